What follows belongs to an exercise in optimizing a design on an open flow for small area, a short achievable clock period and few clock cycles per item; a production flow would make more cautious choices.
Where RTL was checked, it was by simulation tests only, not by an equivalence proof against the original.
Order is by start time. A run may have started before the one above it ended, and the first run may already hold edits.
Some runs may be left out. An edit can pass the tests and still lose a function that they never use.
The RTL of run 1 was laid out without a check of its function.
Power figures rest on the tool's default switching activity, not on a simulated workload.

===== flow/design.v =====
module mmm_control #(
   parameter integer N = 32
) (
   input wire clk,
   input wire rn,
   input wire start,
   output wire active,  
   output wire ready
);
localparam integer CNT_SIZE = $clog2(N);
reg [CNT_SIZE-1:0] cnt;
wire done;
reg i_active;
reg i_ready;
always @(posedge clk, negedge rn) begin
   if (!rn) cnt <= 0;
   else if (start) cnt <= 0;
   else if (active) cnt <= cnt + 1;
end
assign done = (cnt == (N-1));
always @(posedge clk, negedge rn) begin
   if (!rn) i_active <= 1'b0;
   else if (start) i_active <= 1'b1;
   else if (done) i_active <= 1'b0;
end
assign active = i_active;
always @(posedge clk, negedge rn) begin
   if (!rn) i_ready <= 1'b0;
   else i_ready <= done;
end
assign ready = i_ready;
endmodule
module mmm_iteration #(
   parameter integer N = 32
) (
   input wire [N-1:0] a,
   input wire [N-1:0] b,
   input wire [N-1:0] n,
   input wire [N:0] s_ps,
   output wire [N:0] s_ns,
   output wire [N-1:0] y
);
wire [N+1:0] p;
wire q;
wire [N+1:0] t;
wire [N:0] d;
assign p = (s_ps + a[0]*b) % 2;
assign q = p[0];
assign t = (s_ps + q*n + a[0]*b) / 2;
assign d = ((s_ps >= n) ? (s_ps - n) : s_ps);
assign s_ns = t[N:0];
assign y = d[N-1:0];
endmodule
module mmm #(
   parameter integer N = 256
) (
   input wire clk,
   input wire rn,
   input wire start,
   input wire [N-1:0] a,
   input wire [N-1:0] b,
   input wire [N-1:0] n,
   output wire ready,
   output wire [N-1:0] y
);
wire active;
reg [N-1:0] a_reg;
reg [N-1:0] b_reg;
reg [N:0] s_reg;
wire [N:0] mmm_s_ns;
mmm_control #(
   .N(N)
) u_ctrl (
   .clk(clk),
   .rn(rn),
   .start(start),
   .active(active),
   .ready(ready)
);
mmm_iteration #(
   .N(N)
) u_it (
   .a(a_reg),
   .b(b_reg),
   .n(n),
   .s_ps(s_reg),
   .s_ns(mmm_s_ns),
   .y(y)
);
always @(posedge clk, negedge rn) begin
   if (!rn) a_reg <= 0;
   else if (start) a_reg <= a;
   else if (active) a_reg <= a_reg >> 1;
end
always @(posedge clk, negedge rn) begin
   if (!rn) b_reg <= 0;
   else if (start) b_reg <= b;
end
always @(posedge clk, negedge rn) begin
   if (!rn) s_reg <= 0;
   else if (start) s_reg <= 0;
   else if (active) s_reg <= mmm_s_ns;
end
endmodule

===== flow/run.sh =====
#!/bin/bash
# synth_recipe.tcl (not shown) runs the flow's synth.tcl, then flattens the netlist and writes it again
# the make line also repeats each setting of config.mk as NAME=value (left out here)
make -C /OpenROAD-flow-scripts/flow DESIGN_CONFIG=/design/flow/config.mk WORK_HOME=/design/flow/orfs CLKGATE_MAP_FILE= SYNTH_SCRIPT=/design/flow/synth_recipe.tcl finish

===== flow/config.mk =====
export PLATFORM = sky130hd
export DESIGN_NAME = mmm
export DESIGN_NICKNAME = mmm
export VERILOG_FILES = /design/flow/design.v
export SDC_FILE = /design/flow/constraint.sdc
export NUM_CORES = 4
export LEC_CHECK = 0
export CAP_MARGIN = 20
export CORE_MARGIN = 2
export CORE_UTILIZATION = 35
export SETUP_SLACK_MARGIN = 0.3
export SLEW_MARGIN = 20

===== flow/constraint.sdc =====
create_clock -name core_clock -period 12.0 [get_ports {clk}]
set_input_delay 2.4000 -clock core_clock [delete_from_list [all_inputs] [get_ports {clk}]]
set_output_delay 2.4000 -clock core_clock [all_outputs]
set_load 0.01 [all_outputs]

==> key figures, run 1 <==
Finish
  – Layout cells sized above 1: 6.44%
  – Synth-to-layout area growth: 20.7%
  – FF/Latch Area: 19500 sq um
  – Multi-input logic area: 56000 sq um
  – # fillers: 24300
  – Fin area: 99400 sq um
  – Max reg flops: 257
  – Final nets: 13300
  – Final design utilization: 42.4%

Route
  – Post-route antenna net violation count: 0
  – DRC viols: 0
  – Via Count: 87200
  – Drt first-iter violations: 8231
  – Avg Vias per Cell: 5.82
  – Drt first pass iters: 8
  – Drt total wl: 478 mm
  – Routed len/inst: 31.9 um

Global route
  – First-pass GRT wire length: 658 mm
  – Met3 Track Usage GR: 6.95%
  – GRT overflow: 0
  – Initial antenna violation count: 60
  – Met1 Use GR: 48.7%
  – Top Usage Layer GRT: met2
  – Largest net degree at the start of global routing: 217
  – GR Util met2: 61.4%
  – Vias in the first global route: 85700
  – Total GRT Usage: 38.7%

Synthesis
  – Post-synth EDFFs: 0
  – Largest family of logic cells by synthesized area: compound AO/OA/AOI/OAI gates
  – Syn. warnings: 2
  – Async S/R FF share, synth: 100%
  – Synth Flop Type: dfrtp_1
  – Register area share after synthesis: 23.7%
  – Mean Syn Cell Area: 7.50 sq um
  – Post-synthesis mux area share: 8.08%
  – Synth area leader: dfrtp_1
  – Post-synth top cells: nand2_1, inv_1, a21oi_1, o21ai_0, nor2_1
  – Yosys cell types: 104
  – Mapped Area: 82400 sq um
  – Mapped Cells: 11000
  – Count leader, synth: nand2_1
  – Synth Area in Compound Gates: 22.6%
  – Adder-cell share of the synthesized area: 14.1%
  – Post-Synth Simple-Gate Area: 17.7%
  – Synth Area in XOR/XNOR: 5.37%
  – Post-synth top area share: 23.7%
  – Seq cells post-synth: 779
  – Synth area leaders: dfrtp_1, ha_1, nand2_1, a21oi_1, fa_1

Clock network
  – CTS tree: done
  – H-tree levels: 3
  – Reg clk slew, reported paths: 0.06 ns
  – Number of CTS-inserted buffers: 102
  – Clk buf depth: 3
  – CTS sink count: 779
  – Setup bufs post-CTS: 0
  – Root Buffer: clkbuf_16
  – Clock Latency Late Sink: 0.81 ns

Pwr
  – Sequential Power Share: 15.4%
  – Leakage: 46.6 nW
  – Clock Power Share: 13.0%
  – Max VDD drop: 151 uV
  – P_sw: 13.8 mW
  – P_int: 11.0 mW
  – Sw frac: 55.8%
  – Pwr/cell area: 249 nW/um^2
  – Comb pwr share: 71.6%

STA
  – Clock skew: 0.0606 ns
  – Setup TNS: 0 ns
  – Final worst setup slack: 0.428 ns
  – F_max: 86.4 MHz
  – Max Slew Vio Count: 0
  – Period utilisation layout: 96.4%
  – RSZ-0062 raised after global routing: true
  – Slew headroom: 17.0%
  – Min Hold Slack: 0.508 ns
  – # setup viols final: 0
  – Final Hold Viols: 0
  – Final min period: 11.57 ns
  – Worst-margin pin slew: 1.23 ns

Placement
  – DP Worst Slack: 0.398 ns
  – I/O Buffers: 1027
  – DP Area: 96000 sq um
  – Dpl hpwl: 409 mm
  – GP Congestion: 1.10

Setup path
  – CP required: 9.60 ns
  – Reg2reg start: a_reg[0]
  – CP arrival: 9.17 ns
  – Reg2Reg Depth: 23
  – Reg2reg setup slack: 2.46 ns
  – Max incr delay on CP: 0.59 ns
  – Crit path capture type: primary output
  – CP Cell Sequence: clkdlybuf4s50_1 -> inv_1 -> ha_1 -> nor2b_1 -> o31a_1 -> o31ai_1 -> buf_4 -> a21boi_1 -> o311a_1 -> o211ai_2 -> nand3b_1 -> a21oi_2 -> o221ai_1 -> a21oi_1 -> o31ai_1 -> buf_4 -> a31oi_1 -> o311ai_0 -> xnor2_1 -> o21ai_0 -> clkdlybuf4s50_1
  – CP max-delay cell: clkdlybuf4s50_1
  – CP startpoint kind: input pin
  – Crit Path Class: input pin to primary output
  – Crit-path max FO: 5
  – R2R Path End: s_reg[226]

Hold path
  – Class of the most critical hold timing path: register to register
  – Hold path depth: 1
  – Worst hold start: b_reg[179]
  – Hold Path Sink: b_reg[179]

Die
  – Die Ht: 489 um
  – Die width: 489 um
  – FP Rows: 178
  – IO Count: 1028
  – Initial Utilization: 35.1%
  – Core area: 235000 sq um
  – Die ar.: 239000 sq um

Flow run
  – Max-cap check violation count: 0

Status
  – Outcome: timing/DRC/antenna clean
## area by class of cell
cell class | count | area share, %
diodes | 37 | 0.0931
clock buffers | 137 | 2.86
clock inverters | 42 | 0.525
inverters | 1210 | 4.57
multi-input cells | 8392 | 56.3
flip-flops and latches | 779 | 19.6
well taps | 3150 | 3.96
repair buffers | 1237 | 12.1
## power by group through the flow
stage / Clock, mW / Combinational (mW) / Sequential [mW]
after floorplan: 0 / 10.1 / 3.40
after global placement: 0 / 17.3 / 3.82
after detailed placement: 0 / 17.3 / 3.83
after CTS: 3.28 / 17.4 / 3.78
after global routing: 3.37 / 18.8 / 3.82
final: 3.23 / 17.7 / 3.81
## layout by cell type (no fill, tap or decap), drive strengths merged, types with 345 or more instances in the layout
master,count
dfrtp,779
a21oi,1145
nand2,1553
o21ai,964
inv,1217
nor2,898
xnor2,345
mux2i,374
ha,514
clkdlybuf4s50,1019
## critical path: cells and delay by family
family                     cells  cell delay [ns]
buffers and inverters          5             1.59
and+or+nand+nor                2             0.51
xor gates and xnor gates       1             0.47
AOI/OAI and AO/OA             12             3.79
adders and majority gates      1             0.38
## routing by layer
layer	wire [um]	share of wire [%]	vias up
li1	-	-	39200
met3	34900	7.3	916
met2	213000	45	4064
met5	321	0.067	-
met4	34800	7.3	38
met1	195000	41	42900
## per-stage QoR
step / power, mW / instances
floorplan: 13.5 / 11000
global placement: 21.1 / 14800
detailed placement: 21.1 / 14800
CTS: 24.4 / 14900
global route: 26.0 / 15000
finish: 24.8 / 15000
## how the worst max path moves through the flow
stage	from	endpoint	slack [ns]	depth (start not counted)
after floorplan	n[2]	y[234]	3.62	17
after global placement	n[2]	y[166]	0.34	21
after detailed placement	n[2]	y[166]	0.40	21
after CTS	n[2]	y[166]	0.37	21
after global routing	n[2]	y[166]	0.30	21
final	n[2]	y[166]	0.43	21
## kinds of logic (layout without fill, tap and decap cells)
family                     Yosys count  count (layout)
AOI/OAI and AO/OA                 3146            3146
xor gates and xnor gates           505             505
muxes                              633             633
other                                0              37
DFF                                779             779
adders and majority gates          771             771
and+or+nand+nor                   3337            3337
buffers and inverters             1813            2626
## timing repair
item                       in CTS  in global routing
hold buffers                    0                  0
setup endpoints to repair       0                  8
resized for setup               0                  4
==> run 2: changes to the inputs <==
==> flow/design.v (replaced) <==
module mmm_control #(
   parameter integer N = 32,
   parameter integer K = 1,
   parameter integer F = 4
) (
   input wire clk,
   input wire rn,
   input wire start,
   output wire iter,
   output wire fin,
   output wire sel,
   output wire [1:0] fcnt,
   output wire ready
);
localparam integer STEPS = N / K;
localparam integer CNT_SIZE = $clog2(STEPS);
reg [CNT_SIZE-1:0] cnt;
reg i_iter;
reg i_fin;
reg i_sel;
reg i_ready;
wire done_iter = i_iter & (cnt == (STEPS-1));
wire done_fin = i_fin & (cnt[1:0] == (F-1));
always @(posedge clk, negedge rn) begin
   if (!rn) cnt <= 0;
   else if (start | done_iter) cnt <= 0;
   else cnt <= cnt + 1;
end
assign fcnt = cnt[1:0];
always @(posedge clk, negedge rn) begin
   if (!rn) begin
      i_iter <= 1'b0;
      i_fin <= 1'b0;
      i_sel <= 1'b0;
      i_ready <= 1'b0;
   end else begin
      i_iter <= start | (i_iter & ~done_iter);
      i_fin <= ~start & (done_iter | (i_fin & ~done_fin));
      i_sel <= ~start & done_fin;
      i_ready <= ~start & i_sel;
   end
end
assign iter = i_iter;
assign fin = i_fin;
assign sel = i_sel;
assign ready = i_ready;
endmodule
module mmm_iteration #(
   parameter integer N = 32,
   parameter integer K = 4
) (
   input wire [K-1:0] a,
   input wire [N-1:0] b,
   input wire [N-1:0] n,
   input wire [N:0] s_ps,
   input wire [N:0] c_ps,
   input wire ci_ps,
   output wire [N:0] s_ns,
   output wire [N:0] c_ns,
   output wire ci_ns
);
localparam integer TW = N + 5;
wire [3:0] lo = s_ps[3:0] + c_ps[3:0] + ci_ps + (a[0] ? b[3:0] : 4'd0) + (a[1] ? {b[2:0], 1'b0} : 4'd0)
              + (a[2] ? {b[1:0], 2'b00} : 4'd0) + (a[3] ? {b[0], 3'b000} : 4'd0);
wire q0 = lo[0];
wire [3:0] lo1 = lo + (q0 ? n[3:0] : 4'd0);
wire q1 = lo1[1];
wire [3:0] lo2 = lo1 + (q1 ? {n[2:0], 1'b0} : 4'd0);
wire q2 = lo2[2];
wire [3:0] lo3 = lo2 + (q2 ? {n[1:0], 2'b00} : 4'd0);
wire q3 = lo3[3];
wire [TW-1:0] r0 = {{(TW-N-1){1'b0}}, s_ps};
wire [TW-1:0] r1 = {{(TW-N-1){1'b0}}, c_ps};
wire [TW-1:0] p0 = {{(TW-N){1'b0}}, b & {N{a[0]}}};
wire [TW-1:0] p1 = {{(TW-N-1){1'b0}}, b & {N{a[1]}}, ci_ps};
wire [TW-1:0] p2 = {{(TW-N-2){1'b0}}, b & {N{a[2]}}, 2'b0};
wire [TW-1:0] p3 = {{(TW-N-3){1'b0}}, b & {N{a[3]}}, 3'b0};
wire [TW-1:0] m0 = {{(TW-N){1'b0}}, n & {N{q0}}};
wire [TW-1:0] m1 = {{(TW-N-1){1'b0}}, n & {N{q1}}, 1'b0};
wire [TW-1:0] m2 = {{(TW-N-2){1'b0}}, n & {N{q2}}, 2'b0};
wire [TW-1:0] m3 = {{(TW-N-3){1'b0}}, n & {N{q3}}, 3'b0};
   wire [TW-1:0] s1 = r0 ^ r1 ^ p0; 
   wire [TW-1:0] c1 = {((r0 & r1) | (r0 & p0) | (r1 & p0)), 1'b0};
   wire [TW-1:0] s2 = p1 ^ p2 ^ p3; 
   wire [TW-1:0] c2 = {((p1 & p2) | (p1 & p3) | (p2 & p3)), 1'b0};
   wire [TW-1:0] s3 = s1 ^ c1 ^ s2; 
   wire [TW-1:0] c3 = {((s1 & c1) | (s1 & s2) | (c1 & s2)), 1'b0};
   wire [TW-1:0] s4 = s3 ^ c3 ^ c2; 
   wire [TW-1:0] c4 = {((s3 & c3) | (s3 & c2) | (c3 & c2)), 1'b0};
   wire [TW-1:0] s5 = m0 ^ m1 ^ m2; 
   wire [TW-1:0] c5 = {((m0 & m1) | (m0 & m2) | (m1 & m2)), 1'b0};
   wire [TW-1:0] s6 = s4 ^ c4 ^ m3; 
   wire [TW-1:0] c6 = {((s4 & c4) | (s4 & m3) | (c4 & m3)), 1'b0};
   wire [TW-1:0] s7 = s6 ^ c6 ^ s5; 
   wire [TW-1:0] c7 = {((s6 & c6) | (s6 & s5) | (c6 & s5)), 1'b0};
   wire [TW-1:0] s8 = s7 ^ c7 ^ c5; 
   wire [TW-1:0] c8 = {((s7 & c7) | (s7 & c5) | (c7 & c5)), 1'b0};
assign s_ns = s8[N+4:4];
assign c_ns = c8[N+4:4];
assign ci_ns = |{s8[3:0], c8[3:0]};
endmodule
module mmm #(
   parameter integer N = 256,
   parameter integer K = 4,
   parameter integer F = 4
) (
   input wire clk,
   input wire rn,
   input wire start,
   input wire [N-1:0] a,
   input wire [N-1:0] b,
   input wire [N-1:0] n,
   output wire ready,
   output wire [N-1:0] y
);
localparam integer W = (N + 1 + F - 1) / F;   
localparam integer SW = W * F;                
wire iter;
wire fin;
wire sel;
wire [1:0] fcnt;
reg [N-1:0] a_reg;
reg [N-1:0] b_reg;
reg [N-1:0] n_reg;
reg [SW-1:0] s_reg;
reg [SW-1:0] c_reg;
reg [W-1:0] nc_reg;
reg ct_reg;
reg cy_reg;
reg cd_reg;
wire ci_ns;
wire [N:0] s_ns;
wire [N:0] c_ns;
mmm_control #(
   .N(N),
   .K(K),
   .F(F)
) u_ctrl (
   .clk(clk),
   .rn(rn),
   .start(start),
   .iter(iter),
   .fin(fin),
   .sel(sel),
   .fcnt(fcnt),
   .ready(ready)
);
mmm_iteration #(
   .N(N),
   .K(K)
) u_it (
   .a(a_reg[K-1:0]),
   .b(b_reg),
   .n(n_reg),
   .s_ps(s_reg[N:0]),
   .c_ps(c_reg[N:0]),
   .ci_ps(ct_reg),
   .s_ns(s_ns),
   .c_ns(c_ns),
   .ci_ns(ci_ns)
);
always @(posedge clk) n_reg <= n;
always @(posedge clk) begin
   if (start) a_reg <= a;
   else a_reg <= a_reg >> K;
end
always @(posedge clk) begin
   if (start) b_reg <= b;
end
wire [SW-1:0] n_ext = {{(SW-N){1'b0}}, n_reg};
wire [W-1:0] n_chunk = n_ext[fcnt*W +: W];
wire [W:0] t_c = s_reg[W-1:0] + c_reg[W-1:0] + ct_reg;
wire [W-1:0] d_x = s_reg[W-1:0] ^ c_reg[W-1:0] ^ ~n_chunk;
wire [W-1:0] d_y = (s_reg[W-1:0] & c_reg[W-1:0]) | (s_reg[W-1:0] & ~n_chunk) | (c_reg[W-1:0] & ~n_chunk);
wire [W:0] d_c = {1'b0, d_x} + {1'b0, d_y[W-2:0], cy_reg} + cd_reg;
always @(posedge clk) begin
   if (start) begin
      ct_reg <= 1'b0;
      cy_reg <= 1'b0;
      cd_reg <= 1'b1;
   end else if (fin) begin
      ct_reg <= t_c[W];
      cy_reg <= d_y[W-1];
      cd_reg <= d_c[W];
   end else if (!sel) begin
      ct_reg <= ci_ns;
      cy_reg <= ci_ns;
      cd_reg <= 1'b1;
   end
end
always @(posedge clk) begin
   if (start) begin
      s_reg <= 0;
      c_reg <= 0;
   end else if (fin) begin
      s_reg <= {t_c[W-1:0], s_reg[SW-1:W]};
      c_reg <= {d_c[W-1:0], c_reg[SW-1:W]};
   end else if (sel) begin
      if (cd_reg | cy_reg) s_reg <= c_reg;
   end else begin
      s_reg <= {{(SW-N-1){1'b0}}, s_ns};
      c_reg <= {{(SW-N-1){1'b0}}, c_ns};
   end
end
assign y = s_reg[N-1:0];
endmodule
==> run 2 against run 1 <==
Effect of this change: utilization shrank 1.8 points; hold slack lost 0.096 ns; first-iteration DRC count shrank 25%; synthesized cell count grew 11%; sequential share of layout area increased by 1.0 points; critical path type is now register to register; design area grew 40%; critical endpoint is now s_reg[154]; die area up 46%.
==> key figures, run 2 <==
Die
  – Die Ht: 590 um (was 489 um)
  – IO Count: 1028 (unchanged)
  – Die ar.: 348000 sq um (was 239000 sq um)
  – Core area: 342000 sq um (was 235000 sq um)
  – Die width: 590 um (was 489 um)
  – FP Rows: 215 (was 178)
  – Initial Utilization: 35.1% (about the same)

Synthesis
  – Post-synth EDFFs: 256 (was 0)
  – Register area share after synthesis: 23.8% (was 23.7%)
  – Mapped Area: 120000 sq um (was 82400 sq um)
  – Synth Area in XOR/XNOR: 0.998% (was 5.37%)
  – Post-Synth Simple-Gate Area: 15.2% (was 17.7%)
  – Post-synth top area share: 35.2% (was 23.7%)
  – Synth area leaders: fa_1, dfxtp_1, and2_1, edfxtp_1, inv_1 (was dfrtp_1, ha_1, nand2_1, a21oi_1, fa_1)
  – Count leader, synth: fa_1 (was nand2_1)
  – Mean Syn Cell Area: 9.89 sq um (was 7.50 sq um)
  – Synth area leader: fa_1 (was dfrtp_1)
  – Synth Area in Compound Gates: 6.48% (was 22.6%)
  – Yosys cell types: 75 (was 104)
  – Synth Flop Type: dfxtp_1 (was dfrtp_1)
  – Post-synthesis mux area share: 7.01% (was 8.08%)
  – Syn. warnings: 2 (unchanged)
  – Seq cells post-synth: 1301 (was 779)
  – Largest family of logic cells by synthesized area: adder cells (was compound AO/OA/AOI/OAI gates)
  – Async S/R FF share, synth: 0.769% (was 100%)
  – Mapped Cells: 12200 (was 11000)
  – Adder-cell share of the synthesized area: 36.9% (was 14.1%)
  – Post-synth top cells: fa_1, inv_1, and2_1, nand2_1, dfxtp_1 (was nand2_1, inv_1, a21oi_1, o21ai_0, nor2_1)

Clock network
  – Number of CTS-inserted buffers: 173 (was 102)
  – CTS sink count: 1301 (was 779)
  – Reg clk slew, reported paths: 0.07 ns (was 0.06 ns)
  – CTS tree: done (unchanged)
  – Post-CTS Hold Fix Bufs: 0 (unchanged)
  – Setup bufs post-CTS: 0 (unchanged)
  – Clk buf depth: 4 (was 3)
  – Clock Latency Late Sink: 0.92 ns (was 0.81 ns)
  – Post-CTS sizing: 0 (unchanged)
  – Root Buffer: clkbuf_16 (unchanged)
  – H-tree levels: 4 (was 3)

Global route
  – GRT overflow: 0 (unchanged)
  – Initial antenna violation count: 47 (was 60)
  – Largest net degree at the start of global routing: 180 (was 217)
  – Vias in the first global route: 93100 (was 85700)
  – First-pass GRT wire length: 640 mm (was 658 mm)
  – Total GRT Usage: 25.1% (was 38.7%)

Placement
  – GP Congestion: 0.906 (was 1.10)
  – Dpl hpwl: 336 mm (was 409 mm)
  – I/O Buffers: 1027 (unchanged)

Route
  – Drt first-iter violations: 6150 (was 8231)
  – Drt first pass iters: 5 (was 8)
  – Post-route antenna net violation count: 0 (unchanged)
  – Avg Vias per Cell: 5.06 (was 5.82)
  – Drt total wl: 439 mm (was 478 mm)
  – Via Count: 87600 (was 87200)
  – DRC viols: 0 (unchanged)
  – Routed len/inst: 25.3 um (was 31.9 um)

Setup path
  – CP required: 12.81 ns (was 9.60 ns)
  – CP startpoint kind: register (was input pin)
  – Reg2reg setup slack: 3.21 ns (was 2.46 ns)
  – Reg2reg start: b_reg[0] (was a_reg[0])
  – CP Launch Point: b_reg[0] (was n[2])
  – Crit Path Class: register to register (was input pin to primary output)
  – Crit path capture type: register (was primary output)
  – Crit-path max FO: 111 (was 5)
  – CP arrival: 9.61 ns (was 9.17 ns)

STA
  – # setup viols final: 0 (unchanged)
  – Max Slew Vio Count: 0 (unchanged)
  – Period utilisation layout: 73.3% (was 96.4%)
  – Final min period: 8.79 ns (was 11.57 ns)
  – Worst-margin pin slew: 1.26 ns (was 1.23 ns)
  – Setup TNS: 0 ns (unchanged)
  – F_max: 114 MHz (was 86.4 MHz)
  – Clock skew: 0.0877 ns (was 0.0606 ns)
  – RSZ-0062 raised after global routing: false (was true)
  – Slew headroom: 15.6% (was 17.0%)
  – Final Hold Viols: 0 (unchanged)

Flow run
  – Max-cap check violation count: 0 (unchanged)

Finish
  – Commonest non-fill, non-tap cell in the layout: fa_1 (was nand2_1)
  – Final nets: 15600 (was 13300)
  – Layout cells sized above 1: 5.71% (was 6.44%)
  – Synth-to-layout area growth: 15.5% (was 20.7%)
  – Most frequent cells in the layout: fa_1, inv_1, and2_1 (was nand2_1, inv_1, a21oi_1)

Hold path
  – Worst hold start: a_reg[98] (was b_reg[179])
  – Class of the most critical hold timing path: register to register (unchanged)

Status
  – Outcome: timing/DRC/antenna clean (unchanged)
-- run 2: cell types whose count changed in the layout (fill, tap and decap cells not counted), sizes merged, moves of 268 or more --
cell   before   now
a21oi    1145   614
fa        257  2117
nor2      898   528
and2       33  1521
nand4     333    38
xnor2     345    77
dfxtp       0  1035
dfrtp     779    10
nand2    1553  1053
inv      1217  1975
o21ai     964   297
ha        514   156
-- run 2: area by class of cell --
cell class / instances / area [sq um]
timing repair buffer: 1121 / 11200
antenna: 19 / 47.5
clock inverter: 86 / 931
clock buffer: 232 / 4930
tap: 4557 / 5700
multi-input combinational: 8034 / 80100
sequential: 1301 / 28700
inverter: 1964 / 7370
fill: 33700 / 203000
-- run 2: final timing paths --
| check | cells after the start | end |
|---|---|---|
| setup / recovery | 25 | s_reg[154] |
| hold / removal | 1 | a_reg[94] |
| setup reg to reg | 25 | s_reg[154] |
| hold reg to reg | 1 | a_reg[94] |
| max in group asynchronous | 1 | u_ctrl.i_sel |
| min in group asynchronous | 1 | u_ctrl.i_fin |
-- run 2: kinds of logic (layout without fill, tap and decap cells) --
family,Yosys count,in the layout
muxes,734,734
other,0,19
adders and majority gates,2273,2273
AOI/OAI and AO/OA,1325,1325
xor gates and xnor gates,137,137
and+or+nand+nor,3565,3565
buffers and inverters,2826,3403
DFF,1301,1301
-- run 2: stage by stage --
| step | cell area, sq um | std cells | setup WS, ns | utilization [%] | hold WS [ns] |
|---|---|---|---|---|---|
| finish | 139000 | 17300 | 3.21 | 40.6 | 0.412 |
| global route | 139000 | 17300 | 2.87 | 40.6 | 0.433 |
| CTS | 139000 | 17300 | 3.33 | 40.6 | 0.383 |
| detailed placement | 133000 | 17000 | 3.35 | 38.9 | 0.440 |
| global placement | 133000 | 17000 | 3.39 | 38.9 | 0.437 |
| floorplan | 120000 | 12200 | 4.50 | - | 0.434 |
-- run 2: worst max-delay path, cell delays in order, from the launching register on --
cell and delay (ns):
edfxtp_1 0.43, and2_1 0.22, fa_1 0.50, inv_1 0.06, fa_1 0.50, inv_1 0.05, ha_1 0.31, fa_4 1.04
and2_1 0.21, inv_1 0.07, fa_4 1.06, nand2b_1 0.23, xnor2_1 0.16, xnor2_1 0.15, xnor2_1 0.14, xnor2_2 0.39
buf_12 0.44, nand2_1 0.25, fa_1 0.56, fa_1 0.53, inv_1 0.07, fa_1 0.47, mux2i_1 0.06, o21ai_0 0.18
nand2_1 0.07, a21oi_1 0.17
-- run 2: routing by layer --
| metal | GRT usage [%] | wire length (um) | vias to the layer above |
|---|---|---|---|
| li1 | - | - | 38100 |
| met5 | 0 | 149 | - |
| met4 | 9.56 | 19200 | 24 |
| met1 | 32.0 | 177000 | 45400 |
| met3 | 4.61 | 32100 | 738 |
| met2 | 42.1 | 210000 | 3309 |
Testbench counts for the RTL of run 2, summed over its fixed seeds: cycles 17,944, items 256.
Power of run 2 is left out: the tool's default activity adds up to more than one toggle a clock period on the data nets, which glitch-free logic cannot reach.
==> run 3: changes to the inputs <==
==> flow/design.v (replaced) <==
module mmm_control #(
   parameter integer N = 32,
   parameter integer K = 1,
   parameter integer F = 4
) (
   input wire clk,
   input wire rn,
   input wire start,
   output wire iter,
   output wire fin,
   output wire sel,
   output wire [1:0] fcnt,
   output wire ready
);
localparam integer STEPS = N / K;
localparam integer CNT_SIZE = $clog2(STEPS);
reg [CNT_SIZE-1:0] cnt;
reg i_iter;
reg i_fin;
reg i_sel;
reg i_ready;
wire done_iter = i_iter & (cnt == (STEPS-1));
wire done_fin = i_fin & (cnt[1:0] == (F-1));
always @(posedge clk, negedge rn) begin
   if (!rn) cnt <= 0;
   else if (start | done_iter) cnt <= 0;
   else cnt <= cnt + 1;
end
assign fcnt = cnt[1:0];
always @(posedge clk, negedge rn) begin
   if (!rn) begin
      i_iter <= 1'b0;
      i_fin <= 1'b0;
      i_sel <= 1'b0;
      i_ready <= 1'b0;
   end else begin
      i_iter <= start | (i_iter & ~done_iter);
      i_fin <= ~start & (done_iter | (i_fin & ~done_fin));
      i_sel <= ~start & done_fin;
      i_ready <= ~start & i_sel;
   end
end
assign iter = i_iter;
assign fin = i_fin;
assign sel = i_sel;
assign ready = i_ready;
endmodule
module mmm_iteration #(
   parameter integer N = 32
) (
   input wire [3:0] a,
   input wire [3:0] ab,
   input wire [N-1:0] b,
   input wire [N-1:0] n,
   input wire [N+1:0] s_ps,
   input wire [N+1:0] c_ps,
   input wire ci_ps,
   output wire [N+1:0] s_ns,
   output wire [N+1:0] c_ns,
   output wire ci_ns
);
localparam integer TW = N + 6;
wire [3:0] v = s_ps[3:0] + c_ps[3:0] + ci_ps + ab;
wire ni1 = ~n[1];
wire [1:0] m0 = {v[1] ^ (v[0] & ni1), v[0]};
wire e0_s1 = m0[0];                  
wire e0_s2 = m0[1] & ~m0[0];         
wire e0_ng = m0[1] & m0[0];          
wire [3:0] en0 = e0_s1 ? (e0_ng ? (4'd0 - n[3:0]) : n[3:0]) : (e0_s2 ? {n[2:0], 1'b0} : 4'd0);
wire [3:0] v1 = v + en0;
wire [1:0] m1 = {v1[3] ^ (v1[2] & ni1), v1[2]};
wire e1_s1 = m1[0];
wire e1_s2 = m1[1] & ~m1[0];
wire e1_ng = m1[1] & m1[0];
wire [N:0] m0v = ({(N+1){e0_s1}} & {1'b0, n}) | ({(N+1){e0_s2}} & {n, 1'b0});
wire [N:0] m1v = ({(N+1){e1_s1}} & {1'b0, n}) | ({(N+1){e1_s2}} & {n, 1'b0});
wire [TW-1:0] r0 = {{(TW-N-2){1'b0}}, s_ps};
wire [TW-1:0] r1 = {{(TW-N-2){1'b0}}, c_ps};
wire [TW-1:0] p0 = {{(TW-N){1'b0}}, b & {N{a[0]}}};
wire [TW-1:0] p1 = {{(TW-N-1){1'b0}}, b & {N{a[1]}}, ci_ps};
wire [TW-1:0] p2 = {{(TW-N-2){1'b0}}, b & {N{a[2]}}, 1'b0, e0_ng};
wire [TW-1:0] p3 = {{(TW-N-3){1'b0}}, b & {N{a[3]}}, e1_ng, 2'b00};
wire [TW-1:0] q0 = {{(TW-N-2){1'b0}}, ~e0_ng, m0v ^ {(N+1){e0_ng}}};
wire [TW-1:0] q1 = {{(TW-N-4){1'b0}}, ~e1_ng, m1v ^ {(N+1){e1_ng}}, 2'b00};
wire [TW-1:0] s1, c1, s2, c2, s3, c3, s4, c4, s5, c5, s6, c6;
mmm_csa #(.W(TW)) u_l1a (.x(r0), .y(r1), .z(p0), .s(s1), .c(c1));
mmm_csa #(.W(TW)) u_l1b (.x(p1), .y(p2), .z(p3), .s(s2), .c(c2));
mmm_csa #(.W(TW)) u_l2 (.x(s1), .y(c1), .z(s2), .s(s3), .c(c3));
mmm_csa #(.W(TW)) u_l3 (.x(s3), .y(c3), .z(q0), .s(s4), .c(c4));
mmm_csa #(.W(TW)) u_l4 (.x(s4), .y(c4), .z(c2), .s(s5), .c(c5));
mmm_csa #(.W(TW)) u_l5 (.x(s5), .y(c5), .z(q1), .s(s6), .c(c6));
assign s_ns = s6[N+5:4];
assign c_ns = c6[N+5:4];
assign ci_ns = |{s6[3:0], c6[3:0]};
endmodule
module mmm_csa #(
   parameter integer W = 8
) (
   input wire [W-1:0] x,
   input wire [W-1:0] y,
   input wire [W-1:0] z,
   output wire [W-1:0] s,
   output wire [W-1:0] c
);
assign s = x ^ y ^ z;
assign c = {((x[W-2:0] & y[W-2:0]) | (x[W-2:0] & z[W-2:0]) | (y[W-2:0] & z[W-2:0])), 1'b0};
endmodule
module mmm #(
   parameter integer N = 256
) (
   input wire clk,
   input wire rn,
   input wire start,
   input wire [N-1:0] a,
   input wire [N-1:0] b,
   input wire [N-1:0] n,
   output wire ready,
   output wire [N-1:0] y
);
localparam integer K = 4;                     
localparam integer F = 4;                     
localparam integer W = 65;                    
localparam integer SW = W * F;                
localparam integer PW = N + 2;                
localparam [SW-1:0] NEG_CB = 260'hf5555555555555555555555555555555555555555555555555555555555555556;
wire iter;
wire fin;
wire sel;
wire [1:0] fcnt;
reg [N-1:0] a_reg;
reg [SW-1:0] b_reg;
reg [N-1:0] n_reg;
reg [K-1:0] ab_reg;
reg [SW-1:0] s_reg;
reg [SW-1:0] c_reg;
reg yt_reg;    
reg ct_reg;    
reg y1_reg;    
reg c1_reg;    
reg y2_reg;    
reg c2_reg;    
wire [PW-1:0] s_ns;
wire [PW-1:0] c_ns;
wire ci_ns;
mmm_control #(
   .N(N),
   .K(K),
   .F(F)
) u_ctrl (
   .clk(clk),
   .rn(rn),
   .start(start),
   .iter(iter),
   .fin(fin),
   .sel(sel),
   .fcnt(fcnt),
   .ready(ready)
);
mmm_iteration #(
   .N(N)
) u_it (
   .a(a_reg[K-1:0]),
   .ab(ab_reg),
   .b(b_reg[N-1:0]),
   .n(n_reg),
   .s_ps(s_reg[PW-1:0]),
   .c_ps(c_reg[PW-1:0]),
   .ci_ps(yt_reg),
   .s_ns(s_ns),
   .c_ns(c_ns),
   .ci_ns(ci_ns)
);
always @(posedge clk) n_reg <= n;
wire [K-1:0] a_nx = start ? a[K-1:0] : a_reg[2*K-1:K];
wire [K-1:0] b_nx = start ? b[K-1:0] : b_reg[K-1:0];
wire [2*K-1:0] ab_full = a_nx * b_nx;
always @(posedge clk) begin
   if (start) a_reg <= a;
   else a_reg <= a_reg >> K;
end
always @(posedge clk) ab_reg <= ab_full[K-1:0];
wire [SW-1:0] n_ext = {{(SW-N){1'b0}}, n_reg};
wire [W-1:0] nc = n_ext[fcnt*W +: W];
wire [W-1:0] kc = NEG_CB[fcnt*W +: W];
wire [W-1:0] sc = s_reg[W-1:0];
wire [W-1:0] cc = c_reg[W-1:0];
wire [W-1:0] x0 = sc ^ cc ^ kc;
wire [W-1:0] y0 = (sc & cc) | (sc & kc) | (cc & kc);
wire [W-1:0] y0s = {y0[W-2:0], yt_reg};
wire [W:0] t_c = {1'b0, x0} + {1'b0, y0s} + ct_reg;
wire [W-1:0] x1 = x0 ^ y0s ^ ~nc;
wire [W-1:0] y1 = (x0 & y0s) | (x0 & ~nc) | (y0s & ~nc);
wire [W:0] d1_c = {1'b0, x1} + {1'b0, y1[W-2:0], y1_reg} + c1_reg;
wire [W-1:0] x2 = x0 ^ y0s ^ nc;
wire [W-1:0] y2 = (x0 & y0s) | (x0 & nc) | (y0s & nc);
wire [W:0] d2_c = {1'b0, x2} + {1'b0, y2[W-2:0], y2_reg} + c2_reg;
always @(posedge clk) begin
   if (iter) begin
      yt_reg <= ci_ns;
      ct_reg <= 1'b0;
      y1_reg <= 1'b0;
      c1_reg <= 1'b1;
      y2_reg <= 1'b0;
      c2_reg <= 1'b0;
   end else if (fin) begin
      yt_reg <= y0[W-1];
      ct_reg <= t_c[W];
      y1_reg <= y1[W-1];
      c1_reg <= d1_c[W];
      y2_reg <= y2[W-1];
      c2_reg <= d2_c[W];
   end else begin
      yt_reg <= 1'b0;
      ct_reg <= 1'b0;
      y1_reg <= 1'b0;
      c1_reg <= 1'b1;
      y2_reg <= 1'b0;
      c2_reg <= 1'b0;
   end
end
always @(posedge clk) begin
   if (start) b_reg <= {{(SW-N){1'b0}}, b};
   else if (fin) b_reg <= {d2_c[W-1:0], b_reg[SW-1:W]};
end
wire [SW-1:0] s_sel = s_reg[SW-1] ? b_reg : (c_reg[SW-1] ? s_reg : c_reg);
wire [SW-1:0] s_alt = fin ? {t_c[W-1:0], s_reg[SW-1:W]} : sel ? s_sel : {SW{1'b0}};
wire [SW-1:0] c_alt = fin ? {d1_c[W-1:0], c_reg[SW-1:W]} : {SW{1'b0}};
always @(posedge clk) begin
   s_reg <= iter ? {{(SW-PW){1'b0}}, s_ns} : s_alt;
   c_reg <= iter ? {{(SW-PW){1'b0}}, c_ns} : c_alt;
end
assign y = s_reg[N-1:0];
endmodule
--- a/flow/config.mk
+++ b/flow/config.mk
@@ -10,3 +10,4 @@
 export CORE_UTILIZATION = 35
 export SETUP_SLACK_MARGIN = 0.3
 export SLEW_MARGIN = 20
+export SYNTH_HIERARCHICAL = 1
==> run 3 against run 2 <==
Effect of this change: critical path depth is 7 lower; count of clock-buffer cells in the layout decreased by 7; flip-flop and latch count grew 11; global-route usage grew 0.82 points; first-iteration DRC count rose by 42%; hold slack improved by 0.0088 ns; clock skew fell by 0.025 ns; wire length increased by 5.0%.
==> key figures, run 3 <==
Status
  – Outcome: timing/DRC/antenna clean (unchanged)

Route
  – DRC viols: 0 (unchanged)
  – Via Count: 92300 (was 87600)
  – Avg Vias per Cell: 5.53 (was 5.06)
  – Post-route antenna net violation count: 0 (unchanged)
  – Drt total wl: 460 mm (was 439 mm)
  – Drt first-iter violations: 8734 (was 6150)
  – Drt first pass iters: 6 (was 5)
  – Routed len/inst: 27.6 um (was 25.3 um)

Synthesis
  – Post-synth top area share: 29.4% (was 35.2%)
  – Mapped Area: 120000 sq um (about the same)
  – Post-synth top cells: fa_1, o21ai_0, and2_1, nand2_1, dfxtp_1 (was fa_1, inv_1, and2_1, nand2_1, dfxtp_1)
  – Yosys cell types: 95 (was 75)
  – Seq cells post-synth: 1312 (was 1301)
  – Mean Syn Cell Area: 10.3 sq um (was 9.89 sq um)
  – Register area share after synthesis: 26.1% (was 23.8%)
  – Synth Flop Type: dfxtp_1 (unchanged)
  – Synth area leaders: fa_1, dfxtp_1, edfxtp_1, mux2_2, and2_1 (was fa_1, dfxtp_1, and2_1, edfxtp_1, inv_1)
  – Count leader, synth: fa_1 (unchanged)
  – Synth area leader: fa_1 (unchanged)
  – Post-synth EDFFs: 514 (was 256)
  – Syn. warnings: 8 (was 2)
  – Mapped Cells: 11600 (was 12200)
  – Async S/R FF share, synth: 0.762% (was 0.769%)

STA
  – Final min period: 7.91 ns (was 8.79 ns)
  – Slew headroom: 13.5% (was 15.6%)
  – F_max: 126 MHz (was 114 MHz)
  – RSZ-0062 raised after global routing: false (unchanged)
  – Final Hold Viols: 0 (unchanged)
  – Clock skew: 0.0631 ns (was 0.0877 ns)
  – Final worst setup slack: 4.09 ns (was 3.21 ns)
  – Worst-margin pin slew: 1.30 ns (was 1.26 ns)
  – Setup TNS: 0 ns (unchanged)
  – # setup viols final: 0 (unchanged)
  – Max Slew Vio Count: 0 (unchanged)
  – Period utilisation layout: 65.9% (was 73.3%)

Flow run
  – Max-cap check violation count: 0 (unchanged)

Finish
  – Layout cells sized above 1: 9.39% (was 5.71%)
  – Multi-input logic area: 81600 sq um (was 80100 sq um)
  – # fillers: 33500 (was 33700)
  – Commonest non-fill, non-tap cell in the layout: fa_1 (unchanged)
  – Fin area: 139000 sq um (about the same)
  – Post-route insts no fill: 16700 (was 17300)
  – Synth-to-layout area growth: 15.3% (was 15.5%)
  – Final nets: 14700 (was 15600)
  – FF/Latch Area: 31500 sq um (was 28700 sq um)
  – Most frequent cells in the layout: fa_1, o21ai_0, and2_1 (was fa_1, inv_1, and2_1)

Clock network
  – Post-CTS sizing: 0 (unchanged)
  – CTS sink count: 1312 (was 1301)
  – Reg clk slew, reported paths: 0.06 ns (was 0.07 ns)
  – CTS tree: done (unchanged)
  – Clk buf depth: 4 (unchanged)
  – Setup bufs post-CTS: 0 (unchanged)
  – Root Buffer: clkbuf_16 (unchanged)
  – Clock Latency Late Sink: 0.90 ns (was 0.92 ns)
  – Number of CTS-inserted buffers: 171 (was 173)
  – H-tree levels: 4 (unchanged)
  – Post-CTS Hold Fix Bufs: 0 (unchanged)

Placement
  – I/O Buffers: 1027 (unchanged)
  – Dpl hpwl: 342 mm (was 336 mm)
  – GP Congestion: 0.936 (was 0.906)
  – DP Worst Slack: 4.17 ns (was 3.35 ns)
  – Placed Cells: 16400 (was 17000)
  – DP Area: 133000 sq um (about the same)

Setup path
  – CP startpoint kind: register (unchanged)
  – CP arrival: 8.65 ns (was 9.61 ns)
  – Crit-path max FO: 17 (was 111)
  – Crit path capture type: register (unchanged)
  – CP required: 12.74 ns (was 12.81 ns)
  – Crit Path Class: register to register (unchanged)

Die
  – Core area: 343000 sq um (was 342000 sq um)
  – Die ar.: 349000 sq um (was 348000 sq um)
  – Die Ht: 591 um (was 590 um)
  – FP Rows: 215 (unchanged)
  – Initial Utilization: 35.1% (about the same)
  – IO Count: 1028 (unchanged)
  – Die width: 591 um (was 590 um)

Global route
  – Initial antenna violation count: 43 (was 47)
  – Largest net degree at the start of global routing: 196 (was 180)
  – GRT overflow: 0 (unchanged)
  – Vias in the first global route: 94900 (was 93100)
  – Total GRT Usage: 25.9% (was 25.1%)
  – First-pass GRT wire length: 665 mm (was 640 mm)

Hold path
  – Class of the most critical hold timing path: register to register (unchanged)
==> run 3: changes by cell type in the layout (fill, tap and decap cells not counted), sizes merged, moves of 263 or more <==
| cell | previous run | this run |
|---|---|---|
| nor2b | 283 | 20 |
| mux2i | 415 | 70 |
| o21ai | 297 | 1085 |
| xnor2 | 77 | 363 |
| mux2 | 258 | 617 |
| and2 | 1521 | 1040 |
| nor2 | 528 | 191 |
| inv | 1975 | 735 |
| nand3 | 30 | 534 |
| fa | 2117 | 1770 |
==> run 3: final timing paths <==
path	start	to	slack (ns)	cells after the start
hold reg to reg	a_reg[37]	a_reg[33]	0.42	1
min in group asynchronous	rn	u_ctrl.i_ready	1.96	1
setup / recovery	u_ctrl.cnt[0]	c_reg[246]	4.09	18
hold / removal	a_reg[37]	a_reg[33]	0.42	1
max in group asynchronous	rn	u_ctrl.i_fin	9.46	1
setup reg to reg	u_ctrl.cnt[0]	c_reg[246]	4.09	18
==> run 3: per-stage QoR <==
stage          utilization, %  hold WS (ns)
6_report                 40.5         0.421
5_1_grt                  40.5         0.430
4_1_cts                  40.5         0.439
3_5_place_dp             38.7         0.442
3_3_place_gp             38.7         0.438
2_1_floorplan               -         0.434
==> run 3: worst max-delay path: stages, from the launching register on <==
cell and delay [ns]:
dfrtp_4 0.59, inv_4 0.29, buf_4 0.48, fa_1 0.55
inv_1 0.14, fa_1 0.47, ha_1 0.47, nand4_1 0.27
nor4_1 0.79, inv_1 0.12, a211oi_1 0.66, o21ai_0 0.50
a21oi_1 0.59, a221oi_1 0.26, nor3b_1 0.52, a21oi_1 0.27
o21ai_0 0.33, xnor2_1 0.20, o21ai_0 0.11
==> run 3: cell families (layout without fill, tap and decap cells) <==
family,after synthesis,in the layout,share of synthesized area [%]
muxes,748,748,7.49
other,7,69,0.0218
and+or+nand+nor,3085,3085,13.3
DFF,1312,1312,26.1
buffers and inverters,1742,2167,6.31
adders and majority gates,1974,1974,31.5
xor gates and xnor gates,454,454,3.42
AOI/OAI and AO/OA,2326,2326,11.8
==> run 3: final cells by class <==
cell class,count,share of cell area (%)
clock buffers,225,3.59
well taps,4557,4.11
multi-input cells,8630,58.8
flip-flops and latches,1312,22.7
inverters,720,1.96
repair buffers,1136,8.15
diodes,26,0.0469
clock inverters,86,0.712
==> run 3: metal layers <==
metal / share of wire, % / global-route usage, %
met3: 8.9 / 5.25
met2: 47 / 42.6
met1: 39 / 33.2
met4: 4.5 / 10.6
met5: 0.027 / 0
Testbench counts for the RTL of run 3, summed over its fixed seeds: cycles 17,944, items 256.
Power of run 3 is left out for the same reason.
==> run 4: changes to the inputs <==
--- a/flow/design.v
+++ b/flow/design.v
@@ -82,28 +82,21 @@
 wire [TW-1:0] p3 = {{(TW-N-3){1'b0}}, b & {N{a[3]}}, e1_ng, 2'b00};
 wire [TW-1:0] q0 = {{(TW-N-2){1'b0}}, ~e0_ng, m0v ^ {(N+1){e0_ng}}};
 wire [TW-1:0] q1 = {{(TW-N-4){1'b0}}, ~e1_ng, m1v ^ {(N+1){e1_ng}}, 2'b00};
-wire [TW-1:0] s1, c1, s2, c2, s3, c3, s4, c4, s5, c5, s6, c6;
-mmm_csa #(.W(TW)) u_l1a (.x(r0), .y(r1), .z(p0), .s(s1), .c(c1));
-mmm_csa #(.W(TW)) u_l1b (.x(p1), .y(p2), .z(p3), .s(s2), .c(c2));
-mmm_csa #(.W(TW)) u_l2 (.x(s1), .y(c1), .z(s2), .s(s3), .c(c3));
-mmm_csa #(.W(TW)) u_l3 (.x(s3), .y(c3), .z(q0), .s(s4), .c(c4));
-mmm_csa #(.W(TW)) u_l4 (.x(s4), .y(c4), .z(c2), .s(s5), .c(c5));
-mmm_csa #(.W(TW)) u_l5 (.x(s5), .y(c5), .z(q1), .s(s6), .c(c6));
+   wire [TW-1:0] s1 = r0 ^ r1 ^ p0; 
+   wire [TW-1:0] c1 = {((r0 & r1) | (r0 & p0) | (r1 & p0)), 1'b0};
+   wire [TW-1:0] s2 = p1 ^ p2 ^ p3; 
+   wire [TW-1:0] c2 = {((p1 & p2) | (p1 & p3) | (p2 & p3)), 1'b0};
+   wire [TW-1:0] s3 = s1 ^ c1 ^ s2; 
+   wire [TW-1:0] c3 = {((s1 & c1) | (s1 & s2) | (c1 & s2)), 1'b0};
+   wire [TW-1:0] s4 = s3 ^ c3 ^ q0; 
+   wire [TW-1:0] c4 = {((s3 & c3) | (s3 & q0) | (c3 & q0)), 1'b0};
+   wire [TW-1:0] s5 = s4 ^ c4 ^ c2; 
+   wire [TW-1:0] c5 = {((s4 & c4) | (s4 & c2) | (c4 & c2)), 1'b0};
+   wire [TW-1:0] s6 = s5 ^ c5 ^ q1; 
+   wire [TW-1:0] c6 = {((s5 & c5) | (s5 & q1) | (c5 & q1)), 1'b0};
 assign s_ns = s6[N+5:4];
 assign c_ns = c6[N+5:4];
 assign ci_ns = |{s6[3:0], c6[3:0]};
-endmodule
-module mmm_csa #(
-   parameter integer W = 8
-) (
-   input wire [W-1:0] x,
-   input wire [W-1:0] y,
-   input wire [W-1:0] z,
-   output wire [W-1:0] s,
-   output wire [W-1:0] c
-);
-assign s = x ^ y ^ z;
-assign c = {((x[W-2:0] & y[W-2:0]) | (x[W-2:0] & z[W-2:0]) | (y[W-2:0] & z[W-2:0])), 1'b0};
 endmodule
 module mmm #(
    parameter integer N = 256
--- a/flow/config.mk
+++ b/flow/config.mk
@@ -10,4 +10,3 @@
 export CORE_UTILIZATION = 35
 export SETUP_SLACK_MARGIN = 0.3
 export SLEW_MARGIN = 20
-export SYNTH_HIERARCHICAL = 1
==> run 4 against run 3 <==
Effect of this change: hold slack better by 0.021 ns; critical endpoint is now yt_reg; flip-flop and latch count stayed put; maximum frequency is 15% lower; non-clock buffer count is 10 lower; utilization hardly changed; synthesized cell count is 3.5% higher; clock skew is 0.024 ns higher; count of clock-buffer cells in the layout is 14 higher.
==> key figures, run 4 <==
Setup path
  – Crit path capture type: register (unchanged)
  – Crit-path max FO: 41 (was 17)
  – CP required: 12.76 ns (was 12.74 ns)
  – Crit Path Class: register to register (unchanged)
  – CP startpoint kind: register (unchanged)
  – CP arrival: 10.04 ns (was 8.65 ns)

Synthesis
  – Mapped Area: 122000 sq um (was 120000 sq um)
  – Mean Syn Cell Area: 10.1 sq um (was 10.3 sq um)
  – Synth area leader: fa_1 (unchanged)
  – Mapped Cells: 12100 (was 11600)
  – Post-synth EDFFs: 514 (unchanged)
  – Yosys cell types: 88 (was 95)
  – Post-synth top area share: 28.7% (was 29.4%)
  – Synth Flop Type: dfxtp_1 (unchanged)
  – Post-synth top cells: inv_1, fa_1, and2_1, dfxtp_1, nand2_1 (was fa_1, o21ai_0, and2_1, nand2_1, dfxtp_1)
  – Async S/R FF share, synth: 0.762% (unchanged)
  – Count leader, synth: inv_1 (was fa_1)
  – Register area share after synthesis: 25.9% (was 26.1%)
  – Synth area leaders: fa_1, dfxtp_1, edfxtp_1, inv_1, mux2_2 (was fa_1, dfxtp_1, edfxtp_1, mux2_2, and2_1)
  – Seq cells post-synth: 1312 (unchanged)
  – Syn. warnings: 2 (was 8)

STA
  – Final min period: 9.28 ns (was 7.91 ns)
  – Final Hold Viols: 0 (unchanged)
  – Clock skew: 0.0866 ns (was 0.0631 ns)
  – F_max: 108 MHz (was 126 MHz)
  – Period utilisation layout: 77.4% (was 65.9%)
  – Worst-margin pin slew: 1.15 ns (was 1.30 ns)
  – Setup TNS: 0 ns (unchanged)
  – RSZ-0062 raised after global routing: false (unchanged)
  – Min Hold Slack: 0.442 ns (was 0.421 ns)
  – # setup viols final: 0 (unchanged)
  – Slew headroom: 23.1% (was 13.5%)
  – Max Slew Vio Count: 0 (unchanged)

Route
  – Drt first pass iters: 6 (unchanged)
  – Drt total wl: 467 mm (was 460 mm)
  – Drt first-iter violations: 8089 (was 8734)
  – Avg Vias per Cell: 5.29 (was 5.53)
  – Routed len/inst: 27.1 um (was 27.6 um)
  – Post-route antenna net violation count: 0 (unchanged)
  – Via Count: 91200 (was 92300)
  – DRC viols: 0 (unchanged)

Finish
  – Most frequent cells in the layout: inv_1, fa_1, clkdlybuf4s50_1 (was fa_1, o21ai_0, and2_1)
  – Final nets: 15200 (was 14700)
  – Commonest non-fill, non-tap cell in the layout: inv_1 (was fa_1)
  – Synth-to-layout area growth: 15.3% (about the same)
  – Layout cells sized above 1: 8.61% (was 9.39%)

Clock network
  – Root Buffer: clkbuf_16 (unchanged)
  – H-tree levels: 4 (unchanged)
  – Reg clk slew, reported paths: 0.06 ns (about the same)
  – Post-CTS Hold Fix Bufs: 0 (unchanged)
  – Clock Latency Late Sink: 0.93 ns (was 0.90 ns)
  – Post-CTS sizing: 0 (unchanged)
  – Clk buf depth: 4 (unchanged)
  – CTS sink count: 1312 (unchanged)
  – Setup bufs post-CTS: 0 (unchanged)
  – CTS tree: done (unchanged)
  – Number of CTS-inserted buffers: 175 (was 171)

Die
  – Die ar.: 352000 sq um (was 349000 sq um)
  – Initial Utilization: 35.2% (was 35.1%)
  – Die Ht: 594 um (was 591 um)
  – IO Count: 1028 (unchanged)
  – Die width: 594 um (was 591 um)
  – FP Rows: 216 (was 215)
  – Core area: 346000 sq um (was 343000 sq um)

Global route
  – First-pass GRT wire length: 677 mm (was 665 mm)
  – Largest net degree at the start of global routing: 127 (was 196)
  – Total GRT Usage: 26.1% (was 25.9%)
  – Vias in the first global route: 95300 (was 94900)
  – GRT overflow: 0 (unchanged)
  – Initial antenna violation count: 85 (was 43)

Hold path
  – Class of the most critical hold timing path: register to register (unchanged)

Placement
  – I/O Buffers: 1027 (unchanged)
  – Dpl hpwl: 344 mm (was 342 mm)
  – GP Congestion: 0.926 (was 0.936)

Status
  – Outcome: timing/DRC/antenna clean (unchanged)

Flow run
  – Max-cap check violation count: 0 (unchanged)
==> run 4: area by class of cell <==
cell class | count | area, sq um
Antenna cell | 40 | 100
Clock buffer | 239 | 5020
Clock inverter | 83 | 881
Fill cell | 33900 | 206000
Inverter | 2214 | 8320
Multi-Input combinational cell | 7629 | 77500
Sequential cell | 1312 | 31500
Tap cell | 4578 | 5730
Timing Repair Buffer | 1126 | 11200
==> run 4: final timing paths <==
kind                                start              to  slack (ns)  depth (start not counted)
min in group asynchronous              rn  u_ctrl.i_ready        1.94                          1
worst min register to register  a_reg[79]       a_reg[75]        0.44                          1
max in group asynchronous              rn   u_ctrl.cnt[0]        9.39                          1
worst min-delay path            a_reg[79]       a_reg[75]        0.44                          1
worst max-delay path             s_reg[0]          yt_reg        2.72                         26
worst max register to register   s_reg[0]          yt_reg        2.72                         26
==> run 4: metal layers <==
| layer | vias to the layer above | wire [um] | GRT usage [%] |
|---|---|---|---|
| li1 | 39300 | - | - |
| met1 | 46700 | 186000 | 34.0 |
| met5 | - | 285 | 0 |
| met2 | 4294 | 218000 | 42.4 |
| met3 | 761 | 41100 | 5.25 |
| met4 | 44 | 20600 | 10.8 |
==> run 4: through the flow <==
stage	instances	util, %	worst slack (ns)	instance area [sq um]
after floorplan	12100	-	2.44	122000
after global placement	16900	38.8	2.93	134000
after detailed placement	16900	38.8	2.74	134000
after CTS	17200	40.5	2.72	140000
after global routing	17200	40.5	2.25	140000
final	17200	40.6	2.72	140000
==> run 4: worst max-delay path, cell delays in order (launching register included) <==
cell and delay [ns]:
edfxtp_1 0.48, fa_1 0.56, ha_4 0.19, fa_2 1.23, nor2b_4 0.29, buf_4 0.40, nand2_1 0.12, o21ai_0 0.10
ha_1 0.25, a31oi_1 0.49, inv_1 0.09, a21oi_1 0.21, xnor2_1 0.12, xnor2_2 0.44, xnor2_4 0.16, buf_4 0.64
nand2_1 0.39, fa_1 0.55, fa_1 0.55, inv_1 0.05, fa_1 0.38, fa_1 0.53, fa_1 0.41, nor4_1 0.25
nand2_1 0.08, nand2_1 0.06, o21ai_0 0.08
==> run 4: cell families (layout without fill, tap and decap cells) <==
group | after synthesis | count (layout) | synth area share [%]
buffers and inverters | 3118 | 3662 | 10.5
AOI/OAI and AO/OA | 2128 | 2128 | 11.4
and+or+nand+nor | 2124 | 2124 | 9.06
adders and majority gates | 1963 | 1963 | 31.0
DFF | 1312 | 1312 | 25.9
muxes | 716 | 716 | 7.13
xor gates and xnor gates | 698 | 698 | 5.05
other | 0 | 40 | 0
Testbench counts for the RTL of run 4, summed over its fixed seeds: cycles 17,944, items 256.
Power of run 4 is left out for the same reason.
==> run 5: changes to the inputs <==
==> flow/design.v (replaced) <==
module mmm_control #(
   parameter integer STEPS = 65,
   parameter integer F = 4
) (
   input wire clk,
   input wire rn,
   input wire start,
   output wire iter,
   output wire fin,
   output wire sel,
   output wire [1:0] fcnt,
   output wire ready
);
localparam integer CNT_SIZE = $clog2(STEPS);
reg [CNT_SIZE-1:0] cnt;
reg i_iter;
reg i_fin;
reg i_sel;
reg i_ready;
wire done_iter = i_iter & (cnt == (STEPS-1));
wire done_fin = i_fin & (cnt[1:0] == (F-1));
always @(posedge clk, negedge rn) begin
   if (!rn) cnt <= 0;
   else if (start | done_iter) cnt <= 0;
   else cnt <= cnt + 1;
end
assign fcnt = cnt[1:0];
always @(posedge clk, negedge rn) begin
   if (!rn) begin
      i_iter <= 1'b0;
      i_fin <= 1'b0;
      i_sel <= 1'b0;
      i_ready <= 1'b0;
   end else begin
      i_iter <= start | (i_iter & ~done_iter);
      i_fin <= ~start & (done_iter | (i_fin & ~done_fin));
      i_sel <= ~start & done_fin;
      i_ready <= ~start & i_sel;
   end
end
assign iter = i_iter;
assign fin = i_fin;
assign sel = i_sel;
assign ready = i_ready;
endmodule
module mmm_iteration #(
   parameter integer N = 32
) (
   input wire [3:0] a,
   input wire first,
   input wire [N-1:0] b,
   input wire [N-1:0] n,
   input wire [N+4:0] s_ps,
   input wire [N+4:0] c_ps,
   input wire ci_ps,
   output wire [N+4:0] s_ns,
   output wire [N+4:0] c_ns,
   output wire ci_ns
);
localparam integer TW = N + 10;
wire e0_s1, e0_s2, e0_ng, e1_s1, e1_s2, e1_ng;
mmm_qsel u_q (
   .s(s_ps[3:0]),
   .c(c_ps[3:0]),
   .ci(ci_ps),
   .n(n[3:1]),
   .d({e1_ng, e1_s2, e1_s1, e0_ng, e0_s2, e0_s1})
);
wire [N:0] m0v = ({(N+1){e0_s1}} & {1'b0, n}) | ({(N+1){e0_s2}} & {n, 1'b0});
wire [N:0] m1v = ({(N+1){e1_s1}} & {1'b0, n}) | ({(N+1){e1_s2}} & {n, 1'b0});
wire [TW-1:0] r0 = {{(TW-N-5){1'b0}}, s_ps};
wire [TW-1:0] r1 = {{(TW-N-5){1'b0}}, c_ps};
wire [TW-1:0] p0 = {{(TW-N-4){1'b0}}, b & {N{a[0]}}, 4'd0};
wire [TW-1:0] p1 = {{(TW-N-5){1'b0}}, b & {N{a[1]}}, 4'd0, ci_ps};
wire [TW-1:0] p2 = {{(TW-N-6){1'b0}}, b & {N{a[2]}}, 5'd0, e0_ng};
wire [TW-1:0] p3 = {{(TW-N-7){1'b0}}, b & {N{a[3]}}, 4'd0, e1_ng, 2'd0};
wire [TW-1:0] q0 = {{(TW-N-2){1'b0}}, ~e0_ng & ~first, m0v ^ {(N+1){e0_ng}}};
wire [TW-1:0] q1 = {{(TW-N-4){1'b0}}, ~e1_ng & ~first, m1v ^ {(N+1){e1_ng}}, 2'd0};
wire [TW-1:0] s1, c1, s2, c2, s3, c3, s4, c4, s5, c5, s6, c6;
mmm_csa #(.W(TW)) u_l1a (.x(r0), .y(r1), .z(p0), .s(s1), .c(c1));
mmm_csa #(.W(TW)) u_l1b (.x(p1), .y(p2), .z(p3), .s(s2), .c(c2));
mmm_csa #(.W(TW)) u_l2 (.x(s1), .y(c1), .z(s2), .s(s3), .c(c3));
mmm_csa #(.W(TW)) u_l3 (.x(s3), .y(c3), .z(c2), .s(s4), .c(c4));
mmm_csa #(.W(TW)) u_l4 (.x(s4), .y(c4), .z(q0), .s(s5), .c(c5));
mmm_csa #(.W(TW)) u_l5 (.x(s5), .y(c5), .z(q1), .s(s6), .c(c6));
assign s_ns = s6[N+8:4];
assign c_ns = c6[N+8:4];
assign ci_ns = |{s6[3:0], c6[3:0]};
endmodule
module mmm_qsel (
   input wire [3:0] s,
   input wire [3:0] c,
   input wire ci,
   input wire [3:1] n,
   output reg [5:0] d
);
wire [3:0] v = s + c + ci;
always @(*) begin
   case ({n, v})
      7'd0: d = 6'b000000;
      7'd1: d = 6'b000101;
      7'd2: d = 6'b101010;
      7'd3: d = 6'b101001;
      7'd4: d = 6'b101000;
      7'd5: d = 6'b101101;
      7'd6: d = 6'b010010;
      7'd7: d = 6'b010001;
      7'd8: d = 6'b010000;
      7'd9: d = 6'b010101;
      7'd10: d = 6'b001010;
      7'd11: d = 6'b001001;
      7'd12: d = 6'b001000;
      7'd13: d = 6'b001101;
      7'd14: d = 6'b000010;
      7'd15: d = 6'b000001;
      7'd16: d = 6'b000000;
      7'd17: d = 6'b001001;
      7'd18: d = 6'b010010;
      7'd19: d = 6'b000101;
      7'd20: d = 6'b001000;
      7'd21: d = 6'b010001;
      7'd22: d = 6'b101010;
      7'd23: d = 6'b001101;
      7'd24: d = 6'b010000;
      7'd25: d = 6'b101001;
      7'd26: d = 6'b000010;
      7'd27: d = 6'b010101;
      7'd28: d = 6'b101000;
      7'd29: d = 6'b000001;
      7'd30: d = 6'b001010;
      7'd31: d = 6'b101101;
      7'd32: d = 6'b000000;
      7'd33: d = 6'b001101;
      7'd34: d = 6'b001010;
      7'd35: d = 6'b010001;
      7'd36: d = 6'b101000;
      7'd37: d = 6'b000101;
      7'd38: d = 6'b000010;
      7'd39: d = 6'b001001;
      7'd40: d = 6'b010000;
      7'd41: d = 6'b101101;
      7'd42: d = 6'b101010;
      7'd43: d = 6'b000001;
      7'd44: d = 6'b001000;
      7'd45: d = 6'b010101;
      7'd46: d = 6'b010010;
      7'd47: d = 6'b101001;
      7'd48: d = 6'b000000;
      7'd49: d = 6'b010001;
      7'd50: d = 6'b000010;
      7'd51: d = 6'b101101;
      7'd52: d = 6'b001000;
      7'd53: d = 6'b101001;
      7'd54: d = 6'b001010;
      7'd55: d = 6'b000101;
      7'd56: d = 6'b010000;
      7'd57: d = 6'b000001;
      7'd58: d = 6'b010010;
      7'd59: d = 6'b001101;
      7'd60: d = 6'b101000;
      7'd61: d = 6'b001001;
      7'd62: d = 6'b101010;
      7'd63: d = 6'b010101;
      7'd64: d = 6'b000000;
      7'd65: d = 6'b010101;
      7'd66: d = 6'b101010;
      7'd67: d = 6'b001001;
      7'd68: d = 6'b101000;
      7'd69: d = 6'b001101;
      7'd70: d = 6'b010010;
      7'd71: d = 6'b000001;
      7'd72: d = 6'b010000;
      7'd73: d = 6'b000101;
      7'd74: d = 6'b001010;
      7'd75: d = 6'b101001;
      7'd76: d = 6'b001000;
      7'd77: d = 6'b101101;
      7'd78: d = 6'b000010;
      7'd79: d = 6'b010001;
      7'd80: d = 6'b000000;
      7'd81: d = 6'b101001;
      7'd82: d = 6'b010010;
      7'd83: d = 6'b010101;
      7'd84: d = 6'b001000;
      7'd85: d = 6'b000001;
      7'd86: d = 6'b101010;
      7'd87: d = 6'b101101;
      7'd88: d = 6'b010000;
      7'd89: d = 6'b001001;
      7'd90: d = 6'b000010;
      7'd91: d = 6'b000101;
      7'd92: d = 6'b101000;
      7'd93: d = 6'b010001;
      7'd94: d = 6'b001010;
      7'd95: d = 6'b001101;
      7'd96: d = 6'b000000;
      7'd97: d = 6'b101101;
      7'd98: d = 6'b001010;
      7'd99: d = 6'b000001;
      7'd100: d = 6'b101000;
      7'd101: d = 6'b010101;
      7'd102: d = 6'b000010;
      7'd103: d = 6'b101001;
      7'd104: d = 6'b010000;
      7'd105: d = 6'b001101;
      7'd106: d = 6'b101010;
      7'd107: d = 6'b010001;
      7'd108: d = 6'b001000;
      7'd109: d = 6'b000101;
      7'd110: d = 6'b010010;
      7'd111: d = 6'b001001;
      7'd112: d = 6'b000000;
      7'd113: d = 6'b000001;
      7'd114: d = 6'b000010;
      7'd115: d = 6'b001101;
      7'd116: d = 6'b001000;
      7'd117: d = 6'b001001;
      7'd118: d = 6'b001010;
      7'd119: d = 6'b010101;
      7'd120: d = 6'b010000;
      7'd121: d = 6'b010001;
      7'd122: d = 6'b010010;
      7'd123: d = 6'b101101;
      7'd124: d = 6'b101000;
      7'd125: d = 6'b101001;
      7'd126: d = 6'b101010;
      7'd127: d = 6'b000101;      default: d = 6'd0;
   endcase
end
endmodule
module mmm_csa #(
   parameter integer W = 8
) (
   input wire [W-1:0] x,
   input wire [W-1:0] y,
   input wire [W-1:0] z,
   output wire [W-1:0] s,
   output wire [W-1:0] c
);
assign s = x ^ y ^ z;
assign c = {((x[W-2:0] & y[W-2:0]) | (x[W-2:0] & z[W-2:0]) | (y[W-2:0] & z[W-2:0])), 1'b0};
endmodule
module mmm #(
   parameter integer N = 256
) (
   input wire clk,
   input wire rn,
   input wire start,
   input wire [N-1:0] a,
   input wire [N-1:0] b,
   input wire [N-1:0] n,
   output wire ready,
   output wire [N-1:0] y
);
localparam integer K = 4;                     
localparam integer F = 4;                     
localparam integer W = 66;                    
localparam integer SW = W * F;                
localparam integer PW = N + 5;                
localparam [SW-1:0] NEG_CB = 264'hff5555555555555555555555555555555555555555555555555555555555555556;
wire iter;
wire fin;
wire sel;
wire [1:0] fcnt;
reg [N-1:0] a_reg;
reg [SW-1:0] b_reg;
reg [N-1:0] n_reg;
reg [SW-1:0] s_reg;
reg [SW-1:0] c_reg;
reg first;     
reg yt_reg;    
reg ct_reg;    
reg y1_reg;    
reg c1_reg;    
reg y2_reg;    
reg c2_reg;    
wire [PW-1:0] s_ns;
wire [PW-1:0] c_ns;
wire ci_ns;
mmm_control #(
   .STEPS(N/K+1),
   .F(F)
) u_ctrl (
   .clk(clk),
   .rn(rn),
   .start(start),
   .iter(iter),
   .fin(fin),
   .sel(sel),
   .fcnt(fcnt),
   .ready(ready)
);
mmm_iteration #(
   .N(N)
) u_it (
   .a(a_reg[K-1:0]),
   .first(first),
   .b(b_reg[N-1:0]),
   .n(n_reg),
   .s_ps(s_reg[PW-1:0]),
   .c_ps(c_reg[PW-1:0]),
   .ci_ps(yt_reg),
   .s_ns(s_ns),
   .c_ns(c_ns),
   .ci_ns(ci_ns)
);
always @(posedge clk) n_reg <= n;
always @(posedge clk) first <= start;
wire [SW-1:0] n_ext = {{(SW-N){1'b0}}, n_reg};
wire [W-1:0] nc = n_ext[fcnt*W +: W];
wire [W-1:0] kc = NEG_CB[fcnt*W +: W];
wire [W-1:0] sc = s_reg[W-1:0];
wire [W-1:0] cc = c_reg[W-1:0];
wire [W-1:0] x0 = sc ^ cc ^ kc;
wire [W-1:0] y0 = (sc & cc) | (sc & kc) | (cc & kc);
wire [W-1:0] y0s = {y0[W-2:0], yt_reg};
wire [W:0] t_c = {1'b0, x0} + {1'b0, y0s} + ct_reg;
wire [W-1:0] x1 = x0 ^ y0s ^ ~nc;
wire [W-1:0] y1 = (x0 & y0s) | (x0 & ~nc) | (y0s & ~nc);
wire [W:0] d1_c = {1'b0, x1} + {1'b0, y1[W-2:0], y1_reg} + c1_reg;
wire [W-1:0] x2 = x0 ^ y0s ^ nc;
wire [W-1:0] y2 = (x0 & y0s) | (x0 & nc) | (y0s & nc);
wire [W:0] d2_c = {1'b0, x2} + {1'b0, y2[W-2:0], y2_reg} + c2_reg;
always @(posedge clk) begin
   if (iter) begin
      yt_reg <= ci_ns;
      ct_reg <= 1'b0;
      y1_reg <= 1'b0;
      c1_reg <= 1'b1;
      y2_reg <= 1'b0;
      c2_reg <= 1'b0;
   end else if (fin) begin
      yt_reg <= y0[W-1];
      ct_reg <= t_c[W];
      y1_reg <= y1[W-1];
      c1_reg <= d1_c[W];
      y2_reg <= y2[W-1];
      c2_reg <= d2_c[W];
   end else begin
      yt_reg <= 1'b0;
      ct_reg <= 1'b0;
      y1_reg <= 1'b0;
      c1_reg <= 1'b1;
      y2_reg <= 1'b0;
      c2_reg <= 1'b0;
   end
end
wire [N-1:0] result = s_reg[SW-1] ? b_reg[N-1:0] : (c_reg[SW-1] ? s_reg[N-1:0] : c_reg[N-1:0]);
always @(posedge clk) begin
   if (start) a_reg <= a;
   else if (sel) a_reg <= result;
   else a_reg <= a_reg >> K;
end
always @(posedge clk) begin
   if (start) b_reg <= {{(SW-N){1'b0}}, b};
   else if (fin) b_reg <= {d2_c[W-1:0], b_reg[SW-1:W]};
end
wire [SW-1:0] s_alt = fin ? {t_c[W-1:0], s_reg[SW-1:W]} : {SW{1'b0}};
wire [SW-1:0] c_alt = fin ? {d1_c[W-1:0], c_reg[SW-1:W]} : {SW{1'b0}};
always @(posedge clk) begin
   s_reg <= iter ? {{(SW-PW){1'b0}}, s_ns} : s_alt;
   c_reg <= iter ? {{(SW-PW){1'b0}}, c_ns} : c_alt;
end
assign y = a_reg;
endmodule
--- a/flow/config.mk
+++ b/flow/config.mk
@@ -10,3 +10,4 @@
 export CORE_UTILIZATION = 35
 export SETUP_SLACK_MARGIN = 0.3
 export SLEW_MARGIN = 20
+export SYNTH_HIERARCHICAL = 1
==> run 5 against run 4 <==
Effect of this change: still clean on timing, DRC and antenna; sequential share of layout area down 1.1 points; die area shrank 4.3%; hold slack improved by 0.049 ns; critical path type unchanged; largest cell class unchanged.
==> key figures, run 5 <==
Status
  – Outcome: timing/DRC/antenna clean (unchanged)

STA
  – Setup TNS: 0 ns (unchanged)
  – Slew headroom: 14.5% (was 23.1%)
  – Final min period: 7.30 ns (was 9.28 ns)
  – Final Hold Viols: 0 (unchanged)
  – # setup viols final: 0 (unchanged)
  – Clock skew: 0.0623 ns (was 0.0866 ns)
  – Period utilisation layout: 60.9% (was 77.4%)
  – Min Hold Slack: 0.491 ns (was 0.442 ns)
  – Max Slew Vio Count: 0 (unchanged)
  – RSZ-0062 raised after global routing: false (unchanged)
  – Worst-margin pin slew: 1.28 ns (was 1.15 ns)
  – F_max: 137 MHz (was 108 MHz)

Clock network
  – Clock Latency Late Sink: 0.94 ns (was 0.93 ns)
  – Reg clk slew, reported paths: 0.07 ns (was 0.06 ns)
  – CTS tree: done (unchanged)
  – H-tree levels: 4 (unchanged)
  – CTS sink count: 1322 (was 1312)
  – Post-CTS Hold Fix Bufs: 0 (unchanged)
  – Post-CTS sizing: 0 (unchanged)
  – Clk buf depth: 4 (unchanged)
  – Number of CTS-inserted buffers: 180 (was 175)
  – Setup bufs post-CTS: 0 (unchanged)
  – Root Buffer: clkbuf_16 (unchanged)

Setup path
  – CP startpoint kind: register (unchanged)
  – CP required: 12.78 ns (was 12.76 ns)
  – Max incr delay on CP: 1.05 ns (was 1.23 ns)
  – Crit path capture type: register (unchanged)
  – Crit-path max FO: 38 (was 41)
  – Crit Path Class: register to register (unchanged)
  – CP Cell Sequence: buf_4 -> nor2_1 -> fa_1 -> fa_1 -> inv_1 -> fa_1 -> fa_1 -> and2b_1 -> nor3_1 -> o21a_1 -> o31a_1 -> o211ai_2 -> nand3_1 -> o31a_1 -> o41a_1 -> o311ai_2 -> xnor2_1 -> o21ai_1
  – CP max-delay cell: dfrtp_4 (was fa_2)
  – CP arrival: 8.08 ns (was 10.04 ns)
  – Crit-path most repeated cell: fa_1 (unchanged)

Global route
  – Total GRT Usage: 28.1% (was 26.1%)
  – Largest net degree at the start of global routing: 232 (was 127)
  – Vias in the first global route: 92600 (was 95300)
  – Top Usage Layer GRT: met2 (unchanged)
  – First-pass GRT wire length: 688 mm (was 677 mm)
  – Met1 Use GR: 38.1% (was 34.0%)
  – GR Util met2: 43.7% (was 42.4%)
  – Initial antenna violation count: 155 (was 85)
  – Met3 Track Usage GR: 5.90% (was 5.25%)
  – GRT overflow: 0 (unchanged)

Die
  – Die Ht: 581 um (was 594 um)
  – Die ar.: 337000 sq um (was 352000 sq um)
  – IO Count: 1028 (unchanged)
  – Core area: 331000 sq um (was 346000 sq um)
  – FP Rows: 211 (was 216)
  – Die width: 581 um (was 594 um)
  – Initial Utilization: 35.2% (about the same)

Synthesis
  – Mapped Cells: 11400 (was 12100)
  – Mapped Area: 116000 sq um (was 122000 sq um)
  – Mean Syn Cell Area: 10.2 sq um (was 10.1 sq um)
  – Syn. warnings: 9 (was 2)

Finish
  – Most frequent cells in the layout: fa_1, nand2_1, o21ai_0 (was inv_1, fa_1, clkdlybuf4s50_1)
  – Layout cells sized above 1: 5.85% (was 8.61%)
  – Commonest non-fill, non-tap cell in the layout: fa_1 (was inv_1)
  – # fillers: 32500 (was 33900)
  – Synth-to-layout area growth: 17.3% (was 15.3%)
  – Final nets: 14800 (was 15200)
  – Final design utilization: 41.3% (was 40.6%)

Placement
  – GP Congestion: 0.946 (was 0.926)
  – Dpl hpwl: 367 mm (was 344 mm)
  – I/O Buffers: 1027 (unchanged)

Route
  – Drt first-iter violations: 8463 (was 8089)
  – Post-route antenna net violation count: 0 (unchanged)
  – DRC viols: 0 (unchanged)
  – Via Count: 90700 (was 91200)
  – Routed len/inst: 29.1 um (was 27.1 um)
  – Drt first pass iters: 7 (was 6)
  – Drt total wl: 483 mm (was 467 mm)
  – Avg Vias per Cell: 5.45 (was 5.29)

Flow run
  – Max-cap check violation count: 0 (unchanged)

Hold path
  – Class of the most critical hold timing path: register to register (unchanged)
==> run 5: worst max-delay path: cells and delay by family, from the launching register on <==
family	cells	cell delay, ns
buf+inv	2	0.89
flops	1	1.05
simple gates	4	0.75
fa+ha+maj	4	1.97
xor+xnor	1	0.15
compound gates	7	2.29
==> run 5: area by class of cell <==
class	count	area, sq um	share of cell area (%)
Timing Repair Buffer	1122	11200	8.23
Clock inverter	87	1140	0.837
Multi-Input combinational cell	8908	82200	60.3
Sequential cell	1322	29100	21.3
Antenna cell	69	173	0.127
Tap cell	4366	5460	4.00
Clock buffer	247	5150	3.78
Inverter	517	1960	1.43
==> run 5: per-layer routing <==
metal	vias up	routed length, um	share of wire (%)
met5	-	674	0.14
met4	108	19800	4.1
met3	746	39700	8.2
met2	4139	219000	45
met1	46200	204000	42
li1	39400	-	-
==> run 5: worst paths after layout <==
| path | slack [ns] | from | end | cells past startpoint |
|---|---|---|---|---|
| max in group asynchronous | 9.34 | rn | u_ctrl.cnt[0] | 1 |
| worst max register to register | 4.70 | u_ctrl.cnt[0] | c_reg[252] | 18 |
| worst max-delay path | 4.70 | u_ctrl.cnt[0] | c_reg[252] | 18 |
| worst min register to register | 0.49 | c_reg[136] | c_reg[70] | 2 |
| min in group asynchronous | 1.97 | rn | u_ctrl.i_ready | 1 |
| worst min-delay path | 0.49 | c_reg[136] | c_reg[70] | 2 |
==> run 5: through the flow <==
stage	area (sq um)	cells	worst slack (ns)
finish	136000	16600	4.70
CTS	136000	16600	4.57
detailed placement	130000	16200	4.56
floorplan	117000	11500	3.13
global route	136000	16600	4.11
global placement	130000	16200	4.63
Testbench counts for the RTL of run 5, summed over its fixed seeds: cycles 18,200, items 256.
Power of run 5 is left out for the same reason.
==> run 6: changes to the inputs <==
==> flow/flow/run.sh (new file) <==
#!/bin/bash
# The standard layout (its SDC, config and settings), with the timing
# repair steps aiming at 8 ns of setup slack instead of config.mk's margin.
set -euo pipefail
bash standard.sh SETUP_SLACK_MARGIN=8 finish > standard.log 2>&1
==> flow/standard.sh (new file) <==
#!/bin/bash
# synth_recipe.tcl (not shown) runs the flow's synth.tcl, then flattens the netlist and writes it again
# the make line also repeats each setting of config.mk as NAME=value (left out here)
make -C /OpenROAD-flow-scripts/flow DESIGN_CONFIG=/design/flow/config.mk WORK_HOME=/design/flow/orfs CLKGATE_MAP_FILE= SYNTH_SCRIPT=/design/flow/synth_recipe.tcl "${@:-finish}"
removed: flow/run.sh
==> run 6 against run 5 <==
Effect of this change: die area stayed put; global-route usage is 2.4 points higher; count of clock-buffer cells in the layout is 11 higher; non-clock buffer count is 445 higher; largest cell class unchanged.
==> key figures, run 6 <==
Status
  – Outcome: timing/DRC/antenna clean (unchanged)

Route
  – Drt total wl: 525 mm (was 483 mm)
  – Drt first pass iters: 6 (was 7)
  – Via Count: 95700 (was 90700)
  – Drt first-iter violations: 9726 (was 8463)
  – Met2 WL: 233 mm (was 219 mm)
  – Post-route antenna net violation count: 0 (unchanged)
  – DRC viols: 0 (unchanged)
  – Detailed-routed wire length on met3: 52.7 mm (was 39.7 mm)
  – Routed len/inst: 30.7 um (was 29.1 um)
  – Met1 wire length: 209 mm (was 204 mm)
  – DR top layer: met5 (unchanged)
  – Avg Vias per Cell: 5.60 (was 5.45)

Setup path
  – CP startpoint kind: register (unchanged)
  – Reg2reg start: c_reg[0] (was u_ctrl.cnt[0])
  – CP arrival: 6.43 ns (was 8.08 ns)
  – CP Launch Point: c_reg[0] (was u_ctrl.cnt[0])
  – Reg2Reg Depth: 19 (was 18)
  – Crit path capture type: register (unchanged)
  – Crit Path Class: register to register (unchanged)
  – R2R Path End: yt_reg (was c_reg[252])
  – Crit-path max FO: 6 (was 38)
  – Reg2reg setup slack: 6.35 ns (was 4.70 ns)
  – CP required: 12.77 ns (was 12.78 ns)

Hold path
  – Class of the most critical hold timing path: register to register (unchanged)
  – Worst hold start: s_reg[71] (was c_reg[136])
  – Hold path depth: 2 (unchanged)
  – Hold Path Sink: s_reg[5] (was c_reg[70])

Clock network
  – Clk buf depth: 4 (unchanged)
  – Root Buffer: clkbuf_16 (unchanged)
  – CTS tree: done (unchanged)
  – Clock Latency Late Sink: 0.94 ns (about the same)
  – Number of CTS-inserted buffers: 182 (was 180)
  – Post-CTS Hold Fix Bufs: 0 (unchanged)
  – Reg clk slew, reported paths: 0.06 ns (was 0.07 ns)
  – CTS sink count: 1322 (unchanged)
  – H-tree levels: 4 (unchanged)

Finish
  – Commonest non-fill, non-tap cell in the layout: nand2_1 (was fa_1)
  – Layout cells sized above 1: 18.6% (was 5.85%)
  – Fin area: 151000 sq um (was 136000 sq um)
  – Synth-to-layout area growth: 29.5% (was 17.3%)
  – Final nets: 15300 (was 14800)
  – Most frequent cells in the layout: nand2_1, fa_1, and2_1 (was fa_1, nand2_1, o21ai_0)

Die
  – FP Rows: 211 (unchanged)
  – Die width: 581 um (unchanged)
  – IO Count: 1028 (unchanged)
  – Die ar.: 337000 sq um (unchanged)
  – Die Ht: 581 um (unchanged)
  – Initial Utilization: 35.2% (unchanged)
  – Core area: 331000 sq um (unchanged)

STA
  – Final min period: 5.65 ns (was 7.30 ns)
  – Slew headroom: 17.4% (was 14.5%)
  – Final worst setup slack: 6.35 ns (was 4.70 ns)
  – RSZ-0062 raised after global routing: true (was false)
  – Worst-margin pin slew: 1.20 ns (was 1.28 ns)
  – Clock skew: 0.0508 ns (was 0.0623 ns)
  – Setup TNS: 0 ns (unchanged)
  – Max Slew Vio Count: 0 (unchanged)
  – # setup viols final: 0 (unchanged)
  – Period utilisation layout: 47.1% (was 60.9%)
  – Final Hold Viols: 0 (unchanged)
  – F_max: 177 MHz (was 137 MHz)

Placement
  – Dpl hpwl: 363 mm (was 367 mm)
  – DP Area: 130000 sq um (about the same)
  – GP Congestion: 0.924 (was 0.946)
  – I/O Buffers: 1027 (unchanged)
  – DP Worst Slack: 5.50 ns (was 4.56 ns)

Global route
  – Vias in the first global route: 97800 (was 92600)
  – GRT overflow: 0 (unchanged)
  – First-pass GRT wire length: 740 mm (was 688 mm)
  – Total GRT Usage: 30.5% (was 28.1%)
  – Largest net degree at the start of global routing: 185 (was 232)
  – Initial antenna violation count: 153 (was 155)

Synthesis
  – Mapped Cells: 11400 (unchanged)
  – Mapped Area: 116000 sq um (unchanged)
  – Mean Syn Cell Area: 10.2 sq um (unchanged)
  – Syn. warnings: 9 (unchanged)

Flow run
  – Max-cap check violation count: 0 (unchanged)
==> run 6: per-layer routing <==
metal,vias up,GRT usage (%)
li1,40500,-
met1,48900,40.0
met2,5127,46.2
met3,1107,7.85
met4,86,15.6
met5,-,0
==> run 6: critical path, cell delays in order, from the launching register on <==
cell and delay [ns]:
dfxtp_4 0.35, inv_2 0.04, fa_2 0.41, fa_2 0.59, inv_4 0.08, ha_4 0.16
and2_4 0.14, a21oi_2 0.11, nor2_1 0.06, o32a_1 0.39, a32o_4 0.30, fa_1 0.48
fa_2 0.56, fa_2 0.44, fa_2 0.54, fa_1 0.42, nor4_2 0.19, nand2_1 0.09
nand2_1 0.06, o21ai_0 0.09
==> run 6: cell type report <==
| class | instances | area [sq um] |
|---|---|---|
| Fill cell | 31000 | 180000 |
| Multi-Input combinational cell | 8912 | 89200 |
| Sequential cell | 1322 | 29400 |
| Timing Repair Buffer | 1567 | 18100 |
| Tap cell | 4366 | 5460 |
| Clock buffer | 258 | 5320 |
| Inverter | 517 | 1970 |
| Clock inverter | 80 | 1100 |
| Antenna cell | 79 | 198 |
==> run 6: timing repair <==
| action | CTS | global route |
|---|---|---|
| gates cloned | 85 | 0 |
| buffers inserted | 295 | 66 |
| gates resized for setup | 2305 | 238 |
| setup endpoints to repair | 901 | 673 |
| pin swaps | 743 | 282 |
==> run 6: stage by stage <==
step,cells,hold WS (ns),utilization (%)
2_1_floorplan,11500,0.420,-
3_3_place_gp,16200,0.493,39.5
3_5_place_dp,16200,0.494,39.5
4_1_cts,17000,0.484,45.0
5_1_grt,17100,0.510,45.6
6_report,17100,0.491,45.6
==> run 6: worst max-delay path by stage <==
stage / endpoint / slack [ns]
floorplan: b_reg[0] / 4.77
global placement: yt_reg / 5.57
detailed placement: yt_reg / 5.50
CTS: yt_reg / 6.36
global route: yt_reg / 6.20
finish: yt_reg / 6.35
Power of run 6 is left out for the same reason.
==> run 7: changes to the inputs <==
==> flow/design.v (replaced) <==
module mmm_control #(
   parameter integer STEPS = 65,
   parameter integer F = 4
) (
   input wire clk,
   input wire rn,
   input wire start,
   output wire iter,
   output wire fin,
   output wire sel,
   output wire [1:0] fcnt,
   output wire ready
);
localparam integer CNT_SIZE = $clog2(STEPS);
reg [CNT_SIZE-1:0] cnt;
reg i_iter;
reg i_fin;
reg i_sel;
reg i_ready;
wire done_iter = i_iter & (cnt == (STEPS-1));
wire done_fin = i_fin & (cnt[1:0] == (F-1));
always @(posedge clk, negedge rn) begin
   if (!rn) cnt <= 0;
   else if (start | done_iter) cnt <= 0;
   else cnt <= cnt + 1;
end
assign fcnt = cnt[1:0];
always @(posedge clk, negedge rn) begin
   if (!rn) begin
      i_iter <= 1'b0;
      i_fin <= 1'b0;
      i_sel <= 1'b0;
      i_ready <= 1'b0;
   end else begin
      i_iter <= start | (i_iter & ~done_iter);
      i_fin <= ~start & (done_iter | (i_fin & ~done_fin));
      i_sel <= ~start & done_fin;
      i_ready <= ~start & i_sel;
   end
end
assign iter = i_iter;
assign fin = i_fin;
assign sel = i_sel;
assign ready = i_ready;
endmodule
module mmm_iteration #(
   parameter integer N = 32
) (
   input wire [3:0] a,
   input wire first,
   input wire [N-1:0] b,
   input wire [N-1:0] n,
   input wire [N+4:0] s_ps,
   input wire [N+4:0] c_ps,
   input wire ca_ps,
   input wire cb_ps,
   output wire [N+4:0] s_ns,
   output wire [N+4:0] c_ns,
   output wire ca_ns,
   output wire cb_ns
);
localparam integer TW = N + 10;
wire e0_s1, e0_s2, e0_ng, e1_s1, e1_s2, e1_ng;
mmm_qsel u_q (
   .s(s_ps[3:0]),
   .c(c_ps[3:0]),
   .ci({cb_ps, ca_ps}),
   .n(n[3:1]),
   .d({e1_ng, e1_s2, e1_s1, e0_ng, e0_s2, e0_s1})
);
wire [N:0] m0v = ({(N+1){e0_s1}} & {1'b0, n}) | ({(N+1){e0_s2}} & {n, 1'b0});
wire [N:0] m1v = ({(N+1){e1_s1}} & {1'b0, n}) | ({(N+1){e1_s2}} & {n, 1'b0});
wire [TW-1:0] r0 = {{(TW-N-5){1'b0}}, s_ps};
wire [TW-1:0] r1 = {{(TW-N-5){1'b0}}, c_ps};
wire [TW-1:0] p0 = {{(TW-N-4){1'b0}}, b & {N{a[0]}}, 4'd0};
wire [TW-1:0] p1 = {{(TW-N-5){1'b0}}, b & {N{a[1]}}, 4'd0, ca_ps};
wire [TW-1:0] p2 = {{(TW-N-6){1'b0}}, b & {N{a[2]}}, 5'd0, cb_ps};
wire [TW-1:0] p3 = {{(TW-N-7){1'b0}}, b & {N{a[3]}}, 7'd0};
wire [TW-1:0] q0 = {{(TW-N-2){1'b0}}, ~e0_ng & ~first, m0v ^ {(N+1){e0_ng}}};
wire [TW-1:0] q1 = {{(TW-N-4){1'b0}}, ~e1_ng & ~first, m1v ^ {(N+1){e1_ng}}, 2'd0};
wire [TW-1:0] s1, c1, s2, c2, s3, c3, s4, c4, s5, c5, s6, c6;
mmm_csa #(.W(TW)) u_l1a (.x(r0), .y(r1), .z(p0), .s(s1), .c(c1));
mmm_csa #(.W(TW)) u_l1b (.x(p1), .y(p2), .z(p3), .s(s2), .c(c2));
mmm_csa #(.W(TW)) u_l2 (.x(s1), .y(c1), .z(s2), .s(s3), .c(c3));
mmm_csa #(.W(TW)) u_l3 (.x(s3), .y(c3), .z(c2), .s(s4), .c(c4));
mmm_csa #(.W(TW)) u_l4 (.x(s4), .y(c4), .z(q0), .s(s5), .c(c5));
mmm_csa #(.W(TW)) u_l5 (.x(s5), .y(c5), .z(q1), .s(s6), .c(c6));
wire [3:0] lg = s6[3:0] & c6[3:0];
wire [3:0] lp = s6[3:0] | c6[3:0];
assign ca_ns = lg[3] | (lp[3] & lg[2]) | (lp[3] & lp[2] & lg[1]) | (lp[3] & lp[2] & lp[1] & lg[0]);
assign cb_ns = e0_ng | e1_ng;
assign s_ns = s6[N+8:4];
assign c_ns = c6[N+8:4];
endmodule
module mmm_qsel (
   input wire [3:0] s,
   input wire [3:0] c,
   input wire [1:0] ci,
   input wire [3:1] n,
   output reg [5:0] d
);
wire [3:0] g = s & c;
wire [3:0] p = s ^ c;
wire [3:0] k = {g[2] | (p[2] & g[1]) | (p[2] & p[1] & g[0]), g[1] | (p[1] & g[0]), g[0], 1'b0};
wire [3:0] w = p ^ k;
always @(*) begin
   case ({n, w, ci})
      9'd0: d = 6'b000000;
      9'd1: d = 6'b000101;
      9'd2: d = 6'b000101;
      9'd3: d = 6'b101010;
      9'd4: d = 6'b000101;
      9'd5: d = 6'b101010;
      9'd6: d = 6'b101010;
      9'd7: d = 6'b101001;
      9'd8: d = 6'b101010;
      9'd9: d = 6'b101001;
      9'd10: d = 6'b101001;
      9'd11: d = 6'b101000;
      9'd12: d = 6'b101001;
      9'd13: d = 6'b101000;
      9'd14: d = 6'b101000;
      9'd15: d = 6'b101101;
      9'd16: d = 6'b101000;
      9'd17: d = 6'b101101;
      9'd18: d = 6'b101101;
      9'd19: d = 6'b010010;
      9'd20: d = 6'b101101;
      9'd21: d = 6'b010010;
      9'd22: d = 6'b010010;
      9'd23: d = 6'b010001;
      9'd24: d = 6'b010010;
      9'd25: d = 6'b010001;
      9'd26: d = 6'b010001;
      9'd27: d = 6'b010000;
      9'd28: d = 6'b010001;
      9'd29: d = 6'b010000;
      9'd30: d = 6'b010000;
      9'd31: d = 6'b010101;
      9'd32: d = 6'b010000;
      9'd33: d = 6'b010101;
      9'd34: d = 6'b010101;
      9'd35: d = 6'b001010;
      9'd36: d = 6'b010101;
      9'd37: d = 6'b001010;
      9'd38: d = 6'b001010;
      9'd39: d = 6'b001001;
      9'd40: d = 6'b001010;
      9'd41: d = 6'b001001;
      9'd42: d = 6'b001001;
      9'd43: d = 6'b001000;
      9'd44: d = 6'b001001;
      9'd45: d = 6'b001000;
      9'd46: d = 6'b001000;
      9'd47: d = 6'b001101;
      9'd48: d = 6'b001000;
      9'd49: d = 6'b001101;
      9'd50: d = 6'b001101;
      9'd51: d = 6'b000010;
      9'd52: d = 6'b001101;
      9'd53: d = 6'b000010;
      9'd54: d = 6'b000010;
      9'd55: d = 6'b000001;
      9'd56: d = 6'b000010;
      9'd57: d = 6'b000001;
      9'd58: d = 6'b000001;
      9'd59: d = 6'b000000;
      9'd60: d = 6'b000001;
      9'd61: d = 6'b000000;
      9'd62: d = 6'b000000;
      9'd63: d = 6'b000101;
      9'd64: d = 6'b000000;
      9'd65: d = 6'b001001;
      9'd66: d = 6'b001001;
      9'd67: d = 6'b010010;
      9'd68: d = 6'b001001;
      9'd69: d = 6'b010010;
      9'd70: d = 6'b010010;
      9'd71: d = 6'b000101;
      9'd72: d = 6'b010010;
      9'd73: d = 6'b000101;
      9'd74: d = 6'b000101;
      9'd75: d = 6'b001000;
      9'd76: d = 6'b000101;
      9'd77: d = 6'b001000;
      9'd78: d = 6'b001000;
      9'd79: d = 6'b010001;
      9'd80: d = 6'b001000;
      9'd81: d = 6'b010001;
      9'd82: d = 6'b010001;
      9'd83: d = 6'b101010;
      9'd84: d = 6'b010001;
      9'd85: d = 6'b101010;
      9'd86: d = 6'b101010;
      9'd87: d = 6'b001101;
      9'd88: d = 6'b101010;
      9'd89: d = 6'b001101;
      9'd90: d = 6'b001101;
      9'd91: d = 6'b010000;
      9'd92: d = 6'b001101;
      9'd93: d = 6'b010000;
      9'd94: d = 6'b010000;
      9'd95: d = 6'b101001;
      9'd96: d = 6'b010000;
      9'd97: d = 6'b101001;
      9'd98: d = 6'b101001;
      9'd99: d = 6'b000010;
      9'd100: d = 6'b101001;
      9'd101: d = 6'b000010;
      9'd102: d = 6'b000010;
      9'd103: d = 6'b010101;
      9'd104: d = 6'b000010;
      9'd105: d = 6'b010101;
      9'd106: d = 6'b010101;
      9'd107: d = 6'b101000;
      9'd108: d = 6'b010101;
      9'd109: d = 6'b101000;
      9'd110: d = 6'b101000;
      9'd111: d = 6'b000001;
      9'd112: d = 6'b101000;
      9'd113: d = 6'b000001;
      9'd114: d = 6'b000001;
      9'd115: d = 6'b001010;
      9'd116: d = 6'b000001;
      9'd117: d = 6'b001010;
      9'd118: d = 6'b001010;
      9'd119: d = 6'b101101;
      9'd120: d = 6'b001010;
      9'd121: d = 6'b101101;
      9'd122: d = 6'b101101;
      9'd123: d = 6'b000000;
      9'd124: d = 6'b101101;
      9'd125: d = 6'b000000;
      9'd126: d = 6'b000000;
      9'd127: d = 6'b001001;
      9'd128: d = 6'b000000;
      9'd129: d = 6'b001101;
      9'd130: d = 6'b001101;
      9'd131: d = 6'b001010;
      9'd132: d = 6'b001101;
      9'd133: d = 6'b001010;
      9'd134: d = 6'b001010;
      9'd135: d = 6'b010001;
      9'd136: d = 6'b001010;
      9'd137: d = 6'b010001;
      9'd138: d = 6'b010001;
      9'd139: d = 6'b101000;
      9'd140: d = 6'b010001;
      9'd141: d = 6'b101000;
      9'd142: d = 6'b101000;
      9'd143: d = 6'b000101;
      9'd144: d = 6'b101000;
      9'd145: d = 6'b000101;
      9'd146: d = 6'b000101;
      9'd147: d = 6'b000010;
      9'd148: d = 6'b000101;
      9'd149: d = 6'b000010;
      9'd150: d = 6'b000010;
      9'd151: d = 6'b001001;
      9'd152: d = 6'b000010;
      9'd153: d = 6'b001001;
      9'd154: d = 6'b001001;
      9'd155: d = 6'b010000;
      9'd156: d = 6'b001001;
      9'd157: d = 6'b010000;
      9'd158: d = 6'b010000;
      9'd159: d = 6'b101101;
      9'd160: d = 6'b010000;
      9'd161: d = 6'b101101;
      9'd162: d = 6'b101101;
      9'd163: d = 6'b101010;
      9'd164: d = 6'b101101;
      9'd165: d = 6'b101010;
      9'd166: d = 6'b101010;
      9'd167: d = 6'b000001;
      9'd168: d = 6'b101010;
      9'd169: d = 6'b000001;
      9'd170: d = 6'b000001;
      9'd171: d = 6'b001000;
      9'd172: d = 6'b000001;
      9'd173: d = 6'b001000;
      9'd174: d = 6'b001000;
      9'd175: d = 6'b010101;
      9'd176: d = 6'b001000;
      9'd177: d = 6'b010101;
      9'd178: d = 6'b010101;
      9'd179: d = 6'b010010;
      9'd180: d = 6'b010101;
      9'd181: d = 6'b010010;
      9'd182: d = 6'b010010;
      9'd183: d = 6'b101001;
      9'd184: d = 6'b010010;
      9'd185: d = 6'b101001;
      9'd186: d = 6'b101001;
      9'd187: d = 6'b000000;
      9'd188: d = 6'b101001;
      9'd189: d = 6'b000000;
      9'd190: d = 6'b000000;
      9'd191: d = 6'b001101;
      9'd192: d = 6'b000000;
      9'd193: d = 6'b010001;
      9'd194: d = 6'b010001;
      9'd195: d = 6'b000010;
      9'd196: d = 6'b010001;
      9'd197: d = 6'b000010;
      9'd198: d = 6'b000010;
      9'd199: d = 6'b101101;
      9'd200: d = 6'b000010;
      9'd201: d = 6'b101101;
      9'd202: d = 6'b101101;
      9'd203: d = 6'b001000;
      9'd204: d = 6'b101101;
      9'd205: d = 6'b001000;
      9'd206: d = 6'b001000;
      9'd207: d = 6'b101001;
      9'd208: d = 6'b001000;
      9'd209: d = 6'b101001;
      9'd210: d = 6'b101001;
      9'd211: d = 6'b001010;
      9'd212: d = 6'b101001;
      9'd213: d = 6'b001010;
      9'd214: d = 6'b001010;
      9'd215: d = 6'b000101;
      9'd216: d = 6'b001010;
      9'd217: d = 6'b000101;
      9'd218: d = 6'b000101;
      9'd219: d = 6'b010000;
      9'd220: d = 6'b000101;
      9'd221: d = 6'b010000;
      9'd222: d = 6'b010000;
      9'd223: d = 6'b000001;
      9'd224: d = 6'b010000;
      9'd225: d = 6'b000001;
      9'd226: d = 6'b000001;
      9'd227: d = 6'b010010;
      9'd228: d = 6'b000001;
      9'd229: d = 6'b010010;
      9'd230: d = 6'b010010;
      9'd231: d = 6'b001101;
      9'd232: d = 6'b010010;
      9'd233: d = 6'b001101;
      9'd234: d = 6'b001101;
      9'd235: d = 6'b101000;
      9'd236: d = 6'b001101;
      9'd237: d = 6'b101000;
      9'd238: d = 6'b101000;
      9'd239: d = 6'b001001;
      9'd240: d = 6'b101000;
      9'd241: d = 6'b001001;
      9'd242: d = 6'b001001;
      9'd243: d = 6'b101010;
      9'd244: d = 6'b001001;
      9'd245: d = 6'b101010;
      9'd246: d = 6'b101010;
      9'd247: d = 6'b010101;
      9'd248: d = 6'b101010;
      9'd249: d = 6'b010101;
      9'd250: d = 6'b010101;
      9'd251: d = 6'b000000;
      9'd252: d = 6'b010101;
      9'd253: d = 6'b000000;
      9'd254: d = 6'b000000;
      9'd255: d = 6'b010001;
      9'd256: d = 6'b000000;
      9'd257: d = 6'b010101;
      9'd258: d = 6'b010101;
      9'd259: d = 6'b101010;
      9'd260: d = 6'b010101;
      9'd261: d = 6'b101010;
      9'd262: d = 6'b101010;
      9'd263: d = 6'b001001;
      9'd264: d = 6'b101010;
      9'd265: d = 6'b001001;
      9'd266: d = 6'b001001;
      9'd267: d = 6'b101000;
      9'd268: d = 6'b001001;
      9'd269: d = 6'b101000;
      9'd270: d = 6'b101000;
      9'd271: d = 6'b001101;
      9'd272: d = 6'b101000;
      9'd273: d = 6'b001101;
      9'd274: d = 6'b001101;
      9'd275: d = 6'b010010;
      9'd276: d = 6'b001101;
      9'd277: d = 6'b010010;
      9'd278: d = 6'b010010;
      9'd279: d = 6'b000001;
      9'd280: d = 6'b010010;
      9'd281: d = 6'b000001;
      9'd282: d = 6'b000001;
      9'd283: d = 6'b010000;
      9'd284: d = 6'b000001;
      9'd285: d = 6'b010000;
      9'd286: d = 6'b010000;
      9'd287: d = 6'b000101;
      9'd288: d = 6'b010000;
      9'd289: d = 6'b000101;
      9'd290: d = 6'b000101;
      9'd291: d = 6'b001010;
      9'd292: d = 6'b000101;
      9'd293: d = 6'b001010;
      9'd294: d = 6'b001010;
      9'd295: d = 6'b101001;
      9'd296: d = 6'b001010;
      9'd297: d = 6'b101001;
      9'd298: d = 6'b101001;
      9'd299: d = 6'b001000;
      9'd300: d = 6'b101001;
      9'd301: d = 6'b001000;
      9'd302: d = 6'b001000;
      9'd303: d = 6'b101101;
      9'd304: d = 6'b001000;
      9'd305: d = 6'b101101;
      9'd306: d = 6'b101101;
      9'd307: d = 6'b000010;
      9'd308: d = 6'b101101;
      9'd309: d = 6'b000010;
      9'd310: d = 6'b000010;
      9'd311: d = 6'b010001;
      9'd312: d = 6'b000010;
      9'd313: d = 6'b010001;
      9'd314: d = 6'b010001;
      9'd315: d = 6'b000000;
      9'd316: d = 6'b010001;
      9'd317: d = 6'b000000;
      9'd318: d = 6'b000000;
      9'd319: d = 6'b010101;
      9'd320: d = 6'b000000;
      9'd321: d = 6'b101001;
      9'd322: d = 6'b101001;
      9'd323: d = 6'b010010;
      9'd324: d = 6'b101001;
      9'd325: d = 6'b010010;
      9'd326: d = 6'b010010;
      9'd327: d = 6'b010101;
      9'd328: d = 6'b010010;
      9'd329: d = 6'b010101;
      9'd330: d = 6'b010101;
      9'd331: d = 6'b001000;
      9'd332: d = 6'b010101;
      9'd333: d = 6'b001000;
      9'd334: d = 6'b001000;
      9'd335: d = 6'b000001;
      9'd336: d = 6'b001000;
      9'd337: d = 6'b000001;
      9'd338: d = 6'b000001;
      9'd339: d = 6'b101010;
      9'd340: d = 6'b000001;
      9'd341: d = 6'b101010;
      9'd342: d = 6'b101010;
      9'd343: d = 6'b101101;
      9'd344: d = 6'b101010;
      9'd345: d = 6'b101101;
      9'd346: d = 6'b101101;
      9'd347: d = 6'b010000;
      9'd348: d = 6'b101101;
      9'd349: d = 6'b010000;
      9'd350: d = 6'b010000;
      9'd351: d = 6'b001001;
      9'd352: d = 6'b010000;
      9'd353: d = 6'b001001;
      9'd354: d = 6'b001001;
      9'd355: d = 6'b000010;
      9'd356: d = 6'b001001;
      9'd357: d = 6'b000010;
      9'd358: d = 6'b000010;
      9'd359: d = 6'b000101;
      9'd360: d = 6'b000010;
      9'd361: d = 6'b000101;
      9'd362: d = 6'b000101;
      9'd363: d = 6'b101000;
      9'd364: d = 6'b000101;
      9'd365: d = 6'b101000;
      9'd366: d = 6'b101000;
      9'd367: d = 6'b010001;
      9'd368: d = 6'b101000;
      9'd369: d = 6'b010001;
      9'd370: d = 6'b010001;
      9'd371: d = 6'b001010;
      9'd372: d = 6'b010001;
      9'd373: d = 6'b001010;
      9'd374: d = 6'b001010;
      9'd375: d = 6'b001101;
      9'd376: d = 6'b001010;
      9'd377: d = 6'b001101;
      9'd378: d = 6'b001101;
      9'd379: d = 6'b000000;
      9'd380: d = 6'b001101;
      9'd381: d = 6'b000000;
      9'd382: d = 6'b000000;
      9'd383: d = 6'b101001;
      9'd384: d = 6'b000000;
      9'd385: d = 6'b101101;
      9'd386: d = 6'b101101;
      9'd387: d = 6'b001010;
      9'd388: d = 6'b101101;
      9'd389: d = 6'b001010;
      9'd390: d = 6'b001010;
      9'd391: d = 6'b000001;
      9'd392: d = 6'b001010;
      9'd393: d = 6'b000001;
      9'd394: d = 6'b000001;
      9'd395: d = 6'b101000;
      9'd396: d = 6'b000001;
      9'd397: d = 6'b101000;
      9'd398: d = 6'b101000;
      9'd399: d = 6'b010101;
      9'd400: d = 6'b101000;
      9'd401: d = 6'b010101;
      9'd402: d = 6'b010101;
      9'd403: d = 6'b000010;
      9'd404: d = 6'b010101;
      9'd405: d = 6'b000010;
      9'd406: d = 6'b000010;
      9'd407: d = 6'b101001;
      9'd408: d = 6'b000010;
      9'd409: d = 6'b101001;
      9'd410: d = 6'b101001;
      9'd411: d = 6'b010000;
      9'd412: d = 6'b101001;
      9'd413: d = 6'b010000;
      9'd414: d = 6'b010000;
      9'd415: d = 6'b001101;
      9'd416: d = 6'b010000;
      9'd417: d = 6'b001101;
      9'd418: d = 6'b001101;
      9'd419: d = 6'b101010;
      9'd420: d = 6'b001101;
      9'd421: d = 6'b101010;
      9'd422: d = 6'b101010;
      9'd423: d = 6'b010001;
      9'd424: d = 6'b101010;
      9'd425: d = 6'b010001;
      9'd426: d = 6'b010001;
      9'd427: d = 6'b001000;
      9'd428: d = 6'b010001;
      9'd429: d = 6'b001000;
      9'd430: d = 6'b001000;
      9'd431: d = 6'b000101;
      9'd432: d = 6'b001000;
      9'd433: d = 6'b000101;
      9'd434: d = 6'b000101;
      9'd435: d = 6'b010010;
      9'd436: d = 6'b000101;
      9'd437: d = 6'b010010;
      9'd438: d = 6'b010010;
      9'd439: d = 6'b001001;
      9'd440: d = 6'b010010;
      9'd441: d = 6'b001001;
      9'd442: d = 6'b001001;
      9'd443: d = 6'b000000;
      9'd444: d = 6'b001001;
      9'd445: d = 6'b000000;
      9'd446: d = 6'b000000;
      9'd447: d = 6'b101101;
      9'd448: d = 6'b000000;
      9'd449: d = 6'b000001;
      9'd450: d = 6'b000001;
      9'd451: d = 6'b000010;
      9'd452: d = 6'b000001;
      9'd453: d = 6'b000010;
      9'd454: d = 6'b000010;
      9'd455: d = 6'b001101;
      9'd456: d = 6'b000010;
      9'd457: d = 6'b001101;
      9'd458: d = 6'b001101;
      9'd459: d = 6'b001000;
      9'd460: d = 6'b001101;
      9'd461: d = 6'b001000;
      9'd462: d = 6'b001000;
      9'd463: d = 6'b001001;
      9'd464: d = 6'b001000;
      9'd465: d = 6'b001001;
      9'd466: d = 6'b001001;
      9'd467: d = 6'b001010;
      9'd468: d = 6'b001001;
      9'd469: d = 6'b001010;
      9'd470: d = 6'b001010;
      9'd471: d = 6'b010101;
      9'd472: d = 6'b001010;
      9'd473: d = 6'b010101;
      9'd474: d = 6'b010101;
      9'd475: d = 6'b010000;
      9'd476: d = 6'b010101;
      9'd477: d = 6'b010000;
      9'd478: d = 6'b010000;
      9'd479: d = 6'b010001;
      9'd480: d = 6'b010000;
      9'd481: d = 6'b010001;
      9'd482: d = 6'b010001;
      9'd483: d = 6'b010010;
      9'd484: d = 6'b010001;
      9'd485: d = 6'b010010;
      9'd486: d = 6'b010010;
      9'd487: d = 6'b101101;
      9'd488: d = 6'b010010;
      9'd489: d = 6'b101101;
      9'd490: d = 6'b101101;
      9'd491: d = 6'b101000;
      9'd492: d = 6'b101101;
      9'd493: d = 6'b101000;
      9'd494: d = 6'b101000;
      9'd495: d = 6'b101001;
      9'd496: d = 6'b101000;
      9'd497: d = 6'b101001;
      9'd498: d = 6'b101001;
      9'd499: d = 6'b101010;
      9'd500: d = 6'b101001;
      9'd501: d = 6'b101010;
      9'd502: d = 6'b101010;
      9'd503: d = 6'b000101;
      9'd504: d = 6'b101010;
      9'd505: d = 6'b000101;
      9'd506: d = 6'b000101;
      9'd507: d = 6'b000000;
      9'd508: d = 6'b000101;
      9'd509: d = 6'b000000;
      9'd510: d = 6'b000000;
      9'd511: d = 6'b000001;      default: d = 6'd0;
   endcase
end
endmodule
module mmm_csa #(
   parameter integer W = 8
) (
   input wire [W-1:0] x,
   input wire [W-1:0] y,
   input wire [W-1:0] z,
   output wire [W-1:0] s,
   output wire [W-1:0] c
);
assign s = x ^ y ^ z;
assign c = {((x[W-2:0] & y[W-2:0]) | (x[W-2:0] & z[W-2:0]) | (y[W-2:0] & z[W-2:0])), 1'b0};
endmodule
module mmm #(
   parameter integer N = 256
) (
   input wire clk,
   input wire rn,
   input wire start,
   input wire [N-1:0] a,
   input wire [N-1:0] b,
   input wire [N-1:0] n,
   output wire ready,
   output wire [N-1:0] y
);
localparam integer K = 4;                     
localparam integer F = 4;                     
localparam integer W = 66;                    
localparam integer SW = W * F;                
localparam integer PW = N + 5;                
localparam [SW-1:0] NEG_CB = 264'hff5555555555555555555555555555555555555555555555555555555555555556;
wire iter;
wire fin;
wire sel;
wire [1:0] fcnt;
reg [N-1:0] a_reg;
reg [SW-1:0] b_reg;
reg [SW-1:0] n_reg;
reg [SW-1:0] s_reg;
reg [SW-1:0] c_reg;
reg first;     
reg yt_reg;    
reg ct_reg;    
reg y1_reg;    
reg c1_reg;    
reg y2_reg;    
reg c2_reg;    
wire [PW-1:0] s_ns;
wire [PW-1:0] c_ns;
wire ca_ns;
wire cb_ns;
mmm_control #(
   .STEPS(N/K+1),
   .F(F)
) u_ctrl (
   .clk(clk),
   .rn(rn),
   .start(start),
   .iter(iter),
   .fin(fin),
   .sel(sel),
   .fcnt(fcnt),
   .ready(ready)
);
mmm_iteration #(
   .N(N)
) u_it (
   .a(a_reg[K-1:0]),
   .first(first),
   .b(b_reg[N-1:0]),
   .n(n_reg[N-1:0]),
   .s_ps(s_reg[PW-1:0]),
   .c_ps(c_reg[PW-1:0]),
   .ca_ps(yt_reg),
   .cb_ps(ct_reg),
   .s_ns(s_ns),
   .c_ns(c_ns),
   .ca_ns(ca_ns),
   .cb_ns(cb_ns)
);
always @(posedge clk) begin
   if (fin) n_reg <= {n_reg[W-1:0], n_reg[SW-1:W]};
   else n_reg <= {{(SW-N){1'b0}}, n};
end
always @(posedge clk) first <= start;
wire [W-1:0] nc = n_reg[W-1:0];
wire [W-1:0] kc = NEG_CB[fcnt*W +: W];
wire [W-1:0] sc = s_reg[W-1:0];
wire [W-1:0] cc = c_reg[W-1:0];
wire [W-1:0] x0 = sc ^ cc ^ kc;
wire [W-1:0] y0 = (sc & cc) | (sc & kc) | (cc & kc);
wire [W-1:0] y0s = {y0[W-2:0], yt_reg};
wire [W+1:0] t_f = {1'b0, x0, 1'b1} + {1'b0, y0s, ct_reg};
wire [W-1:0] x1 = x0 ^ y0s ^ ~nc;
wire [W-1:0] y1 = (x0 & y0s) | (x0 & ~nc) | (y0s & ~nc);
wire [W+1:0] d1_f = {1'b0, x1, 1'b1} + {1'b0, y1[W-2:0], y1_reg, c1_reg};
wire [W-1:0] x2 = x0 ^ y0s ^ nc;
wire [W-1:0] y2 = (x0 & y0s) | (x0 & nc) | (y0s & nc);
wire [W+1:0] d2_f = {1'b0, x2, 1'b1} + {1'b0, y2[W-2:0], y2_reg, c2_reg};
wire [W:0] t_c = t_f[W+1:1];
wire [W:0] d1_c = d1_f[W+1:1];
wire [W:0] d2_c = d2_f[W+1:1];
always @(posedge clk) begin
   if (iter) begin
      yt_reg <= ca_ns;
      ct_reg <= cb_ns;
      y1_reg <= cb_ns;
      c1_reg <= 1'b1;
      y2_reg <= cb_ns;
      c2_reg <= 1'b0;
   end else if (fin) begin
      yt_reg <= y0[W-1];
      ct_reg <= t_c[W];
      y1_reg <= y1[W-1];
      c1_reg <= d1_c[W];
      y2_reg <= y2[W-1];
      c2_reg <= d2_c[W];
   end else begin
      yt_reg <= 1'b0;
      ct_reg <= 1'b0;
      y1_reg <= 1'b0;
      c1_reg <= 1'b1;
      y2_reg <= 1'b0;
      c2_reg <= 1'b0;
   end
end
wire [N-1:0] result = s_reg[SW-1] ? b_reg[N-1:0] : (c_reg[SW-1] ? s_reg[N-1:0] : c_reg[N-1:0]);
always @(posedge clk) begin
   if (start) a_reg <= a;
   else if (sel) a_reg <= result;
   else a_reg <= a_reg >> K;
end
always @(posedge clk) begin
   if (start) b_reg <= {{(SW-N){1'b0}}, b};
   else if (fin) b_reg <= {d2_c[W-1:0], b_reg[SW-1:W]};
end
wire [SW-1:0] s_alt = fin ? {t_c[W-1:0], s_reg[SW-1:W]} : {SW{1'b0}};
wire [SW-1:0] c_alt = fin ? {d1_c[W-1:0], c_reg[SW-1:W]} : {SW{1'b0}};
always @(posedge clk) begin
   s_reg <= iter ? {{(SW-PW){1'b0}}, s_ns} : s_alt;
   c_reg <= iter ? {{(SW-PW){1'b0}}, c_ns} : c_alt;
end
assign y = a_reg;
endmodule
==> flow/run.sh (new file) <==
#!/bin/bash
# synth_recipe.tcl (not shown) runs the flow's synth.tcl, then flattens the netlist and writes it again
# the make line also repeats each setting of config.mk as NAME=value (left out here)
make -C /OpenROAD-flow-scripts/flow DESIGN_CONFIG=/design/flow/config.mk WORK_HOME=/design/flow/orfs CLKGATE_MAP_FILE= SYNTH_SCRIPT=/design/flow/synth_recipe.tcl finish
removed: flow/flow/run.sh
removed: flow/standard.sh
==> run 7 against run 6 <==
Effect of this change: non-clock buffer count decreased by 430; via count down 1.6%; critical path type unchanged; global-route usage fell by 2.5 points; clock skew down 0.0053 ns; largest cell class unchanged; still clean; sequential share of layout area increased by 1.6 points.
==> key figures, run 7 <==
STA
  – Final worst setup slack: 5.81 ns (was 6.35 ns)
  – Clock skew: 0.0455 ns (was 0.0508 ns)
  – Period utilisation layout: 51.6% (was 47.1%)
  – Max Slew Vio Count: 0 (unchanged)
  – F_max: 161 MHz (was 177 MHz)
  – RSZ-0062 raised after global routing: false (was true)
  – # setup viols final: 0 (unchanged)
  – Slew headroom: 19.9% (was 17.4%)
  – Final min period: 6.19 ns (was 5.65 ns)
  – Setup TNS: 0 ns (unchanged)
  – Min Hold Slack: 0.457 ns (was 0.491 ns)
  – Worst-margin pin slew: 1.17 ns (was 1.20 ns)
  – Final Hold Viols: 0 (unchanged)

Placement
  – I/O Buffers: 1027 (unchanged)
  – GP Congestion: 0.939 (was 0.924)
  – Dpl hpwl: 377 mm (was 363 mm)
  – DP Worst Slack: 5.80 ns (was 5.50 ns)

Global route
  – Vias in the first global route: 95700 (was 97800)
  – First-pass GRT wire length: 706 mm (was 740 mm)
  – Initial antenna violation count: 143 (was 153)
  – Largest net degree at the start of global routing: 205 (was 185)
  – Total GRT Usage: 28.0% (was 30.5%)
  – GRT overflow: 0 (unchanged)

Hold path
  – Hold path depth: 1 (was 2)
  – Class of the most critical hold timing path: register to register (unchanged)

Die
  – Die Ht: 587 um (was 581 um)
  – FP Rows: 213 (was 211)
  – Die ar.: 344000 sq um (was 337000 sq um)
  – Core area: 337000 sq um (was 331000 sq um)
  – Die width: 587 um (was 581 um)
  – Initial Utilization: 35.2% (about the same)
  – IO Count: 1028 (unchanged)

Finish
  – Final design utilization: 41.2% (was 45.6%)
  – # fillers: 33400 (was 31000)
  – Commonest non-fill, non-tap cell in the layout: fa_1 (was nand2_1)
  – FF/Latch Area: 29300 sq um (was 29400 sq um)
  – Multi-input logic area: 84600 sq um (was 89200 sq um)
  – Most frequent cells in the layout: fa_1, nand2_1, o21ai_0 (was nand2_1, fa_1, and2_1)
  – Synth-to-layout area growth: 16.8% (was 29.5%)
  – Layout cells sized above 1: 7.31% (was 18.6%)
  – Final nets: 15200 (was 15300)

Route
  – Via Count: 94200 (was 95700)
  – DRC viols: 0 (unchanged)
  – Post-route antenna net violation count: 0 (unchanged)
  – Avg Vias per Cell: 5.50 (was 5.60)
  – Drt total wl: 494 mm (was 525 mm)
  – Drt first-iter violations: 9331 (was 9726)
  – Routed len/inst: 28.8 um (was 30.7 um)
  – Drt first pass iters: 6 (unchanged)

Setup path
  – Max incr delay on CP: 0.88 ns (was 0.59 ns)
  – CP required: 12.78 ns (was 12.77 ns)
  – CP max-delay cell: ha_1 (was fa_2)
  – CP top delay family: buffers and inverters (was adder cells)
  – CP Depth: 17 (was 19)
  – Crit Path Class: register to register (unchanged)
  – CP Cell Sequence: ha_1 -> xor2_4 -> buf_4 -> nand2_1 -> o211ai_1 -> o211a_1 -> a211oi_1 -> a21oi_4 -> buf_4 -> buf_4 -> buf_4 -> a22oi_1 -> xnor2_1 -> fa_1 -> nand2_1 -> o311ai_0 -> a211o_1 (was inv_2 -> fa_2 -> fa_2 -> inv_4 -> ha_4 -> and2_4 -> a21oi_2 -> nor2_1 -> o32a_1 -> a32o_4 -> fa_1 -> fa_2 -> fa_2 -> fa_2 -> fa_1 -> nor4_2 -> nand2_1 -> nand2_1 -> o21ai_0)
  – CP startpoint kind: register (unchanged)
  – Crit-path most repeated cell: buf_4 (was fa_2)
  – Crit path capture type: register (unchanged)
  – Reg2Reg Depth: 17 (was 19)
  – CP arrival: 6.98 ns (was 6.43 ns)
  – Crit-path max FO: 51 (was 6)
  – Critical path buffer and inverter count: 4 (was 2)

Synthesis
  – Mapped Cells: 11800 (was 11400)
  – Syn. warnings: 9 (unchanged)
  – Mapped Area: 119000 sq um (was 116000 sq um)
  – Mean Syn Cell Area: 10.1 sq um (was 10.2 sq um)

Clock network
  – Setup bufs post-CTS: 0 (was 295)
  – Post-CTS Hold Fix Bufs: 0 (unchanged)
  – Reg clk slew, reported paths: 0.06 ns (about the same)
  – Root Buffer: clkbuf_16 (unchanged)
  – Clk buf depth: 4 (unchanged)
  – CTS sink count: 1330 (was 1322)
  – H-tree levels: 4 (unchanged)
  – Clock Latency Late Sink: 0.91 ns (was 0.94 ns)
  – Post-CTS sizing: 0 (was 2305)
  – CTS tree: done (unchanged)
  – Number of CTS-inserted buffers: 176 (was 182)

Flow run
  – Max-cap check violation count: 0 (unchanged)

Status
  – Outcome: timing/DRC/antenna clean (unchanged)
==> run 7: changes by cell type in the layout (fill, tap and decap cells not counted), moves of 219 or more <==
cell	change
a22oi_2	-251
o21ai_1	-378
a22oi_1	+252
fa_2	-219
clkdlybuf4s50_1	+257
o21ai_0	+445
mux2_2	+261
==> run 7: area by class of cell <==
| cell class | count | share of cell area, % |
|---|---|---|
| Multi-Input combinational cell | 9268 | 60.9 |
| Sequential cell | 1330 | 21.1 |
| Timing Repair Buffer | 1137 | 8.14 |
| Tap cell | 4515 | 4.07 |
| Clock buffer | 263 | 3.89 |
| Inverter | 481 | 1.31 |
| Clock inverter | 61 | 0.452 |
| Antenna cell | 62 | 0.112 |
==> run 7: layer usage <==
metal / share of wire (%) / routed length, um / global-route usage (%) / vias to the layer above
met2: 45 / 222000 / 43.4 / 4305
met4: 3.8 / 19000 / 10.5 / 88
met5: 0.11 / 537 / 0 / -
met3: 8.6 / 42600 / 6.00 / 747
met1: 42 / 209000 / 38.2 / 48100
li1: - / - / - / 40900
==> run 7: final timing paths <==
| check | start | to | slack, ns |
|---|---|---|---|
| min in group asynchronous | rn | u_ctrl.i_ready | 1.99 |
| max | c_reg[0] | c_reg[238] | 5.81 |
| min reg2reg | n_reg[257] | n_reg[191] | 0.46 |
| min | n_reg[257] | n_reg[191] | 0.46 |
| max in group asynchronous | rn | u_ctrl.i_iter | 9.44 |
| max reg2reg | c_reg[0] | c_reg[238] | 5.81 |
==> run 7: per-stage QoR <==
step	area, sq um	std cells
after floorplan	119000	11900
after global placement	133000	16700
after detailed placement	133000	16700
after CTS	139000	17100
after global routing	139000	17100
final	139000	17100
Testbench counts for the RTL of run 7, summed over its fixed seeds: cycles 18,200, items 256.
Power of run 7 is left out for the same reason.
==> run 8: changes to the inputs <==
==> flow/design.v (replaced) <==
module mmm_control #(
   parameter integer STEPS = 65,
   parameter integer F = 4
) (
   input wire clk,
   input wire rn,
   input wire start,
   output wire iter,
   output wire fin,
   output wire sel,
   output wire [2:0] fcnt,
   output wire ready
);
localparam integer CNT_SIZE = $clog2(STEPS);
reg [CNT_SIZE-1:0] cnt;
reg i_iter;
reg i_fin;
reg i_sel;
reg i_ready;
wire done_iter = i_iter & (cnt == (STEPS-1));
wire done_fin = i_fin & (cnt[2:0] == F);
always @(posedge clk, negedge rn) begin
   if (!rn) cnt <= 0;
   else if (start | done_iter) cnt <= 0;
   else cnt <= cnt + 1;
end
assign fcnt = cnt[2:0];
always @(posedge clk, negedge rn) begin
   if (!rn) begin
      i_iter <= 1'b0;
      i_fin <= 1'b0;
      i_sel <= 1'b0;
      i_ready <= 1'b0;
   end else begin
      i_iter <= start | (i_iter & ~done_iter);
      i_fin <= ~start & (done_iter | (i_fin & ~done_fin));
      i_sel <= ~start & done_fin;
      i_ready <= ~start & i_sel;
   end
end
assign iter = i_iter;
assign fin = i_fin;
assign sel = i_sel;
assign ready = i_ready;
endmodule
module mmm_iteration #(
   parameter integer N = 32
) (
   input wire [3:0] a,
   input wire first,
   input wire [N-1:0] b,
   input wire [N-1:0] n,
   input wire [3:1] nq,
   input wire [N+4:0] s_ps,
   input wire [N+4:0] c_ps,
   input wire ca_ps,
   input wire cc_ps,
   output wire [N+4:0] s_ns,
   output wire [N+4:0] c_ns,
   output wire ca_ns,
   output wire cc_ns
);
localparam integer TW = N + 10;
localparam integer QC = 4;                    
localparam integer QW = (N + 1 + QC - 1) / QC;
wire [N:0] q0v;
wire [N:0] q1v;
wire e0_ng;
wire e1_ng;
genvar i;
generate
   for (i = 0; i < QC; i = i + 1) begin : g_q
      localparam integer LO = i * QW;
      localparam integer HI = (LO + QW > N + 1) ? N : LO + QW - 1;
      wire [5:0] d;
      mmm_qsel u_q (
         .s(s_ps[3:0]),
         .ci(ca_ps),
         .n(nq),
         .d(d)
      );
      wire [N+1:0] nx = {1'b0, n, 1'b0};
      genvar j;
      for (j = LO; j <= HI; j = j + 1) begin : g_b
         if (j == 0) begin : g_lsb
            assign q0v[j] = d[0];
            assign q1v[j] = d[3];
         end else begin : g_bit
            assign q0v[j] = ((d[0] & nx[j+1]) | (d[1] & nx[j])) ^ d[2];
            assign q1v[j] = ((d[3] & nx[j+1]) | (d[4] & nx[j])) ^ d[5];
         end
      end
      if (i == 0) begin : g_ng
         assign e0_ng = d[2];
         assign e1_ng = d[5];
      end
   end
endgenerate
wire [TW-1:0] r0 = {{(TW-N-5){1'b0}}, s_ps};
wire [TW-1:0] r1 = {{(TW-N-5){1'b0}}, c_ps};
wire [TW-1:0] p0 = {{(TW-N-4){1'b0}}, b & {N{a[0]}}, 4'd0};
wire [TW-1:0] p1 = {{(TW-N-5){1'b0}}, b & {N{a[1]}}, cc_ps, 3'd0, ca_ps};
wire [TW-1:0] p2 = {{(TW-N-6){1'b0}}, b & {N{a[2]}}, 6'd0};
wire [TW-1:0] p3 = {{(TW-N-7){1'b0}}, b & {N{a[3]}}, 7'd0};
wire [TW-1:0] q0 = {{(TW-N-2){1'b0}}, ~e0_ng & ~first, q0v};
wire [TW-1:0] q1 = {{(TW-N-4){1'b0}}, ~e1_ng & ~first, q1v, 2'd0};
wire [TW-1:0] s1, c1, s2, c2, s3, c3, s4, c4, s5, c5, s6, c6;
mmm_csa #(.W(TW)) u_l1a (.x(r0), .y(r1), .z(p0), .s(s1), .c(c1));
mmm_csa #(.W(TW)) u_l1b (.x(p1), .y(p2), .z(p3), .s(s2), .c(c2));
mmm_csa #(.W(TW)) u_l2 (.x(s1), .y(c1), .z(s2), .s(s3), .c(c3));
mmm_csa #(.W(TW)) u_l3 (.x(s3), .y(c3), .z(c2), .s(s4), .c(c4));
mmm_csa #(.W(TW)) u_l4 (.x(s4), .y(c4), .z(q0), .s(s5), .c(c5));
mmm_csa #(.W(TW)) u_l5 (.x(s5), .y(c5), .z(q1), .s(s6), .c(c6));
reg [4:0] z;
always @(*) begin
   case ({s6[7:4], c6[7:4]})
      8'd0: z = 5'd0;
      8'd1: z = 5'd1;
      8'd2: z = 5'd2;
      8'd3: z = 5'd3;
      8'd4: z = 5'd4;
      8'd5: z = 5'd5;
      8'd6: z = 5'd6;
      8'd7: z = 5'd7;
      8'd8: z = 5'd8;
      8'd9: z = 5'd9;
      8'd10: z = 5'd10;
      8'd11: z = 5'd11;
      8'd12: z = 5'd12;
      8'd13: z = 5'd13;
      8'd14: z = 5'd14;
      8'd15: z = 5'd15;
      8'd16: z = 5'd1;
      8'd17: z = 5'd2;
      8'd18: z = 5'd3;
      8'd19: z = 5'd4;
      8'd20: z = 5'd5;
      8'd21: z = 5'd6;
      8'd22: z = 5'd7;
      8'd23: z = 5'd8;
      8'd24: z = 5'd9;
      8'd25: z = 5'd10;
      8'd26: z = 5'd11;
      8'd27: z = 5'd12;
      8'd28: z = 5'd13;
      8'd29: z = 5'd14;
      8'd30: z = 5'd15;
      8'd31: z = 5'd16;
      8'd32: z = 5'd2;
      8'd33: z = 5'd3;
      8'd34: z = 5'd4;
      8'd35: z = 5'd5;
      8'd36: z = 5'd6;
      8'd37: z = 5'd7;
      8'd38: z = 5'd8;
      8'd39: z = 5'd9;
      8'd40: z = 5'd10;
      8'd41: z = 5'd11;
      8'd42: z = 5'd12;
      8'd43: z = 5'd13;
      8'd44: z = 5'd14;
      8'd45: z = 5'd15;
      8'd46: z = 5'd16;
      8'd47: z = 5'd17;
      8'd48: z = 5'd3;
      8'd49: z = 5'd4;
      8'd50: z = 5'd5;
      8'd51: z = 5'd6;
      8'd52: z = 5'd7;
      8'd53: z = 5'd8;
      8'd54: z = 5'd9;
      8'd55: z = 5'd10;
      8'd56: z = 5'd11;
      8'd57: z = 5'd12;
      8'd58: z = 5'd13;
      8'd59: z = 5'd14;
      8'd60: z = 5'd15;
      8'd61: z = 5'd16;
      8'd62: z = 5'd17;
      8'd63: z = 5'd18;
      8'd64: z = 5'd4;
      8'd65: z = 5'd5;
      8'd66: z = 5'd6;
      8'd67: z = 5'd7;
      8'd68: z = 5'd8;
      8'd69: z = 5'd9;
      8'd70: z = 5'd10;
      8'd71: z = 5'd11;
      8'd72: z = 5'd12;
      8'd73: z = 5'd13;
      8'd74: z = 5'd14;
      8'd75: z = 5'd15;
      8'd76: z = 5'd16;
      8'd77: z = 5'd17;
      8'd78: z = 5'd18;
      8'd79: z = 5'd19;
      8'd80: z = 5'd5;
      8'd81: z = 5'd6;
      8'd82: z = 5'd7;
      8'd83: z = 5'd8;
      8'd84: z = 5'd9;
      8'd85: z = 5'd10;
      8'd86: z = 5'd11;
      8'd87: z = 5'd12;
      8'd88: z = 5'd13;
      8'd89: z = 5'd14;
      8'd90: z = 5'd15;
      8'd91: z = 5'd16;
      8'd92: z = 5'd17;
      8'd93: z = 5'd18;
      8'd94: z = 5'd19;
      8'd95: z = 5'd20;
      8'd96: z = 5'd6;
      8'd97: z = 5'd7;
      8'd98: z = 5'd8;
      8'd99: z = 5'd9;
      8'd100: z = 5'd10;
      8'd101: z = 5'd11;
      8'd102: z = 5'd12;
      8'd103: z = 5'd13;
      8'd104: z = 5'd14;
      8'd105: z = 5'd15;
      8'd106: z = 5'd16;
      8'd107: z = 5'd17;
      8'd108: z = 5'd18;
      8'd109: z = 5'd19;
      8'd110: z = 5'd20;
      8'd111: z = 5'd21;
      8'd112: z = 5'd7;
      8'd113: z = 5'd8;
      8'd114: z = 5'd9;
      8'd115: z = 5'd10;
      8'd116: z = 5'd11;
      8'd117: z = 5'd12;
      8'd118: z = 5'd13;
      8'd119: z = 5'd14;
      8'd120: z = 5'd15;
      8'd121: z = 5'd16;
      8'd122: z = 5'd17;
      8'd123: z = 5'd18;
      8'd124: z = 5'd19;
      8'd125: z = 5'd20;
      8'd126: z = 5'd21;
      8'd127: z = 5'd22;
      8'd128: z = 5'd8;
      8'd129: z = 5'd9;
      8'd130: z = 5'd10;
      8'd131: z = 5'd11;
      8'd132: z = 5'd12;
      8'd133: z = 5'd13;
      8'd134: z = 5'd14;
      8'd135: z = 5'd15;
      8'd136: z = 5'd16;
      8'd137: z = 5'd17;
      8'd138: z = 5'd18;
      8'd139: z = 5'd19;
      8'd140: z = 5'd20;
      8'd141: z = 5'd21;
      8'd142: z = 5'd22;
      8'd143: z = 5'd23;
      8'd144: z = 5'd9;
      8'd145: z = 5'd10;
      8'd146: z = 5'd11;
      8'd147: z = 5'd12;
      8'd148: z = 5'd13;
      8'd149: z = 5'd14;
      8'd150: z = 5'd15;
      8'd151: z = 5'd16;
      8'd152: z = 5'd17;
      8'd153: z = 5'd18;
      8'd154: z = 5'd19;
      8'd155: z = 5'd20;
      8'd156: z = 5'd21;
      8'd157: z = 5'd22;
      8'd158: z = 5'd23;
      8'd159: z = 5'd24;
      8'd160: z = 5'd10;
      8'd161: z = 5'd11;
      8'd162: z = 5'd12;
      8'd163: z = 5'd13;
      8'd164: z = 5'd14;
      8'd165: z = 5'd15;
      8'd166: z = 5'd16;
      8'd167: z = 5'd17;
      8'd168: z = 5'd18;
      8'd169: z = 5'd19;
      8'd170: z = 5'd20;
      8'd171: z = 5'd21;
      8'd172: z = 5'd22;
      8'd173: z = 5'd23;
      8'd174: z = 5'd24;
      8'd175: z = 5'd25;
      8'd176: z = 5'd11;
      8'd177: z = 5'd12;
      8'd178: z = 5'd13;
      8'd179: z = 5'd14;
      8'd180: z = 5'd15;
      8'd181: z = 5'd16;
      8'd182: z = 5'd17;
      8'd183: z = 5'd18;
      8'd184: z = 5'd19;
      8'd185: z = 5'd20;
      8'd186: z = 5'd21;
      8'd187: z = 5'd22;
      8'd188: z = 5'd23;
      8'd189: z = 5'd24;
      8'd190: z = 5'd25;
      8'd191: z = 5'd26;
      8'd192: z = 5'd12;
      8'd193: z = 5'd13;
      8'd194: z = 5'd14;
      8'd195: z = 5'd15;
      8'd196: z = 5'd16;
      8'd197: z = 5'd17;
      8'd198: z = 5'd18;
      8'd199: z = 5'd19;
      8'd200: z = 5'd20;
      8'd201: z = 5'd21;
      8'd202: z = 5'd22;
      8'd203: z = 5'd23;
      8'd204: z = 5'd24;
      8'd205: z = 5'd25;
      8'd206: z = 5'd26;
      8'd207: z = 5'd27;
      8'd208: z = 5'd13;
      8'd209: z = 5'd14;
      8'd210: z = 5'd15;
      8'd211: z = 5'd16;
      8'd212: z = 5'd17;
      8'd213: z = 5'd18;
      8'd214: z = 5'd19;
      8'd215: z = 5'd20;
      8'd216: z = 5'd21;
      8'd217: z = 5'd22;
      8'd218: z = 5'd23;
      8'd219: z = 5'd24;
      8'd220: z = 5'd25;
      8'd221: z = 5'd26;
      8'd222: z = 5'd27;
      8'd223: z = 5'd28;
      8'd224: z = 5'd14;
      8'd225: z = 5'd15;
      8'd226: z = 5'd16;
      8'd227: z = 5'd17;
      8'd228: z = 5'd18;
      8'd229: z = 5'd19;
      8'd230: z = 5'd20;
      8'd231: z = 5'd21;
      8'd232: z = 5'd22;
      8'd233: z = 5'd23;
      8'd234: z = 5'd24;
      8'd235: z = 5'd25;
      8'd236: z = 5'd26;
      8'd237: z = 5'd27;
      8'd238: z = 5'd28;
      8'd239: z = 5'd29;
      8'd240: z = 5'd15;
      8'd241: z = 5'd16;
      8'd242: z = 5'd17;
      8'd243: z = 5'd18;
      8'd244: z = 5'd19;
      8'd245: z = 5'd20;
      8'd246: z = 5'd21;
      8'd247: z = 5'd22;
      8'd248: z = 5'd23;
      8'd249: z = 5'd24;
      8'd250: z = 5'd25;
      8'd251: z = 5'd26;
      8'd252: z = 5'd27;
      8'd253: z = 5'd28;
      8'd254: z = 5'd29;
      8'd255: z = 5'd30;
      default: z = 5'd0;
   endcase
end
assign ca_ns = |{s6[3:0], c6[3:0]};
assign cc_ns = z[4];
assign s_ns = {s6[N+8:8], z[3:0]};
assign c_ns = {c6[N+8:8], 4'd0};
endmodule
module mmm_qsel (
   input wire [3:0] s,
   input wire ci,
   input wire [3:1] n,
   output reg [5:0] d
);
always @(*) begin
   case ({n, s, ci})
      8'd0: d = 6'b000000;
      8'd1: d = 6'b000101;
      8'd2: d = 6'b000101;
      8'd3: d = 6'b101010;
      8'd4: d = 6'b101010;
      8'd5: d = 6'b101001;
      8'd6: d = 6'b101001;
      8'd7: d = 6'b101000;
      8'd8: d = 6'b101000;
      8'd9: d = 6'b101101;
      8'd10: d = 6'b101101;
      8'd11: d = 6'b010010;
      8'd12: d = 6'b010010;
      8'd13: d = 6'b010001;
      8'd14: d = 6'b010001;
      8'd15: d = 6'b010000;
      8'd16: d = 6'b010000;
      8'd17: d = 6'b010101;
      8'd18: d = 6'b010101;
      8'd19: d = 6'b001010;
      8'd20: d = 6'b001010;
      8'd21: d = 6'b001001;
      8'd22: d = 6'b001001;
      8'd23: d = 6'b001000;
      8'd24: d = 6'b001000;
      8'd25: d = 6'b001101;
      8'd26: d = 6'b001101;
      8'd27: d = 6'b000010;
      8'd28: d = 6'b000010;
      8'd29: d = 6'b000001;
      8'd30: d = 6'b000001;
      8'd31: d = 6'b000000;
      8'd32: d = 6'b000000;
      8'd33: d = 6'b001001;
      8'd34: d = 6'b001001;
      8'd35: d = 6'b010010;
      8'd36: d = 6'b010010;
      8'd37: d = 6'b000101;
      8'd38: d = 6'b000101;
      8'd39: d = 6'b001000;
      8'd40: d = 6'b001000;
      8'd41: d = 6'b010001;
      8'd42: d = 6'b010001;
      8'd43: d = 6'b101010;
      8'd44: d = 6'b101010;
      8'd45: d = 6'b001101;
      8'd46: d = 6'b001101;
      8'd47: d = 6'b010000;
      8'd48: d = 6'b010000;
      8'd49: d = 6'b101001;
      8'd50: d = 6'b101001;
      8'd51: d = 6'b000010;
      8'd52: d = 6'b000010;
      8'd53: d = 6'b010101;
      8'd54: d = 6'b010101;
      8'd55: d = 6'b101000;
      8'd56: d = 6'b101000;
      8'd57: d = 6'b000001;
      8'd58: d = 6'b000001;
      8'd59: d = 6'b001010;
      8'd60: d = 6'b001010;
      8'd61: d = 6'b101101;
      8'd62: d = 6'b101101;
      8'd63: d = 6'b000000;
      8'd64: d = 6'b000000;
      8'd65: d = 6'b001101;
      8'd66: d = 6'b001101;
      8'd67: d = 6'b001010;
      8'd68: d = 6'b001010;
      8'd69: d = 6'b010001;
      8'd70: d = 6'b010001;
      8'd71: d = 6'b101000;
      8'd72: d = 6'b101000;
      8'd73: d = 6'b000101;
      8'd74: d = 6'b000101;
      8'd75: d = 6'b000010;
      8'd76: d = 6'b000010;
      8'd77: d = 6'b001001;
      8'd78: d = 6'b001001;
      8'd79: d = 6'b010000;
      8'd80: d = 6'b010000;
      8'd81: d = 6'b101101;
      8'd82: d = 6'b101101;
      8'd83: d = 6'b101010;
      8'd84: d = 6'b101010;
      8'd85: d = 6'b000001;
      8'd86: d = 6'b000001;
      8'd87: d = 6'b001000;
      8'd88: d = 6'b001000;
      8'd89: d = 6'b010101;
      8'd90: d = 6'b010101;
      8'd91: d = 6'b010010;
      8'd92: d = 6'b010010;
      8'd93: d = 6'b101001;
      8'd94: d = 6'b101001;
      8'd95: d = 6'b000000;
      8'd96: d = 6'b000000;
      8'd97: d = 6'b010001;
      8'd98: d = 6'b010001;
      8'd99: d = 6'b000010;
      8'd100: d = 6'b000010;
      8'd101: d = 6'b101101;
      8'd102: d = 6'b101101;
      8'd103: d = 6'b001000;
      8'd104: d = 6'b001000;
      8'd105: d = 6'b101001;
      8'd106: d = 6'b101001;
      8'd107: d = 6'b001010;
      8'd108: d = 6'b001010;
      8'd109: d = 6'b000101;
      8'd110: d = 6'b000101;
      8'd111: d = 6'b010000;
      8'd112: d = 6'b010000;
      8'd113: d = 6'b000001;
      8'd114: d = 6'b000001;
      8'd115: d = 6'b010010;
      8'd116: d = 6'b010010;
      8'd117: d = 6'b001101;
      8'd118: d = 6'b001101;
      8'd119: d = 6'b101000;
      8'd120: d = 6'b101000;
      8'd121: d = 6'b001001;
      8'd122: d = 6'b001001;
      8'd123: d = 6'b101010;
      8'd124: d = 6'b101010;
      8'd125: d = 6'b010101;
      8'd126: d = 6'b010101;
      8'd127: d = 6'b000000;
      8'd128: d = 6'b000000;
      8'd129: d = 6'b010101;
      8'd130: d = 6'b010101;
      8'd131: d = 6'b101010;
      8'd132: d = 6'b101010;
      8'd133: d = 6'b001001;
      8'd134: d = 6'b001001;
      8'd135: d = 6'b101000;
      8'd136: d = 6'b101000;
      8'd137: d = 6'b001101;
      8'd138: d = 6'b001101;
      8'd139: d = 6'b010010;
      8'd140: d = 6'b010010;
      8'd141: d = 6'b000001;
      8'd142: d = 6'b000001;
      8'd143: d = 6'b010000;
      8'd144: d = 6'b010000;
      8'd145: d = 6'b000101;
      8'd146: d = 6'b000101;
      8'd147: d = 6'b001010;
      8'd148: d = 6'b001010;
      8'd149: d = 6'b101001;
      8'd150: d = 6'b101001;
      8'd151: d = 6'b001000;
      8'd152: d = 6'b001000;
      8'd153: d = 6'b101101;
      8'd154: d = 6'b101101;
      8'd155: d = 6'b000010;
      8'd156: d = 6'b000010;
      8'd157: d = 6'b010001;
      8'd158: d = 6'b010001;
      8'd159: d = 6'b000000;
      8'd160: d = 6'b000000;
      8'd161: d = 6'b101001;
      8'd162: d = 6'b101001;
      8'd163: d = 6'b010010;
      8'd164: d = 6'b010010;
      8'd165: d = 6'b010101;
      8'd166: d = 6'b010101;
      8'd167: d = 6'b001000;
      8'd168: d = 6'b001000;
      8'd169: d = 6'b000001;
      8'd170: d = 6'b000001;
      8'd171: d = 6'b101010;
      8'd172: d = 6'b101010;
      8'd173: d = 6'b101101;
      8'd174: d = 6'b101101;
      8'd175: d = 6'b010000;
      8'd176: d = 6'b010000;
      8'd177: d = 6'b001001;
      8'd178: d = 6'b001001;
      8'd179: d = 6'b000010;
      8'd180: d = 6'b000010;
      8'd181: d = 6'b000101;
      8'd182: d = 6'b000101;
      8'd183: d = 6'b101000;
      8'd184: d = 6'b101000;
      8'd185: d = 6'b010001;
      8'd186: d = 6'b010001;
      8'd187: d = 6'b001010;
      8'd188: d = 6'b001010;
      8'd189: d = 6'b001101;
      8'd190: d = 6'b001101;
      8'd191: d = 6'b000000;
      8'd192: d = 6'b000000;
      8'd193: d = 6'b101101;
      8'd194: d = 6'b101101;
      8'd195: d = 6'b001010;
      8'd196: d = 6'b001010;
      8'd197: d = 6'b000001;
      8'd198: d = 6'b000001;
      8'd199: d = 6'b101000;
      8'd200: d = 6'b101000;
      8'd201: d = 6'b010101;
      8'd202: d = 6'b010101;
      8'd203: d = 6'b000010;
      8'd204: d = 6'b000010;
      8'd205: d = 6'b101001;
      8'd206: d = 6'b101001;
      8'd207: d = 6'b010000;
      8'd208: d = 6'b010000;
      8'd209: d = 6'b001101;
      8'd210: d = 6'b001101;
      8'd211: d = 6'b101010;
      8'd212: d = 6'b101010;
      8'd213: d = 6'b010001;
      8'd214: d = 6'b010001;
      8'd215: d = 6'b001000;
      8'd216: d = 6'b001000;
      8'd217: d = 6'b000101;
      8'd218: d = 6'b000101;
      8'd219: d = 6'b010010;
      8'd220: d = 6'b010010;
      8'd221: d = 6'b001001;
      8'd222: d = 6'b001001;
      8'd223: d = 6'b000000;
      8'd224: d = 6'b000000;
      8'd225: d = 6'b000001;
      8'd226: d = 6'b000001;
      8'd227: d = 6'b000010;
      8'd228: d = 6'b000010;
      8'd229: d = 6'b001101;
      8'd230: d = 6'b001101;
      8'd231: d = 6'b001000;
      8'd232: d = 6'b001000;
      8'd233: d = 6'b001001;
      8'd234: d = 6'b001001;
      8'd235: d = 6'b001010;
      8'd236: d = 6'b001010;
      8'd237: d = 6'b010101;
      8'd238: d = 6'b010101;
      8'd239: d = 6'b010000;
      8'd240: d = 6'b010000;
      8'd241: d = 6'b010001;
      8'd242: d = 6'b010001;
      8'd243: d = 6'b010010;
      8'd244: d = 6'b010010;
      8'd245: d = 6'b101101;
      8'd246: d = 6'b101101;
      8'd247: d = 6'b101000;
      8'd248: d = 6'b101000;
      8'd249: d = 6'b101001;
      8'd250: d = 6'b101001;
      8'd251: d = 6'b101010;
      8'd252: d = 6'b101010;
      8'd253: d = 6'b000101;
      8'd254: d = 6'b000101;
      8'd255: d = 6'b000000;
      default: d = 6'd0;
   endcase
end
endmodule
module mmm_csa #(
   parameter integer W = 8
) (
   input wire [W-1:0] x,
   input wire [W-1:0] y,
   input wire [W-1:0] z,
   output wire [W-1:0] s,
   output wire [W-1:0] c
);
assign s = x ^ y ^ z;
assign c = {((x[W-2:0] & y[W-2:0]) | (x[W-2:0] & z[W-2:0]) | (y[W-2:0] & z[W-2:0])), 1'b0};
endmodule
module mmm #(
   parameter integer N = 256
) (
   input wire clk,
   input wire rn,
   input wire start,
   input wire [N-1:0] a,
   input wire [N-1:0] b,
   input wire [N-1:0] n,
   output wire ready,
   output wire [N-1:0] y
);
localparam integer K = 4;                     
localparam integer F = 4;                     
localparam integer W = 66;                    
localparam integer SW = W * F;                
localparam integer PW = N + 5;                
localparam [SW-1:0] NEG_CB = 264'hff5555555555555555555555555555555555555555555555555555555555555556;
wire iter;
wire fin;
wire sel;
wire [2:0] fcnt;
reg [N-1:0] a_reg;
reg [SW-1:0] b_reg;
reg [3:1] nq_reg;
reg [W-1:0] nc_reg;
reg [SW-1:0] s_reg;
reg [SW-1:0] c_reg;
reg first;     
reg yt_reg;    
reg ct_reg;    
reg cc_reg;    
reg c1_reg;    
reg c2_reg;    
wire [PW-1:0] s_ns;
wire [PW-1:0] c_ns;
wire ca_ns;
wire cc_ns;
mmm_control #(
   .STEPS(N/K+1),
   .F(F)
) u_ctrl (
   .clk(clk),
   .rn(rn),
   .start(start),
   .iter(iter),
   .fin(fin),
   .sel(sel),
   .fcnt(fcnt),
   .ready(ready)
);
mmm_iteration #(
   .N(N)
) u_it (
   .a(a_reg[K-1:0]),
   .first(first),
   .b(b_reg[N-1:0]),
   .n(n),
   .nq(nq_reg),
   .s_ps(s_reg[PW-1:0]),
   .c_ps(c_reg[PW-1:0]),
   .ca_ps(yt_reg),
   .cc_ps(cc_reg),
   .s_ns(s_ns),
   .c_ns(c_ns),
   .ca_ns(ca_ns),
   .cc_ns(cc_ns)
);
wire [SW-1:0] n_ext = {{(SW-N){1'b0}}, n};
always @(posedge clk) begin
   nq_reg <= n[3:1];
   nc_reg <= n_ext[fcnt[1:0]*W +: W];
end
always @(posedge clk) first <= start;
wire t_on = fin & (fcnt != F);
wire [W-1:0] kb = NEG_CB[fcnt[1:0]*W +: W];
wire [W-1:0] kc = (fcnt == 3'd0) ? {kb[W-1:6], cc_reg, ~cc_reg, kb[3:0]} : kb;
wire [W-1:0] sc = s_reg[W-1:0];
wire [W-1:0] cc = c_reg[W-1:0];
wire [W-1:0] x0 = sc ^ cc ^ kc;
wire [W-1:0] y0 = (sc & cc) | (sc & kc) | (cc & kc);
wire [W-1:0] y0s = {y0[W-2:0], yt_reg};
wire [W+1:0] t_f = {1'b0, x0, 1'b1} + {1'b0, y0s, ct_reg};
wire [W-1:0] tp = s_reg[SW-1:SW-W];
wire [W+1:0] d1_f = {1'b0, tp, 1'b1} + {1'b0, ~nc_reg, c1_reg};
wire [W+1:0] d2_f = {1'b0, tp, 1'b1} + {1'b0, nc_reg, c2_reg};
wire [W:0] t_c = t_f[W+1:1];
wire [W:0] d1_c = d1_f[W+1:1];
wire [W:0] d2_c = d2_f[W+1:1];
always @(posedge clk) begin
   if (fin) begin
      cc_reg <= cc_reg;
      yt_reg <= y0[W-1];
      ct_reg <= t_c[W];
      c1_reg <= (fcnt == 3'd0) | d1_c[W];
      c2_reg <= (fcnt != 3'd0) & d2_c[W];
   end else begin
      yt_reg <= iter & ca_ns;
      cc_reg <= iter & cc_ns;
      ct_reg <= 1'b0;
      c1_reg <= 1'b1;
      c2_reg <= 1'b0;
   end
end
wire [N-1:0] result = s_reg[SW-1] ? b_reg[N-1:0] : (c_reg[SW-1] ? s_reg[N-1:0] : c_reg[N-1:0]);
always @(posedge clk) begin
   if (start) a_reg <= a;
   else if (sel) a_reg <= result;
   else a_reg <= a_reg >> K;
end
always @(posedge clk) begin
   if (start) b_reg <= {{(SW-N){1'b0}}, b};
   else if (fin) b_reg <= {d2_c[W-1:0], b_reg[SW-1:W]};
end
wire [SW-1:0] s_alt = t_on ? {t_c[W-1:0], s_reg[SW-1:W]} : (fin ? s_reg : {SW{1'b0}});
wire [SW-1:0] c_alt = fin ? {d1_c[W-1:0], c_reg[SW-1:W]} : {SW{1'b0}};
always @(posedge clk) begin
   s_reg <= iter ? {{(SW-PW){1'b0}}, s_ns} : s_alt;
   c_reg <= iter ? {{(SW-PW){1'b0}}, c_ns} : c_alt;
end
assign y = a_reg;
endmodule
==> flow/flow/run.sh (new file) <==
#!/bin/bash
# The standard layout (its SDC, config and settings) with two changes:
# the timing repair steps aim at 7.8 ns of setup slack instead of config.mk's
# margin, and the port buffers are buf_2 cells.
set -euo pipefail
bash standard.sh SETUP_SLACK_MARGIN=7.8 "BUFFER_PORTS_ARGS=-buffer_cell sky130_fd_sc_hd__buf_2" finish > standard.log 2>&1
==> flow/standard.sh (new file) <==
#!/bin/bash
# synth_recipe.tcl (not shown) runs the flow's synth.tcl, then flattens the netlist and writes it again
# the make line also repeats each setting of config.mk as NAME=value (left out here)
make -C /OpenROAD-flow-scripts/flow DESIGN_CONFIG=/design/flow/config.mk WORK_HOME=/design/flow/orfs CLKGATE_MAP_FILE= SYNTH_SCRIPT=/design/flow/synth_recipe.tcl "${@:-finish}"
--- a/flow/config.mk
+++ b/flow/config.mk
@@ -7,7 +7,7 @@
 export LEC_CHECK = 0
 export CAP_MARGIN = 20
 export CORE_MARGIN = 2
-export CORE_UTILIZATION = 35
-export SETUP_SLACK_MARGIN = 0.3
+export CORE_UTILIZATION = 45
+export SETUP_SLACK_MARGIN = 5
 export SLEW_MARGIN = 20
 export SYNTH_HIERARCHICAL = 1
removed: flow/run.sh
==> run 8 against run 7 <==
Effect of this change: still clean on timing, DRC and antenna; hold slack improved by 0.020 ns; via count grew 7.5%; final cell count decreased by 8.3%; synthesized area decreased by 3.6%; critical path depth unchanged.
==> key figures, run 8 <==
Status
  – Outcome: timing/DRC/antenna clean (unchanged)

Setup path
  – Crit-path max FO: 5 (was 51)
  – Critical path buffer and inverter count: 3 (was 4)
  – CP arrival: 5.53 ns (was 6.98 ns)
  – CP max-delay cell: fa_2 (was ha_1)
  – R2R Path End: s_reg[259] (was c_reg[238])
  – Reg2reg setup slack: 7.05 ns (was 5.81 ns)
  – Reg2reg start: u_ctrl.cnt[0] (was c_reg[0])
  – Max incr delay on CP: 0.59 ns (was 0.88 ns)
  – CP Cell Sequence: nor2_4 -> nand3b_1 -> fa_2 -> inv_2 -> ha_4 -> a21o_1 -> a221o_1 -> or4b_4 -> o21ai_4 -> a211oi_4 -> buf_4 -> o21ai_4 -> o41ai_2 -> buf_4 -> a31oi_4 -> xor2_4 -> o21ai_2 (was ha_1 -> xor2_4 -> buf_4 -> nand2_1 -> o211ai_1 -> o211a_1 -> a211oi_1 -> a21oi_4 -> buf_4 -> buf_4 -> buf_4 -> a22oi_1 -> xnor2_1 -> fa_1 -> nand2_1 -> o311ai_0 -> a211o_1)
  – Reg2Reg Depth: 17 (unchanged)
  – Setup crit end: s_reg[259] (was c_reg[238])
  – CP Depth: 17 (unchanged)
  – CP startpoint kind: register (unchanged)
  – Crit path capture type: register (unchanged)
  – Crit Path Class: register to register (unchanged)
  – CP top delay family: compound AO/OA/AOI/OAI gates (was buffers and inverters)
  – CP Launch Point: u_ctrl.cnt[0] (was c_reg[0])
  – CP required: 12.58 ns (was 12.78 ns)

Hold path
  – Class of the most critical hold timing path: register to register (unchanged)

Die
  – IO Count: 1028 (unchanged)
  – Die width: 509 um (was 587 um)
  – Die Ht: 509 um (was 587 um)
  – Core area: 254000 sq um (was 337000 sq um)
  – Initial Utilization: 45.2% (was 35.2%)
  – FP Rows: 185 (was 213)
  – Die ar.: 259000 sq um (was 344000 sq um)

Placement
  – DP Worst Slack: 4.93 ns (was 5.80 ns)
  – I/O Buffers: 1027 (unchanged)
  – Dpl hpwl: 390 mm (was 377 mm)
  – DP Area: 122000 sq um (was 133000 sq um)
  – GP Congestion: 0.979 (was 0.939)

Clock network
  – Root Buffer: clkbuf_16 (unchanged)
  – Post-CTS Hold Fix Bufs: 0 (unchanged)
  – Reg clk slew, reported paths: 0.06 ns (about the same)
  – CTS sink count: 1134 (was 1330)
  – Clk buf depth: 3 (was 4)
  – CTS tree: done (unchanged)
  – Number of CTS-inserted buffers: 155 (was 176)
  – Clock Latency Late Sink: 0.87 ns (was 0.91 ns)
  – H-tree levels: 4 (unchanged)

Finish
  – Most frequent cells in the layout: nand2_1, buf_2, fa_1 (was fa_1, nand2_1, o21ai_0)
  – Synth-to-layout area growth: 21.9% (was 16.8%)
  – Layout cells sized above 1: 28.6% (was 7.31%)
  – Fin area: 140000 sq um (was 139000 sq um)
  – Final nets: 14800 (was 15200)
  – Commonest non-fill, non-tap cell in the layout: nand2_1 (was fa_1)

Synthesis
  – Mean Syn Cell Area: 10.3 sq um (was 10.1 sq um)
  – Syn. warnings: 10 (was 9)
  – Mapped Area: 115000 sq um (was 119000 sq um)
  – Mapped Cells: 11100 (was 11800)

Global route
  – Largest net degree at the start of global routing: 197 (was 205)
  – Initial antenna violation count: 114 (was 143)
  – First-pass GRT wire length: 780 mm (was 706 mm)
  – Vias in the first global route: 101000 (was 95700)
  – Total GRT Usage: 43.0% (was 28.0%)
  – GRT overflow: 0 (unchanged)

Route
  – Drt first pass iters: 8 (was 6)
  – Drt first-iter violations: 13000 (was 9331)
  – DRC viols: 0 (unchanged)
  – Routed len/inst: 36.8 um (was 28.8 um)
  – Post-route antenna net violation count: 0 (unchanged)
  – Avg Vias per Cell: 6.45 (was 5.50)
  – Drt total wl: 577 mm (was 494 mm)
  – Via Count: 101000 (was 94200)

STA
  – Final min period: 4.95 ns (was 6.19 ns)
  – F_max: 202 MHz (was 161 MHz)
  – Final Hold Viols: 0 (unchanged)
  – Final worst setup slack: 7.05 ns (was 5.81 ns)
  – Max Slew Vio Count: 0 (unchanged)
  – Slew headroom: 9.38% (was 19.9%)
  – Worst-margin pin slew: 1.32 ns (was 1.17 ns)
  – Clock skew: 0.0690 ns (was 0.0455 ns)
  – Setup TNS: 0 ns (unchanged)
  – Period utilisation layout: 41.2% (was 51.6%)
  – RSZ-0062 raised after global routing: true (was false)
  – # setup viols final: 0 (unchanged)

Flow run
  – Max-cap check violation count: 0 (unchanged)
run 8: through the flow:
stage                     cells  hold WS (ns)  util [%]
after floorplan           11200         0.420         -
after global placement    14900         0.451      48.2
after detailed placement  14900         0.441      48.2
after CTS                 15500         0.481      53.6
after global routing      15600         0.489      55.0
final                     15700         0.477      55.0
run 8: worst min path at each step:
| stage | startpoint | endpoint | cells after the start |
|---|---|---|---|
| finish | c_reg[262] | c_reg[196] | 1 |
| global route | c_reg[262] | c_reg[196] | 1 |
| CTS | c_reg[261] | c_reg[195] | 1 |
| detailed placement | c_reg[261] | c_reg[195] | 1 |
| global placement | b_reg[262] | b_reg[262] | 2 |
| floorplan | c_reg[261] | c_reg[195] | 1 |
run 8: layer usage:
layer / wire length (um) / part of all wire, % / up-vias / track usage, %
met2: 251000 / 43 / 7441 / 64.6
met1: 215000 / 37 / 51500 / 55.1
met3: 68600 / 12 / 1679 / 12.4
met5: 454 / 0.079 / - / 0
li1: - / - / 40500 / -
met4: 42600 / 7.4 / 74 / 25.6
run 8: what timing repair did:
item                                    CTS  global route
gates resized for setup                1054           897
pin swaps                               495           513
endpoints found under the hold margin     0             0
setup endpoints to repair               761           687
setup buffers                           227            82
gates cloned                             91            17
run 8: cell type report:
cell class	count	area, sq um
repair buffers	1578	13700
well taps	3366	4210
fillers	22400	114000
multi-input cells	8902	86800
flip-flops and latches	1134	28000
diodes	84	210
clock inverters	63	796
inverters	344	1310
clock buffers	228	4600
run 8: worst register-to-register path, cell delays in order (launching register included):
cell      delay (ns)
dfrtp_4         0.51
nor2_4          0.28
nand3b_1        0.21
fa_2            0.59
inv_2           0.05
ha_4            0.15
a21o_1          0.21
a221o_1         0.38
or4b_4          0.51
o21ai_4         0.30
a211oi_4        0.19
buf_4           0.20
o21ai_4         0.20
o41ai_2         0.09
buf_4           0.20
a31oi_4         0.29
xor2_4          0.26
o21ai_2         0.08
Testbench counts for the RTL of run 8, summed over its fixed seeds: cycles 18,456, items 256.
Power of run 8 is left out for the same reason.
==> run 9: changes to the inputs <==
==> flow/design.v (replaced) <==
module mmm_control #(
   parameter integer STEPS = 65,
   parameter integer F = 4
) (
   input wire clk,
   input wire rn,
   input wire start,
   output wire iter,
   output wire fin,
   output wire sel,
   output wire [2:0] fcnt,
   output wire ready
);
localparam integer CNT_SIZE = $clog2(STEPS);
reg [CNT_SIZE-1:0] cnt;
reg i_iter;
reg i_fin;
reg i_sel;
reg i_ready;
wire done_iter = i_iter & (cnt == (STEPS-1));
wire done_fin = i_fin & (cnt[2:0] == F);
always @(posedge clk, negedge rn) begin
   if (!rn) cnt <= 0;
   else if (start | done_iter) cnt <= 0;
   else cnt <= cnt + 1;
end
assign fcnt = cnt[2:0];
always @(posedge clk, negedge rn) begin
   if (!rn) begin
      i_iter <= 1'b0;
      i_fin <= 1'b0;
      i_sel <= 1'b0;
      i_ready <= 1'b0;
   end else begin
      i_iter <= start | (i_iter & ~done_iter);
      i_fin <= ~start & (done_iter | (i_fin & ~done_fin));
      i_sel <= ~start & done_fin;
      i_ready <= ~start & i_sel;
   end
end
assign iter = i_iter;
assign fin = i_fin;
assign sel = i_sel;
assign ready = i_ready;
endmodule
module mmm_iteration #(
   parameter integer N = 32
) (
   input wire [3:0] a,
   input wire first,
   input wire [N-1:0] b,
   input wire [N-1:0] n,
   input wire [3:1] nq,
   input wire [N+4:0] s_ps,
   input wire [N+4:0] c_ps,
   input wire ca_ps,
   output wire [N+4:0] s_ns,
   output wire [N+4:0] c_ns,
   output wire ca_ns
);
localparam integer TW = N + 10;
localparam integer QC = 4;                    
localparam integer QW = (N + 1 + QC - 1) / QC;
wire [N:0] q0v;
wire [N:0] q1v;
wire e0_ng;
wire e1_ng;
genvar i;
generate
   for (i = 0; i < QC; i = i + 1) begin : g_q
      localparam integer LO = i * QW;
      localparam integer HI = (LO + QW > N + 1) ? N : LO + QW - 1;
      wire [5:0] d;
      mmm_qsel u_q (
         .s(s_ps[3:0]),
         .c(c_ps[3:0]),
         .ci(ca_ps),
         .n(nq),
         .d(d)
      );
      wire [N+1:0] nx = {1'b0, n, 1'b0};
      genvar j;
      for (j = LO; j <= HI; j = j + 1) begin : g_b
         if (j == 0) begin : g_lsb
            assign q0v[j] = d[0];
            assign q1v[j] = d[3];
         end else begin : g_bit
            assign q0v[j] = ((d[0] & nx[j+1]) | (d[1] & nx[j])) ^ d[2];
            assign q1v[j] = ((d[3] & nx[j+1]) | (d[4] & nx[j])) ^ d[5];
         end
      end
      if (i == 0) begin : g_ng
         assign e0_ng = d[2];
         assign e1_ng = d[5];
      end
   end
endgenerate
wire [TW-1:0] r0 = {{(TW-N-5){1'b0}}, s_ps};
wire [TW-1:0] r1 = {{(TW-N-5){1'b0}}, c_ps};
wire [TW-1:0] p0 = {{(TW-N-4){1'b0}}, b & {N{a[0]}}, 4'd0};
wire [TW-1:0] p1 = {{(TW-N-5){1'b0}}, b & {N{a[1]}}, 4'd0, ca_ps};
wire [TW-1:0] p2 = {{(TW-N-6){1'b0}}, b & {N{a[2]}}, 6'd0};
wire [TW-1:0] p3 = {{(TW-N-7){1'b0}}, b & {N{a[3]}}, 7'd0};
wire [TW-1:0] q0 = {{(TW-N-2){1'b0}}, ~e0_ng & ~first, q0v};
wire [TW-1:0] q1 = {{(TW-N-4){1'b0}}, ~e1_ng & ~first, q1v, 2'd0};
wire [TW-1:0] s1, c1, s2, c2, s3, c3, s4, c4, s5, c5, s6, c6;
mmm_csa #(.W(TW)) u_l1a (.x(r0), .y(r1), .z(p0), .s(s1), .c(c1));
mmm_csa #(.W(TW)) u_l1b (.x(p1), .y(p2), .z(p3), .s(s2), .c(c2));
mmm_csa #(.W(TW)) u_l2 (.x(s1), .y(c1), .z(s2), .s(s3), .c(c3));
mmm_csa #(.W(TW)) u_l3 (.x(s3), .y(c3), .z(c2), .s(s4), .c(c4));
mmm_csa #(.W(TW)) u_l4 (.x(s4), .y(c4), .z(q0), .s(s5), .c(c5));
mmm_csa #(.W(TW)) u_l5 (.x(s5), .y(c5), .z(q1), .s(s6), .c(c6));
assign ca_ns = |{s6[3:0], c6[3:0]};
assign s_ns = s6[N+8:4];
assign c_ns = c6[N+8:4];
endmodule
module mmm_qsel (
   input wire [3:0] s,
   input wire [3:0] c,
   input wire ci,
   input wire [3:1] n,
   output reg [5:0] d
);
wire [3:0] g = s & c;
wire [3:0] p = s ^ c;
wire [3:0] k;
assign k[0] = ci;
assign k[1] = g[0] | (p[0] & ci);
assign k[2] = g[1] | (p[1] & g[0]) | (p[1] & p[0] & ci);
assign k[3] = g[2] | (p[2] & g[1]) | (p[2] & p[1] & g[0]) | (p[2] & p[1] & p[0] & ci);
wire [3:0] v = p ^ k;
always @(*) begin
   case ({n, v})
      7'd0: d = 6'b000000;
      7'd1: d = 6'b000101;
      7'd2: d = 6'b101010;
      7'd3: d = 6'b101001;
      7'd4: d = 6'b101000;
      7'd5: d = 6'b101101;
      7'd6: d = 6'b010010;
      7'd7: d = 6'b010001;
      7'd8: d = 6'b010000;
      7'd9: d = 6'b010101;
      7'd10: d = 6'b001010;
      7'd11: d = 6'b001001;
      7'd12: d = 6'b001000;
      7'd13: d = 6'b001101;
      7'd14: d = 6'b000010;
      7'd15: d = 6'b000001;
      7'd16: d = 6'b000000;
      7'd17: d = 6'b001001;
      7'd18: d = 6'b010010;
      7'd19: d = 6'b000101;
      7'd20: d = 6'b001000;
      7'd21: d = 6'b010001;
      7'd22: d = 6'b101010;
      7'd23: d = 6'b001101;
      7'd24: d = 6'b010000;
      7'd25: d = 6'b101001;
      7'd26: d = 6'b000010;
      7'd27: d = 6'b010101;
      7'd28: d = 6'b101000;
      7'd29: d = 6'b000001;
      7'd30: d = 6'b001010;
      7'd31: d = 6'b101101;
      7'd32: d = 6'b000000;
      7'd33: d = 6'b001101;
      7'd34: d = 6'b001010;
      7'd35: d = 6'b010001;
      7'd36: d = 6'b101000;
      7'd37: d = 6'b000101;
      7'd38: d = 6'b000010;
      7'd39: d = 6'b001001;
      7'd40: d = 6'b010000;
      7'd41: d = 6'b101101;
      7'd42: d = 6'b101010;
      7'd43: d = 6'b000001;
      7'd44: d = 6'b001000;
      7'd45: d = 6'b010101;
      7'd46: d = 6'b010010;
      7'd47: d = 6'b101001;
      7'd48: d = 6'b000000;
      7'd49: d = 6'b010001;
      7'd50: d = 6'b000010;
      7'd51: d = 6'b101101;
      7'd52: d = 6'b001000;
      7'd53: d = 6'b101001;
      7'd54: d = 6'b001010;
      7'd55: d = 6'b000101;
      7'd56: d = 6'b010000;
      7'd57: d = 6'b000001;
      7'd58: d = 6'b010010;
      7'd59: d = 6'b001101;
      7'd60: d = 6'b101000;
      7'd61: d = 6'b001001;
      7'd62: d = 6'b101010;
      7'd63: d = 6'b010101;
      7'd64: d = 6'b000000;
      7'd65: d = 6'b010101;
      7'd66: d = 6'b101010;
      7'd67: d = 6'b001001;
      7'd68: d = 6'b101000;
      7'd69: d = 6'b001101;
      7'd70: d = 6'b010010;
      7'd71: d = 6'b000001;
      7'd72: d = 6'b010000;
      7'd73: d = 6'b000101;
      7'd74: d = 6'b001010;
      7'd75: d = 6'b101001;
      7'd76: d = 6'b001000;
      7'd77: d = 6'b101101;
      7'd78: d = 6'b000010;
      7'd79: d = 6'b010001;
      7'd80: d = 6'b000000;
      7'd81: d = 6'b101001;
      7'd82: d = 6'b010010;
      7'd83: d = 6'b010101;
      7'd84: d = 6'b001000;
      7'd85: d = 6'b000001;
      7'd86: d = 6'b101010;
      7'd87: d = 6'b101101;
      7'd88: d = 6'b010000;
      7'd89: d = 6'b001001;
      7'd90: d = 6'b000010;
      7'd91: d = 6'b000101;
      7'd92: d = 6'b101000;
      7'd93: d = 6'b010001;
      7'd94: d = 6'b001010;
      7'd95: d = 6'b001101;
      7'd96: d = 6'b000000;
      7'd97: d = 6'b101101;
      7'd98: d = 6'b001010;
      7'd99: d = 6'b000001;
      7'd100: d = 6'b101000;
      7'd101: d = 6'b010101;
      7'd102: d = 6'b000010;
      7'd103: d = 6'b101001;
      7'd104: d = 6'b010000;
      7'd105: d = 6'b001101;
      7'd106: d = 6'b101010;
      7'd107: d = 6'b010001;
      7'd108: d = 6'b001000;
      7'd109: d = 6'b000101;
      7'd110: d = 6'b010010;
      7'd111: d = 6'b001001;
      7'd112: d = 6'b000000;
      7'd113: d = 6'b000001;
      7'd114: d = 6'b000010;
      7'd115: d = 6'b001101;
      7'd116: d = 6'b001000;
      7'd117: d = 6'b001001;
      7'd118: d = 6'b001010;
      7'd119: d = 6'b010101;
      7'd120: d = 6'b010000;
      7'd121: d = 6'b010001;
      7'd122: d = 6'b010010;
      7'd123: d = 6'b101101;
      7'd124: d = 6'b101000;
      7'd125: d = 6'b101001;
      7'd126: d = 6'b101010;
      7'd127: d = 6'b000101;      default: d = 6'd0;
   endcase
end
endmodule
module mmm_csa #(
   parameter integer W = 8
) (
   input wire [W-1:0] x,
   input wire [W-1:0] y,
   input wire [W-1:0] z,
   output wire [W-1:0] s,
   output wire [W-1:0] c
);
assign s = x ^ y ^ z;
assign c = {((x[W-2:0] & y[W-2:0]) | (x[W-2:0] & z[W-2:0]) | (y[W-2:0] & z[W-2:0])), 1'b0};
endmodule
module mmm #(
   parameter integer N = 256
) (
   input wire clk,
   input wire rn,
   input wire start,
   input wire [N-1:0] a,
   input wire [N-1:0] b,
   input wire [N-1:0] n,
   output wire ready,
   output wire [N-1:0] y
);
localparam integer K = 4;                     
localparam integer F = 4;                     
localparam integer W = 66;                    
localparam integer SW = W * F;                
localparam integer PW = N + 5;                
localparam [SW-1:0] NEG_CB = 264'hff5555555555555555555555555555555555555555555555555555555555555556;
wire iter;
wire fin;
wire sel;
wire [2:0] fcnt;
reg [N-1:0] a_reg;
reg [K-1:0] ad_reg;    
reg [SW-1:0] b_reg;
reg [3:1] nq_reg;
reg [W-1:0] nc_reg;
reg [SW-1:0] s_reg;
reg [SW-1:0] c_reg;
reg first;     
reg yt_reg;    
reg ct_reg;    
reg c1_reg;    
reg c2_reg;    
wire [PW-1:0] s_ns;
wire [PW-1:0] c_ns;
wire ca_ns;
mmm_control #(
   .STEPS(N/K+1),
   .F(F)
) u_ctrl (
   .clk(clk),
   .rn(rn),
   .start(start),
   .iter(iter),
   .fin(fin),
   .sel(sel),
   .fcnt(fcnt),
   .ready(ready)
);
mmm_iteration #(
   .N(N)
) u_it (
   .a(ad_reg),
   .first(first),
   .b(b_reg[N-1:0]),
   .n(n),
   .nq(nq_reg),
   .s_ps(s_reg[PW-1:0]),
   .c_ps(c_reg[PW-1:0]),
   .ca_ps(yt_reg),
   .s_ns(s_ns),
   .c_ns(c_ns),
   .ca_ns(ca_ns)
);
wire [SW-1:0] n_ext = {{(SW-N){1'b0}}, n};
always @(posedge clk) begin
   nq_reg <= n[3:1];
   nc_reg <= n_ext[fcnt[1:0]*W +: W];
end
always @(posedge clk) first <= start;
wire t_on = fin & (fcnt != F);
reg kf_reg;
reg kl_reg;
always @(posedge clk) begin
   kf_reg <= ~fin;
   kl_reg <= fin & (fcnt == 3'd2);
end
wire [W-1:0] kc = {kl_reg, 1'b1, kl_reg, 1'b1, kl_reg, 1'b1, kl_reg, 1'b1, {28{2'b01}}, kf_reg, ~kf_reg};
wire [W-1:0] sc = s_reg[W-1:0];
wire [W-1:0] cc = c_reg[W-1:0];
wire [W-1:0] x0 = sc ^ cc ^ kc;
wire [W-1:0] y0 = (sc & cc) | (sc & kc) | (cc & kc);
wire [W-1:0] y0s = {y0[W-2:0], yt_reg};
wire [W+1:0] t_f = {1'b0, x0, 1'b1} + {1'b0, y0s, ct_reg};
wire [W-1:0] tp = s_reg[SW-1:SW-W];
wire [W+1:0] d1_f = {1'b0, tp, 1'b1} + {1'b0, ~nc_reg, c1_reg};
wire [W+1:0] d2_f = {1'b0, tp, 1'b1} + {1'b0, nc_reg, c2_reg};
wire [W:0] t_c = t_f[W+1:1];
wire [W:0] d1_c = d1_f[W+1:1];
wire [W:0] d2_c = d2_f[W+1:1];
always @(posedge clk) begin
   if (fin) begin
      yt_reg <= y0[W-1];
      ct_reg <= t_c[W];
      c1_reg <= (fcnt == 3'd0) | d1_c[W];
      c2_reg <= (fcnt != 3'd0) & d2_c[W];
   end else begin
      yt_reg <= iter & ca_ns;
      ct_reg <= 1'b0;
      c1_reg <= 1'b1;
      c2_reg <= 1'b0;
   end
end
wire [N-1:0] result = s_reg[SW-1] ? b_reg[N-1:0] : (c_reg[SW-1] ? s_reg[N-1:0] : c_reg[N-1:0]);
always @(posedge clk) begin
   if (start) a_reg <= a;
   else if (sel) a_reg <= result;
   else a_reg <= a_reg >> K;
end
always @(posedge clk) begin
   if (start) ad_reg <= a[K-1:0];
   else ad_reg <= a_reg[2*K-1:K];
end
always @(posedge clk) begin
   if (start) b_reg <= {{(SW-N){1'b0}}, b};
   else if (fin) b_reg <= {d2_c[W-1:0], b_reg[SW-1:W]};
end
wire [SW-1:0] s_alt = t_on ? {t_c[W-1:0], s_reg[SW-1:W]} : (fin ? s_reg : {SW{1'b0}});
wire [SW-1:0] c_alt = fin ? {d1_c[W-1:0], c_reg[SW-1:W]} : {SW{1'b0}};
always @(posedge clk) begin
   s_reg <= iter ? {{(SW-PW){1'b0}}, s_ns} : s_alt;
   c_reg <= iter ? {{(SW-PW){1'b0}}, c_ns} : c_alt;
end
assign y = a_reg;
endmodule
==> flow/flow/run.sh (replaced) <==
#!/bin/bash
# The standard layout (its SDC, config and settings) with two changes:
# the timing repair steps aim at 7.8 ns of setup slack instead of config.mk's
# margin, and the port buffers are buf_1 cells.
set -euo pipefail
bash standard.sh SETUP_SLACK_MARGIN=7.8 "BUFFER_PORTS_ARGS=-buffer_cell sky130_fd_sc_hd__buf_1" finish > standard.log 2>&1
==> run 9 against run 8 <==
Effect of this change: hold slack worse by 0.016 ns; clock skew is 0.011 ns lower; flip-flop and latch count is 5 higher; first-iteration DRC count is 1.3% lower; via count is 0.90% lower; wire length is 0.39% lower.
==> key figures, run 9 <==
STA
  – Final Hold Viols: 0 (unchanged)
  – F_max: 217 MHz (was 202 MHz)
  – Final min period: 4.61 ns (was 4.95 ns)
  – Setup TNS: 0 ns (unchanged)
  – Period utilisation layout: 38.4% (was 41.2%)
  – # setup viols final: 0 (unchanged)
  – Max Slew Vio Count: 0 (unchanged)
  – Slew headroom: 11.3% (was 9.38%)
  – RSZ-0062 raised after global routing: true (unchanged)
  – Clock skew: 0.0582 ns (was 0.0690 ns)
  – Worst-margin pin slew: 1.32 ns (about the same)
  – Min Hold Slack: 0.461 ns (was 0.477 ns)

Die
  – FP Rows: 186 (was 185)
  – Die ar.: 262000 sq um (was 259000 sq um)
  – Die width: 512 um (was 509 um)
  – IO Count: 1028 (unchanged)
  – Initial Utilization: 45.3% (was 45.2%)
  – Core area: 257000 sq um (was 254000 sq um)
  – Die Ht: 512 um (was 509 um)

Finish
  – Final nets: 14800 (about the same)
  – Multi-input logic area: 88100 sq um (was 86800 sq um)
  – Commonest non-fill, non-tap cell in the layout: fa_1 (was nand2_1)
  – # fillers: 22700 (was 22400)
  – Synth-to-layout area growth: 19.4% (was 21.9%)
  – Most frequent cells in the layout: fa_1, nand2_1, and2_1 (was nand2_1, buf_2, fa_1)
  – Layout cells sized above 1: 17.0% (was 28.6%)
  – FF/Latch Area: 28100 sq um (was 28000 sq um)

Route
  – Drt first pass iters: 8 (unchanged)
  – Post-route antenna net violation count: 0 (unchanged)
  – DRC viols: 0 (unchanged)
  – Drt first-iter violations: 12800 (was 13000)
  – Avg Vias per Cell: 6.39 (was 6.45)
  – Via Count: 100000 (was 101000)
  – Drt total wl: 575 mm (was 577 mm)
  – Routed len/inst: 36.6 um (was 36.8 um)

Hold path
  – Hold path depth: 1 (unchanged)
  – Worst hold start: c_reg[261] (was c_reg[262])
  – Class of the most critical hold timing path: register to register (unchanged)
  – Hold Path Sink: c_reg[195] (was c_reg[196])

Clock network
  – Clock Latency Late Sink: 0.87 ns (about the same)
  – Root Buffer: clkbuf_16 (unchanged)
  – Number of CTS-inserted buffers: 153 (was 155)
  – Post-CTS Hold Fix Bufs: 0 (unchanged)
  – H-tree levels: 4 (unchanged)
  – Clk buf depth: 3 (unchanged)
  – CTS tree: done (unchanged)
  – Reg clk slew, reported paths: 0.06 ns (about the same)
  – CTS sink count: 1139 (was 1134)

Setup path
  – CP required: 12.56 ns (was 12.58 ns)
  – R2R Path End: s_reg[228] (was s_reg[259])
  – Reg2Reg Depth: 20 (was 17)
  – CP Launch Point: s_reg[0] (was u_ctrl.cnt[0])
  – Crit-path max FO: 6 (was 5)
  – Crit path capture type: register (unchanged)
  – CP startpoint kind: register (unchanged)
  – CP arrival: 5.17 ns (was 5.53 ns)
  – Reg2reg start: s_reg[0] (was u_ctrl.cnt[0])
  – Reg2reg setup slack: 7.39 ns (was 7.05 ns)
  – Crit Path Class: register to register (unchanged)

Global route
  – Largest net degree at the start of global routing: 166 (was 197)
  – First-pass GRT wire length: 787 mm (was 780 mm)
  – GRT overflow: 0 (unchanged)
  – Total GRT Usage: 42.6% (was 43.0%)
  – Vias in the first global route: 102000 (was 101000)
  – Initial antenna violation count: 100 (was 114)

Flow run
  – Max-cap check violation count: 0 (unchanged)

Placement
  – GP Congestion: 0.984 (was 0.979)
  – Dpl hpwl: 388 mm (was 390 mm)
  – I/O Buffers: 1027 (unchanged)

Synthesis
  – Mapped Area: 116000 sq um (was 115000 sq um)
  – Mapped Cells: 11100 (about the same)
  – Syn. warnings: 9 (was 10)
  – Mean Syn Cell Area: 10.4 sq um (was 10.3 sq um)

Status
  – Outcome: timing/DRC/antenna clean (unchanged)
[run 9: layout make-up]
cell class                      instances  share of cell area (%)
Antenna cell                           80                   0.144
Clock buffer                          196                    3.02
Clock inverter                         91                   0.745
Inverter                              335                   0.972
Multi-Input combinational cell       8920                    63.5
Sequential cell                      1139                    20.3
Tap cell                             3384                    3.05
Timing Repair Buffer                 1549                    8.31
Timing Repair inverter                  4                  0.0253
[run 9: worst max-delay path by stage]
stage,to,depth (start not counted)
detailed placement,s_reg[186],16
global placement,s_reg[187],15
finish,s_reg[228],20
floorplan,b_reg[0],5
global route,s_reg[147],21
CTS,s_reg[80],21
[run 9: critical path, cell delays in order, from the launching register on]
cell and delay [ns]:
edfxtp_1 0.37, buf_6 0.15, buf_4 0.11, buf_6 0.09, inv_4 0.03, fa_1 0.55, buf_4 0.11, inv_2 0.03
ha_4 0.20, a211o_1 0.34, a211o_1 0.33, a21oi_4 0.22, o21ai_1 0.10, buf_4 0.17, buf_4 0.15, nand2_1 0.08
o31a_1 0.30, o21ai_2 0.20, a31oi_1 0.25, xor2_1 0.45, o21ai_1 0.11
[run 9: repair_timing]
action / CTS / global route
cloned: 84 / 7
endpoints found under the setup margin: 776 / 764
buffers inserted: 250 / 54
gates resized for setup: 864 / 571
pin swaps: 449 / 263
[run 9: metal layers]
metal  global-route usage (%)  up-vias  part of all wire [%]
li1                         -    40400                     -
met1                     54.1    51200                    37
met2                     63.0     7039                    43
met3                     12.7     1578                    12
met4                     27.8       52                   8.1
met5                        0        -                 0.057
[run 9: metrics by stage]
step                      area (sq um)  cells  util, %  setup slack (ns)
after global routing            139000  15700     54.0              7.27
after global placement          122000  14900     47.5              5.19
after CTS                       136000  15600     53.0              7.45
final                           139000  15700     54.0              7.39
after detailed placement        122000  14900     47.5              5.15
after floorplan                 117000  11200        -              4.83
Testbench counts for the RTL of run 9, summed over its fixed seeds: cycles 18,456, items 256.
Power of run 9 is left out for the same reason.
==> run 10: changes to the inputs <==
--- a/flow/design.v
+++ b/flow/design.v
@@ -378,7 +378,8 @@
       c2_reg <= 1'b0;
    end
 end
-wire [N-1:0] result = s_reg[SW-1] ? b_reg[N-1:0] : (c_reg[SW-1] ? s_reg[N-1:0] : c_reg[N-1:0]);
+wire [SW-1:0] t_fin = {s_reg[SW-W-1:0], s_reg[SW-1:SW-W]};
+wire [N-1:0] result = t_fin[SW-1] ? b_reg[N-1:0] : (c_reg[SW-1] ? t_fin[N-1:0] : c_reg[N-1:0]);
 always @(posedge clk) begin
    if (start) a_reg <= a;
    else if (sel) a_reg <= result;
@@ -392,7 +393,7 @@
    if (start) b_reg <= {{(SW-N){1'b0}}, b};
    else if (fin) b_reg <= {d2_c[W-1:0], b_reg[SW-1:W]};
 end
-wire [SW-1:0] s_alt = t_on ? {t_c[W-1:0], s_reg[SW-1:W]} : (fin ? s_reg : {SW{1'b0}});
+wire [SW-1:0] s_alt = fin ? {(t_on ? t_c[W-1:0] : s_reg[W-1:0]), s_reg[SW-1:W]} : {SW{1'b0}};
 wire [SW-1:0] c_alt = fin ? {d1_c[W-1:0], c_reg[SW-1:W]} : {SW{1'b0}};
 always @(posedge clk) begin
    s_reg <= iter ? {{(SW-PW){1'b0}}, s_ns} : s_alt;
==> run 10 against run 9 <==
Effect of this change: design area fell by 3.2%; still clean; critical path depth down 2; die area down 1.3%; hold slack better by 0.0019 ns; via count decreased by 0.21%; non-clock buffer count down 99; clock skew fell by 0.0034 ns; final cell count increased by 2.2%; maximum frequency is 4.0% higher; synthesized cell count is 4.2% higher; first-iteration DRC count shrank 4.2%; flip-flop and latch count did not move.
==> key figures, run 10 <==
Global route
  – Met1 Use GR: 52.5% (was 54.1%)
  – GR Util met2: 60.2% (was 63.0%)
  – GRT overflow: 0 (unchanged)
  – Top Usage Layer GRT: met2 (unchanged)
  – Vias in the first global route: 100000 (was 102000)
  – Met3 Track Usage GR: 10.1% (was 12.7%)
  – First-pass GRT wire length: 741 mm (was 787 mm)
  – Largest net degree at the start of global routing: 204 (was 166)
  – Total GRT Usage: 40.1% (was 42.6%)
  – Initial antenna violation count: 90 (was 100)

Die
  – IO Count: 1028 (unchanged)
  – Die ar.: 259000 sq um (was 262000 sq um)
  – FP Rows: 185 (was 186)
  – Initial Utilization: 45.2% (was 45.3%)
  – Die Ht: 509 um (was 512 um)
  – Core area: 254000 sq um (was 257000 sq um)
  – Die width: 509 um (was 512 um)

Clock network
  – Number of CTS-inserted buffers: 150 (was 153)
  – Post-CTS Hold Fix Bufs: 0 (unchanged)
  – Root Buffer: clkbuf_16 (unchanged)
  – Clock Latency Late Sink: 0.86 ns (was 0.87 ns)
  – H-tree levels: 4 (unchanged)
  – CTS tree: done (unchanged)
  – Reg clk slew, reported paths: 0.07 ns (was 0.06 ns)
  – Clk buf depth: 3 (unchanged)
  – CTS sink count: 1139 (unchanged)

Setup path
  – Reg2reg setup slack: 7.57 ns (was 7.39 ns)
  – CP arrival: 5.14 ns (was 5.17 ns)
  – CP startpoint kind: register (unchanged)
  – Crit-path max FO: 44 (was 6)
  – Setup crit end: s_reg[234] (was s_reg[228])
  – CP Launch Point: s_reg[0] (unchanged)
  – Crit Path Class: register to register (unchanged)
  – CP required: 12.71 ns (was 12.56 ns)
  – Crit path capture type: register (unchanged)
  – R2R Path End: s_reg[234] (was s_reg[228])
  – Reg2Reg Depth: 18 (was 20)
  – Reg2reg start: s_reg[0] (unchanged)

STA
  – # setup viols final: 0 (unchanged)
  – Clock skew: 0.0548 ns (was 0.0582 ns)
  – Period utilisation layout: 36.9% (was 38.4%)
  – Worst-margin pin slew: 1.31 ns (was 1.32 ns)
  – Slew headroom: 12.0% (was 11.3%)
  – F_max: 226 MHz (was 217 MHz)
  – Final Hold Viols: 0 (unchanged)
  – RSZ-0062 raised after global routing: true (unchanged)
  – Max Slew Vio Count: 0 (unchanged)
  – Final min period: 4.43 ns (was 4.61 ns)
  – Setup TNS: 0 ns (unchanged)

Route
  – Drt first pass iters: 8 (unchanged)
  – Post-route antenna net violation count: 0 (unchanged)
  – Avg Vias per Cell: 6.24 (was 6.39)
  – Drt first-iter violations: 12300 (was 12800)
  – Via Count: 100000 (about the same)
  – Routed len/inst: 34.0 um (was 36.6 um)
  – Drt total wl: 546 mm (was 575 mm)
  – DRC viols: 0 (unchanged)

Placement
  – GP Congestion: 1.01 (was 0.984)
  – Dpl hpwl: 384 mm (was 388 mm)
  – I/O Buffers: 1027 (unchanged)
  – DP Area: 120000 sq um (was 122000 sq um)

Synthesis
  – Mean Syn Cell Area: 9.89 sq um (was 10.4 sq um)
  – Mapped Cells: 11600 (was 11100)
  – Syn. warnings: 9 (unchanged)
  – Mapped Area: 115000 sq um (was 116000 sq um)

Finish
  – Most frequent cells in the layout: nand2_1, fa_1, and2_1 (was fa_1, nand2_1, and2_1)
  – Synth-to-layout area growth: 17.2% (was 19.4%)
  – Commonest non-fill, non-tap cell in the layout: nand2_1 (was fa_1)
  – Layout cells sized above 1: 13.9% (was 17.0%)
  – Fin area: 134000 sq um (was 139000 sq um)
  – Final nets: 15100 (was 14800)

Flow run
  – Max-cap check violation count: 0 (unchanged)

Status
  – Outcome: timing/DRC/antenna clean (unchanged)

Hold path
  – Class of the most critical hold timing path: register to register (unchanged)
## run 10: timing repair
action | CTS | global route
buffers inserted | 173 | 68
setup endpoints to repair | 857 | 670
cloned | 41 | 25
pin swaps | 167 | 362
gates resized for setup | 516 | 625
## run 10: worst min-delay path by stage
stage | slack [ns] | depth (start not counted) | startpoint | to
3_5_place_dp | 0.46 | 1 | c_reg[262] | c_reg[196]
5_1_grt | 0.48 | 1 | c_reg[262] | c_reg[196]
2_1_floorplan | 0.42 | 1 | c_reg[261] | c_reg[195]
4_1_cts | 0.47 | 1 | c_reg[262] | c_reg[196]
6_report | 0.46 | 1 | c_reg[262] | c_reg[196]
3_3_place_gp | 0.43 | 1 | c_reg[262] | c_reg[196]
## run 10: critical path, cell delays in order, from the launching register on
cell and delay (ns):
dfxtp_4 0.40, buf_6 0.11, inv_2 0.03, fa_2 0.59, buf_12 0.13, inv_16 0.04, buf_16 0.13, ha_4 0.18
buf_4 0.17, o211ai_1 0.17, o21ai_0 0.18, mux2i_4 0.26, clkbuf_8 0.43, a22oi_2 0.21, xnor2_2 0.18, fa_1 0.49
a22oi_2 0.17, o311a_1 0.18, nand2_1 0.06
## run 10: cell type report
class | count | area (sq um)
timing repair buffer | 1450 | 9790
inverter | 336 | 1360
sequential | 1139 | 25500
tap | 3366 | 4210
clock inverter | 60 | 627
antenna | 114 | 285
multi-input combinational | 9359 | 88100
fill | 23200 | 119000
clock buffer | 217 | 4340
timing repair inverter | 4 | 35.0
## run 10: per-layer routing
layer	up-vias	share of wire, %
met5	-	0.065
met4	54	7.1
met3	1398	11
met2	6645	43
met1	50800	38
li1	41200	-
## run 10: per-stage QoR
stage / cells / setup WS [ns] / utilization (%) / hold slack [ns]
2_1_floorplan: 11600 / 6.75 / - / 0.420
3_3_place_gp: 15300 / 5.14 / 47.4 / 0.434
3_5_place_dp: 15300 / 4.92 / 47.4 / 0.456
4_1_cts: 15800 / 7.65 / 51.4 / 0.471
5_1_grt: 16000 / 7.47 / 52.9 / 0.480
6_report: 16000 / 7.57 / 52.9 / 0.463
Testbench counts for the RTL of run 10, summed over its fixed seeds: cycles 18,456, items 256.
Power of run 10 is left out for the same reason.
==> run 11: changes to the inputs <==
--- a/flow/design.v
+++ b/flow/design.v
@@ -7,7 +7,7 @@
    input wire start,
    output wire iter,
    output wire fin,
-   output wire sel,
+   output wire last,
    output wire [2:0] fcnt,
    output wire ready
 );
@@ -15,7 +15,6 @@
 reg [CNT_SIZE-1:0] cnt;
 reg i_iter;
 reg i_fin;
-reg i_sel;
 reg i_ready;
 wire done_iter = i_iter & (cnt == (STEPS-1));
 wire done_fin = i_fin & (cnt[2:0] == F);
@@ -29,18 +28,16 @@
    if (!rn) begin
       i_iter <= 1'b0;
       i_fin <= 1'b0;
-      i_sel <= 1'b0;
       i_ready <= 1'b0;
    end else begin
       i_iter <= start | (i_iter & ~done_iter);
       i_fin <= ~start & (done_iter | (i_fin & ~done_fin));
-      i_sel <= ~start & done_fin;
-      i_ready <= ~start & i_sel;
+      i_ready <= ~start & done_fin;
    end
 end
 assign iter = i_iter;
 assign fin = i_fin;
-assign sel = i_sel;
+assign last = done_fin;
 assign ready = i_ready;
 endmodule
 module mmm_iteration #(
@@ -258,7 +255,8 @@
       7'd124: d = 6'b101000;
       7'd125: d = 6'b101001;
       7'd126: d = 6'b101010;
-      7'd127: d = 6'b000101;      default: d = 6'd0;
+      7'd127: d = 6'b000101;
+      default: d = 6'd0;
    endcase
 end
 endmodule
@@ -294,7 +292,7 @@
 localparam [SW-1:0] NEG_CB = 264'hff5555555555555555555555555555555555555555555555555555555555555556;
 wire iter;
 wire fin;
-wire sel;
+wire last;
 wire [2:0] fcnt;
 reg [N-1:0] a_reg;
 reg [K-1:0] ad_reg;    
@@ -320,7 +318,7 @@
    .start(start),
    .iter(iter),
    .fin(fin),
-   .sel(sel),
+   .last(last),
    .fcnt(fcnt),
    .ready(ready)
 );
@@ -378,11 +376,12 @@
       c2_reg <= 1'b0;
    end
 end
-wire [SW-1:0] t_fin = {s_reg[SW-W-1:0], s_reg[SW-1:SW-W]};
-wire [N-1:0] result = t_fin[SW-1] ? b_reg[N-1:0] : (c_reg[SW-1] ? t_fin[N-1:0] : c_reg[N-1:0]);
+wire [SW-1:0] d1_fin = {d1_c[W-1:0], c_reg[SW-1:W]};
+wire [SW-1:0] d2_fin = {d2_c[W-1:0], b_reg[SW-1:W]};
+wire [N-1:0] result = s_reg[SW-1] ? d2_fin[N-1:0] : (d1_fin[SW-1] ? s_reg[N-1:0] : d1_fin[N-1:0]);
 always @(posedge clk) begin
    if (start) a_reg <= a;
-   else if (sel) a_reg <= result;
+   else if (last) a_reg <= result;
    else a_reg <= a_reg >> K;
 end
 always @(posedge clk) begin
@@ -393,7 +392,7 @@
    if (start) b_reg <= {{(SW-N){1'b0}}, b};
    else if (fin) b_reg <= {d2_c[W-1:0], b_reg[SW-1:W]};
 end
-wire [SW-1:0] s_alt = fin ? {(t_on ? t_c[W-1:0] : s_reg[W-1:0]), s_reg[SW-1:W]} : {SW{1'b0}};
+wire [SW-1:0] s_alt = t_on ? {t_c[W-1:0], s_reg[SW-1:W]} : {SW{1'b0}};
 wire [SW-1:0] c_alt = fin ? {d1_c[W-1:0], c_reg[SW-1:W]} : {SW{1'b0}};
 always @(posedge clk) begin
    s_reg <= iter ? {{(SW-PW){1'b0}}, s_ns} : s_alt;
==> run 11 against run 10 <==
Effect of this change: still clean; utilization increased by 0.74 points; critical path depth shrank 4; synthesized area shrank 2.8%; global-route usage increased by 1.5 points; via count down 2.5%; sequential share of layout area rose by 0.30 points; first-iteration DRC count rose by 7.4%; design area shrank 1.6%; clock skew is 0.016 ns lower; setup slack got worse by 0.020 ns; final cell count decreased by 6.5%; maximum frequency down 0.44%; critical path type unchanged; critical endpoint is now s_reg[223]; largest cell class unchanged; highest routed layer unchanged.
==> key figures, run 11 <==
Flow run
  – Max-cap check violation count: 0 (unchanged)

Die
  – Die Ht: 502 um (was 509 um)
  – IO Count: 1028 (unchanged)
  – Core area: 246000 sq um (was 254000 sq um)
  – Die width: 502 um (was 509 um)
  – FP Rows: 182 (was 185)
  – Initial Utilization: 45.3% (was 45.2%)
  – Die ar.: 252000 sq um (was 259000 sq um)

Synthesis
  – Syn. warnings: 9 (unchanged)
  – Mapped Cells: 10600 (was 11600)
  – Mapped Area: 111000 sq um (was 115000 sq um)
  – Mean Syn Cell Area: 10.5 sq um (was 9.89 sq um)

Setup path
  – CP required: 12.74 ns (was 12.71 ns)
  – Reg2reg setup slack: 7.55 ns (was 7.57 ns)
  – Crit-path max FO: 32 (was 44)
  – CP arrival: 5.19 ns (was 5.14 ns)
  – Crit Path Class: register to register (unchanged)
  – CP Launch Point: s_reg[2] (was s_reg[0])
  – Reg2Reg Depth: 14 (was 18)
  – CP startpoint kind: register (unchanged)
  – Setup crit end: s_reg[223] (was s_reg[234])
  – R2R Path End: s_reg[223] (was s_reg[234])
  – Crit path capture type: register (unchanged)
  – Reg2reg start: s_reg[2] (was s_reg[0])

Clock network
  – H-tree levels: 4 (unchanged)
  – Clk buf depth: 3 (unchanged)
  – Number of CTS-inserted buffers: 153 (was 150)
  – CTS sink count: 1138 (was 1139)
  – Post-CTS Hold Fix Bufs: 0 (unchanged)
  – Reg clk slew, reported paths: 0.06 ns (was 0.07 ns)
  – Clock Latency Late Sink: 0.88 ns (was 0.86 ns)
  – CTS tree: done (unchanged)
  – Root Buffer: clkbuf_16 (unchanged)

STA
  – Worst-margin pin slew: 1.38 ns (was 1.31 ns)
  – Final worst setup slack: 7.55 ns (was 7.57 ns)
  – Final min period: 4.45 ns (was 4.43 ns)
  – Period utilisation layout: 37.1% (was 36.9%)
  – Setup TNS: 0 ns (unchanged)
  – RSZ-0062 raised after global routing: true (unchanged)
  – Max Slew Vio Count: 0 (unchanged)
  – # setup viols final: 0 (unchanged)
  – Slew headroom: 8.26% (was 12.0%)
  – Min Hold Slack: 0.487 ns (was 0.463 ns)
  – Final Hold Viols: 0 (unchanged)
  – Clock skew: 0.0386 ns (was 0.0548 ns)
  – F_max: 225 MHz (was 226 MHz)

Finish
  – Most frequent cells in the layout: fa_1, and2_1, buf_1 (was nand2_1, fa_1, and2_1)
  – Commonest non-fill, non-tap cell in the layout: fa_1 (was nand2_1)
  – Synth-to-layout area growth: 18.6% (was 17.2%)
  – Layout cells sized above 1: 16.4% (was 13.9%)
  – Final nets: 14200 (was 15100)

Global route
  – Largest net degree at the start of global routing: 187 (was 204)
  – GRT overflow: 0 (unchanged)
  – Vias in the first global route: 98500 (was 100000)
  – Initial antenna violation count: 84 (was 90)
  – First-pass GRT wire length: 741 mm (about the same)
  – Total GRT Usage: 41.5% (was 40.1%)

Placement
  – GP Congestion: 0.993 (was 1.01)
  – Dpl hpwl: 379 mm (was 384 mm)
  – DP Worst Slack: 5.65 ns (was 4.92 ns)
  – I/O Buffers: 1027 (unchanged)

Route
  – Drt first pass iters: 6 (was 8)
  – Drt first-iter violations: 13200 (was 12300)
  – Via Count: 97600 (was 100000)
  – Drt total wl: 558 mm (was 546 mm)
  – Post-route antenna net violation count: 0 (unchanged)
  – Routed len/inst: 37.2 um (was 34.0 um)
  – DRC viols: 0 (unchanged)
  – Avg Vias per Cell: 6.51 (was 6.24)

Hold path
  – Class of the most critical hold timing path: register to register (unchanged)

Status
  – Outcome: timing/DRC/antenna clean (unchanged)
==> run 11: changes by cell type in the layout (fill, tap and decap cells not counted), moves of 148 or more <==
cell and delta:
nand2_1 -922, a22o_1 +422, a31oi_1 +203, o21ai_1 +148, o21ai_0 -690, mux2i_1 -340
==> run 11: routing by layer <==
metal,part of all wire (%),track usage (%)
met1,36,52.3
met2,43,62.5
met3,12,11.6
met4,8.4,27.2
met5,0.069,0
==> run 11: final cells by class <==
class	instances	area, sq um
Timing Repair Buffer	1469	10300
Inverter	324	1310
Tap cell	3312	4140
Sequential cell	1138	25500
Multi-Input combinational cell	8415	85700
Antenna cell	59	148
Clock buffer	211	4250
Clock inverter	76	733
Fill cell	21900	114000
Timing Repair inverter	3	33.8
==> run 11: how the worst min path moves through the flow <==
stage                           from  cells after the start          to  slack [ns]
after global placement    c_reg[263]                      2  c_reg[197]        0.47
final                       a_reg[5]                      2   ad_reg[1]        0.49
after global routing        a_reg[5]                      2   ad_reg[1]        0.49
after CTS                   a_reg[5]                      2   ad_reg[1]        0.48
after floorplan           c_reg[261]                      2  c_reg[195]        0.44
after detailed placement    a_reg[5]                      2   ad_reg[1]        0.48
==> run 11: critical path: stages (launching register included) <==
cell      delay (ns)
dfxtp_2         0.53
ha_2            0.44
o21ai_1         0.27
nor2_4          0.12
nor2_4          0.23
buf_4           0.16
ha_1            0.23
nor3b_1         0.14
o311ai_0        0.56
o31ai_4         0.11
buf_12          0.18
buf_16          0.17
xnor2_1         0.33
fa_2            0.47
a22o_1          0.23
==> run 11: timing repair <==
| item | in CTS | in global routing |
|---|---|---|
| gates cloned | 35 | 42 |
| pin swaps | 142 | 246 |
| gates resized for setup | 603 | 634 |
| setup endpoints to repair | 1090 | 784 |
| buffers inserted | 161 | 88 |
| endpoints found under the hold margin | 0 | 0 |
==> run 11: metrics by stage <==
| stage | instances | util (%) | instance area, sq um |
|---|---|---|---|
| floorplan | 10600 | - | 112000 |
| global placement | 14300 | 47.6 | 117000 |
| detailed placement | 14300 | 47.6 | 117000 |
| CTS | 14800 | 51.8 | 127000 |
| global route | 15000 | 53.6 | 132000 |
| finish | 15000 | 53.7 | 132000 |
Testbench counts for the RTL of run 11, summed over its fixed seeds: cycles 18,200, items 256.
Power of run 11 is left out for the same reason.
==> run 12: changes to the inputs <==
--- a/flow/config.mk
+++ b/flow/config.mk
@@ -7,7 +7,8 @@
 export LEC_CHECK = 0
 export CAP_MARGIN = 20
 export CORE_MARGIN = 2
-export CORE_UTILIZATION = 45
+export CORE_UTILIZATION = 55
+export PLACE_DENSITY = 0.78
 export SETUP_SLACK_MARGIN = 5
 export SLEW_MARGIN = 20
 export SYNTH_HIERARCHICAL = 1
==> run 12 against run 11 <==
Effect of this change: register-to-register slack worse by 0.03 ns; final cell count is 4.5% lower; synthesized cell count unchanged; die area decreased by 18%; sequential share of layout area up 0.18 points; critical path depth increased by 3.
==> key figures, run 12 <==
Status
  – Outcome: timing/DRC/antenna clean (unchanged)

Clock network
  – H-tree levels: 4 (unchanged)
  – Clk buf depth: 3 (unchanged)
  – Number of CTS-inserted buffers: 142 (was 153)
  – Root Buffer: clkbuf_16 (unchanged)
  – Clock Latency Late Sink: 0.87 ns (was 0.88 ns)
  – Reg clk slew, reported paths: 0.07 ns (was 0.06 ns)
  – CTS sink count: 1138 (unchanged)
  – CTS tree: done (unchanged)

STA
  – Clock skew: 0.0545 ns (was 0.0386 ns)
  – Slew headroom: 22.0% (was 8.26%)
  – # setup viols final: 0 (unchanged)
  – Final Hold Viols: 0 (unchanged)
  – Worst-margin pin slew: 1.17 ns (was 1.38 ns)
  – Period utilisation layout: 37.3% (was 37.1%)
  – Final min period: 4.48 ns (was 4.45 ns)
  – Setup TNS: 0 ns (unchanged)
  – Max Slew Vio Count: 0 (unchanged)
  – RSZ-0062 raised after global routing: true (unchanged)
  – F_max: 223 MHz (was 225 MHz)

Route
  – Post-route antenna net violation count: 0 (unchanged)
  – Drt first pass iters: 7 (was 6)
  – DRC viols: 0 (unchanged)
  – Routed len/inst: 36.7 um (was 37.2 um)
  – Drt total wl: 526 mm (was 558 mm)
  – Avg Vias per Cell: 7.01 (was 6.51)
  – Via Count: 100000 (was 97600)
  – Drt first-iter violations: 15200 (was 13200)

Setup path
  – Reg2Reg Depth: 17 (was 14)
  – Crit-path max FO: 5 (was 32)
  – CP required: 12.75 ns (was 12.74 ns)
  – Setup crit end: ct_reg (was s_reg[223])
  – CP Depth: 17 (was 14)
  – Critical path buffer and inverter count: 4 (was 3)
  – CP arrival: 5.23 ns (was 5.19 ns)
  – R2R Path End: ct_reg (was s_reg[223])
  – CP Launch Point: c_reg[0] (was s_reg[2])
  – Crit path capture type: register (unchanged)
  – Reg2reg start: c_reg[0] (was s_reg[2])
  – CP max-delay cell: fa_1 (was o311ai_0)
  – CP Cell Sequence: inv_1 -> fa_1 -> inv_1 -> ha_4 -> a211oi_4 -> o21bai_4 -> a32o_2 -> o211ai_1 -> a211oi_1 -> buf_4 -> o2111ai_4 -> a21oi_4 -> o31ai_2 -> buf_4 -> o31a_1 -> o221ai_2 -> o211a_1 (was ha_2 -> o21ai_1 -> nor2_4 -> nor2_4 -> buf_4 -> ha_1 -> nor3b_1 -> o311ai_0 -> o31ai_4 -> buf_12 -> buf_16 -> xnor2_1 -> fa_2 -> a22o_1)
  – CP top delay family: compound AO/OA/AOI/OAI gates (unchanged)
  – CP startpoint kind: register (unchanged)
  – Reg2reg setup slack: 7.52 ns (was 7.55 ns)
  – Max incr delay on CP: 0.56 ns (about the same)
  – Crit Path Class: register to register (unchanged)

Synthesis
  – Mapped Cells: 10600 (unchanged)
  – Mean Syn Cell Area: 10.5 sq um (unchanged)
  – Mapped Area: 111000 sq um (unchanged)
  – Syn. warnings: 9 (unchanged)

Finish
  – Final nets: 14200 (about the same)
  – Most frequent cells in the layout: fa_1, and2_1, buf_1 (unchanged)
  – Commonest non-fill, non-tap cell in the layout: fa_1 (unchanged)
  – Synth-to-layout area growth: 17.5% (was 18.6%)
  – # fillers: 15500 (was 21900)
  – Layout cells sized above 1: 15.9% (was 16.4%)

Placement
  – GP Congestion: 1.05 (was 0.993)
  – I/O Buffers: 1027 (unchanged)
  – Dpl hpwl: 361 mm (was 379 mm)

Die
  – Die Ht: 454 um (was 502 um)
  – Core area: 202000 sq um (was 246000 sq um)
  – FP Rows: 165 (was 182)
  – Die width: 454 um (was 502 um)
  – Initial Utilization: 55.2% (was 45.3%)
  – Die ar.: 206000 sq um (was 252000 sq um)
  – IO Count: 1028 (unchanged)

Global route
  – Total GRT Usage: 47.9% (was 41.5%)
  – Vias in the first global route: 99300 (was 98500)
  – GRT overflow: 0 (unchanged)
  – Initial antenna violation count: 77 (was 84)
  – Largest net degree at the start of global routing: 194 (was 187)
  – First-pass GRT wire length: 706 mm (was 741 mm)

Flow run
  – Max-cap check violation count: 0 (unchanged)

Hold path
  – Class of the most critical hold timing path: register to register (unchanged)
## run 12: how the worst min path moves through the flow
| stage | end | slack [ns] | cells after the start | startpoint |
|---|---|---|---|---|
| final | c_reg[197] | 0.49 | 2 | c_reg[263] |
| after global routing | c_reg[31] | 0.53 | 2 | c_reg[97] |
| after CTS | c_reg[197] | 0.49 | 2 | c_reg[263] |
| after detailed placement | c_reg[197] | 0.47 | 2 | c_reg[263] |
| after global placement | c_reg[197] | 0.46 | 2 | c_reg[263] |
| after floorplan | c_reg[195] | 0.44 | 2 | c_reg[261] |
## run 12: area by class of cell
class	count	area (sq um)	share of cell area, %
multi-input cells	8416	85600	65.4
flip-flops and latches	1138	25500	19.5
repair buffers	1456	9930	7.59
clock buffers	198	4080	3.12
well taps	2672	3340	2.55
inverters	324	1340	1.02
clock inverters	64	893	0.683
diodes	54	135	0.103
repair inverters	3	26.3	0.0201
## run 12: through the flow
stage / hold WS, ns / std cells / utilization, % / worst slack (ns) / area [sq um]
after floorplan: 0.445 / 10600 / - / 7.73 / 112000
after global placement: 0.462 / 13700 / 57.6 / 5.49 / 116000
after detailed placement: 0.465 / 13700 / 57.6 / 5.21 / 116000
after CTS: 0.487 / 14100 / 62.5 / 7.72 / 126000
after global routing: 0.535 / 14300 / 64.9 / 7.53 / 131000
final: 0.489 / 14300 / 64.9 / 7.52 / 131000
## run 12: metal layers
| metal | vias to the layer above | wire, um | global-route usage [%] |
|---|---|---|---|
| met2 | 9168 | 220000 | 69.9 |
| met1 | 50000 | 176000 | 57.3 |
| met3 | 2455 | 74500 | 17.3 |
| li1 | 38800 | - | - |
| met5 | - | 770 | 0.630 |
| met4 | 56 | 54900 | 37.6 |
## run 12: what timing repair did
action,4_1_cts,5_1_grt
gates cloned,35,32
gates resized for setup,576,634
endpoints found under the setup margin,1124,775
buffers inserted,151,102
hold buffers,0,0
pin swaps,159,300
## run 12: worst register-to-register path, stage by stage, from the launching register on
cell and delay, ns:
dfxtp_4 0.38, inv_1 0.08, fa_1 0.56, inv_1 0.08
ha_4 0.29, a211oi_4 0.07, o21bai_4 0.33, a32o_2 0.31
o211ai_1 0.15, a211oi_1 0.26, buf_4 0.29, o2111ai_4 0.20
a21oi_4 0.35, o31ai_2 0.11, buf_4 0.17, o31a_1 0.32
o221ai_2 0.20, o211a_1 0.28
Power of run 12 is left out for the same reason.

-- afterwards: timing with drivers on the ports --
In the flow no input, the clock included, has a driving cell. The finished layouts below were timed again as built, in two steps. Step 1 sets driving cells, clkbuf_16 on the clock port and buf_2 on the other inputs (assumed; they add their load-dependent delay and slew). Step 2 times the ports against the registers' clock, not the clock port: input delays grow and output delays shrink by t, the midpoint of the rising clock arrivals with the driver on. Slacks: ideal ports / drivers / drivers and shift; pairs: ideal ports / drivers.
run	t (ns)	slack for setup (ns)	worst setup path after step 2
run 1	0.880	0.428 / 0.388 / 0.388	input to output
run 2	0.991	3.207 / 3.207 / 3.207	register to register
run 3	0.969	4.087 / 4.087 / 4.087	register to register
run 4	0.993	2.717 / 2.717 / 2.717	register to register
run 5	1.008	4.698 / 4.698 / 4.698	register to register
run 6	1.012	6.345 / 6.345 / 6.345	register to register
run 7	0.989	5.806 / 5.806 / 5.806	register to register
run 8	0.942	7.052 / 7.052 / 6.306	input to register
run 9	0.934	7.392 / 7.392 / 7.027	input to register
run 10	0.940	7.568 / 7.568 / 6.905	input to register
run 11	0.964	7.548 / 7.548 / 6.848	input to register
run 12	0.936	7.518 / 7.518 / 6.850	input to register
After both steps setup and hold are still met in every run listed. For run 8, which loses most, drivers alone change the setup slack by 0.000 ns; drivers and shift together by -0.746 ns.
